This is an optimization exercise on Yosys and OpenROAD, whose aim is small area, a short achievable clock period and few clock cycles, not a production implementation. Where RTL was checked, it was by simulation tests only, not by an equivalence proof against the original. The runs stand in the order in which they began. Some may have run side by side, so a run need not build on the results above it, and the first need not be the original design. Not every run is shown, and edits may drop behaviour that the tests do not exercise. Function not checked in runs 2 and 3: the RTL went through the layout flow alone. Power is estimated from default activity; no workload was simulated.

==> flow/design.v <==
module alu (
    input [31:0] a,
    input [31:0] b,
    input [3:0] op,
    output [31:0] out
);
    reg [31:0] c;
    always @(*) 
    begin
        case(op)
            4'b0000 : c <= a + b; 
            4'b1000 : c <= a - b;
            4'b0001 : c <= a << b[4:0];
            4'b0010 : c <= $signed(a) < $signed(b) ? 1 : 0;
            4'b0011 : c <= a < b ? 1 : 0;
            4'b0100 : c <= a ^ b;
            4'b0101 : c <= a >> b[4:0];
            4'b1101 : c <= $signed(a) >>> b[4:0];
            4'b0110 : c <= a | b;
            4'b0111 : c <= a & b;
            default : c <= 0;
        endcase
    end
    assign out = c;
endmodule
module regfile(
    input RegWrite,
    input clk,
    input reset,
    input [4:0] rs1,
    input [4:0] rs2,
    input [4:0] rd,
    input [31:0] rwdata,
    output [31:0] rv1,
    output [31:0] rv2
);
    reg [31:0] bank [0:31];  
    integer i;
    always @(posedge clk)
    begin
        if (reset == 1)
        begin
            for (i=0 ; i<32 ; i=i+1)
                bank[i] <= 0;
        end
        else
        begin
            if (RegWrite && rd != 5'b0)     
                bank[rd] <= rwdata;
            else
                bank[0] <= 0;
        end   
    end
    assign rv1 = bank[rs1];
    assign rv2 = bank[rs2];
endmodule
module immgen(
    input [31:0] instr,
    output [31:0] imm
);
    reg [31:0] c;
    always @(*)
    begin
        case(instr[6:0])
            7'b0110111,      
            7'b0010111:      
                c           <= {instr[31:12], 12'b0};  
            7'b1101111:      
                c           <= $signed({instr[31], instr[19:12], instr[20], instr[30:21], 1'b0});
            7'b1100111,      
            7'b0010011,      
            7'b0000011:      
                c           <= $signed(instr[31:20]);
            7'b0100011:      
                c           <= $signed({instr[31:25], instr[11:7]});
            7'b1100011:      
                c           <= $signed({instr[31], instr[7], instr[30:25], instr[11:8], 1'b0});
            default:
                c           <= 0;
        endcase
    end
    assign imm = c;
endmodule
module mask_n_shift(
    input [1:0] twolsb,
    input [2:0] funct3,
    input [31:0] drdata,
    output reg [31:0] sliced_drdata
);
    always @(*)
    begin
        case(funct3)
            3'b000:  
            begin
                case(twolsb)
                    2'b00: sliced_drdata <= $signed({drdata[7:0]});
                    2'b01: sliced_drdata <= $signed({drdata[15:8]});
                    2'b10: sliced_drdata <= $signed({drdata[23:16]});
                    2'b11: sliced_drdata <= $signed({drdata[31:24]});
                    default: sliced_drdata <= 32'b0;    
                endcase
            end
            3'b001:  
            begin
                case(twolsb)
                    2'b00: sliced_drdata <= $signed({drdata[15:0]});
                    2'b10: sliced_drdata <= $signed({drdata[31:16]});
                    default: sliced_drdata <= 32'b0;
                endcase    
            end
            3'b010:  
            begin
                case(twolsb)
                    2'b00: sliced_drdata <= drdata;
                    default: sliced_drdata <= 32'b0;
                endcase
            end
            3'b100:  
            begin
                case(twolsb)
                    2'b00: sliced_drdata <= {24'b0, drdata[7:0]};
                    2'b01: sliced_drdata <= {24'b0, drdata[15:8]};
                    2'b10: sliced_drdata <= {24'b0, drdata[23:16]};
                    2'b11: sliced_drdata <= {24'b0, drdata[31:24]};
                    default: sliced_drdata <= 32'b0;    
                endcase
            end
            3'b101:  
            begin
                case(twolsb)
                    2'b00: sliced_drdata <= {16'b0, drdata[15:0]};
                    2'b10: sliced_drdata <= {16'b0, drdata[31:16]};
                    default: sliced_drdata <= 32'b0;
                endcase    
            end
            default:  
                sliced_drdata <= 32'b0;
        endcase
    end
endmodule
module control (
    input [31:0] instr,
    input [31:0] ALU_out,      
    input reset,                 
    output [2:0] B_Target,         
    output MemToReg,         
    output [3:0] ALUOp,      
    output [3:0] dwe,        
    output RegWrite,         
    output [2:0] ALU_rv1,          
    output [2:0] ALU_rv2          
);
    reg [2:0] B_Target_r, ALU_rv1_r, ALU_rv2_r;
    reg [3:0] ALUOp_r, dwe_r;
    reg RegWrite_r, MemToReg_r;
    assign B_Target     = B_Target_r;
    assign ALU_rv1      = ALU_rv1_r;
    assign ALU_rv2      = ALU_rv2_r;
    assign ALUOp        = ALUOp_r;
    assign dwe          = dwe_r;
    assign RegWrite     = RegWrite_r;
    assign MemToReg     = MemToReg_r;
    always @(*)
    begin
        case(instr[6:2])  
            5'b01101:        
            begin
                B_Target_r      <= 3'b100;                       
                MemToReg_r      <= 0;
                ALUOp_r         <= 4'b0000;                      
                dwe_r           <= 4'b0000;
                ALU_rv1_r       <= 3'b010;                       
                ALU_rv2_r       <= 3'b010;                       
                RegWrite_r      <= reset == 1 ? 0 : (instr[11:7] != 5'b0 ? 1 : 0);  
            end   
            5'b00101:        
            begin
                B_Target_r      <= 3'b100;                       
                MemToReg_r      <= 0;
                ALUOp_r         <= 4'b0000;                      
                dwe_r           <= 4'b0000;
                ALU_rv1_r       <= 3'b001;                       
                ALU_rv2_r       <= 3'b010;                       
                RegWrite_r      <= reset == 1 ? 0 : (instr[11:7] != 5'b0 ? 1 : 0);
            end
            5'b11011:        
            begin
                B_Target_r      <= 3'b010;                       
                MemToReg_r      <= 0;
                ALUOp_r         <= 4'b0000;                      
                dwe_r           <= 4'b0000;
                ALU_rv1_r       <= 3'b001;                       
                ALU_rv2_r       <= 3'b001;                       
                RegWrite_r      <= reset == 1 ? 0 : (instr[11:7] != 5'b0 ? 1 : 0);
            end
            5'b11001:        
            begin
                B_Target_r      <= 3'b001;                       
                MemToReg_r      <= 0;
                ALUOp_r         <= 4'b0000;                      
                dwe_r           <= 4'b0000;
                ALU_rv1_r       <= 3'b001;                       
                ALU_rv2_r       <= 3'b001;                       
                RegWrite_r      <= reset == 1 ? 0 : (instr[11:7] != 5'b0 ? 1 : 0);
            end
            5'b11000:        
            begin
                MemToReg_r      <= 0;
                dwe_r           <= 4'b0000;
                ALU_rv1_r       <= 3'b100;                       
                ALU_rv2_r       <= 3'b100;                       
                RegWrite_r      <= 0;
                case(instr[14:12])                           
                    3'b000 :
                    begin 
                        ALUOp_r     = 4'b1000;                     
                        B_Target_r  = ALU_out == 32'b0 ? 3'b010 : 3'b100;
                    end
                    3'b001 :
                    begin 
                        ALUOp_r     = 4'b1000;                     
                        B_Target_r  = ALU_out != 32'b0 ? 3'b010 : 3'b100;
                    end
                    3'b100 : 
                    begin
                        ALUOp_r     = 4'b0010;                     
                        B_Target_r  = ALU_out[0] == 1 ? 3'b010 : 3'b100;
                    end
                    3'b101 : 
                    begin
                        ALUOp_r     = 4'b0010;                     
                        B_Target_r  = ALU_out[0] == 0 ? 3'b010 : 3'b100;
                    end
                    3'b110 : 
                    begin
                        ALUOp_r     = 4'b0011;                     
                        B_Target_r  = ALU_out[0] == 1 ? 3'b010 : 3'b100;
                    end
                    3'b111 : 
                    begin
                        ALUOp_r     = 4'b0011;                     
                        B_Target_r  = ALU_out[0] == 0 ? 3'b010 : 3'b100;
                    end
                    default :                                      
                    begin
                        ALUOp_r     = 4'b0000;                     
                        B_Target_r  = 3'b100;                      
                    end
                endcase
            end
            5'b00000:        
            begin
                B_Target_r      <= 3'b100;                       
                MemToReg_r      <= 1;                            
                ALUOp_r         <= 4'b0000;                      
                ALU_rv1_r       <= 3'b100;                       
                ALU_rv2_r       <= 3'b010;                       
                RegWrite_r      <= reset == 1 ? 0 : (instr[11:7] != 5'b0 ? 1 : 0);
                dwe_r           <= 4'b0000;
            end
            5'b01000:        
            begin
                B_Target_r      <= 3'b100;                       
                MemToReg_r      <= 0;
                ALU_rv1_r       <= 3'b100;                       
                ALU_rv2_r       <= 3'b010;                       
                ALUOp_r         <= 4'b0000;                      
                RegWrite_r      <= 0;                            
                case(reset)
                    1: dwe_r <= 4'b0000;
                    0:  
                    begin
                    case(instr[14:12])
                        3'b000:  
                        begin
                            case(ALU_out[1:0])
                                2'b00:  dwe_r <= 4'b0001;
                                2'b01:  dwe_r <= 4'b0010;
                                2'b10:  dwe_r <= 4'b0100;
                                2'b11:  dwe_r <= 4'b1000;
                                default: dwe_r <= 4'b0000;  
                            endcase
                        end
                        3'b001:  
                        begin
                            case(ALU_out[1:0])
                                2'b00: dwe_r <= 4'b0011;
                                2'b10: dwe_r <= 4'b1100;
                                default:  
                                        dwe_r <= 4'b0000;
                            endcase
                        end
                        3'b010:  
                        begin
                            dwe_r <= ALU_out[1:0] == 2'b00 ? 4'b1111 : 4'b0000;
                        end
                        default: dwe_r <= 4'b0000;  
                    endcase
                    end
                endcase
            end
            5'b00100:        
            begin
                B_Target_r      <= 3'b100;                       
                MemToReg_r      <= 0;
                ALUOp_r         <= {instr[30], instr[14:12]} == 4'b1101 ? {instr[30], instr[14:12]} : {1'b0, instr[14:12]};    
                dwe_r           <= 4'b0000;
                ALU_rv1_r       <= 3'b100;                       
                ALU_rv2_r       <= 3'b010;                       
                RegWrite_r      <= reset == 1 ? 0 : (instr[11:7] != 5'b0 ? 1 : 0);
            end
            5'b01100:        
            begin
                B_Target_r      <= 3'b100;                       
                MemToReg_r      <= 0;
                ALUOp_r         <= {instr[30], instr[14:12]};    
                dwe_r           <= 4'b0000;
                ALU_rv1_r       <= 3'b100;                       
                ALU_rv2_r       <= 3'b100;                       
                RegWrite_r      <= reset == 1 ? 0 : (instr[11:7] != 5'b0 ? 1 : 0);
            end  
            default:         
            begin
                B_Target_r      <= 3'b100;                       
                MemToReg_r      <= 0;
                ALUOp_r         <= 4'b0000;                      
                dwe_r           <= 4'b0000;
                ALU_rv1_r       <= 3'b100;                       
                ALU_rv2_r       <= 3'b100;                       
                RegWrite_r      <= 0;
            end     
        endcase
    end
endmodule
module cpu (
    input clk, 
    input reset,
    output reg [31:0] iaddr,
    input [31:0] idata,
    output reg [31:0] daddr,
    input [31:0] drdata,
    output reg [31:0] dwdata,
    output reg [3:0] dwe
);
    reg [31:0] iaddr_r;
    wire [3:0] dwe_w;
    wire [31:0] daddr_w;
    wire [31:0] dwdata_w;
    wire [31:0] PC_new;
    wire [31:0] ALU_a, ALU_b, ALU_out;
    wire [4:0] rs1, rs2, rd;
    wire [31:0] rwdata;
    wire [31:0] rv1, rv2;
    wire [31:0] imm;
    wire [2:0] B_Target, ALU_rv1, ALU_rv2;
    wire MemToReg, RegWrite;
    wire [3:0] ALUOp;
    wire [31:0] twocopy, fourcopy;
    wire [31:0] sliced_drdata;
    wire [31:0] rv1_plus_imm_full;
    wire [31:0] rv1_plus_imm_except_last;
    assign rs1 = idata[19:15];
    assign rs2 = idata[24:20];
    assign rd  = idata[11:7];
    assign daddr_w = {ALU_out[31:2], 2'b00};       
    assign rwdata = MemToReg == 1 ? sliced_drdata : ALU_out;
    assign ALU_a = ALU_rv1 == 3'b100 ? rv1 : (ALU_rv1 == 3'b010 ? 32'b0 : (ALU_rv1 == 3'b001 ? iaddr : 32'b0));
    assign ALU_b = ALU_rv2 == 3'b100 ? rv2 : (ALU_rv2 == 3'b010 ? imm : (ALU_rv2 == 3'b001 ? {29'b0, 3'b100} : 32'b0));
    assign rv1_plus_imm_full = rv1 + imm;
    assign rv1_plus_imm_except_last = rv1_plus_imm_full[31:1];
    assign PC_new = B_Target == 3'b100 ? iaddr_r+4 : (B_Target == 3'b010 ? iaddr_r+imm : (B_Target == 3'b001 ? {rv1_plus_imm_except_last, 1'b0} : iaddr_r+4));
    assign twocopy = {rv2[15:0], rv2[15:0]};         
    assign fourcopy = {rv2[7:0], rv2[7:0], rv2[7:0], rv2[7:0]};  
    assign dwdata_w = idata[14:12] == 3'b000 ? fourcopy : (idata[14:12] == 3'b001 ? twocopy : (idata[14:12] == 3'b010 ? rv2 : 32'b0));
    always @(*)
    begin
        case(reset)
            0:
            begin
                daddr   <= daddr_w;
                dwe     <= dwe_w;
                dwdata  <= dwdata_w;
            end
            1:
            begin
                daddr   <= 0;
                dwe     <= 0;
                dwdata  <= 0;
            end
        endcase
    end
    always @(posedge clk) begin
        if (reset) begin
            iaddr <= 0;
            iaddr_r <= 0;
        end else begin 
            iaddr <= PC_new;
            iaddr_r <= PC_new;
        end
    end
    alu _alu(
        .a(ALU_a),
        .b(ALU_b),
        .op(ALUOp),
        .out(ALU_out)
    );
    regfile _regfile(
        .clk(clk),
        .RegWrite(RegWrite),
        .rs1(rs1),
        .rs2(rs2),
        .rd(rd),
        .rwdata(rwdata),
        .reset(reset),
        .rv1(rv1),
        .rv2(rv2)
    );
    immgen _immgen(
        .instr(idata),
        .imm(imm)
    );
    control _control(
        .instr(idata),
        .ALU_out(ALU_out),
        .reset(reset),
        .B_Target(B_Target),
        .MemToReg(MemToReg),
        .ALUOp(ALUOp),
        .dwe(dwe_w),
        .ALU_rv1(ALU_rv1),
        .ALU_rv2(ALU_rv2),
        .RegWrite(RegWrite)
    );
    mask_n_shift _mask_n_shift(
        .twolsb(ALU_out[1:0]),
        .funct3(idata[14:12]),
        .drdata(drdata),
        .sliced_drdata(sliced_drdata)
    );
endmodule
==> flow/run.sh <==
#!/bin/bash
# synth_recipe.tcl (not shown) runs the flow's synth.tcl, then flattens the netlist and writes it again
# the make line also repeats each setting of config.mk as NAME=value (left out here)
make -C /OpenROAD-flow-scripts/flow DESIGN_CONFIG=/design/flow/config.mk WORK_HOME=/design/flow/orfs CLKGATE_MAP_FILE= SYNTH_SCRIPT=/design/flow/synth_recipe.tcl finish
==> flow/config.mk <==
export PLATFORM = sky130hd
export DESIGN_NAME = cpu
export DESIGN_NICKNAME = cpu
export VERILOG_FILES = /design/flow/design.v
export SDC_FILE = /design/flow/constraint.sdc
export NUM_CORES = 4
export LEC_CHECK = 0
export CAP_MARGIN = 20
export CORE_MARGIN = 2
export CORE_UTILIZATION = 45
export PLACE_DENSITY = 0.6
export SETUP_SLACK_MARGIN = 5
export SLEW_MARGIN = 20
export TNS_END_PERCENT = 5
==> flow/constraint.sdc <==
create_clock -name core_clock -period 10.5 [get_ports {clk}]
set_input_delay 2.1000 -clock core_clock [delete_from_list [all_inputs] [get_ports {clk}]]
set_output_delay 2.1000 -clock core_clock [all_outputs]
set_load 0.01 [all_outputs]
==> results.txt, run 1 <==
- Switch share: 36.6%
- Finished Core Util: 57.5%
- Cts bufs inserted: 112
- Drt first-iter violations: 8814
- Clock skew: 70.8 ps
- Number of flops mapped to enable cells by yosys: 1024
- Warning count from the yosys run: 6
- Core ar.: 0.152 sq mm
- Height of the die: 395 microns
- DR WL/cell: 36.2 microns
- Die Width: 395 microns
- Critical path arrival: 7490 ps
- Critical-path cell with the highest stage delay: sky130_fd_sc_hd__nor4_4
- Longest Clk Path Bufs: 3
- Initial antenna violation count: 10
- Maximum capacitance violations: 0
- Areal power density over the cells: 171 mW/mm^2
- Hold violation total from the final report: 0
- GPL Wtd Cong: 1.12
- Post-synthesis sequential area ratio: 45.6%
- Most common cell on crit path: sky130_fd_sc_hd__buf_6
- P_sw: 5.46 mW
- Type of the setup path with the least slack: in2out
- Site row count: 143
- Unrepaired setup endpoints after global routing: yes
- Internal power summed over all cells: 9.48 mW
- Combined area of the multi-input logic cells: 0.0374 sq mm
- Sequential cell area: 0.0314 sq mm
- Critical path endpoint category: output port
- Minimum period implied by the final worst setup slack: 9590 ps
- # DRC: 0
- TritonCTS clock tree: built
- Highest clock rate: 104 MHz
- Pins over their slew limit: 0
- Biggest fanout along the worst timing path: 6
- Leak Pwr: 34.3 nW
- Post-route setup TNS: 0 ps
- Post-Syn Area: 0.0688 sq mm
- Peak supply drop: 0.157 mV
- Most frequently used flop master after synthesis: sky130_fd_sc_hd__edfxtp_1
- Overflow left after global routing: 0
- Post-synthesis cell count: 6327
- Top Ports: 166
- Number of global-route vias before repair: 60300
- Synthesized area per cell: 10.9 sq um
- Master cell of the clock root buffer: sky130_fd_sc_hd__clkbuf_16
- Wire length of the first global-routing pass: 459 mm
- ANT nets after route: 0
- Final Cycle Share: 91.4%
- Starting density of the core: 45.3%
- Delay of the slowest cell on the worst path: 600 ps
- Worst hold slack after final layout: 575 ps
- Part of the power in combinational logic: 39.8%
- Clock H-tree levels: 3
- Worst setup slack after layout: 907 ps
- Slew at the pin closest to its max-slew limit: 1030 ps
- Clk pwr share: 27.6%
- Number of endpoints failing setup at the final stage: 0
- Number of clock sinks seen by CTS: 1056
- Status: timing/DRC/antenna clean
- HPWL after detailed placement: 219 mm
- Port Buf Inserts: 163
- Largest net degree at the start of global routing: 67
- Fraction of layout instances using a drive strength above 1: 28.6%
- Global-route usage over all layers: 41.5%
- Req. time, crit path: 8400 ps
- Worst-path clk slew: 80 ps
- Synth async-reset ratio: 0%
- Minimum setup slack after placement: -473 ps
- Element type at the critical path start: input port
- Final std cells w/o fill: 9198
- Post-Place Cells: 8774
- Clock latency at the later pin of the worst-skew pair: 780 ps
- Worst Hold Class: reg2reg
- Flop pwr share: 32.6%
- Number of nets in the finished design: 7302
- Die outline area: 0.156 sq mm
- Detailed Routing Iterations Pass 1: 8
- Filler cell count: 12800
- Area Overhead vs Synth: 26.9%
- Count of distinct cell types in the synthesized netlist: 100
- Total number of vias: 62000
- FF+latch count, synth: 1056
- Remaining max-slew budget at the tightest pin: 31.0%
- Via/cell ratio: 6.74
- Total length of routed wires: 333 mm
worst max-delay path: cells and delay by family:
kind	cells	cell delay [ps]
compound gates	11	2090
simple gates	9	1730
buf+inv	8	950
fa+ha+maj	2	580
per-layer routing:
metal  GRT usage [%]  routed length [microns]  vias to the layer above
li1                -                        -                    25400
met3            10.5                    39200                     1188
met4            28.5                    28300                        4
met5               0                       33                        -
met2            64.7                   149000                     4730
met1            50.7                   117000                    30700
synth_stat cells (48+ instances only):
master | n | area [sq um]
sky130_fd_sc_hd__a21oi_1 | 375 | 1880
sky130_fd_sc_hd__a22oi_1 | 299 | 2240
sky130_fd_sc_hd__buf_2 | 96 | 480
sky130_fd_sc_hd__clkbuf_1 | 373 | 1400
sky130_fd_sc_hd__edfxtp_1 | 1024 | 30700
sky130_fd_sc_hd__ha_1 | 162 | 2030
sky130_fd_sc_hd__inv_1 | 124 | 465
sky130_fd_sc_hd__mux2i_1 | 728 | 7290
sky130_fd_sc_hd__mux4_2 | 294 | 6620
sky130_fd_sc_hd__nand2_1 | 247 | 927
sky130_fd_sc_hd__nand3_1 | 48 | 240
sky130_fd_sc_hd__nor2_1 | 1289 | 4840
sky130_fd_sc_hd__nor3_1 | 83 | 415
sky130_fd_sc_hd__o21ai_0 | 117 | 586
sky130_fd_sc_hd__o22ai_1 | 59 | 369
sky130_fd_sc_hd__xnor2_1 | 62 | 543
cells in the final DEF, fill, tap and decap left out, types with 25 or more instances in the layout:
cell type	instances
sky130_fd_sc_hd__nand2_1	175
sky130_fd_sc_hd__nor3_1	74
sky130_fd_sc_hd__clkbuf_16	117
sky130_fd_sc_hd__a22oi_2	33
sky130_fd_sc_hd__xor2_1	41
sky130_fd_sc_hd__and2_1	34
sky130_fd_sc_hd__mux2i_2	39
sky130_fd_sc_hd__nand3_1	48
sky130_fd_sc_hd__a21o_1	29
sky130_fd_sc_hd__mux2i_1	678
sky130_fd_sc_hd__conb_1	34
sky130_fd_sc_hd__a21oi_1	301
sky130_fd_sc_hd__and3_1	25
sky130_fd_sc_hd__inv_1	121
sky130_fd_sc_hd__clkinv_1	27
sky130_fd_sc_hd__ha_1	145
sky130_fd_sc_hd__xnor2_1	60
sky130_fd_sc_hd__buf_16	48
sky130_fd_sc_hd__clkdlybuf4s50_1	112
sky130_fd_sc_hd__dfxtp_1	32
sky130_fd_sc_hd__buf_6	90
sky130_fd_sc_hd__o22ai_1	46
sky130_fd_sc_hd__buf_12	82
sky130_fd_sc_hd__a31oi_1	40
sky130_fd_sc_hd__clkinv_2	27
sky130_fd_sc_hd__o211ai_1	25
sky130_fd_sc_hd__a211oi_1	33
sky130_fd_sc_hd__nor2_1	1254
sky130_fd_sc_hd__a22oi_1	267
sky130_fd_sc_hd__o21ai_1	27
sky130_fd_sc_hd__o221ai_1	34
sky130_fd_sc_hd__nand2_2	52
sky130_fd_sc_hd__o21a_1	30
sky130_fd_sc_hd__buf_4	769
sky130_fd_sc_hd__o21ai_0	86
sky130_fd_sc_hd__a22o_1	27
sky130_fd_sc_hd__mux4_2	294
sky130_fd_sc_hd__a21oi_2	64
sky130_fd_sc_hd__edfxtp_1	1024
logic make-up (layout without fill, tap and decap cells):
logic type / after synthesis / after routing / share of synthesized area (%)
DFF: 1056 / 1056 / 45.6
adders and majority gates: 166 / 166 / 3.06
AOI/OAI and AO/OA: 1313 / 1313 / 12.9
muxes: 1053 / 1053 / 20.7
and+or+nand+nor: 1929 / 1929 / 11.9
other: 1 / 39 / 0.00545
xor gates and xnor gates: 103 / 103 / 1.31
buffers and inverters: 706 / 1509 / 4.46
state kept, by name, summed over array words and instances, names as in the netlist:
signal,flops
_regfile.bank,1024
iaddr,32
power groups by stage:
stage / clock network, mW / logic (mW) / registers [mW]
after floorplan: 0 / 2.61 / 4.93
after global placement: 0 / 5.10 / 4.95
after detailed placement: 0 / 5.09 / 4.96
after CTS: 4.12 / 5.49 / 4.88
after global routing: 4.28 / 6.10 / 4.90
final: 4.13 / 5.94 / 4.88
path summary, 6_finish.rpt:
kind                                           start        end  slack [ps]  cells past startpoint
worst min register to register              iaddr[0]   iaddr[0]         580                      2
worst min-delay path                        iaddr[0]   iaddr[0]         580                      2
worst max-delay path                       idata[17]     dwe[3]         910                     30
worst max register to register  _regfile.bank[31][8]  iaddr[20]        3080                     33
stage by stage:
stage | total power, mW | cell area, sq um
finish | 14.9 | 87300
global route | 15.3 | 87300
CTS | 14.5 | 85600
detailed placement | 10.0 | 78100
global placement | 10.1 | 78100
floorplan | 7.54 | 69600
repair_timing:
action	4_1_cts	5_1_grt
endpoints found under the setup margin	1740	1681
setup buffers	125	57
cloned	25	4
pin swaps	122	143
resized for setup	482	311
hold buffers	0	0
final cells by class:
type	count	share of cell area, %
clock buffers	126	3.30
clock inverters	81	0.980
well taps	2030	2.91
repair buffers	1167	13.4
flip-flops and latches	1056	36.0
multi-input cells	4598	42.8
diodes	5	0.0143
inverters	135	0.589
Testbench counts, summed over its fixed seeds: cycles 115,203.
==> inputs of run 2 (changes only) <==
==> flow/design.v (replaced) <==
module alu (
    input  [31:0] a,
    input  [31:0] b,
    input  [2:0]  f3,
    input         sub,     
    input         sra,     
    output reg [31:0] out,
    output [31:0] sum,     
    output        eq,
    output        lt,
    output        ltu
);
    wire [32:0] s33 = {1'b0, a} + {1'b0, b ^ {32{sub}}} + {32'd0, sub};
    assign sum = s33[31:0];
    wire [31:0] x = a ^ b;
    assign eq  = (x == 32'd0);
    assign ltu = ~s33[32];
    assign lt  = (a[31] ^ b[31]) ? a[31] : s33[31];
    wire        left = (f3 == 3'b001);
    reg  [31:0] ra, rr;
    integer k;
    always @(*) for (k = 0; k < 32; k = k + 1) ra[k] = a[31 - k];
    wire [31:0] sin = left ? ra : a;
    wire [31:0] sr  = $signed({sra & ~left & a[31], sin}) >>> b[4:0];
    always @(*) for (k = 0; k < 32; k = k + 1) rr[k] = sr[31 - k];
    always @(*) begin
        case (f3)
            3'b000: out = sum;
            3'b001: out = rr;
            3'b010: out = {31'd0, lt};
            3'b011: out = {31'd0, ltu};
            3'b100: out = x;
            3'b101: out = sr;
            3'b110: out = a | b;
            default: out = a & b;
        endcase
    end
endmodule
module regfile (
    input clk,
    input reset,
    input we,
    input [4:0] rd,
    input [31:0] wdata,
    input [4:0] rs1,
    input [4:0] rs2,
    output reg [31:0] rv1,
    output reg [31:0] rv2
);
    reg [31:0] bank [1:31];
    wire [31:0] wd = reset ? 32'd0 : wdata;
    integer i;
    always @(posedge clk)
        for (i = 1; i < 32; i = i + 1)
            if (reset | (we & (rd == i)))
                bank[i] <= wd;
    always @(*) begin
        rv1 = 32'd0;
        rv2 = 32'd0;
        for (i = 1; i < 32; i = i + 1) begin
            rv1 = rv1 | (bank[i] & {32{rs1 == i}});
            rv2 = rv2 | (bank[i] & {32{rs2 == i}});
        end
    end
endmodule
module immgen (
    input  [31:0] instr,
    output [31:0] imm_i,
    output [31:0] imm_s,
    output [31:0] imm_u,
    output [31:0] imm_f     
);
    wire [4:0] opc = instr[6:2];
    wire [31:0] imm_j = {{12{instr[31]}}, instr[19:12], instr[20], instr[30:21], 1'b0};
    wire [31:0] imm_b = {{20{instr[31]}}, instr[7], instr[30:25], instr[11:8], 1'b0};
    assign imm_i = {{20{instr[31]}}, instr[31:20]};
    assign imm_s = {{20{instr[31]}}, instr[31:25], instr[11:7]};
    assign imm_u = {instr[31:12], 12'b0};
    assign imm_f = ~opc[4] ? imm_u : (opc[1] ? imm_j : imm_b);
endmodule
module mask_n_shift (
    input  [1:0]  twolsb,
    input  [2:0]  funct3,
    input  [31:0] drdata,
    output [31:0] sliced_drdata
);
    wire [7:0]  byte_v = twolsb[1] ? (twolsb[0] ? drdata[31:24] : drdata[23:16])
                                   : (twolsb[0] ? drdata[15:8]  : drdata[7:0]);
    wire [15:0] half_v = twolsb[1] ? drdata[31:16] : drdata[15:0];
    reg  [31:0] r;
    always @(*) begin
        case (funct3)
            3'b000:  r = {{24{byte_v[7]}}, byte_v};
            3'b001:  r = twolsb[0] ? 32'd0 : {{16{half_v[15]}}, half_v};
            3'b010:  r = (twolsb == 2'b00) ? drdata : 32'd0;
            3'b100:  r = {24'd0, byte_v};
            3'b101:  r = twolsb[0] ? 32'd0 : {16'd0, half_v};
            default: r = 32'd0;
        endcase
    end
    assign sliced_drdata = r;
endmodule
module control (
    input  [31:0] instr,
    output lui, auipc, jal, jalr, br, load, store, opimm, op,
    output wen,        
    output use_imm,    
    output pass_b,     
    output sub,        
    output sra         
);
    wire [4:0] opc = instr[6:2];
    assign lui   = opc == 5'b01101;
    assign auipc = opc == 5'b00101;
    assign jal   = opc == 5'b11011;
    assign jalr  = opc == 5'b11001;
    assign br    = opc == 5'b11000;
    assign load  = opc == 5'b00000;
    assign store = opc == 5'b01000;
    assign opimm = opc == 5'b00100;
    assign op    = opc == 5'b01100;
    assign wen     = (lui | auipc | jal | jalr | load | opimm | op) & (instr[11:7] != 5'd0);
    assign use_imm = load | store | opimm | jalr;
    assign pass_b  = lui | auipc | jal | jalr;
    assign sub     = (op & instr[30]) | ((op | opimm) & (instr[14:13] == 2'b01)) | br;
    assign sra     = instr[30];
endmodule
module cpu (
    input clk,
    input reset,
    output [31:0] iaddr,
    input [31:0] idata,
    output [31:0] daddr,
    input [31:0] drdata,
    output [31:0] dwdata,
    output [3:0] dwe
);
    reg  [31:0] pc_f;                           
    wire        redirect;                       
    wire [31:0] target;
    wire [31:0] pc = redirect ? target : pc_f;  
    assign iaddr = pc;
    wire [4:0] rs1 = idata[19:15];
    wire [4:0] rs2 = idata[24:20];
    wire [4:0] rd  = idata[11:7];
    wire d_lui, d_auipc, d_jal, d_jalr, d_br, d_load, d_store, d_opimm, d_op;
    wire d_wen, d_use_imm, d_pass_b, d_sub, d_sra;
    control _control (
        .instr(idata),
        .lui(d_lui), .auipc(d_auipc), .jal(d_jal), .jalr(d_jalr), .br(d_br),
        .load(d_load), .store(d_store), .opimm(d_opimm), .op(d_op),
        .wen(d_wen), .use_imm(d_use_imm), .pass_b(d_pass_b), .sub(d_sub), .sra(d_sra)
    );
    wire [31:0] imm_i, imm_s, imm_u, imm_f;
    immgen _immgen (.instr(idata), .imm_i(imm_i), .imm_s(imm_s), .imm_u(imm_u), .imm_f(imm_f));
    wire [31:0] pc4   = pc + 32'd4;
    wire [31:0] fsum  = pc + imm_f;             
    reg  [31:0] a_e, b_e, i_e;
    reg  [4:0]  rd_e;
    reg  [2:0]  f3_e;
    reg         v_e, wen_e, load_e, store_e, br_e, jalr_e, pass_e, useimm_e, sub_e, sra_e;
    wire [31:0] res_e;
    wire        we_e = v_e & wen_e;
    wire [31:0] rv1, rv2;
    regfile _regfile (
        .clk(clk), .reset(reset),
        .we(we_e), .rd(rd_e), .wdata(res_e),
        .rs1(rs1), .rs2(rs2), .rv1(rv1), .rv2(rv2)
    );
    wire fwd1 = we_e & (rd_e == rs1);
    wire fwd2 = we_e & (rd_e == rs2);
    wire [31:0] opa = fwd1 ? res_e : rv1;
    wire [31:0] opb = fwd2 ? res_e : rv2;
    always @(posedge clk) begin
        if (reset)
            pc_f <= 32'd0;
        else if (d_jal)
            pc_f <= fsum;
        else
            pc_f <= pc4;
        v_e      <= ~reset;
        a_e      <= opa;
        b_e      <= (d_jal | d_jalr) ? pc4 : d_lui ? imm_u : d_auipc ? fsum : opb;
        i_e      <= d_br ? fsum : d_store ? imm_s : imm_i;
        rd_e     <= rd;
        f3_e     <= idata[14:12];
        wen_e    <= d_wen;
        load_e   <= d_load;
        store_e  <= d_store;
        br_e     <= d_br;
        jalr_e   <= d_jalr;
        pass_e   <= d_pass_b;
        useimm_e <= d_use_imm;
        sub_e    <= d_sub;
        sra_e    <= d_sra;
    end
    wire [31:0] alu_out, sum;
    wire        eq, lt, ltu;
    alu _alu (
        .a(a_e), .b(useimm_e ? i_e : b_e), .f3(f3_e), .sub(sub_e), .sra(sra_e),
        .out(alu_out), .sum(sum), .eq(eq), .lt(lt), .ltu(ltu)
    );
    wire [31:0] ldata;
    mask_n_shift _mask_n_shift (.twolsb(sum[1:0]), .funct3(f3_e), .drdata(drdata), .sliced_drdata(ldata));
    assign res_e = load_e ? ldata : pass_e ? b_e : alu_out;
    reg taken;
    always @(*) begin
        case (f3_e)
            3'b000:  taken = eq;
            3'b001:  taken = ~eq;
            3'b100:  taken = lt;
            3'b101:  taken = ~lt;
            3'b110:  taken = ltu;
            3'b111:  taken = ~ltu;
            default: taken = 1'b0;
        endcase
    end
    assign redirect = v_e & ((br_e & taken) | jalr_e);
    assign target   = jalr_e ? {sum[31:1], 1'b0} : i_e;
    reg [3:0] be;
    always @(*) begin
        case (f3_e[1:0])
            2'b00:   be = 4'b0001 << sum[1:0];
            2'b01:   be = sum[0] ? 4'b0000 : (sum[1] ? 4'b1100 : 4'b0011);
            2'b10:   be = (sum[1:0] == 2'b00) ? 4'b1111 : 4'b0000;
            default: be = 4'b0000;
        endcase
    end
    assign dwe    = (v_e & store_e & ~f3_e[2] & ~reset) ? be : 4'b0000;
    assign daddr  = {sum[31:2], 2'b00};
    assign dwdata = {f3_e[1] ? b_e[31:24] : f3_e[0] ? b_e[15:8] : b_e[7:0],
                     f3_e[1] ? b_e[23:16] : b_e[7:0],
                     (f3_e[1] | f3_e[0]) ? b_e[15:8] : b_e[7:0],
                     b_e[7:0]};
endmodule
==> results.txt, run 2 <==
- Status: timing/DRC/antenna clean
- Finished Core Util: 54.9% (-2.5 points)
- Critical path endpoint category: output port
- Beginning of the worst register-to-register path: useimm_e
- Cells on worst reg2reg path: 33 (unchanged)
- Site row count: 133 (-7.0%)
- Slew at the pin closest to its max-slew limit: 1430 ps (+395 ps)
- Synthesized area per cell: 11.8 sq um (+8.2%)
- P_sw: 5.21 mW (-4.7%)
- End point of the worst hold path: a_e[8]
- Most common cell in the synthesized netlist: sky130_fd_sc_hd__edfxtp_1
- Worst Hold Class: reg2reg
- Most frequent cells after synthesis: sky130_fd_sc_hd__edfxtp_1 (992), sky130_fd_sc_hd__a22oi_1 (377), sky130_fd_sc_hd__clkbuf_1 (307), sky130_fd_sc_hd__a221oi_1 (298), sky130_fd_sc_hd__nand2_1 (281)
- Element type at the critical path start: flip-flop
- Remaining max-slew budget at the tightest pin: 4.00% (-27 points)
- HPWL after detailed placement: 194 mm (-11%)
- Hold violation total from the final report: 0 (unchanged)
- Leak Pwr: 25.9 nW (-24%)
- Hold Path Depth: 4 (+2)
- Most common cell after layout, fill and taps aside: sky130_fd_sc_hd__edfxtp_1
- Post-route setup TNS: 0 ps (unchanged)
- Worst setup slack after layout: 3340 ps (+2440 ps)
- Clk pwr share: 29.5% (+1.9 points)
- Flop pwr share: 42.1% (+9.5 points)
- Master cell of the clock root buffer: sky130_fd_sc_hd__clkbuf_16
- Via/cell ratio: 7.78 (+15%)
- Warning count from the yosys run: 5 (-1)
- Number of endpoints failing setup at the final stage: 0 (unchanged)
- Longest Clk Path Bufs: 3 (unchanged)
- Cts bufs inserted: 116 (+3.6%)
- Height of the die: 367 microns (-7.2%)
- Initial antenna violation count: 21 (+11)
- ANT nets after route: 0 (unchanged)
- Largest net degree at the start of global routing: 55 (-18%)
- Highest clock rate: 140 MHz (+34%)
- Post-Place Cell Area: 0.0641 sq mm (-18%)
- Post-CTS Hold Fix Bufs: 0 (unchanged)
- Die Width: 367 microns (-7.2%)
- Starting density of the core: 45.2% (-0.076 points)
- Critical path arrival: 5060 ps (-2430 ps)
- TritonCTS clock tree: built
- Biggest fanout along the worst timing path: 6 (unchanged)
- Post-synthesis cell count: 5034 (-20%)
- Wire length of the first global-routing pass: 431 mm (-6.1%)
- Number of flops mapped to enable cells by yosys: 992 (-3.1%)
- Reg2Reg Capture Point: b_e[31]
- Total length of routed wires: 323 mm (-3.0%)
- Part of the power in combinational logic: 28.5% (-11 points)
- Top post-synthesis cells by area: sky130_fd_sc_hd__edfxtp_1 (50%), sky130_fd_sc_hd__dfxtp_1 (4.9%), sky130_fd_sc_hd__a22oi_1 (4.8%)
- DR WL/cell: 44.6 microns (+23%)
- Filler cell count: 11100 (-13%)
- Core ar.: 0.131 sq mm (-14%)
- Clock skew: 59.6 ps (-11.1 ps)
- Final instance area: 0.0719 sq mm (-18%)
- Synth async-reset ratio: 0% (unchanged)
- Largest Register: _regfile.bank
- Commonest non-fill, non-tap cells in the layout: sky130_fd_sc_hd__edfxtp_1 (992), sky130_fd_sc_hd__buf_4 (382), sky130_fd_sc_hd__a22oi_1 (377), sky130_fd_sc_hd__a221oi_1 (296), sky130_fd_sc_hd__a22o_1 (277)
- Req. time, crit path: 8400 ps (about the same)
- FF+latch count, synth: 1138 (+7.8%)
- Unrepaired setup endpoints after global routing: yes
- Global-route usage over all layers: 46.4% (+4.9 points)
- Switch share: 35.4% (-1.1 points)
- Sequential cell area: 0.0327 sq mm (+4.3%)
- Peak supply drop: 0.150 mV (-4.8%)
- Minimum setup slack after placement: 1760 ps (+2240 ps)
- Overflow left after global routing: 0 (unchanged)
- Final Cycle Share: 68.1% (-23 points)
- Total number of vias: 56400 (-9.0%)
- Cell accounting for the most synthesized area: sky130_fd_sc_hd__edfxtp_1
- Type of the setup path with the least slack: reg2out
- Internal power summed over all cells: 9.50 mW (+0.11%)
- Source of the worst hold timing path: _regfile.bank[18][8]
- Fraction of layout instances using a drive strength above 1: 20.2% (-8.4 points)
- Number of global-route vias before repair: 52200 (-13%)
- # DRC: 0 (unchanged)
- Clock H-tree levels: 3 (unchanged)
- Minimum period implied by the final worst setup slack: 7160 ps (-2440 ps)
- Post-Syn Area: 0.0592 sq mm (-14%)
- Top cell type's share of synthesized area: 50.3% (+5.6 points)
- Die outline area: 0.134 sq mm (-14%)
- Maximum capacitance violations: 0 (unchanged)
- Drt first-iter violations: 12100 (+37%)
- Number of nets in the finished design: 5569 (-24%)
- Pins over their slew limit: 0 (unchanged)
- Most frequently used flop master after synthesis: sky130_fd_sc_hd__edfxtp_1
- Combined area of the multi-input logic cells: 0.0272 sq mm (-27%)
- Clock latency at the later pin of the worst-skew pair: 790 ps (about the same)
- Areal power density over the cells: 204 mW/mm^2 (+19%)
- Area Overhead vs Synth: 21.5%
- Detailed Routing Iterations Pass 1: 10 (+2)
- Register-to-register path setup slack: 3570 ps (+490 ps)
- Number of clock sinks seen by CTS: 1138 (+7.8%)
- Flip-flop count of the largest register after layout: 992 (-3.1%)
- Post-synthesis sequential area ratio: 55.3% (+9.6 points)
- GPL Wtd Cong: 1.03 (-7.6%)
- Port Buf Inserts: 161 (-1.2%)
- Worst-path clk slew: 60 ps (-20 ps)
- Count of distinct cell types in the synthesized netlist: 97 (-3.0%)
- Top Ports: 166 (unchanged)
[run 2: cells by family after synthesis]
family	after synthesis	share of synthesized area, %
buf+inv	509	3.44
flops	1138	55.3
mux	259	5.25
fa+ha+maj	128	2.73
simple gates	1118	9.21
other cells	1	0.00633
compound gates	1757	22.3
xor+xnor	124	1.83
[run 2: stage by stage]
stage | power [mW] | hold WS (ps) | std cells
finish | 14.7 | 685 | 7254
global route | 14.9 | 735 | 7232
CTS | 14.3 | 702 | 7183
floorplan | 7.84 | 492 | 5035
global placement | 9.78 | 622 | 6794
detailed placement | 9.79 | 626 | 6796
[run 2: layout make-up]
cell class	count	share of cell area, %
well taps	1755	3.05
inverters	120	0.635
repair buffers	603	7.49
clock inverters	83	1.22
multi-input cells	3396	37.8
diodes	24	0.0835
clock buffers	135	4.25
flip-flops and latches	1138	45.5
[run 2: worst max path at each step]
| stage | start | endpoint | depth (start not counted) |
|---|---|---|---|
| 2_1_floorplan | useimm_e | pc_f[29] | 32 |
| 5_1_grt | useimm_e | iaddr[23] | 20 |
| 4_1_cts | useimm_e | iaddr[31] | 19 |
| 3_3_place_gp | useimm_e | iaddr[29] | 17 |
| 6_report | useimm_e | iaddr[23] | 18 |
| 3_5_place_dp | useimm_e | pc_f[29] | 26 |
[run 2: layer usage]
metal	part of all wire, %	up-vias	routed length (microns)	global-route usage, %
li1	-	21200	-	-
met1	32	27000	105000	55.1
met2	40	6247	129000	65.6
met3	17	1964	54300	20.5
met4	11	13	34200	35.7
met5	0.13	-	427	1.07
[run 2: what timing repair did]
action,4_1_cts,5_1_grt
pin swaps,87,38
buffers inserted,158,45
resized for setup,501,61
gates cloned,11,1
setup endpoints to repair,1047,744
[run 2: critical path, stage by stage, from the launching register on]
cell and delay, ps:
sky130_fd_sc_hd__dfxtp_4 430, sky130_fd_sc_hd__buf_4 180, sky130_fd_sc_hd__buf_12 160, sky130_fd_sc_hd__mux2i_4 360
sky130_fd_sc_hd__ha_1 450, sky130_fd_sc_hd__nor4_1 440, sky130_fd_sc_hd__nand4_1 230, sky130_fd_sc_hd__o31ai_2 340
sky130_fd_sc_hd__o311a_1 280, sky130_fd_sc_hd__o41ai_4 90, sky130_fd_sc_hd__buf_4 190, sky130_fd_sc_hd__o21ai_4 150
sky130_fd_sc_hd__buf_6 150, sky130_fd_sc_hd__nand2_8 80, sky130_fd_sc_hd__buf_12 160, sky130_fd_sc_hd__buf_4 150
sky130_fd_sc_hd__mux2i_4 190, sky130_fd_sc_hd__inv_2 130, sky130_fd_sc_hd__buf_6 120
[run 2: power by group through the flow]
stage | combinational [mW] | clock [mW] | sequential [mW]
after global placement | 3.56 | 0 | 6.22
after detailed placement | 3.57 | 0 | 6.22
after CTS | 3.89 | 4.30 | 6.15
after global routing | 4.24 | 4.47 | 6.20
final | 4.19 | 4.33 | 6.18
after floorplan | 1.87 | 0 | 5.96
==> inputs of run 3 (changes only) <==
==> flow/design.v (replaced) <==
module alu (
    input  [31:0] a,
    input  [31:0] b,
    input  [2:0]  f3,
    input         sub,     
    input         sra,     
    output reg [31:0] out
);
    wire [32:0] s33 = {1'b0, a} + {1'b0, b ^ {32{sub}}} + {32'd0, sub};
    wire        ltu = ~s33[32];
    wire        lt  = (a[31] ^ b[31]) ? a[31] : s33[31];
    wire        left = (f3 == 3'b001);
    reg  [31:0] ra, rr;
    integer k;
    always @(*) for (k = 0; k < 32; k = k + 1) ra[k] = a[31 - k];
    wire [31:0] sin = left ? ra : a;
    wire [31:0] sr  = $signed({sra & ~left & a[31], sin}) >>> b[4:0];
    always @(*) for (k = 0; k < 32; k = k + 1) rr[k] = sr[31 - k];
    always @(*) begin
        case (f3)
            3'b000: out = s33[31:0];
            3'b001: out = rr;
            3'b010: out = {31'd0, lt};
            3'b011: out = {31'd0, ltu};
            3'b100: out = a ^ b;
            3'b101: out = sr;
            3'b110: out = a | b;
            default: out = a & b;
        endcase
    end
endmodule
module regfile (
    input clk,
    input reset,
    input we,
    input [4:0] rd,
    input [31:0] wdata,
    input [4:0] rs1,
    input [4:0] rs2,
    output reg [31:0] rv1,
    output reg [31:0] rv2
);
    reg [31:0] bank [1:31];
    wire [31:0] wd = reset ? 32'd0 : wdata;
    integer i;
    always @(posedge clk)
        for (i = 1; i < 32; i = i + 1)
            if (reset | (we & (rd == i)))
                bank[i] <= wd;
    always @(*) begin
        rv1 = 32'd0;
        rv2 = 32'd0;
        for (i = 1; i < 32; i = i + 1) begin
            rv1 = rv1 | (bank[i] & {32{rs1 == i}});
            rv2 = rv2 | (bank[i] & {32{rs2 == i}});
        end
    end
endmodule
module immgen (
    input  [31:0] instr,
    output [31:0] imm_i,
    output [31:0] imm_s,
    output [31:0] imm_u,
    output [31:0] imm_f     
);
    wire [4:0] opc = instr[6:2];
    wire [31:0] imm_j = {{12{instr[31]}}, instr[19:12], instr[20], instr[30:21], 1'b0};
    wire [31:0] imm_b = {{20{instr[31]}}, instr[7], instr[30:25], instr[11:8], 1'b0};
    assign imm_i = {{20{instr[31]}}, instr[31:20]};
    assign imm_s = {{20{instr[31]}}, instr[31:25], instr[11:7]};
    assign imm_u = {instr[31:12], 12'b0};
    assign imm_f = ~opc[4] ? imm_u : (opc[1] ? imm_j : imm_b);
endmodule
module mask_n_shift (
    input  [1:0]  twolsb,
    input  [2:0]  funct3,
    input  [31:0] drdata,
    output [31:0] sliced_drdata
);
    wire [7:0]  byte_v = twolsb[1] ? (twolsb[0] ? drdata[31:24] : drdata[23:16])
                                   : (twolsb[0] ? drdata[15:8]  : drdata[7:0]);
    wire [15:0] half_v = twolsb[1] ? drdata[31:16] : drdata[15:0];
    reg  [31:0] r;
    always @(*) begin
        case (funct3)
            3'b000:  r = {{24{byte_v[7]}}, byte_v};
            3'b001:  r = twolsb[0] ? 32'd0 : {{16{half_v[15]}}, half_v};
            3'b010:  r = (twolsb == 2'b00) ? drdata : 32'd0;
            3'b100:  r = {24'd0, byte_v};
            3'b101:  r = twolsb[0] ? 32'd0 : {16'd0, half_v};
            default: r = 32'd0;
        endcase
    end
    assign sliced_drdata = r;
endmodule
module control (
    input  [31:0] instr,
    output lui, auipc, jal, jalr, br, load, store, op,
    output wen,        
    output pass_b,     
    output sub,        
    output sra         
);
    wire [4:0] opc = instr[6:2];
    wire opimm;
    assign lui   = opc == 5'b01101;
    assign auipc = opc == 5'b00101;
    assign jal   = opc == 5'b11011;
    assign jalr  = opc == 5'b11001;
    assign br    = opc == 5'b11000;
    assign load  = opc == 5'b00000;
    assign store = opc == 5'b01000;
    assign opimm = opc == 5'b00100;
    assign op    = opc == 5'b01100;
    assign wen    = (lui | auipc | jal | jalr | load | opimm | op) & (instr[11:7] != 5'd0);
    assign pass_b = lui | auipc | jal | jalr;
    assign sub    = (op & instr[30]) | (instr[14:13] == 2'b01);
    assign sra    = instr[30];
endmodule
module cpu (
    input clk,
    input reset,
    output [31:0] iaddr,
    input [31:0] idata,
    output [31:0] daddr,
    input [31:0] drdata,
    output [31:0] dwdata,
    output [3:0] dwe
);
    reg  [31:0] pc_f;                  
    reg  [31:0] a_e, b_e, x_e;         
    reg  [4:0]  rd_e;
    reg  [2:0]  f3_e;
    reg  [3:0]  be_e;
    reg         v_e, redir_e, wen_e, load_e, pass_e, sub_e, sra_e;
    wire [31:0] pc = (v_e & redir_e) ? x_e : pc_f;    
    assign iaddr = pc;
    wire [4:0] rs1 = idata[19:15];
    wire [4:0] rs2 = idata[24:20];
    wire [2:0] f3  = idata[14:12];
    wire d_lui, d_auipc, d_jal, d_jalr, d_br, d_load, d_store, d_op;
    wire d_wen, d_pass, d_sub, d_sra;
    control _control (
        .instr(idata),
        .lui(d_lui), .auipc(d_auipc), .jal(d_jal), .jalr(d_jalr), .br(d_br),
        .load(d_load), .store(d_store), .op(d_op),
        .wen(d_wen), .pass_b(d_pass), .sub(d_sub), .sra(d_sra)
    );
    wire [31:0] imm_i, imm_s, imm_u, imm_f;
    immgen _immgen (.instr(idata), .imm_i(imm_i), .imm_s(imm_s), .imm_u(imm_u), .imm_f(imm_f));
    wire [31:0] res_e;
    wire        we_e = v_e & wen_e;
    wire [31:0] rv1, rv2;
    regfile _regfile (
        .clk(clk), .reset(reset),
        .we(we_e), .rd(rd_e), .wdata(res_e),
        .rs1(rs1), .rs2(rs2), .rv1(rv1), .rv2(rv2)
    );
    wire [31:0] opa = (we_e & (rd_e == rs1)) ? res_e : rv1;
    wire [31:0] opb = (we_e & (rd_e == rs2)) ? res_e : rv2;
    wire [31:0] pc4  = pc + 32'd4;
    wire [31:0] fsum = pc + imm_f;                           
    wire [31:0] asum = opa + (d_store ? imm_s : imm_i);      
    wire eq  = (opa == opb);
    wire ltu = (opa < opb);
    wire lt  = (opa[31] ^ opb[31]) ? opa[31] : ltu;
    reg  cond;
    always @(*) begin
        case (f3)
            3'b000:  cond = eq;
            3'b001:  cond = ~eq;
            3'b100:  cond = lt;
            3'b101:  cond = ~lt;
            3'b110:  cond = ltu;
            3'b111:  cond = ~ltu;
            default: cond = 1'b0;
        endcase
    end
    reg [3:0] be;
    always @(*) begin
        case (f3)
            3'b000:  be = 4'b0001 << asum[1:0];
            3'b001:  be = asum[0] ? 4'b0000 : (asum[1] ? 4'b1100 : 4'b0011);
            3'b010:  be = (asum[1:0] == 2'b00) ? 4'b1111 : 4'b0000;
            default: be = 4'b0000;
        endcase
    end
    wire [31:0] sdata = {f3[1] ? opb[31:24] : f3[0] ? opb[15:8] : opb[7:0],
                         f3[1] ? opb[23:16] : opb[7:0],
                         (f3[1] | f3[0]) ? opb[15:8] : opb[7:0],
                         opb[7:0]};
    always @(posedge clk) begin
        if (reset)
            pc_f <= 32'd0;
        else if (d_jal)
            pc_f <= fsum;
        else
            pc_f <= pc4;
        v_e     <= ~reset;
        redir_e <= d_jalr | (d_br & cond);
        x_e     <= d_br ? fsum : {asum[31:1], asum[0] & ~d_jalr};
        be_e    <= d_store ? be : 4'b0000;
        a_e     <= opa;
        b_e     <= d_store ? sdata :
                   d_op    ? opb :
                   (d_jal | d_jalr) ? pc4 :
                   d_lui   ? imm_u :
                   d_auipc ? fsum : imm_i;
        rd_e    <= idata[11:7];
        f3_e    <= f3;
        wen_e   <= d_wen;
        load_e  <= d_load;
        pass_e  <= d_pass;
        sub_e   <= d_sub;
        sra_e   <= d_sra;
    end
    wire [31:0] alu_out;
    alu _alu (.a(a_e), .b(b_e), .f3(f3_e), .sub(sub_e), .sra(sra_e), .out(alu_out));
    wire [31:0] ldata;
    mask_n_shift _mask_n_shift (.twolsb(x_e[1:0]), .funct3(f3_e), .drdata(drdata), .sliced_drdata(ldata));
    assign res_e  = load_e ? ldata : pass_e ? b_e : alu_out;
    assign daddr  = {x_e[31:2], 2'b00};
    assign dwe    = be_e & {4{v_e & ~reset}};
    assign dwdata = b_e;
endmodule
==> results.txt, run 3 <==
- Starting density of the core: 45.2% (about the same)
- Element type at the critical path start: input port
- # DRC: 0 (unchanged)
- Critical path endpoint category: flip-flop
- Type of the setup path with the least slack: in2reg
- Clk pwr share: 30.7% (+1.2 points)
- Slew at the pin closest to its max-slew limit: 1220 ps (-207 ps)
- Clock skew: 101 ps (+41.3 ps)
- Drt first-iter violations: 12600 (+4.3%)
- Filler cell count: 11600 (+4.5%)
- Mux share of post-synthesis cell area: 3.63% (-1.6 points)
- Clock H-tree levels: 3 (unchanged)
- Top post-synthesis cells by area: sky130_fd_sc_hd__edfxtp_1 (48%), sky130_fd_sc_hd__a22oi_1 (6.5%), sky130_fd_sc_hd__dfxtp_1 (4.7%)
- Combined area of the multi-input logic cells: 0.0299 sq mm (+9.9%)
- Register-to-register path setup slack: 4350 ps (+780 ps)
- Most frequent cells after synthesis: sky130_fd_sc_hd__edfxtp_1 (992), sky130_fd_sc_hd__a22oi_1 (539), sky130_fd_sc_hd__nand2_1 (444), sky130_fd_sc_hd__nor2_1 (334), sky130_fd_sc_hd__clkbuf_1 (323)
- Initial antenna violation count: 19 (-9.5%)
- Finished Core Util: 55.7% (+0.77 points)
- Core ar.: 0.137 sq mm (+4.7%)
- Crit path capture: redir_e
- Port Buf Inserts: 161 (unchanged)
- Post-synthesis adder-cell area fraction: 3.91% (+1.2 points)
- Flop pwr share: 42.8% (+0.7 points)
- Die Width: 375 microns (+2.3%)
- Top Ports: 166 (unchanged)
- DR WL/cell: 43.1 microns (-3.4%)
- Largest net degree at the start of global routing: 65 (+18%)
- Synthesized-area fraction occupied by xor and xnor cells: 1.94% (+0.10 points)
- Post-route setup TNS: 0 ps (unchanged)
- Largest Register: _regfile.bank
- Leak Pwr: 28.3 nW (+9.1%)
- P_sw: 4.85 mW (-6.9%)
- Overflow left after global routing: 0 (unchanged)
- Post-Place Cells: 7372 (+8.5%)
- Warning count from the yosys run: 5 (unchanged)
- Worst-path clk slew: 70 ps (about the same)
- Via/cell ratio: 7.73 (-0.58%)
- Remaining max-slew budget at the tightest pin: 18.6% (+15 points)
- Biggest fanout along the worst timing path: 9 (+3)
- Combinational family with the most area after synthesis: compound AO/OA/AOI/OAI gates
- Number of nets in the finished design: 6254 (+12%)
- Longest Clk Path Bufs: 3 (unchanged)
- Reg2Reg Capture Point: x_e[24]
- Global-route usage over all layers: 46.9% (+0.49 points)
- Post-Syn Area: 0.0620 sq mm (+4.7%)
- Cell accounting for the most synthesized area: sky130_fd_sc_hd__edfxtp_1
- Site row count: 136 (+2.3%)
- ANT nets after route: 0 (unchanged)
- FF+latch count, synth: 1139 (+0.088%)
- Minimum period implied by the final worst setup slack: 6200 ps (-950 ps)
- Height of the die: 375 microns (+2.3%)
- Switch share: 34.2% (-1.3 points)
- Post-synthesis compound-gate area fraction: 23.0% (+0.69 points)
- Highest clock rate: 161 MHz (+15%)
- Detailed Routing Iterations Pass 1: 13 (+3)
- Cts bufs inserted: 117 (+0.86%)
- Post-synthesis cell count: 5558 (+10%)
- Fraction of layout instances using a drive strength above 1: 20.6% (+0.37 points)
- Status: timing/DRC/antenna clean
- GPL Wtd Cong: 1.05 (+1.7%)
- Worst Hold Class: reg2reg
- Unrepaired setup endpoints after global routing: yes
- HPWL after detailed placement: 204 mm (+5.2%)
- Minimum setup slack after placement: 1600 ps (-163 ps)
- Post-CTS Hold Fix Bufs: 0 (unchanged)
- Flip-flop count of the largest register after layout: 992 (unchanged)
- Commonest non-fill, non-tap cells in the layout: sky130_fd_sc_hd__edfxtp_1 (992), sky130_fd_sc_hd__a22oi_1 (533), sky130_fd_sc_hd__buf_4 (443), sky130_fd_sc_hd__nand2_1 (417), sky130_fd_sc_hd__nor2_1 (259)
- TritonCTS clock tree: built
- Number of flops mapped to enable cells by yosys: 992 (unchanged)
- Req. time, crit path: 11160 ps (+2760 ps)
- Wire length of the first global-routing pass: 461 mm (+6.8%)
- Final std cells w/o fill: 7903 (+8.9%)
- Synth async-reset ratio: 0% (unchanged)
- Total length of routed wires: 340 mm (+5.2%)
- Cells on worst reg2reg path: 24 (-27%)
- Maximum capacitance violations: 0 (unchanged)
- Count of distinct cell types in the synthesized netlist: 103 (+6.2%)
- Sequential cell area: 0.0328 sq mm (about the same)
- Pins over their slew limit: 0 (unchanged)
- Die outline area: 0.141 sq mm (+4.6%)
- Worst hold slack after final layout: 603 ps (-82.6 ps)
- Final Cycle Share: 59.1% (-9.1 points)
- Critical path arrival: 6860 ps (+1800 ps)
- Most frequently used flop master after synthesis: sky130_fd_sc_hd__edfxtp_1
- Area share of and/or/nand/nor cells after synthesis: 11.2% (+2.0 points)
- Most common cell after layout, fill and taps aside: sky130_fd_sc_hd__edfxtp_1
- Hold violation total from the final report: 0 (unchanged)
- Part of the power in combinational logic: 26.5% (-2.0 points)
- Critical path launch point: idata[16]
- Beginning of the worst register-to-register path: b_e[2]
- Worst setup slack after layout: 4300 ps (+950 ps)
- Master cell of the clock root buffer: sky130_fd_sc_hd__clkbuf_16
- Number of global-route vias before repair: 57100 (+9.3%)
- Most common cell in the synthesized netlist: sky130_fd_sc_hd__edfxtp_1
- Areal power density over the cells: 186 mW/mm^2 (-9.1%)
- Clock latency at the later pin of the worst-skew pair: 810 ps (+20 ps)
- Internal power summed over all cells: 9.34 mW (-1.6%)
- Area Overhead vs Synth: 23.3%
- Synthesized area per cell: 11.1 sq um (-5.2%)
- Number of endpoints failing setup at the final stage: 0 (unchanged)
- Peak supply drop: 0.159 mV (+5.9%)
- Total number of vias: 61100 (+8.3%)
- Post-synthesis sequential area ratio: 52.8% (-2.4 points)
- Top cell type's share of synthesized area: 48.1% (-2.2 points)
- Number of clock sinks seen by CTS: 1139 (+0.088%)
run 3: changes by cell type in the layout (fill, tap and decap cells not counted), moves of 36 or more:
cell	change
sky130_fd_sc_hd__a221oi_1	-117
sky130_fd_sc_hd__inv_1	+37
sky130_fd_sc_hd__ha_1	+68
sky130_fd_sc_hd__buf_4	+61
sky130_fd_sc_hd__nand2_1	+158
sky130_fd_sc_hd__buf_12	+44
sky130_fd_sc_hd__nor2_1	+76
sky130_fd_sc_hd__mux2i_1	-50
sky130_fd_sc_hd__xor2_1	+36
sky130_fd_sc_hd__a22oi_1	+156
sky130_fd_sc_hd__a22o_1	-83
run 3: through the flow:
stage	area (sq um)	total power [mW]
floorplan	62600	7.69
global placement	67200	9.23
detailed placement	67200	9.23
CTS	76300	13.9
global route	76400	14.5
finish	76400	14.2
run 3: critical path: stages:
cell                       delay [ps]
sky130_fd_sc_hd__buf_12           150
sky130_fd_sc_hd__or2_4            190
sky130_fd_sc_hd__buf_4            140
sky130_fd_sc_hd__nor2_4            50
sky130_fd_sc_hd__buf_4            220
sky130_fd_sc_hd__buf_4            190
sky130_fd_sc_hd__buf_4            180
sky130_fd_sc_hd__a221oi_1         430
sky130_fd_sc_hd__nand3_1          140
sky130_fd_sc_hd__nor3_1           900
sky130_fd_sc_hd__a21oi_4          260
sky130_fd_sc_hd__ha_1             350
sky130_fd_sc_hd__nand4_1          100
sky130_fd_sc_hd__nor2_1           140
sky130_fd_sc_hd__nand2_1           90
sky130_fd_sc_hd__or3_4            440
sky130_fd_sc_hd__nor3b_4          230
sky130_fd_sc_hd__nor3_2            90
sky130_fd_sc_hd__xor2_1           150
sky130_fd_sc_hd__o211ai_1         100
sky130_fd_sc_hd__a31oi_1          190
run 3: power by group through the flow:
stage / combinational, mW / sequential [mW] / clock (mW)
after floorplan: 1.73 / 5.97 / 0
after global placement: 3.10 / 6.12 / 0
after detailed placement: 3.11 / 6.12 / 0
after CTS: 3.53 / 6.04 / 4.33
after global routing: 3.86 / 6.10 / 4.50
final: 3.76 / 6.07 / 4.36
run 3: kinds of logic (layout without fill, tap and decap cells):
group,count (synthesis),in the layout
buffers and inverters,549,1088
xor gates and xnor gates,137,137
adders and majority gates,192,192
other,1,11
muxes,168,168
AOI/OAI and AO/OA,1925,1925
and+or+nand+nor,1447,1449
DFF,1139,1139
run 3: cell type report:
cell class              count  area share [%]
repair buffers            717            9.14
clock buffers             129            3.90
diodes                      9          0.0295
multi-input cells        3873            39.1
well taps                1794            2.94
clock inverters            94            1.28
repair inverters            1         0.00655
flip-flops and latches   1139            42.9
inverters                 147           0.744
run 3: worst min path at each step:
stage	start	endpoint	slack (ps)	cells after the start
6_report	pc_f[0]	pc_f[0]	600	2
5_1_grt	pc_f[0]	pc_f[0]	690	2
4_1_cts	pc_f[0]	pc_f[0]	610	2
3_5_place_dp	pc_f[0]	pc_f[0]	600	2
3_3_place_gp	pc_f[0]	pc_f[0]	600	2
2_1_floorplan	pc_f[0]	pc_f[0]	520	2
run 3: layer usage:
metal	global-route usage [%]	vias to the layer above	share of wire [%]
met5	0	-	0.068
met4	36.7	24	11
met3	21.2	2216	17
met2	66.6	6654	40
met1	54.9	29000	32
li1	-	23200	-
run 3: repair_timing:
item	in CTS	in global routing
buffers inserted	280	5
resized for setup	555	12
setup endpoints to repair	283	49
cloned	13	0
pin swaps	135	19
==> inputs of run 4 (changes only) <==
==> flow/design.v (replaced) <==
module regfile (
    input clk,
    input reset,
    input we,
    input [4:0] rd,
    input [31:0] wdata,
    input [4:0] rs1,
    input [4:0] rs2,
    output [31:0] rv1,
    output [31:0] rv2
);
    reg [31:0] bank [1:31];
    wire [31:0] wd = reset ? 32'd0 : wdata;
    wire [31:1] wr;                    
    wire [31:0] sel1, sel2;            
    integer i;
    always @(posedge clk)
        for (i = 1; i < 32; i = i + 1)
            if (reset | wr[i])
                bank[i] <= wd;
    assign sel1[0] = we & (rd == rs1) & (rd != 5'd0);
    assign sel2[0] = we & (rd == rs2) & (rd != 5'd0);
    genvar g, b;
    generate
        for (g = 1; g < 32; g = g + 1) begin : dec
            assign wr[g]   = we & (rd == g);
            assign sel1[g] = (rs1 == g) & ~wr[g];
            assign sel2[g] = (rs2 == g) & ~wr[g];
        end
        for (b = 0; b < 32; b = b + 1) begin : bits
            wire [31:0] col;
            assign col[0] = wdata[b];
            for (g = 1; g < 32; g = g + 1) begin : c
                assign col[g] = bank[g][b];
            end
            rdmux _m1 (.d(col), .s(sel1), .y(rv1[b]));
            rdmux _m2 (.d(col), .s(sel2), .y(rv2[b]));
        end
    endgenerate
endmodule
module rdmux (
    input  [31:0] d,
    input  [31:0] s,
    output y
);
    assign y = |(d & s);
endmodule
module cpu (
    input clk,
    input reset,
    output [31:0] iaddr,
    input [31:0] idata,
    output [31:0] daddr,
    input [31:0] drdata,
    output [31:0] dwdata,
    output [3:0] dwe
);
    reg  [31:0] pc_f;                  
    reg  [31:0] a_e, b_e;              
    reg  [11:0] x_e;                   
    reg         inc_e, dec_e;          
    reg  [4:0]  rd_e;
    reg  [2:0]  f3_e;
    reg  [3:0]  be_e;
    reg         redir_e, wen_e, load_e, pass_e, sub_e, sra_e;    
    wire [19:0] a_inc = a_e[31:12] + 20'd1;
    wire [19:0] a_dec = a_e[31:12] - 20'd1;
    wire [19:0] hi = inc_e ? a_inc : dec_e ? a_dec : a_e[31:12];
    wire [31:0] tgt = {hi, x_e};                         
    wire [31:0] pc = {redir_e ? (inc_e ? a_inc : dec_e ? a_dec : a_e[31:12]) : pc_f[31:12],
                      redir_e ? x_e : pc_f[11:0]};
    assign iaddr = pc;
    wire [4:0] rs1 = idata[19:15];
    wire [4:0] rs2 = idata[24:20];
    wire [2:0] f3  = idata[14:12];
    wire [4:0] opc   = idata[6:2];
    wire d_lui   = opc == 5'b01101;
    wire d_auipc = opc == 5'b00101;
    wire d_jal   = opc == 5'b11011;
    wire d_jalr  = opc == 5'b11001;
    wire d_br    = opc == 5'b11000;
    wire d_load  = opc == 5'b00000;
    wire d_store = opc == 5'b01000;
    wire d_opimm = opc == 5'b00100;
    wire d_op    = opc == 5'b01100;
    wire d_wen   = (d_lui | d_auipc | d_jal | d_jalr | d_load | d_opimm | d_op) & (idata[11:7] != 5'd0);
    wire d_pass  = d_lui | d_auipc | d_jal | d_jalr;
    wire d_sub   = (d_op & idata[30]) | (idata[14:13] == 2'b01);    
    wire d_sra   = idata[30];
    wire [31:0] imm_i = {{20{idata[31]}}, idata[31:20]};
    wire [31:0] imm_s = {{20{idata[31]}}, idata[31:25], idata[11:7]};
    wire [31:0] imm_u = {idata[31:12], 12'b0};
    wire [31:0] imm_j = {{12{idata[31]}}, idata[19:12], idata[20], idata[30:21], 1'b0};
    wire [31:0] imm_b = {{20{idata[31]}}, idata[7], idata[30:25], idata[11:8], 1'b0};
    wire [31:0] imm_f = ~opc[4] ? imm_u : (opc[1] ? imm_j : imm_b);    
    wire [31:0] res_e;
    wire [31:0] opa, opb;
    regfile _regfile (
        .clk(clk), .reset(reset),
        .we(wen_e), .rd(rd_e), .wdata(res_e),
        .rs1(rs1), .rs2(rs2), .rv1(opa), .rv2(opb)
    );
    wire [31:0] pc4  = pc + 32'd4;
    wire [31:0] fsum = pc + imm_f;                           
    wire [11:0] imm12 = d_store ? imm_s[11:0] : imm_i[11:0];
    wire [12:0] lsum = {1'b0, opa[11:0]} + {1'b0, imm12};   
    wire [11:0] asum = lsum[11:0];
    wire eq  = (opa == opb);
    wire ltu = (opa < opb);
    wire lt  = (opa[31] ^ opb[31]) ? opa[31] : ltu;
    reg  cond;
    always @(*) begin
        case (f3)
            3'b000:  cond = eq;
            3'b001:  cond = ~eq;
            3'b100:  cond = lt;
            3'b101:  cond = ~lt;
            3'b110:  cond = ltu;
            3'b111:  cond = ~ltu;
            default: cond = 1'b0;
        endcase
    end
    reg [3:0] be;
    always @(*) begin
        case (f3)
            3'b000:  be = 4'b0001 << asum[1:0];
            3'b001:  be = asum[0] ? 4'b0000 : (asum[1] ? 4'b1100 : 4'b0011);
            3'b010:  be = (asum[1:0] == 2'b00) ? 4'b1111 : 4'b0000;
            default: be = 4'b0000;
        endcase
    end
    wire [31:0] sdata = {f3[1] ? opb[31:24] : f3[0] ? opb[15:8] : opb[7:0],
                         f3[1] ? opb[23:16] : opb[7:0],
                         (f3[1] | f3[0]) ? opb[15:8] : opb[7:0],
                         opb[7:0]};
    always @(posedge clk) begin
        if (reset)
            pc_f <= 32'd0;
        else if (d_jal)
            pc_f <= fsum;
        else
            pc_f <= pc4;
        redir_e <= ~reset & (d_jalr | (d_br & cond));
        x_e     <= d_br ? fsum[11:0] : {asum[11:1], asum[0] & ~d_jalr};
        inc_e   <= ~d_br & lsum[12] & ~imm12[11];
        dec_e   <= ~d_br & ~lsum[12] & imm12[11];
        be_e    <= (d_store & ~reset) ? be : 4'b0000;
        a_e     <= d_br ? fsum : opa;
        b_e     <= d_store ? sdata :
                   d_op    ? opb :
                   (d_jal | d_jalr) ? pc4 :
                   d_lui   ? imm_u :
                   d_auipc ? fsum : imm_i;
        rd_e    <= idata[11:7];
        f3_e    <= f3;
        wen_e   <= d_wen & ~reset;
        load_e  <= d_load;
        pass_e  <= d_pass;
        sub_e   <= d_sub;
        sra_e   <= d_sra;
    end
    wire [32:0] s33 = {1'b0, a_e} + {1'b0, b_e ^ {32{sub_e}}} + {32'd0, sub_e};
    wire        altu = ~s33[32];
    wire        alt  = (a_e[31] ^ b_e[31]) ? a_e[31] : s33[31];
    wire        left = (f3_e == 3'b001);
    reg  [31:0] ra, rr;
    integer k;
    always @(*) for (k = 0; k < 32; k = k + 1) ra[k] = a_e[31 - k];
    wire [31:0] sin = left ? ra : a_e;
    wire [31:0] sr  = $signed({sra_e & ~left & a_e[31], sin}) >>> b_e[4:0];
    always @(*) for (k = 0; k < 32; k = k + 1) rr[k] = sr[31 - k];
    reg  [31:0] alu_out;
    always @(*) begin
        case (f3_e)
            3'b000: alu_out = s33[31:0];
            3'b001: alu_out = rr;
            3'b010: alu_out = {31'd0, alt};
            3'b011: alu_out = {31'd0, altu};
            3'b100: alu_out = a_e ^ b_e;
            3'b101: alu_out = sr;
            3'b110: alu_out = a_e | b_e;
            default: alu_out = a_e & b_e;
        endcase
    end
    wire [7:0]  lbyte = x_e[1] ? (x_e[0] ? drdata[31:24] : drdata[23:16])
                               : (x_e[0] ? drdata[15:8]  : drdata[7:0]);
    wire [15:0] lhalf = x_e[1] ? drdata[31:16] : drdata[15:0];
    reg  [31:0] ldata;
    always @(*) begin
        case (f3_e)
            3'b000:  ldata = {{24{lbyte[7]}}, lbyte};
            3'b001:  ldata = x_e[0] ? 32'd0 : {{16{lhalf[15]}}, lhalf};
            3'b010:  ldata = (x_e[1:0] == 2'b00) ? drdata : 32'd0;
            3'b100:  ldata = {24'd0, lbyte};
            3'b101:  ldata = x_e[0] ? 32'd0 : {16'd0, lhalf};
            default: ldata = 32'd0;
        endcase
    end
    assign res_e  = load_e ? ldata : pass_e ? b_e : alu_out;
    assign daddr  = {tgt[31:2], 2'b00};
    assign dwe    = be_e & {4{~reset}};
    assign dwdata = b_e;
endmodule
--- a/flow/config.mk
+++ b/flow/config.mk
@@ -12,3 +12,5 @@
 export SETUP_SLACK_MARGIN = 5
 export SLEW_MARGIN = 20
+export SYNTH_HIERARCHICAL = 1
+export SYNTH_MINIMUM_KEEP_SIZE = 0
 export TNS_END_PERCENT = 5
==> results.txt, run 4 <==
- Status: timing/DRC/antenna clean
- Synthesized-area fraction occupied by xor and xnor cells: 2.11% (+0.18 points)
- Remaining max-slew budget at the tightest pin: 19.7% (+1.1 points)
- Worst setup slack after layout: 3890 ps (-407 ps)
- Area share of and/or/nand/nor cells after synthesis: 11.5% (+0.29 points)
- Minimum setup slack after placement: 2430 ps (+828 ps)
- Clock skew: 86.2 ps (-14.8 ps)
- Clock latency at the later pin of the worst-skew pair: 800 ps (about the same)
- Number of global-route vias before repair: 48100 (-16%)
- Overflow left after global routing: 0 (unchanged)
- Pins over their slew limit: 0 (unchanged)
- Highest clock rate: 151 MHz (-6.2%)
- ANT nets after route: 0 (unchanged)
- Worst-path clk slew: 60 ps (about the same)
- Post-synthesis compound-gate area fraction: 22.1% (-0.82 points)
- Flip-flop count of the largest register after layout: 992 (unchanged)
- Initial antenna violation count: 12 (-7)
- Post-CTS Hold Fix Bufs: 0 (unchanged)
- Largest Register: _regfile.bank
- Most common cell in the synthesized netlist: sky130_fd_sc_hd__edfxtp_1
- GPL Wtd Cong: 1.04 (-1.4%)
- Number of clock sinks seen by CTS: 1120 (-1.7%)
- Post-synthesis cell count: 5075 (-8.7%)
- Post-synthesis adder-cell area fraction: 3.73% (-0.18 points)
- # DRC: 0 (unchanged)
- Combinational family with the most area after synthesis: compound AO/OA/AOI/OAI gates
- Post-synthesis sequential area ratio: 54.6% (+1.8 points)
- Post-Place Cell Area: 0.0646 sq mm (-3.9%)
- Most frequently used flop master after synthesis: sky130_fd_sc_hd__edfxtp_1
- Worst Hold Class: reg2reg
- Drt first-iter violations: 7912 (-37%)
- Number of flops mapped to enable cells by yosys: 992 (unchanged)
- Number of endpoints failing setup at the final stage: 0 (unchanged)
- Post-route setup TNS: 0 ps (unchanged)
- Synth async-reset ratio: 0% (unchanged)
- Core ar.: 0.131 sq mm (-4.4%)
- Wire length of the first global-routing pass: 372 mm (-19%)
- Most frequent cells after synthesis: sky130_fd_sc_hd__edfxtp_1 (992), sky130_fd_sc_hd__a22oi_1 (973), sky130_fd_sc_hd__nand2_1 (348), sky130_fd_sc_hd__nand4_1 (289), sky130_fd_sc_hd__a21oi_1 (236)
- Power after layout: 13.1 mW (-7.5%)
- Commonest non-fill, non-tap cells in the layout: sky130_fd_sc_hd__edfxtp_1 (992), sky130_fd_sc_hd__a22oi_1 (967), sky130_fd_sc_hd__nand2_1 (343), sky130_fd_sc_hd__buf_4 (304), sky130_fd_sc_hd__nand4_1 (289)
- Critical path endpoint category: flip-flop
- Req. time, crit path: 11150 ps (about the same)
- DR WL/cell: 37.0 microns (-14%)
- Slew at the pin closest to its max-slew limit: 1200 ps (-17.0 ps)
- Mux share of post-synthesis cell area: 3.26% (-0.37 points)
- Maximum capacitance violations: 0 (unchanged)
- Warning count from the yosys run: 9 (+4)
- Area Overhead vs Synth: 19.4%
- Most common cell after layout, fill and taps aside: sky130_fd_sc_hd__edfxtp_1
- Hold violation total from the final report: 0 (unchanged)
- Post-Syn Area: 0.0593 sq mm (-4.4%)
- Areal power density over the cells: 186 mW/mm^2 (about the same)
- Final instance area: 0.0707 sq mm (-7.4%)
- Detailed Routing Iterations Pass 1: 7 (-6)
- Total length of routed wires: 271 mm (-20%)
- Peak supply drop: 0.203 mV (+28%)
- Largest net degree at the start of global routing: 54 (-17%)
- Biggest fanout along the worst timing path: 32 (+23)
- HPWL after detailed placement: 182 mm (-11%)
- Starting density of the core: 45.2% (about the same)
- Leak Pwr: 25.1 nW (-11%)
- Critical path arrival: 7260 ps (+400 ps)
- Number of nets in the finished design: 5717 (-8.6%)
- Global-route usage over all layers: 38.8% (-8.1 points)
- Site row count: 133 (-2.2%)
- Top cell type's share of synthesized area: 50.3% (+2.2 points)
- Height of the die: 367 microns (-2.2%)
- Port Buf Inserts: 161 (unchanged)
- Final Cycle Share: 63.0% (+3.9 points)
- Type of the setup path with the least slack: in2reg
- FF+latch count, synth: 1120 (-1.7%)
- Worst hold slack after final layout: 605 ps (+2.66 ps)
- Unrepaired setup endpoints after global routing: yes
- Top post-synthesis cells by area: sky130_fd_sc_hd__edfxtp_1 (50%), sky130_fd_sc_hd__a22oi_1 (12%), sky130_fd_sc_hd__dfxtp_1 (4.3%)
- Die Width: 367 microns (-2.2%)
- Synthesized area per cell: 11.7 sq um (+4.7%)
- Minimum period implied by the final worst setup slack: 6610 ps (+407 ps)
- Total number of vias: 52100 (-15%)
- Fraction of layout instances using a drive strength above 1: 17.6% (-3.0 points)
- Via/cell ratio: 7.10 (-8.2%)
- Longest Clk Path Bufs: 3 (unchanged)
- Cts bufs inserted: 118 (+0.85%)
- Element type at the critical path start: input port
- Count of distinct cell types in the synthesized netlist: 96 (-6.8%)
- Top Ports: 166 (unchanged)
- Die outline area: 0.135 sq mm (-4.3%)
- Master cell of the clock root buffer: sky130_fd_sc_hd__clkbuf_16
- TritonCTS clock tree: built
- Clock H-tree levels: 3 (unchanged)
- Cell accounting for the most synthesized area: sky130_fd_sc_hd__edfxtp_1
[run 4: cell types whose count changed in the layout (fill, tap and decap cells not counted), moves of 64 or more]
cell,change
sky130_fd_sc_hd__nand3_1,-70
sky130_fd_sc_hd__a22oi_1,+434
sky130_fd_sc_hd__nor2_1,-78
sky130_fd_sc_hd__nand4_1,+150
sky130_fd_sc_hd__a221oi_1,-157
sky130_fd_sc_hd__buf_4,-139
sky130_fd_sc_hd__nand2_1,-74
sky130_fd_sc_hd__a22oi_2,+64
sky130_fd_sc_hd__a22o_1,-189
[run 4: path summary, 6_finish.rpt]
check	start	to	slack (ps)	depth (start not counted)
min	pc_f[0]	pc_f[0]	610	2
max	idata[18]	redir_e	3890	19
min reg2reg	pc_f[0]	pc_f[0]	610	2
max reg2reg	f3_e[1]	redir_e	3980	27
[run 4: modules after synthesis, one instance, submodules excluded]
module	cells	flip-flops and latches
cpu	2503	128
regfile	1228	992
rdmux	21	0
[run 4: cell families after synthesis]
family	after synthesis
AND/OR/NAND/NOR	1294
other	1
multiplexers	146
XOR/XNOR	143
buffers and inverters	374
AO/OA/AOI/OAI	1822
adder cells (fa/ha/maj)	175
flip-flops	1120
[run 4: where the power goes]
| part | total (mW) | internal [mW] | switching [mW] |
|---|---|---|---|
| Combinational | 3.13 | 1.07 | 2.06 |
| Sequential | 5.85 | 5.47 | 0.374 |
| Clock | 4.16 | 2.35 | 1.81 |
| Total | 13.1 | 8.89 | 4.24 |
[run 4: metal layers]
metal	share of wire, %	routed length, microns	GRT usage [%]	up-vias
met5	0.070	190	0.855	-
met4	9.4	25600	29.3	10
met3	12	31600	9.47	891
met2	44	118000	58.6	3893
met1	35	95500	48.2	25700
li1	-	-	-	21500
[run 4: area by class of cell]
cell class	count	area (sq um)
clock buffer	150	3130
fill	11300	60400
multi-input combinational	3583	27200
inverter	158	601
antenna	7	17.5
clock inverter	61	667
sequential	1120	32400
tap	1755	2200
timing repair buffer	495	4570
[run 4: critical path: stages]
cell                            delay (ps)
sky130_fd_sc_hd__dlygate4sd2_1         670
sky130_fd_sc_hd__buf_4                 330
sky130_fd_sc_hd__nand2b_2              340
sky130_fd_sc_hd__nor3_4                 70
sky130_fd_sc_hd__buf_4                 350
sky130_fd_sc_hd__a22oi_2               240
sky130_fd_sc_hd__nand4_1               520
sky130_fd_sc_hd__or4_4                 790
sky130_fd_sc_hd__buf_4                 170
sky130_fd_sc_hd__ha_1                  310
sky130_fd_sc_hd__o21ai_0                90
sky130_fd_sc_hd__nand2b_1              120
sky130_fd_sc_hd__a21oi_2               190
sky130_fd_sc_hd__nor2b_1                70
sky130_fd_sc_hd__o21ai_1               110
sky130_fd_sc_hd__a21oi_1               100
sky130_fd_sc_hd__o31ai_2               350
sky130_fd_sc_hd__nor2b_1               180
sky130_fd_sc_hd__o211ai_1              100
[run 4: timing repair]
| item | in CTS | in global routing |
|---|---|---|
| gates cloned | 7 | 4 |
| buffers inserted | 75 | 36 |
| setup endpoints to repair | 296 | 85 |
| pin swaps | 76 | 80 |
| gates resized for setup | 164 | 112 |
[run 4: through the flow]
stage,std cells,utilization [%]
after floorplan,5076,-
after global placement,6983,49.2
after detailed placement,6985,49.3
after CTS,7278,53.2
after global routing,7328,53.9
final,7329,53.9
Testbench counts for the RTL of run 4, summed over its fixed seeds: cycles 115,251.
==> inputs of run 5 (changes only) <==
==> flow/design.v (replaced) <==
module regfile (
    input clk,
    input clr,
    input we,
    input [4:0] rd,
    input [31:0] wdata,
    input [4:0] rs1,
    input [4:0] rs2,
    output [31:0] rv1,
    output [31:0] rv2
);
    reg [31:0] bank [1:31];
    wire [31:0] wd = clr ? 32'd0 : wdata;
    integer i;
    always @(posedge clk)
        for (i = 1; i < 32; i = i + 1)
            if (clr | (we & (rd == i)))
                bank[i] <= wd;
    wire       f1 = we & (rd == rs1) & (rd != 5'd0);
    wire       f2 = we & (rd == rs2) & (rd != 5'd0);
    wire [7:0] lo1, lo2;
    wire [4:0] hi1, hi2;               
    genvar g, b;
    generate
        for (g = 0; g < 8; g = g + 1) begin : dlo
            assign lo1[g] = (rs1[2:0] == g);
            assign lo2[g] = (rs2[2:0] == g);
        end
        for (g = 0; g < 4; g = g + 1) begin : dhi
            assign hi1[g] = (rs1[4:3] == g) & ~f1;
            assign hi2[g] = (rs2[4:3] == g) & ~f2;
        end
    endgenerate
    assign hi1[4] = f1;
    assign hi2[4] = f2;
    generate
        for (b = 0; b < 32; b = b + 1) begin : bits
            wire [3:0] g1, g2;
            rgrp7 _a1 (.d({bank[7][b], bank[6][b], bank[5][b], bank[4][b], bank[3][b], bank[2][b], bank[1][b]}),
                       .s(lo1[7:1]), .y(g1[0]));
            rgrp7 _a2 (.d({bank[7][b], bank[6][b], bank[5][b], bank[4][b], bank[3][b], bank[2][b], bank[1][b]}),
                       .s(lo2[7:1]), .y(g2[0]));
            for (g = 1; g < 4; g = g + 1) begin : grp
                wire [7:0] d = {bank[8*g+7][b], bank[8*g+6][b], bank[8*g+5][b], bank[8*g+4][b],
                                bank[8*g+3][b], bank[8*g+2][b], bank[8*g+1][b], bank[8*g][b]};
                rgrp8 _b1 (.d(d), .s(lo1), .y(g1[g]));
                rgrp8 _b2 (.d(d), .s(lo2), .y(g2[g]));
            end
            rfin _f1 (.d({wdata[b], g1}), .s(hi1), .y(rv1[b]));
            rfin _f2 (.d({wdata[b], g2}), .s(hi2), .y(rv2[b]));
        end
    endgenerate
endmodule
module rgrp8 (input [7:0] d, input [7:0] s, output y);
    assign y = |(d & s);
endmodule
module rgrp7 (input [6:0] d, input [6:0] s, output y);
    assign y = |(d & s);
endmodule
module rfin (input [4:0] d, input [4:0] s, output y);
    assign y = |(d & s);
endmodule
module cpu (
    input clk,
    input reset,
    output [31:0] iaddr,
    input [31:0] idata,
    output [31:0] daddr,
    input [31:0] drdata,
    output [31:0] dwdata,
    output [3:0] dwe
);
    reg  [31:0] pc_f;                  
    reg  [31:0] a_e, b_e;              
    reg  [11:0] x_e;                   
    reg  [4:0]  rd_e;
    reg  [2:0]  f3_e;
    reg  [3:0]  be_e;                  
    reg         wen_e;                 
    reg         cin_e, sra_e;        
    reg         clr;                 
    reg         go_e;                
    reg         jalr_e, br_e;
    reg         c12_e, s12_e;        
    reg         eq_e, lt_e, ltu_e;   
    reg         o_add, o_sll, o_slt, o_sltu, o_xor, o_sr, o_or, o_and;    
    reg         r_b;                                     
    reg  [3:0]  r_l;                                     
    reg         r_m0, r_m1;                              
    reg         r_w;                                     
    reg  [3:0]  r_sb;                                    
    reg  [3:0]  r_sh;                                    
    wire [19:0] a_inc, a_dec;
    incdec20 _incdec (.a(a_e[31:12]), .inc(a_inc), .dec(a_dec));
    wire        d_inc = c12_e & ~s12_e;
    wire        d_dec = ~c12_e & s12_e;
    reg         cond;
    always @(*) begin
        case (f3_e)
            3'b000:  cond = eq_e;
            3'b001:  cond = ~eq_e;
            3'b100:  cond = lt_e;
            3'b101:  cond = ~lt_e;
            3'b110:  cond = ltu_e;
            3'b111:  cond = ~ltu_e;
            default: cond = 1'b0;
        endcase
    end
    wire        ia_x    = jalr_e | (br_e & cond);           
    wire        ia_pc   = go_e & ~ia_x;
    wire        ia_inc  = jalr_e & d_inc;
    wire        ia_dec  = jalr_e & d_dec;
    wire        ia_keep = (br_e & cond) | (jalr_e & ~d_inc & ~d_dec);
    wire [31:0] pc;                    
    assign pc[31:12] = ({20{ia_inc}} & a_inc) | ({20{ia_dec}} & a_dec) |
                       ({20{ia_keep}} & a_e[31:12]) | ({20{ia_pc}} & pc_f[31:12]);
    assign pc[11:0]  = ({12{ia_x}} & x_e) | ({12{ia_pc}} & pc_f[11:0]);
    assign iaddr = pc;
    wire [4:0] rs1 = idata[19:15];
    wire [4:0] rs2 = idata[24:20];
    wire [2:0] f3  = idata[14:12];
    wire [4:0] opc   = idata[6:2];
    wire d_lui   = opc == 5'b01101;
    wire d_auipc = opc == 5'b00101;
    wire d_jal   = opc == 5'b11011;
    wire d_jalr  = opc == 5'b11001;
    wire d_br    = opc == 5'b11000;
    wire d_load  = opc == 5'b00000;
    wire d_store = opc == 5'b01000;
    wire d_opimm = opc == 5'b00100;
    wire d_op    = opc == 5'b01100;
    wire d_wen   = (d_lui | d_auipc | d_jal | d_jalr | d_load | d_opimm | d_op) & (idata[11:7] != 5'd0);
    wire d_pass  = d_lui | d_auipc | d_jal | d_jalr;
    wire [31:0] imm_i = {{20{idata[31]}}, idata[31:20]};
    wire [31:0] imm_s = {{20{idata[31]}}, idata[31:25], idata[11:7]};
    wire [31:0] imm_u = {idata[31:12], 12'b0};
    wire [31:0] imm_j = {{12{idata[31]}}, idata[19:12], idata[20], idata[30:21], 1'b0};
    wire [31:0] imm_b = {{20{idata[31]}}, idata[7], idata[30:25], idata[11:8], 1'b0};
    wire [31:0] imm_f = ~opc[4] ? imm_u : (opc[1] ? imm_j : imm_b);    
    wire [31:0] res_e;
    wire [31:0] opa, opb;
    regfile _regfile (
        .clk(clk), .clr(clr),
        .we(wen_e), .rd(rd_e), .wdata(res_e),
        .rs1(rs1), .rs2(rs2), .rv1(opa), .rv2(opb)
    );
    wire [31:0] pc4, fsum;
    inc30 _pc4 (.a(pc[31:2]), .y(pc4[31:2]));
    assign pc4[1:0] = pc[1:0];
    add32 _fsum (.a(pc), .b(imm_f), .y(fsum));                
    wire [11:0] imm12 = d_store ? imm_s[11:0] : imm_i[11:0];
    wire [12:0] lsum;                                         
    add12 _lsum (.a(opa[11:0]), .b(imm12), .y(lsum));
    wire [1:0]  lo2 = lsum[1:0];
    wire eq, lt, ltu;
    cmp32 _cmp (.a(opa), .b(opb), .eq(eq), .lt(lt), .ltu(ltu));
    wire d_sub = (d_op & idata[30] & (f3 == 3'b000)) | ((d_op | d_opimm) & (f3[2:1] == 2'b01));   
    wire d_alu = d_op | d_opimm;
    reg [3:0] be;
    always @(*) begin
        case (f3)
            3'b000:  be = 4'b0001 << lo2;
            3'b001:  be = lo2[0] ? 4'b0000 : (lo2[1] ? 4'b1100 : 4'b0011);
            3'b010:  be = (lo2 == 2'b00) ? 4'b1111 : 4'b0000;
            default: be = 4'b0000;
        endcase
    end
    wire [31:0] sdata = {f3[1] ? opb[31:24] : f3[0] ? opb[15:8] : opb[7:0],
                         f3[1] ? opb[23:16] : opb[7:0],
                         (f3[1] | f3[0]) ? opb[15:8] : opb[7:0],
                         opb[7:0]};
    wire ld_b  = d_load & (f3[1:0] == 2'b00);                  
    wire ld_h  = d_load & (f3[1:0] == 2'b01) & ~lo2[0];        
    wire ld_w  = d_load & (f3 == 3'b010) & (lo2 == 2'b00);     
    wire ld_s  = ~f3[2];                                       
    wire [3:0] lane = 4'b0001 << lo2;
    always @(posedge clk) begin
        clr     <= reset;
        pc_f    <= d_jal ? fsum : pc4;
        x_e     <= d_br ? fsum[11:0] : {lsum[11:1], lsum[0] & ~d_jalr};
        a_e     <= d_br ? fsum : opa;
        b_e     <= d_store ? sdata :
                   d_op    ? (opb ^ {32{d_sub}}) :
                   (d_jal | d_jalr) ? pc4 :
                   d_lui   ? imm_u :
                   d_auipc ? fsum : (imm_i ^ {32{d_sub}});
        be_e    <= (d_store & ~reset) ? be : 4'b0000;
        rd_e    <= idata[11:7];
        f3_e    <= f3;
        wen_e   <= d_wen & ~reset;
        cin_e   <= d_sub;
        sra_e   <= idata[30];
        o_add   <= d_alu & (f3 == 3'b000);
        o_sll   <= d_alu & (f3 == 3'b001);
        o_slt   <= d_alu & (f3 == 3'b010);
        o_sltu  <= d_alu & (f3 == 3'b011);
        o_xor   <= d_alu & (f3 == 3'b100);
        o_sr    <= d_alu & (f3 == 3'b101);
        o_or    <= d_alu & (f3 == 3'b110);
        o_and   <= d_alu & (f3 == 3'b111);
        go_e    <= ~reset;             
        jalr_e  <= d_jalr & ~reset;
        br_e    <= d_br & ~reset;
        c12_e   <= lsum[12];
        s12_e   <= imm12[11] & ~d_br;
        eq_e    <= eq;
        lt_e    <= lt;
        ltu_e   <= ltu;
        r_b     <= d_pass;
        r_l     <= {4{ld_b}} & lane | {3'b000, ld_h & ~lo2[1] | ld_w} | {1'b0, ld_h & lo2[1], 2'b00};
        r_m0    <= (ld_h & ~lo2[1]) | ld_w;
        r_m1    <= ld_h & lo2[1];
        r_w     <= ld_w;
        r_sb    <= {4{ld_b & ld_s}} & lane;
        r_sh    <= ({4{ld_b & ld_s}} & lane) | {ld_h & ld_s & lo2[1], 1'b0, ld_h & ld_s & ~lo2[1], 1'b0};
    end
    wire [32:0] s33;
    add33 _add (.a(a_e), .b(b_e), .cin(cin_e), .y(s33));
    wire        altu = ~s33[32];
    wire        alt  = (a_e[31] == b_e[31]) ? a_e[31] : s33[31];
    wire [31:0] sr;
    shr32 _shr (.a(a_e), .left(o_sll), .fill(sra_e & ~o_sll & a_e[31]), .sh(b_e[4:0]), .y(sr));
    reg  [31:0] rr;
    integer k;
    always @(*) for (k = 0; k < 32; k = k + 1) rr[k] = sr[31 - k];
    wire [31:0] alu_out = ({32{o_add}} & s33[31:0]) | ({32{o_sll}} & rr) | ({32{o_sr}} & sr) |
                          {31'd0, (o_slt & alt) | (o_sltu & altu)} |
                          ({32{o_xor}} & (a_e ^ b_e)) | ({32{o_or}} & (a_e | b_e)) |
                          ({32{o_and}} & (a_e & b_e));
    wire [7:0] lbyte = ({8{r_l[0]}} & drdata[7:0])   | ({8{r_l[1]}} & drdata[15:8]) |
                       ({8{r_l[2]}} & drdata[23:16]) | ({8{r_l[3]}} & drdata[31:24]);
    wire       sgnb  = (r_sb[0] & drdata[7]) | (r_sb[1] & drdata[15]) |
                       (r_sb[2] & drdata[23]) | (r_sb[3] & drdata[31]);
    wire       sgnh  = (r_sh[0] & drdata[7]) | (r_sh[1] & drdata[15]) |
                       (r_sh[2] & drdata[23]) | (r_sh[3] & drdata[31]);
    wire [31:0] ldata = {({16{r_w}} & drdata[31:16]) | {16{sgnh}},
                         ({8{r_m0}} & drdata[15:8]) | ({8{r_m1}} & drdata[31:24]) | {8{sgnb}},
                         lbyte};
    assign res_e  = ldata | ({32{r_b}} & b_e) | alu_out;
    assign daddr  = {({20{d_inc}} & a_inc) | ({20{d_dec}} & a_dec) | ({20{~d_inc & ~d_dec}} & a_e[31:12]),
                     x_e[11:2], 2'b00};
    assign dwe    = be_e & {4{~reset}};
    assign dwdata = b_e;
endmodule
module add12 (input [11:0] a, input [11:0] b, output [12:0] y);
    assign y = {1'b0, a} + {1'b0, b};
endmodule
module add32 (input [31:0] a, input [31:0] b, output [31:0] y);
    assign y = a + b;
endmodule
module inc30 (input [29:0] a, output [29:0] y);
    assign y = a + 30'd1;
endmodule
module incdec20 (input [19:0] a, output [19:0] inc, output [19:0] dec);
    assign inc = a + 20'd1;
    assign dec = a - 20'd1;
endmodule
module add33 (input [31:0] a, input [31:0] b, input cin, output [32:0] y);
    assign y = {1'b0, a} + {1'b0, b} + {32'd0, cin};
endmodule
module shr32 (input [31:0] a, input left, input fill, input [4:0] sh, output [31:0] y);
    reg  [31:0] ra;
    integer k;
    always @(*) for (k = 0; k < 32; k = k + 1) ra[k] = a[31 - k];
    wire [31:0] sin = left ? ra : a;
    assign y = $signed({fill, sin}) >>> sh;
endmodule
module cmp32 (input [31:0] a, input [31:0] b, output eq, output lt, output ltu);
    assign eq  = (a == b);
    assign ltu = (a < b);
    assign lt  = (a[31] ^ b[31]) ? a[31] : ltu;
endmodule
==> flow/flow/run.sh (new file) <==
#!/bin/bash
# The standard layout (standard.sh: standard synthesis, floorplan,
# placement, CTS, routing), with two changes to how it is made:
#  - the port buffers are buf_4 cells instead of the default delay-cell
#    buffers, which the timing repair cannot resize;
#  - the timing repair aims for a setup margin of 5.8 ns.
# The clock, the constraints and the synthesis are the standard flow's own.
set -euo pipefail
bash standard.sh SETUP_SLACK_MARGIN=5.8 "BUFFER_PORTS_ARGS=-buffer_cell sky130_fd_sc_hd__buf_4" finish > standard_flow.log 2>&1
==> flow/standard.sh (new file) <==
#!/bin/bash
# synth_recipe.tcl (not shown) runs the flow's synth.tcl, then flattens the netlist and writes it again
# the make line also repeats each setting of config.mk as NAME=value (left out here)
make -C /OpenROAD-flow-scripts/flow DESIGN_CONFIG=/design/flow/config.mk WORK_HOME=/design/flow/orfs CLKGATE_MAP_FILE= SYNTH_SCRIPT=/design/flow/synth_recipe.tcl "${@:-finish}"
removed: flow/run.sh
==> results.txt, run 5 <==
- Largest Register: _regfile.bank
- Source of the worst hold timing path: x_e[0]
- Beginning of the worst register-to-register path: f3_e[2]
- Warning count from the yosys run: 10 (+1)
- Number of endpoints failing setup at the final stage: 0 (unchanged)
- Post-CTS Hold Fix Bufs: 0 (unchanged)
- Top cell type's share of synthesized area: 48.4% (-1.8 points)
- Sequence of cells on the critical path: buf_16 -> clkinvlp_4 -> buf_6 -> nor2_2 -> fa_1 -> a21o_1 -> a311o_1 -> nand4_1 -> a211oi_1 -> nor2_1 -> xnor2_1 -> mux2_2 -> a21oi_1 -> o22ai_1 -> a21o_1
- Post-synthesis sequential area ratio: 53.5% (-1.1 points)
- Peak supply drop: 0.151 mV (-26%)
- Post-route setup TNS: 0 ps (unchanged)
- Detailed Routing Iterations Pass 1: 9 (+2)
- # DRC: 0 (unchanged)
- Initial antenna violation count: 8 (-4)
- Synthesized area per cell: 11.9 sq um (+1.5%)
- Slew at the pin closest to its max-slew limit: 1180 ps (-21.3 ps)
- FF+latch count, synth: 1146 (+2.3%)
- Final Cycle Share: 49.6% (-13 points)
- Worst setup slack after layout: 5290 ps (+1400 ps)
- Fraction of layout instances using a drive strength above 1: 21.2% (+3.7 points)
- Areal power density over the cells: 169 mW/mm^2 (-8.7%)
- Flop pwr share: 43.8% (-0.7 points)
- Die outline area: 0.140 sq mm (+3.7%)
- DR WL/cell: 36.0 microns (-2.7%)
- TritonCTS clock tree: built
- Die Width: 374 microns (+1.8%)
- Longest Clk Path Bufs: 3 (unchanged)
- Clock H-tree levels: 3 (unchanged)
- Type of the setup path with the least slack: in2reg
- Global-route usage over all layers: 37.3% (-1.5 points)
- Commonest non-fill, non-tap cells in the layout: sky130_fd_sc_hd__a22oi_1 (1008), sky130_fd_sc_hd__edfxtp_1 (992), sky130_fd_sc_hd__nand2_1 (376), sky130_fd_sc_hd__buf_4 (366), sky130_fd_sc_hd__nand4_1 (252)
- Master cell of the clock root buffer: sky130_fd_sc_hd__clkbuf_16
- Post-Place Cells: 7063 (+1.1%)
- Biggest fanout along the worst timing path: 28 (-13%)
- Final std cells w/o fill: 7476 (+2.0%)
- Largest net degree at the start of global routing: 97 (+80%)
- Cells on worst reg2reg path: 16 (-41%)
- Element type at the critical path start: input port
- Highest clock rate: 192 MHz (+27%)
- Overflow left after global routing: 0 (unchanged)
- Final instance area: 0.0738 sq mm (+4.4%)
- Switch share: 31.1% (-1.2 points)
- ANT nets after route: 0 (unchanged)
- Clock skew: 53.8 ps (-32.4 ps)
- Height of the die: 374 microns (+1.8%)
- Buffers and inverters on the worst path: 3 (-1)
- Worst Hold Class: reg2reg
- Worst-path clk slew: 60 ps (about the same)
- Synth async-reset ratio: 0% (unchanged)
- Number of global-route vias before repair: 51900 (+8.0%)
- Maximum capacitance violations: 0 (unchanged)
- Hold violation total from the final report: 0 (unchanged)
- Clock latency at the later pin of the worst-skew pair: 760 ps (-40 ps)
- Req. time, crit path: 11100 ps (-50 ps)
- End point of the worst hold path: pc_f[0]
- Part of the power in combinational logic: 23.0% (-0.8 points)
- Total length of routed wires: 269 mm (-0.71%)
- Critical path endpoint category: flip-flop
- Status: timing/DRC/antenna clean
- Total number of vias: 54400 (+4.6%)
- Core ar.: 0.135 sq mm (+3.3%)
- Critical path arrival: 5810 ps (-1450 ps)
- Area Overhead vs Synth: 20.1%
- Most common cell after layout, fill and taps aside: sky130_fd_sc_hd__a22oi_1
- Count of distinct cell types in the synthesized netlist: 128 (+33%)
- Port Buf Inserts: 161 (unchanged)
- P_sw: 3.89 mW (-8.4%)
- Unrepaired setup endpoints after global routing: yes
- Minimum setup slack after placement: 3950 ps (+1520 ps)
- Post-synthesis cell count: 5188 (+2.2%)
- GPL Wtd Cong: 1.04 (+0.59%)
- Clk pwr share: 33.2% (+1.5 points)
- Delay of the slowest cell on the worst path: 500 ps (-290 ps)
- Starting density of the core: 45.4% (+0.20 points)
- Hold Path Depth: 3 (+1)
- Reg2Reg Capture Point: b_e[16]
- Drt first-iter violations: 9144 (+16%)
- Register-to-register path setup slack: 5370 ps (+1390 ps)
- HPWL after detailed placement: 157 mm (-13%)
- Minimum period implied by the final worst setup slack: 5210 ps (-1400 ps)
- Cts bufs inserted: 117 (-0.85%)
- Post-Place Cell Area: 0.0656 sq mm (+1.5%)
- Critical-path cell with the highest stage delay: sky130_fd_sc_hd__a211oi_1
- Number of flops mapped to enable cells by yosys: 992 (unchanged)
- Via/cell ratio: 7.28 (+2.5%)
- Remaining max-slew budget at the tightest pin: 21.1% (+1.4 points)
- Most common cell in the synthesized netlist: sky130_fd_sc_hd__a22oi_1
- Internal power summed over all cells: 8.62 mW (-3.0%)
- Most common cell on crit path: sky130_fd_sc_hd__a21o_1
- Top Ports: 166 (unchanged)
- Pins over their slew limit: 0 (unchanged)
- Most frequently used flop master after synthesis: sky130_fd_sc_hd__edfxtp_1
- Post-Syn Area: 0.0615 sq mm (+3.8%)
- Site row count: 135 (+1.5%)
- Cell accounting for the most synthesized area: sky130_fd_sc_hd__edfxtp_1
- Gate family responsible for the most delay along the worst path: compound AO/OA/AOI/OAI gates
- Most frequent cells after synthesis: sky130_fd_sc_hd__a22oi_1 (1039), sky130_fd_sc_hd__edfxtp_1 (992), sky130_fd_sc_hd__nand2_1 (424), sky130_fd_sc_hd__nand4_1 (252), sky130_fd_sc_hd__ha_1 (175)
- Number of nets in the finished design: 5832 (+2.0%)
- Leak Pwr: 26.9 nW (+7.2%)
- Flip-flop count of the largest register after layout: 992 (unchanged)
- Number of clock sinks seen by CTS: 1146 (+2.3%)
- Wire length of the first global-routing pass: 378 mm (+1.6%)
- Top post-synthesis cells by area: sky130_fd_sc_hd__edfxtp_1 (48%), sky130_fd_sc_hd__a22oi_1 (13%), sky130_fd_sc_hd__dfxtp_1 (5.0%)
[run 5: cell types whose count changed after synthesis, sizes merged, moves of 28 or more]
cell	delta
mux2	+51
nand4	-31
or2	-33
nor3	-59
o221ai	-28
nand3	+72
or4	-57
a222oi	+136
a21oi	-92
nand2	+78
[run 5: power groups by stage]
stage | Combinational, mW | Sequential (mW) | Clock (mW)
detailed placement | 2.33 | 5.56 | 0
CTS | 2.71 | 5.46 | 4.16
global route | 2.98 | 5.50 | 4.35
finish | 2.88 | 5.48 | 4.16
global placement | 2.31 | 5.55 | 0
floorplan | 1.41 | 5.50 | 0
[run 5: stage by stage]
step | power, mW | hold WS, ps | utilization (%)
finish | 12.5 | 824 | 54.5
CTS | 12.3 | 816 | 54.1
global placement | 7.86 | 901 | 48.4
floorplan | 6.91 | 703 | -
global route | 12.8 | 865 | 54.5
detailed placement | 7.89 | 893 | 48.4
[run 5: area by class of cell]
cell class / instances / area (sq um)
repair buffers: 479 / 4960
multi-input cells: 3676 / 29300
clock buffers: 137 / 3060
flip-flops and latches: 1146 / 32900
well taps: 1781 / 2230
inverters: 166 / 642
repair inverters: 1 / 7.51
fillers: 11500 / 61600
diodes: 8 / 20.0
clock inverters: 82 / 722
[run 5: what timing repair did]
action | in CTS | in global routing
pin swaps | 147 | 49
endpoints found under the setup margin | 809 | 111
cloned | 25 | 0
resized for setup | 491 | 37
buffers inserted | 143 | 17
[run 5: Yosys stat by module, one instance, submodules excluded]
module / cells inside / flip-flops and latches / times used
add12: 82 / 0 / 1
rgrp8: 5 / 0 / 192
add33: 259 / 0 / 1
regfile: 1140 / 992 / 1
rgrp7: 4 / 0 / 64
inc30: 81 / 0 / 1
cmp32: 120 / 0 / 1
cpu: 1387 / 154 / 1
shr32: 320 / 0 / 1
incdec20: 116 / 0 / 1
add32: 275 / 0 / 1
rfin: 3 / 0 / 64
[run 5: how the worst max path moves through the flow]
stage / slack (ps) / endpoint / from / cells past startpoint
floorplan: 3600 / lt_e / idata[22] / 12
global placement: 3830 / lt_e / idata[21] / 14
detailed placement: 3950 / lt_e / idata[22] / 15
CTS: 5400 / iaddr[31] / a_e[26] / 9
global route: 5210 / x_e[10] / a_e[0] / 24
finish: 5290 / b_e[16] / idata[6] / 15
[run 5: logic make-up (layout without fill, tap and decap cells)]
group	Yosys count	count (layout)	synth area share (%)
multiplexers	194	194	4.29
AND/OR/NAND/NOR	1242	1247	10.5
XOR/XNOR	167	167	2.42
AO/OA/AOI/OAI	1886	1886	22.9
buffers and inverters	373	865	2.76
flip-flops	1146	1146	53.5
other	1	11	0.00610
adder cells (fa/ha/maj)	179	179	3.69
[run 5: tightest hold or removal path: cells and delay by family (launching register included)]
family,cells,cell delay (ps)
muxes,2,420
DFF,1,290
buffers and inverters,1,60
[run 5: routing by layer]
metal	share of wire, %	vias up	GRT usage, %
li1	-	22300	-
met1	36	26700	46.3
met2	44	4303	57.7
met3	12	1117	8.29
met4	8.2	6	26.6
met5	0.015	-	0
Testbench counts for the RTL of run 5, summed over its fixed seeds: cycles 115,251.
==> inputs of run 6 (changes only) <==
--- a/flow/design.v
+++ b/flow/design.v
@@ -157,4 +157,8 @@
     wire d_sub = (d_op & idata[30] & (f3 == 3'b000)) | ((d_op | d_opimm) & (f3[2:1] == 2'b01));   
     wire d_alu = d_op | d_opimm;
+    wire d_sll = d_alu & (f3 == 3'b001);
+    reg  [31:0] opa_rev;
+    integer m;
+    always @(*) for (m = 0; m < 32; m = m + 1) opa_rev[m] = opa[31 - m];
     reg [3:0] be;
     always @(*) begin
@@ -179,5 +183,5 @@
         pc_f    <= d_jal ? fsum : pc4;
         x_e     <= d_br ? fsum[11:0] : {lsum[11:1], lsum[0] & ~d_jalr};
-        a_e     <= d_br ? fsum : opa;
+        a_e     <= d_br ? fsum : d_sll ? opa_rev : opa;    
         b_e     <= d_store ? sdata :
                    d_op    ? (opb ^ {32{d_sub}}) :
@@ -220,5 +224,5 @@
     wire        alt  = (a_e[31] == b_e[31]) ? a_e[31] : s33[31];
     wire [31:0] sr;
-    shr32 _shr (.a(a_e), .left(o_sll), .fill(sra_e & ~o_sll & a_e[31]), .sh(b_e[4:0]), .y(sr));
+    shr32 _shr (.a(a_e), .fill(sra_e & ~o_sll & a_e[31]), .sh(b_e[4:0]), .y(sr));
     reg  [31:0] rr;
     integer k;
@@ -259,10 +263,30 @@
     assign y = {1'b0, a} + {1'b0, b} + {32'd0, cin};
 endmodule
-module shr32 (input [31:0] a, input left, input fill, input [4:0] sh, output [31:0] y);
-    reg  [31:0] ra;
+module shr32 (input [31:0] a, input fill, input [4:0] sh, output [31:0] y);
     integer k;
-    always @(*) for (k = 0; k < 32; k = k + 1) ra[k] = a[31 - k];
-    wire [31:0] sin = left ? ra : a;
-    assign y = $signed({fill, sin}) >>> sh;
+    wire [63:0] x0 = {{32{fill}}, a};
+    reg  [34:0] x1;
+    reg  [31:0] x2;
+    always @(*) begin
+        for (k = 0; k < 35; k = k + 1)
+            case (sh[1:0])
+                2'd0: x1[k] = x0[k];
+                2'd1: x1[k] = x0[k + 1];
+                2'd2: x1[k] = x0[k + 2];
+                default: x1[k] = x0[k + 3];
+            endcase
+    end
+    wire [63:0] x1e = {{29{fill}}, x1};
+    always @(*) begin
+        for (k = 0; k < 32; k = k + 1)
+            case (sh[3:2])
+                2'd0: x2[k] = x1e[k];
+                2'd1: x2[k] = x1e[k + 4];
+                2'd2: x2[k] = x1e[k + 8];
+                default: x2[k] = x1e[k + 12];
+            endcase
+    end
+    wire [47:0] x2e = {{16{fill}}, x2};
+    assign y = sh[4] ? x2e[47:16] : x2;
 endmodule
 module cmp32 (input [31:0] a, input [31:0] b, output eq, output lt, output ltu);
--- a/flow/config.mk
+++ b/flow/config.mk
@@ -8,6 +8,6 @@
 export CAP_MARGIN = 20
 export CORE_MARGIN = 2
-export CORE_UTILIZATION = 45
-export PLACE_DENSITY = 0.6
+export CORE_UTILIZATION = 62
+export PLACE_DENSITY = 0.8
 export SETUP_SLACK_MARGIN = 5
 export SLEW_MARGIN = 20
==> results.txt, run 6 <==
- Post-route setup TNS: 0 ps (unchanged)
- Critical-path cell with the highest stage delay: sky130_fd_sc_hd__nand2_1
- Clock skew: 39.6 ps (-14.2 ps)
- Post-CTS Hold Fix Bufs: 0 (unchanged)
- Post-synthesis sequential area ratio: 54.2% (+0.70 points)
- Most frequent cells after synthesis: sky130_fd_sc_hd__a22oi_1 (1044), sky130_fd_sc_hd__edfxtp_1 (992), sky130_fd_sc_hd__nand2_1 (347), sky130_fd_sc_hd__nand4_1 (258), sky130_fd_sc_hd__ha_1 (175)
- Overflow left after global routing: 0 (unchanged)
- Status: timing/DRC/antenna clean
- Most common cell after layout, fill and taps aside: sky130_fd_sc_hd__a22oi_1
- Top post-synthesis cells by area: sky130_fd_sc_hd__edfxtp_1 (49%), sky130_fd_sc_hd__a22oi_1 (13%), sky130_fd_sc_hd__dfxtp_1 (5.1%)
- Number of flops mapped to enable cells by yosys: 992 (unchanged)
- Biggest fanout along the worst timing path: 64 (+130%)
- Type of the setup path with the least slack: in2reg
- Final Cycle Share: 52.1% (+2.5 points)
- Die Width: 317 microns (-15%)
- Areal power density over the cells: 178 mW/mm^2 (+5.1%)
- Number of clock sinks seen by CTS: 1146 (unchanged)
- Synthesized area per cell: 12.0 sq um (+0.88%)
- Remaining max-slew budget at the tightest pin: 16.8% (-4.4 points)
- HPWL after detailed placement: 141 mm (-10%)
- Flip-flop count of the largest register after layout: 992 (unchanged)
- # DRC: 0 (unchanged)
- ANT nets after route: 0 (unchanged)
- Internal power summed over all cells: 8.73 mW (+1.3%)
- P_sw: 3.89 mW (+0.17%)
- Finished Core Util: 73.2% (+19 points)
- Most common cell on crit path: sky130_fd_sc_hd__a22oi_1
- Top cell type's share of synthesized area: 49.1% (+0.64 points)
- Worst-path clk slew: 70 ps (about the same)
- Largest Register: _regfile.bank
- Leak Pwr: 25.9 nW (-3.6%)
- Starting density of the core: 62.7% (+17 points)
- Post-synthesis cell count: 5076 (-2.2%)
- Global-route usage over all layers: 48.2% (+11 points)
- Clock H-tree levels: 3 (unchanged)
- Longest Clk Path Bufs: 3 (unchanged)
- Number of global-route vias before repair: 52100 (+0.37%)
- Top Ports: 166 (unchanged)
- Cell accounting for the most synthesized area: sky130_fd_sc_hd__edfxtp_1
- Total length of routed wires: 247 mm (-8.1%)
- Number of endpoints failing setup at the final stage: 0 (unchanged)
- Master cell of the clock root buffer: sky130_fd_sc_hd__clkbuf_16
- GPL Wtd Cong: 1.07 (+2.2%)
- Peak supply drop: 0.169 mV (+12%)
- Clock latency at the later pin of the worst-skew pair: 760 ps (about the same)
- Port Buf Inserts: 161 (unchanged)
- Critical path endpoint category: flip-flop
- Wire length of the first global-routing pass: 350 mm (-7.4%)
- Count of distinct cell types in the synthesized netlist: 121 (-5.5%)
- Highest clock rate: 183 MHz (-4.8%)
- Drt first-iter violations: 11500 (+25%)
- Site row count: 114 (-16%)
- Height of the die: 317 microns (-15%)
- Initial antenna violation count: 14 (+6)
- Largest net degree at the start of global routing: 129 (+33%)
- Minimum period implied by the final worst setup slack: 5470 ps (+262 ps)
- Maximum capacitance violations: 0 (unchanged)
- Post-Syn Area: 0.0607 sq mm (-1.3%)
- Clk pwr share: 34.3% (+1.1 points)
- TritonCTS clock tree: built
- Via/cell ratio: 8.05 (+11%)
- Power after layout: 12.6 mW (+0.92%)
- FF+latch count, synth: 1146 (unchanged)
- DR WL/cell: 36.4 microns (+1.1%)
- Synth async-reset ratio: 0% (unchanged)
- Unrepaired setup endpoints after global routing: yes
- Element type at the critical path start: input port
- Most frequently used flop master after synthesis: sky130_fd_sc_hd__edfxtp_1
- Flop pwr share: 43.5% (-0.3 points)
- Core ar.: 0.0969 sq mm (-29%)
- Warning count from the yosys run: 10 (unchanged)
- Delay of the slowest cell on the worst path: 580 ps (+80 ps)
- Slew at the pin closest to its max-slew limit: 1250 ps (+65.4 ps)
- Area Overhead vs Synth: 16.8%
- Die outline area: 0.100 sq mm (-28%)
- Switch share: 30.8% (-0.23 points)
- Sequence of cells on the critical path: buf_4 -> nor3b_4 -> buf_4 -> bufbuf_16 -> a22oi_1 -> nand4_1 -> a22oi_1 -> nand2_1 -> mux2i_1 -> o21ai_0 -> a22oi_1 -> nand3_1
- Detailed Routing Iterations Pass 1: 13 (+4)
- Hold violation total from the final report: 0 (unchanged)
- Pins over their slew limit: 0 (unchanged)
- Fraction of layout instances using a drive strength above 1: 19.0% (-2.3 points)
- Number of nets in the finished design: 5658 (-3.0%)
- Worst Hold Class: reg2reg
- Req. time, crit path: 10950 ps (-150 ps)
- Critical path arrival: 5920 ps (+110 ps)
- Most common cell in the synthesized netlist: sky130_fd_sc_hd__a22oi_1
- Commonest non-fill, non-tap cells in the layout: sky130_fd_sc_hd__a22oi_1 (1029), sky130_fd_sc_hd__edfxtp_1 (992), sky130_fd_sc_hd__buf_4 (330), sky130_fd_sc_hd__nand2_1 (311), sky130_fd_sc_hd__nand4_1 (258)
- Cts bufs inserted: 111 (-5.1%)
- Part of the power in combinational logic: 22.3% (-0.7 points)
- Total number of vias: 54700 (+0.50%)
[run 6: cell type report]
cell class	instances	area (sq um)
diodes	6	15.0
clock buffers	136	3030
clock inverters	76	910
fillers	6337	26000
inverters	158	603
multi-input cells	3585	27900
flip-flops and latches	1146	32900
well taps	1276	1600
repair buffers	410	3890
repair inverters	1	7.51
[run 6: through the flow]
stage | hold slack [ps] | cells | worst slack [ps] | instance area (sq um)
finish | 634 | 6794 | 5030 | 70900
global route | 655 | 6788 | 5060 | 70900
CTS | 625 | 6766 | 5390 | 70100
detailed placement | 613 | 6456 | 3630 | 64200
global placement | 592 | 6456 | 3740 | 64200
floorplan | 517 | 5078 | 3600 | 60900
[run 6: power by group through the flow]
stage / combinational, mW / clock, mW / sequential (mW)
floorplan: 1.44 / 0 / 5.51
global placement: 2.30 / 0 / 5.53
detailed placement: 2.34 / 0 / 5.56
CTS: 2.57 / 4.28 / 5.47
global route: 2.89 / 4.47 / 5.51
finish: 2.81 / 4.33 / 5.49
[run 6: path summary, 6_finish.rpt]
kind | start | end | slack (ps) | cells past startpoint
max | idata[20] | b_e[25] | 5030 | 12
min reg2reg | x_e[1] | pc_f[1] | 630 | 2
max reg2reg | b_e[0] | lt_e | 5170 | 21
min | x_e[1] | pc_f[1] | 630 | 2
[run 6: per-module statistics from Yosys (local to each module, per instance), excerpt]
module    cell area, sq um  cells inside  flops+latches  times used
rgrp7                 30.0             4              0          64
rfin                  21.3             3              0          64
add32                 1730           235              0           1
shr32                 2060           230              0           1
cmp32                  843           120              0           1
inc30                  566            81              0           1
rgrp8                 36.3             5              0         192
incdec20               833           116              0           1
regfile              30800          1140            992           1
[run 6: metal layers]
layer  share of wire (%)  up-vias  track usage, %
met5               0.067        -           0.379
met1                  31    25600            56.8
met4                  10       20            38.5
met2                  42     5649            70.7
li1                    -    21800               -
met3                  17     1618            18.5
[run 6: logic make-up (layout without fill, tap and decap cells)]
logic type / after synthesis / in the layout / share of synthesized area [%]
AO/OA/AOI/OAI: 1873 / 1873 / 23.0
XOR/XNOR: 162 / 162 / 2.35
adder cells (fa/ha/maj): 179 / 179 / 3.74
buffers and inverters: 352 / 781 / 2.53
flip-flops: 1146 / 1146 / 54.2
multiplexers: 196 / 196 / 3.96
other: 1 / 9 / 0.00618
AND/OR/NAND/NOR: 1167 / 1172 / 10.3
[run 6: critical path, delay by kind of cell]
kind,cells,cell delay [ps]
AOI/OAI and AO/OA,4,1230
muxes,1,270
and+or+nand+nor,4,1290
buffers and inverters,3,960
[run 6: what timing repair did]
| action | 4_1_cts | 5_1_grt |
|---|---|---|
| endpoints found under the setup margin | 434 | 128 |
| buffers inserted | 85 | 18 |
| cloned | 13 | 1 |
| gates resized for setup | 243 | 107 |
| pin swaps | 94 | 36 |
Testbench counts for the RTL of run 6, summed over its fixed seeds: cycles 115,251.
==> inputs of run 7 (changes only) <==
--- a/flow/config.mk
+++ b/flow/config.mk
@@ -9,4 +9,6 @@
 export CORE_MARGIN = 2
 export CORE_UTILIZATION = 62
+export CTS_CLUSTER_DIAMETER = 100
+export CTS_CLUSTER_SIZE = 30
 export PLACE_DENSITY = 0.8
 export SETUP_SLACK_MARGIN = 5
==> results.txt, run 7 <==
- # DRC: 0 (unchanged)
- GPL Wtd Cong: 1.07 (unchanged)
- Delay of the slowest cell on the worst path: 440 ps (-140 ps)
- Drt first-iter violations: 10900 (-5.0%)
- Total length of routed wires: 244 mm (-1.4%)
- Type of the setup path with the least slack: in2reg
- Final Cycle Share: 51.1% (-0.96 points)
- Minimum setup slack after placement: 3630 ps (unchanged)
- Slew at the pin closest to its max-slew limit: 1240 ps (-10.8 ps)
- Number of clock sinks seen by CTS: 1146 (unchanged)
- Critical-path cell with the highest stage delay: sky130_fd_sc_hd__a22oi_1
- Core ar.: 0.0969 sq mm (unchanged)
- Number of flops mapped to enable cells by yosys: 992 (unchanged)
- Highest clock rate: 186 MHz (+1.9%)
- Synth async-reset ratio: 0% (unchanged)
- Height of the die: 317 microns (unchanged)
- Longest Clk Path Bufs: 3 (unchanged)
- Number of global-route vias before repair: 50700 (-2.6%)
- Pins over their slew limit: 0 (unchanged)
- Largest Register: _regfile.bank
- Buffers and inverters on the worst path: 2 (-1)
- Post-synthesis sequential area ratio: 54.2% (unchanged)
- HPWL after detailed placement: 141 mm (unchanged)
- Maximum capacitance violations: 0 (unchanged)
- Port Buf Inserts: 161 (unchanged)
- Global-route usage over all layers: 47.3% (-0.93 points)
- Reg2Reg Capture Point: lt_e
- Commonest non-fill, non-tap cells in the layout: sky130_fd_sc_hd__a22oi_1 (1027), sky130_fd_sc_hd__edfxtp_1 (992), sky130_fd_sc_hd__buf_4 (341), sky130_fd_sc_hd__nand2_1 (305), sky130_fd_sc_hd__nand4_1 (258)
- Post-CTS Hold Fix Bufs: 0 (unchanged)
- Overflow left after global routing: 0 (unchanged)
- Post-route setup TNS: 0 ps (unchanged)
- Total number of vias: 54200 (-0.84%)
- Post-synthesis cell count: 5076 (unchanged)
- Largest net degree at the start of global routing: 129 (unchanged)
- Worst Hold Class: reg2reg
- Finished Core Util: 70.6% (-2.6 points)
- Area Overhead vs Synth: 12.6%
- Worst setup slack after layout: 5130 ps (+101 ps)
- Critical path arrival: 5950 ps (+30 ps)
- Remaining max-slew budget at the tightest pin: 17.5% (+0.72 points)
- Warning count from the yosys run: 10 (unchanged)
- Minimum period implied by the final worst setup slack: 5370 ps (-101 ps)
- Starting density of the core: 62.7% (unchanged)
- Flip-flop count of the largest register after layout: 992 (unchanged)
- Leak Pwr: 24.7 nW (-4.6%)
- Beginning of the worst register-to-register path: a_e[31]
- Element type at the critical path start: input port
- ANT nets after route: 0 (unchanged)
- Areal power density over the cells: 155 mW/mm^2 (-13%)
- Most frequently used flop master after synthesis: sky130_fd_sc_hd__edfxtp_1
- Critical path launch point: idata[15]
- Worst-path clk slew: 100 ps (+30 ps)
- Biggest fanout along the worst timing path: 127 (+98%)
- Req. time, crit path: 11080 ps (+130 ps)
- Filler cell count: 6698 (+5.7%)
- Top Ports: 166 (unchanged)
- Initial antenna violation count: 9 (-5)
- Peak supply drop: 0.194 mV (+15%)
- Top post-synthesis cells by area: sky130_fd_sc_hd__edfxtp_1 (49%), sky130_fd_sc_hd__a22oi_1 (13%), sky130_fd_sc_hd__dfxtp_1 (5.1%)
- Wire length of the first global-routing pass: 344 mm (-1.6%)
- Die Width: 317 microns (unchanged)
- Sequence of cells on the critical path: buf_6 -> nand2_1 -> nor2_4 -> buf_12 -> a22oi_1 -> nand4_1 -> a22oi_1 -> nand2_1 -> ha_1 -> nand4_1 -> nor4b_2 -> o21ai_0 -> a21oi_2 -> o32ai_1
- Synthesized area per cell: 12.0 sq um (unchanged)
- Number of endpoints failing setup at the final stage: 0 (unchanged)
- Via/cell ratio: 8.15 (+1.2%)
- Clock H-tree levels: 2 (-1)
- Register-to-register path setup slack: 5140 ps (-30 ps)
- Most frequent cells after synthesis: sky130_fd_sc_hd__a22oi_1 (1044), sky130_fd_sc_hd__edfxtp_1 (992), sky130_fd_sc_hd__nand2_1 (347), sky130_fd_sc_hd__nand4_1 (258), sky130_fd_sc_hd__ha_1 (175)
- Master cell of the clock root buffer: sky130_fd_sc_hd__clkbuf_16
- Source of the worst hold timing path: x_e[1]
- DR WL/cell: 36.6 microns (+0.63%)
- Detailed Routing Iterations Pass 1: 14 (+1)
- Critical path endpoint category: flip-flop
- Gate family responsible for the most delay along the worst path: compound AO/OA/AOI/OAI gates
- Hold violation total from the final report: 0 (unchanged)
- Site row count: 114 (unchanged)
- FF+latch count, synth: 1146 (unchanged)
- End point of the worst hold path: pc_f[1]
- Cts bufs inserted: 47 (-58%)
- Hold Path Depth: 2 (unchanged)
- Post-Syn Area: 0.0607 sq mm (unchanged)
- Cell accounting for the most synthesized area: sky130_fd_sc_hd__edfxtp_1
- Count of distinct cell types in the synthesized netlist: 121 (unchanged)
- Number of nets in the finished design: 5605 (-0.94%)
- Top cell type's share of synthesized area: 49.1% (unchanged)
- Most common cell after layout, fill and taps aside: sky130_fd_sc_hd__a22oi_1
- TritonCTS clock tree: built
- Status: timing/DRC/antenna clean
- Fraction of layout instances using a drive strength above 1: 17.5% (-1.4 points)
- Clock latency at the later pin of the worst-skew pair: 700 ps (-60 ps)
- Clock skew: 33.1 ps (-6.48 ps)
- Most common cell in the synthesized netlist: sky130_fd_sc_hd__a22oi_1
- Cells on worst reg2reg path: 20 (-4.8%)
- Die outline area: 0.100 sq mm (unchanged)
- Unrepaired setup endpoints after global routing: yes
==> run 7: changes by cell type in the layout (fill, tap and decap cells not counted), sizes merged <==
| cell | delta |
|---|---|
| buf | +13 |
| bufbuf | -2 |
| bufinv | -17 |
| clkbuf | -80 |
| clkinv | -37 |
| clkinvlp | -8 |
| diode | -3 |
| inv | -2 |
==> run 7: worst min-delay path, stage by stage (launching register included) <==
cell and delay (ps):
sky130_fd_sc_hd__dfxtp_1 330, sky130_fd_sc_hd__mux2i_1 140, sky130_fd_sc_hd__a21oi_1 150
==> run 7: Yosys stat by module, one instance, submodules excluded <==
module	area, sq um	flops+latches	cells inside
add12	628	0	82
add32	1730	0	235
add33	1830	0	258
cmp32	843	0	120
cpu	11200	154	1406
inc30	566	0	81
incdec20	833	0	116
regfile	30800	992	1140
rfin	21.3	0	3
rgrp7	30.0	0	4
rgrp8	36.3	0	5
shr32	2060	0	230
==> run 7: area by class of cell <==
type	instances	area (sq um)	share of cell area [%]
flip-flops and latches	1146	32900	48.1
multi-input cells	3585	27900	40.9
repair buffers	421	3910	5.73
well taps	1276	1600	2.34
clock buffers	56	1230	1.80
inverters	158	608	0.890
clock inverters	12	153	0.223
repair inverters	1	7.51	0.0110
diodes	3	7.51	0.0110
==> run 7: metrics by stage <==
step	hold WS [ps]	cell area, sq um	total power, mW	std cells
after global routing	665	68300	10.8	6657
after detailed placement	613	64200	7.89	6456
final	650	68300	10.6	6658
after CTS	633	67600	10.3	6623
after global placement	592	64200	7.84	6456
after floorplan	517	60900	6.95	5078
==> run 7: cell families after synthesis <==
family / Yosys count / synth area share [%]
buffers and inverters: 352 / 2.53
xor gates and xnor gates: 162 / 2.35
AOI/OAI and AO/OA: 1873 / 23.0
and+or+nand+nor: 1167 / 10.3
other: 1 / 0.00618
adders and majority gates: 179 / 3.74
DFF: 1146 / 54.2
muxes: 196 / 3.96
==> run 7: power by group <==
group	switching (mW)	internal, mW
Clock	1.43	0.871
Combinational	1.83	0.976
Sequential	0.218	5.26
Total	3.48	7.10
==> run 7: what timing repair did <==
| item | CTS | global route |
|---|---|---|
| cloned | 13 | 3 |
| endpoints found under the setup margin | 435 | 120 |
| endpoints found under the hold margin | 0 | 0 |
| pin swaps | 75 | 45 |
| resized for setup | 258 | 100 |
| buffers inserted | 86 | 29 |
==> run 7: layer usage <==
metal / vias up / GRT usage [%] / part of all wire, %
met5: - / 0.189 / 0.037
met2: 5580 / 69.9 / 42
met3: 1603 / 17.0 / 17
met4: 10 / 36.0 / 10
li1: 21600 / - / -
met1: 25500 / 56.8 / 31
==> run 7: worst max-delay path by stage <==
stage               endpoint  cells past startpoint
floorplan            x_e[11]                     13
global placement       c12_e                     21
detailed placement   x_e[10]                     23
CTS                  x_e[10]                     24
global route            lt_e                     20
finish                  lt_e                     14
==> inputs of run 8 (changes only) <==
--- a/flow/config.mk
+++ b/flow/config.mk
@@ -8,8 +8,8 @@
 export CAP_MARGIN = 20
 export CORE_MARGIN = 2
-export CORE_UTILIZATION = 62
+export CORE_UTILIZATION = 45
 export CTS_CLUSTER_DIAMETER = 100
 export CTS_CLUSTER_SIZE = 30
-export PLACE_DENSITY = 0.8
+export PLACE_DENSITY = 0.6
 export SETUP_SLACK_MARGIN = 5
 export SLEW_MARGIN = 20
==> results.txt, run 8 <==
- Via/cell ratio: 7.31 (-10%)
- Pins over their slew limit: 0 (unchanged)
- Synthesized area per cell: 12.0 sq um (unchanged)
- Post-synthesis sequential area ratio: 54.2% (unchanged)
- Longest Clk Path Bufs: 3 (unchanged)
- Number of nets in the finished design: 5571 (-0.61%)
- Flip-flop count of the largest register after layout: 992 (unchanged)
- ANT nets after route: 0 (unchanged)
- Total number of vias: 52000 (-4.1%)
- Unrepaired setup endpoints after global routing: yes
- Final Cycle Share: 50.9% (-0.28 points)
- Cts bufs inserted: 47 (unchanged)
- TritonCTS clock tree: built
- Worst hold slack after final layout: 659 ps (+9.08 ps)
- Maximum capacitance violations: 0 (unchanged)
- Commonest non-fill, non-tap cells in the layout: sky130_fd_sc_hd__a22oi_1 (1027), sky130_fd_sc_hd__edfxtp_1 (992), sky130_fd_sc_hd__buf_4 (306), sky130_fd_sc_hd__nand2_1 (305), sky130_fd_sc_hd__nand4_1 (258)
- Most common cell on crit path: sky130_fd_sc_hd__nand2_1
- Drt first-iter violations: 8465 (-22%)
- Top post-synthesis cells by area: sky130_fd_sc_hd__edfxtp_1 (49%), sky130_fd_sc_hd__a22oi_1 (13%), sky130_fd_sc_hd__dfxtp_1 (5.1%)
- Sequence of cells on the critical path: buf_4 -> buf_12 -> mux4_2 -> mux2_2 -> o211ai_1 -> nand3_1 -> a221oi_1 -> and3_1 -> nand2_1 -> a222oi_1 -> nand2_2 -> ha_2 -> and4_2 -> a2111oi_0 -> a2111oi_1 -> o211ai_1 -> nand2_1 -> nand2_1
- Site row count: 134 (+18%)
- Biggest fanout along the worst timing path: 43 (-66%)
- Detailed Routing Iterations Pass 1: 10 (-4)
- Peak supply drop: 0.116 mV (-40%)
- Register-to-register path setup slack: 5160 ps (+20 ps)
- Hold violation total from the final report: 0 (unchanged)
- Minimum period implied by the final worst setup slack: 5340 ps (-29.5 ps)
- Critical path arrival: 5940 ps (about the same)
- Number of endpoints failing setup at the final stage: 0 (unchanged)
- Starting density of the core: 45.4% (-17 points)
- FF+latch count, synth: 1146 (unchanged)
- Leak Pwr: 24.5 nW (-0.64%)
- # DRC: 0 (unchanged)
- Post-Syn Area: 0.0607 sq mm (unchanged)
- Initial antenna violation count: 10 (+1)
- Clock latency at the later pin of the worst-skew pair: 720 ps (+20 ps)
- Global-route usage over all layers: 36.3% (-11 points)
- Critical path endpoint category: flip-flop
- Top cell type's share of synthesized area: 49.1% (unchanged)
- Wire length of the first global-routing pass: 359 mm (+4.3%)
- Port Buf Inserts: 161 (unchanged)
- Areal power density over the cells: 154 mW/mm^2 (-0.68%)
- Remaining max-slew budget at the tightest pin: 24.3% (+6.8 points)
- Number of global-route vias before repair: 48700 (-3.9%)
- Type of the setup path with the least slack: reg2reg
- Core ar.: 0.134 sq mm (+38%)
- Master cell of the clock root buffer: sky130_fd_sc_hd__clkbuf_16
- Clock skew: 41.5 ps (+8.44 ps)
- Warning count from the yosys run: 10 (unchanged)
- Highest clock rate: 187 MHz (+0.55%)
- Delay of the slowest cell on the worst path: 560 ps (+120 ps)
- Fraction of layout instances using a drive strength above 1: 16.6% (-0.94 points)
- Die outline area: 0.138 sq mm (+37%)
- Most frequent cells after synthesis: sky130_fd_sc_hd__a22oi_1 (1044), sky130_fd_sc_hd__edfxtp_1 (992), sky130_fd_sc_hd__nand2_1 (347), sky130_fd_sc_hd__nand4_1 (258), sky130_fd_sc_hd__ha_1 (175)
- Cell accounting for the most synthesized area: sky130_fd_sc_hd__edfxtp_1
- Met2 Wirelength: 115 mm (+12%)
- Total length of routed wires: 258 mm (+5.7%)
- Post-CTS Hold Fix Bufs: 0 (unchanged)
- Most common cell after layout, fill and taps aside: sky130_fd_sc_hd__a22oi_1
- Most frequently used flop master after synthesis: sky130_fd_sc_hd__edfxtp_1
- Slew at the pin closest to its max-slew limit: 1140 ps (-102 ps)
- Critical-path cell with the highest stage delay: sky130_fd_sc_hd__mux4_2
- Uppermost metal layer occupied by signal nets: met5
- Count of distinct cell types in the synthesized netlist: 121 (unchanged)
- Worst-path clk slew: 120 ps (+20 ps)
- Clock H-tree levels: 2 (unchanged)
- GPL Wtd Cong: 1.01 (-4.8%)
- Height of the die: 371 microns (+17%)
- Area Overhead vs Synth: 13.2%
- Wire length on met3: 30.1 mm (-26%)
- Finished Core Util: 51.4% (-19 points)
- Largest Register: _regfile.bank
- Status: timing/DRC/antenna clean
- Power after layout: 10.6 mW (-0.17%)
- Top Ports: 166 (unchanged)
- Routed metal-1 wire length: 93.0 mm (+23%)
- DR WL/cell: 36.2 microns (-1.1%)
- Overflow left after global routing: 0 (unchanged)
- Element type at the critical path start: flip-flop
- Post-route setup TNS: 0 ps (unchanged)
- Synth async-reset ratio: 0% (unchanged)
- HPWL after detailed placement: 154 mm (+9.1%)
- Die Width: 371 microns (+17%)
- Number of flops mapped to enable cells by yosys: 992 (unchanged)
- Worst Hold Class: reg2reg
- Number of clock sinks seen by CTS: 1146 (unchanged)
- Largest net degree at the start of global routing: 97 (-25%)
- Req. time, crit path: 11100 ps (+20 ps)
- Most common cell in the synthesized netlist: sky130_fd_sc_hd__a22oi_1
- Post-synthesis cell count: 5076 (unchanged)
==> run 8: cell types whose count changed in the layout (fill, tap and decap cells not counted), sizes merged <==
| cell | before | now |
|---|---|---|
| buf | 415 | 383 |
| clkinv | 4 | 10 |
| inv | 163 | 159 |
| clkinvlp | 4 | 2 |
| and3 | 32 | 31 |
| and3b | 6 | 7 |
| diode | 3 | 2 |
| nor2 | 146 | 145 |
==> run 8: layer usage <==
| metal | GRT usage [%] | up-vias |
|---|---|---|
| li1 | - | 21500 |
| met2 | 56.4 | 3780 |
| met5 | 0 | - |
| met4 | 22.9 | 8 |
| met3 | 7.84 | 930 |
| met1 | 46.1 | 25800 |
==> run 8: where the power goes <==
part / internal [mW] / total (mW) / switching [mW]
clock: 0.874 / 2.35 / 1.47
combinational: 0.943 / 2.76 / 1.81
sequential: 5.26 / 5.46 / 0.205
total: 7.07 / 10.6 / 3.49
==> run 8: repair_timing <==
item,in CTS,in global routing
setup endpoints to repair,500,119
gates cloned,10,0
pin swaps,58,16
resized for setup,272,24
setup buffers,84,6
==> run 8: kinds of logic (layout without fill, tap and decap cells) <==
| kind of cell | count (synthesis) | in the layout | share of synthesized area (%) |
|---|---|---|---|
| and+or+nand+nor | 1167 | 1171 | 10.3 |
| buffers and inverters | 352 | 616 | 2.53 |
| muxes | 196 | 196 | 3.96 |
| DFF | 1146 | 1146 | 54.2 |
| xor gates and xnor gates | 162 | 162 | 2.35 |
| AOI/OAI and AO/OA | 1873 | 1873 | 23.0 |
| other | 1 | 5 | 0.00618 |
| adders and majority gates | 179 | 179 | 3.74 |
==> run 8: worst paths after layout <==
check,cells after the start,startpoint,endpoint
setup / recovery,18,b_e[0],x_e[11]
hold / removal,2,x_e[0],pc_f[0]
setup reg to reg,18,b_e[0],x_e[11]
hold reg to reg,2,x_e[0],pc_f[0]
==> run 8: area by class of cell <==
| class | instances | area (sq um) |
|---|---|---|
| diodes | 2 | 5.00 |
| clock buffers | 57 | 1230 |
| clock inverters | 12 | 174 |
| fillers | 11600 | 64900 |
| inverters | 158 | 604 |
| multi-input cells | 3584 | 27900 |
| flip-flops and latches | 1146 | 32900 |
| well taps | 1768 | 2210 |
| repair buffers | 388 | 3690 |
| repair inverters | 1 | 7.51 |
==> run 8: per-stage QoR <==
step | instance area [sq um] | cells | worst slack [ps]
floorplan | 60900 | 5078 | 3600
global placement | 64900 | 6943 | 3840
detailed placement | 64900 | 6943 | 3830
CTS | 68400 | 7106 | 5370
global route | 68700 | 7115 | 5020
finish | 68700 | 7116 | 5160
==> run 8: Yosys stat by module, one instance, submodules excluded <==
| module | copies in the design | flip-flops and latches | area, sq um | cells |
|---|---|---|---|---|
| cmp32 | 1 | 0 | 843 | 120 |
| add12 | 1 | 0 | 628 | 82 |
| inc30 | 1 | 0 | 566 | 81 |
| rfin | 64 | 0 | 21.3 | 3 |
| shr32 | 1 | 0 | 2060 | 230 |
| add33 | 1 | 0 | 1830 | 258 |
| rgrp7 | 64 | 0 | 30.0 | 4 |
| incdec20 | 1 | 0 | 833 | 116 |
| add32 | 1 | 0 | 1730 | 235 |
| rgrp8 | 192 | 0 | 36.3 | 5 |
| cpu | 1 | 154 | 11200 | 1406 |
| regfile | 1 | 992 | 30800 | 1140 |
==> run 8: critical path: cells and delay by family, from the launching register on <==
family | cells | cell delay (ps)
adders and majority gates | 1 | 510
AOI/OAI and AO/OA | 6 | 1580
buffers and inverters | 2 | 390
DFF | 1 | 390
muxes | 2 | 860
and+or+nand+nor | 7 | 1450
==> inputs of run 9 (changes only) <==
--- a/flow/design.v
+++ b/flow/design.v
@@ -109,7 +109,7 @@
     wire        ia_x    = jalr_e | (br_e & cond);           
     wire        ia_pc   = go_e & ~ia_x;
-    wire        ia_inc  = jalr_e & d_inc;
-    wire        ia_dec  = jalr_e & d_dec;
-    wire        ia_keep = (br_e & cond) | (jalr_e & ~d_inc & ~d_dec);
+    wire        ia_inc  = ia_x & d_inc;
+    wire        ia_dec  = ia_x & d_dec;
+    wire        ia_keep = ia_x & ~d_inc & ~d_dec;
     wire [31:0] pc;                    
     assign pc[31:12] = ({20{ia_inc}} & a_inc) | ({20{ia_dec}} & a_dec) |
@@ -137,5 +137,4 @@
     wire [31:0] imm_j = {{12{idata[31]}}, idata[19:12], idata[20], idata[30:21], 1'b0};
     wire [31:0] imm_b = {{20{idata[31]}}, idata[7], idata[30:25], idata[11:8], 1'b0};
-    wire [31:0] imm_f = ~opc[4] ? imm_u : (opc[1] ? imm_j : imm_b);    
     wire [31:0] res_e;
     wire [31:0] opa, opb;
@@ -148,6 +147,8 @@
     inc30 _pc4 (.a(pc[31:2]), .y(pc4[31:2]));
     assign pc4[1:0] = pc[1:0];
-    add32 _fsum (.a(pc), .b(imm_f), .y(fsum));                
-    wire [11:0] imm12 = d_store ? imm_s[11:0] : imm_i[11:0];
+    add32 _fsum (.a(pc), .b(imm_j), .y(fsum));                
+    wire [12:0] bsum;                                         
+    add12 _bsum (.a(pc[11:0]), .b(imm_b[11:0]), .y(bsum));
+    wire [11:0] imm12 = d_store ? imm_s[11:0] : imm_i[11:0];    
     wire [12:0] lsum;                                         
     add12 _lsum (.a(opa[11:0]), .b(imm12), .y(lsum));
@@ -170,8 +171,4 @@
         endcase
     end
-    wire [31:0] sdata = {f3[1] ? opb[31:24] : f3[0] ? opb[15:8] : opb[7:0],
-                         f3[1] ? opb[23:16] : opb[7:0],
-                         (f3[1] | f3[0]) ? opb[15:8] : opb[7:0],
-                         opb[7:0]};
     wire ld_b  = d_load & (f3[1:0] == 2'b00);                  
     wire ld_h  = d_load & (f3[1:0] == 2'b01) & ~lo2[0];        
@@ -182,11 +179,9 @@
         clr     <= reset;
         pc_f    <= d_jal ? fsum : pc4;
-        x_e     <= d_br ? fsum[11:0] : {lsum[11:1], lsum[0] & ~d_jalr};
-        a_e     <= d_br ? fsum : d_sll ? opa_rev : opa;    
-        b_e     <= d_store ? sdata :
-                   d_op    ? (opb ^ {32{d_sub}}) :
+        x_e     <= d_br ? bsum[11:0] : {lsum[11:1], lsum[0] & ~d_jalr};
+        a_e     <= (d_br | d_auipc) ? pc : d_sll ? opa_rev : opa;    
+        b_e     <= (d_store | d_op) ? (opb ^ {32{d_sub}}) :
                    (d_jal | d_jalr) ? pc4 :
-                   d_lui   ? imm_u :
-                   d_auipc ? fsum : (imm_i ^ {32{d_sub}});
+                   (d_lui | d_auipc) ? imm_u : (imm_i ^ {32{d_sub}});
         be_e    <= (d_store & ~reset) ? be : 4'b0000;
         rd_e    <= idata[11:7];
@@ -195,5 +190,5 @@
         cin_e   <= d_sub;
         sra_e   <= idata[30];
-        o_add   <= d_alu & (f3 == 3'b000);
+        o_add   <= (d_alu & (f3 == 3'b000)) | d_auipc;
         o_sll   <= d_alu & (f3 == 3'b001);
         o_slt   <= d_alu & (f3 == 3'b010);
@@ -206,10 +201,10 @@
         jalr_e  <= d_jalr & ~reset;
         br_e    <= d_br & ~reset;
-        c12_e   <= lsum[12];
-        s12_e   <= imm12[11] & ~d_br;
+        c12_e   <= d_br ? bsum[12] : lsum[12];
+        s12_e   <= d_br ? imm_b[12] : imm12[11];
         eq_e    <= eq;
         lt_e    <= lt;
         ltu_e   <= ltu;
-        r_b     <= d_pass;
+        r_b     <= d_pass & ~d_auipc;
         r_l     <= {4{ld_b}} & lane | {3'b000, ld_h & ~lo2[1] | ld_w} | {1'b0, ld_h & lo2[1], 2'b00};
         r_m0    <= (ld_h & ~lo2[1]) | ld_w;
@@ -245,5 +240,8 @@
                      x_e[11:2], 2'b00};
     assign dwe    = be_e & {4{~reset}};
-    assign dwdata = b_e;
+    assign dwdata = {f3_e[1] ? b_e[31:24] : f3_e[0] ? b_e[15:8] : b_e[7:0],
+                     f3_e[1] ? b_e[23:16] : b_e[7:0],
+                     (f3_e[1] | f3_e[0]) ? b_e[15:8] : b_e[7:0],
+                     b_e[7:0]};
 endmodule
 module add12 (input [11:0] a, input [11:0] b, output [12:0] y);
==> results.txt, run 9 <==
- Core ar.: 0.134 sq mm (unchanged)
- Most common cell in the synthesized netlist: sky130_fd_sc_hd__a22oi_1
- Post-CTS Hold Fix Bufs: 0 (unchanged)
- # DRC: 0 (unchanged)
- Beginning of the worst register-to-register path: a_e[31]
- Most frequently used flop master after synthesis: sky130_fd_sc_hd__edfxtp_1
- Biggest fanout along the worst timing path: 86 (+100%)
- Top Ports: 166 (unchanged)
- Post-synthesis cell count: 5047 (-0.57%)
- Via/cell ratio: 7.36 (+0.62%)
- Commonest non-fill, non-tap cells in the layout: sky130_fd_sc_hd__a22oi_1 (1023), sky130_fd_sc_hd__edfxtp_1 (992), sky130_fd_sc_hd__buf_4 (336), sky130_fd_sc_hd__nand4_1 (288), sky130_fd_sc_hd__nand2_1 (224)
- Final std cells w/o fill: 7129 (+0.18%)
- Clock H-tree levels: 2 (unchanged)
- Peak supply drop: 0.123 mV (+6.1%)
- Largest Register: _regfile.bank
- Height of the die: 371 microns (about the same)
- Fraction of layout instances using a drive strength above 1: 17.3% (+0.73 points)
- Post-route setup TNS: 0 ps (unchanged)
- Cell accounting for the most synthesized area: sky130_fd_sc_hd__edfxtp_1
- Minimum period implied by the final worst setup slack: 5250 ps (-87.7 ps)
- Req. time, crit path: 11120 ps (+20 ps)
- Post-Syn Area: 0.0607 sq mm (about the same)
- Final instance area: 0.0695 sq mm (+1.2%)
- Worst-path clk slew: 120 ps (about the same)
- Total number of vias: 52500 (+0.80%)
- Site row count: 134 (unchanged)
- Areal power density over the cells: 153 mW/mm^2 (-0.32%)
- Number of clock sinks seen by CTS: 1146 (unchanged)
- Number of global-route vias before repair: 49000 (+0.52%)
- Unrepaired setup endpoints after global routing: yes
- Highest clock rate: 190 MHz (+1.7%)
- Top post-synthesis cells by area: sky130_fd_sc_hd__edfxtp_1 (49%), sky130_fd_sc_hd__a22oi_1 (13%), sky130_fd_sc_hd__dfxtp_1 (5.1%)
- Slew at the pin closest to its max-slew limit: 1100 ps (-35.4 ps)
- Drt first-iter violations: 8555 (+1.1%)
- Total length of routed wires: 261 mm (+1.4%)
- Top cell type's share of synthesized area: 49.1% (about the same)
- Post-Place Cells: 6909 (-0.49%)
- Critical path arrival: 5880 ps (-60 ps)
- Post-synthesis sequential area ratio: 54.2% (about the same)
- Most frequent cells after synthesis: sky130_fd_sc_hd__a22oi_1 (1037), sky130_fd_sc_hd__edfxtp_1 (992), sky130_fd_sc_hd__nand4_1 (288), sky130_fd_sc_hd__nand2_1 (265), sky130_fd_sc_hd__a21oi_1 (188)
- Initial antenna violation count: 7 (-3)
- Status: timing/DRC/antenna clean
- Most common cell after layout, fill and taps aside: sky130_fd_sc_hd__a22oi_1
- Leak Pwr: 25.0 nW (+2.0%)
- Longest Clk Path Bufs: 3 (unchanged)
- Number of nets in the finished design: 5594 (+0.41%)
- HPWL after detailed placement: 151 mm (-1.8%)
- Pins over their slew limit: 0 (unchanged)
- Master cell of the clock root buffer: sky130_fd_sc_hd__clkbuf_16
- Hold Path Depth: 2 (unchanged)
- Detailed Routing Iterations Pass 1: 11 (+1)
- Area Overhead vs Synth: 14.6%
- Count of distinct cell types in the synthesized netlist: 114 (-5.8%)
- Reg2Reg Capture Point: x_e[9]
- Die outline area: 0.138 sq mm (about the same)
- Die Width: 371 microns (about the same)
- Register-to-register path setup slack: 5270 ps (+110 ps)
- End point of the worst hold path: a_e[27]
- Maximum capacitance violations: 0 (unchanged)
- Global-route usage over all layers: 36.8% (+0.53 points)
- Synthesized area per cell: 12.0 sq um (+0.51%)
- Post-Place Cell Area: 0.0648 sq mm (about the same)
- Hold violation total from the final report: 0 (unchanged)
- Minimum setup slack after placement: 3570 ps (-259 ps)
- Final Cycle Share: 50.0% (-0.83 points)
- Source of the worst hold timing path: pc_f[27]
- Remaining max-slew budget at the tightest pin: 25.9% (+1.6 points)
- Warning count from the yosys run: 10 (unchanged)
- Clock skew: 49.2 ps (+7.64 ps)
- Worst hold slack after final layout: 528 ps (-131 ps)
- Element type at the critical path start: input port
- TritonCTS clock tree: built
- Critical path endpoint category: flip-flop
- Wire length of the first global-routing pass: 364 mm (+1.3%)
- Number of flops mapped to enable cells by yosys: 992 (unchanged)
- Power after layout: 10.7 mW (+0.84%)
- GPL Wtd Cong: 1.01 (-0.49%)
- Worst setup slack after layout: 5250 ps (+87.7 ps)
- ANT nets after route: 0 (unchanged)
- Number of endpoints failing setup at the final stage: 0 (unchanged)
- Finished Core Util: 52.0% (+0.60 points)
- Type of the setup path with the least slack: in2reg
- FF+latch count, synth: 1146 (unchanged)
- Starting density of the core: 45.4% (about the same)
- Port Buf Inserts: 161 (unchanged)
- Largest net degree at the start of global routing: 129 (+33%)
- Cts bufs inserted: 48 (+2.1%)
- Overflow left after global routing: 0 (unchanged)
- Clock latency at the later pin of the worst-skew pair: 740 ps (+20 ps)
- Cells on worst reg2reg path: 19 (+1)
- DR WL/cell: 36.6 microns (+1.2%)
- Flip-flop count of the largest register after layout: 992 (unchanged)
- Synth async-reset ratio: 0% (unchanged)
- Filler cell count: 11500 (-1.1%)
- Worst Hold Class: reg2reg
-- run 9: how the worst max path moves through the flow --
stage | startpoint | to | slack (ps) | cells after the start
after floorplan | idata[17] | c12_e | 3390 | 12
after global placement | b_e[0] | c12_e | 3560 | 21
after detailed placement | b_e[0] | c12_e | 3570 | 21
after CTS | a_e[15] | iaddr[25] | 5390 | 9
after global routing | a_e[13] | c12_e | 5190 | 23
final | idata[17] | lt_e | 5250 | 13
-- run 9: repair_timing --
action | 4_1_cts | 5_1_grt
setup buffers | 105 | 16
setup endpoints to repair | 544 | 87
resized for setup | 303 | 48
pin swaps | 82 | 22
gates cloned | 24 | 0
-- run 9: area by class of cell --
type                            count  area [sq um]  area share (%)
Sequential cell                  1146         32900            47.4
Clock buffer                       55          1230            1.77
Multi-Input combinational cell   3545         27900            40.1
Clock inverter                     16           223           0.320
Timing Repair Buffer              428          4390            6.32
Tap cell                         1768          2210            3.18
Inverter                          167           634           0.913
Antenna cell                        4          10.0          0.0144
-- run 9: cell families (layout without fill, tap and decap cells) --
| kind of cell | after synthesis | after routing | share of synthesized area, % |
|---|---|---|---|
| fa+ha+maj | 192 | 192 | 4.02 |
| mux | 175 | 175 | 3.63 |
| simple gates | 1107 | 1116 | 10.0 |
| compound gates | 1878 | 1880 | 22.8 |
| buf+inv | 370 | 666 | 2.71 |
| xor+xnor | 178 | 178 | 2.58 |
| flops | 1146 | 1146 | 54.2 |
| other cells | 1 | 8 | 0.00618 |
-- run 9: per-module statistics from Yosys, one instance, submodules excluded, excerpt --
module / cells inside / flops+latches / times used
add32: 235 / 0 / 1
add33: 258 / 0 / 1
rfin: 3 / 0 / 64
rgrp8: 5 / 0 / 192
add12: 82 / 0 / 2
cpu: 1295 / 154 / 1
cmp32: 120 / 0 / 1
incdec20: 116 / 0 / 1
inc30: 81 / 0 / 1
shr32: 230 / 0 / 1
rgrp7: 4 / 0 / 64
-- run 9: worst max-delay path: stages --
cell,delay [ps]
sky130_fd_sc_hd__buf_8,160
sky130_fd_sc_hd__and3_4,310
sky130_fd_sc_hd__buf_16,250
sky130_fd_sc_hd__a22oi_1,320
sky130_fd_sc_hd__nand4_1,130
sky130_fd_sc_hd__a22oi_1,640
sky130_fd_sc_hd__nand2_2,330
sky130_fd_sc_hd__ha_1,390
sky130_fd_sc_hd__a21oi_1,140
sky130_fd_sc_hd__o21ai_1,90
sky130_fd_sc_hd__a211oi_2,250
sky130_fd_sc_hd__o2111ai_1,160
sky130_fd_sc_hd__o32ai_1,310
-- run 9: report_power, final --
part	switching, mW	total, mW	internal [mW]
registers	0.247	5.53	5.28
clock network	1.52	2.40	0.888
logic	1.76	2.72	0.963
total	3.52	10.7	7.13
-- run 9: routing by layer --
layer / up-vias / global-route usage, % / part of all wire (%)
met5: - / 0 / 0.026
met4: 10 / 22.3 / 7.1
met3: 886 / 9.12 / 12
met1: 26000 / 47.4 / 36
li1: 21600 / - / -
met2: 3998 / 56.1 / 44
Testbench counts for the RTL of run 9, summed over its fixed seeds: cycles 115,251.
==> inputs of run 10 (changes only) <==
--- a/flow/design.v
+++ b/flow/design.v
@@ -5,4 +5,7 @@
     input [4:0] rd,
     input [31:0] wdata,
+    input [31:0] fslow,                
+    input [31:0] ffast,
+    input fast,
     input [4:0] rs1,
     input [4:0] rs2,
@@ -19,34 +22,34 @@
     wire       f1 = we & (rd == rs1) & (rd != 5'd0);
     wire       f2 = we & (rd == rs2) & (rd != 5'd0);
-    wire [7:0] lo1, lo2;
-    wire [4:0] hi1, hi2;               
+    wire [7:0] lo1 [0:3];
+    wire [7:0] lo2 [0:3];
+    wire [5:0] hi1 [0:3];              
+    wire [5:0] hi2 [0:3];
     genvar g, b;
     generate
-        for (g = 0; g < 8; g = g + 1) begin : dlo
-            assign lo1[g] = (rs1[2:0] == g);
-            assign lo2[g] = (rs2[2:0] == g);
-        end
-        for (g = 0; g < 4; g = g + 1) begin : dhi
-            assign hi1[g] = (rs1[4:3] == g) & ~f1;
-            assign hi2[g] = (rs2[4:3] == g) & ~f2;
+        for (g = 0; g < 4; g = g + 1) begin : dec
+            rdec3 _l1 (.a(rs1[2:0]), .y(lo1[g]));
+            rdec3 _l2 (.a(rs2[2:0]), .y(lo2[g]));
+            rdec2 _h1 (.a(rs1[4:3]), .f(f1), .fast(fast), .y(hi1[g]));
+            rdec2 _h2 (.a(rs2[4:3]), .f(f2), .fast(fast), .y(hi2[g]));
         end
     endgenerate
-    assign hi1[4] = f1;
-    assign hi2[4] = f2;
     generate
         for (b = 0; b < 32; b = b + 1) begin : bits
             wire [3:0] g1, g2;
+            wire [7:0] s1 = lo1[b / 8];
+            wire [7:0] s2 = lo2[b / 8];
             rgrp7 _a1 (.d({bank[7][b], bank[6][b], bank[5][b], bank[4][b], bank[3][b], bank[2][b], bank[1][b]}),
-                       .s(lo1[7:1]), .y(g1[0]));
+                       .s(s1[7:1]), .y(g1[0]));
             rgrp7 _a2 (.d({bank[7][b], bank[6][b], bank[5][b], bank[4][b], bank[3][b], bank[2][b], bank[1][b]}),
-                       .s(lo2[7:1]), .y(g2[0]));
+                       .s(s2[7:1]), .y(g2[0]));
             for (g = 1; g < 4; g = g + 1) begin : grp
                 wire [7:0] d = {bank[8*g+7][b], bank[8*g+6][b], bank[8*g+5][b], bank[8*g+4][b],
                                 bank[8*g+3][b], bank[8*g+2][b], bank[8*g+1][b], bank[8*g][b]};
-                rgrp8 _b1 (.d(d), .s(lo1), .y(g1[g]));
-                rgrp8 _b2 (.d(d), .s(lo2), .y(g2[g]));
+                rgrp8 _b1 (.d(d), .s(s1), .y(g1[g]));
+                rgrp8 _b2 (.d(d), .s(s2), .y(g2[g]));
             end
-            rfin _f1 (.d({wdata[b], g1}), .s(hi1), .y(rv1[b]));
-            rfin _f2 (.d({wdata[b], g2}), .s(hi2), .y(rv2[b]));
+            rfin _f1 (.d({ffast[b], fslow[b], g1}), .s(hi1[b / 8]), .y(rv1[b]));
+            rfin _f2 (.d({ffast[b], fslow[b], g2}), .s(hi2[b / 8]), .y(rv2[b]));
         end
     endgenerate
@@ -58,7 +61,13 @@
     assign y = |(d & s);
 endmodule
-module rfin (input [4:0] d, input [4:0] s, output y);
+module rfin (input [5:0] d, input [5:0] s, output y);
     assign y = |(d & s);
 endmodule
+module rdec3 (input [2:0] a, output [7:0] y);
+    assign y = 8'b1 << a;
+endmodule
+module rdec2 (input [1:0] a, input f, input fast, output [5:0] y);
+    assign y = {f & fast, f, (4'b1 << a) & {4{~f}}};
+endmodule
 module cpu (
     input clk,
@@ -137,9 +146,11 @@
     wire [31:0] imm_j = {{12{idata[31]}}, idata[19:12], idata[20], idata[30:21], 1'b0};
     wire [31:0] imm_b = {{20{idata[31]}}, idata[7], idata[30:25], idata[11:8], 1'b0};
-    wire [31:0] res_e;
+    wire [31:0] res_e, res_slow;
+    wire [32:0] s33;
     wire [31:0] opa, opb;
     regfile _regfile (
         .clk(clk), .clr(clr),
         .we(wen_e), .rd(rd_e), .wdata(res_e),
+        .fslow(res_slow), .ffast(s33[31:0]), .fast(o_add),
         .rs1(rs1), .rs2(rs2), .rv1(opa), .rv2(opb)
     );
@@ -214,5 +225,4 @@
         r_sh    <= ({4{ld_b & ld_s}} & lane) | {ld_h & ld_s & lo2[1], 1'b0, ld_h & ld_s & ~lo2[1], 1'b0};
     end
-    wire [32:0] s33;
     add33 _add (.a(a_e), .b(b_e), .cin(cin_e), .y(s33));
     wire        altu = ~s33[32];
@@ -223,5 +233,6 @@
     integer k;
     always @(*) for (k = 0; k < 32; k = k + 1) rr[k] = sr[31 - k];
-    wire [31:0] alu_out = ({32{o_add}} & s33[31:0]) | ({32{o_sll}} & rr) | ({32{o_sr}} & sr) |
+    wire [31:0] alu_out;    
+    assign alu_out = ({32{o_sll}} & rr) | ({32{o_sr}} & sr) |
                           {31'd0, (o_slt & alt) | (o_sltu & altu)} |
                           ({32{o_xor}} & (a_e ^ b_e)) | ({32{o_or}} & (a_e | b_e)) |
@@ -236,5 +247,6 @@
                          ({8{r_m0}} & drdata[15:8]) | ({8{r_m1}} & drdata[31:24]) | {8{sgnb}},
                          lbyte};
-    assign res_e  = ldata | ({32{r_b}} & b_e) | alu_out;
+    assign res_slow = ldata | ({32{r_b}} & b_e) | alu_out;
+    assign res_e    = res_slow | ({32{o_add}} & s33[31:0]);
     assign daddr  = {({20{d_inc}} & a_inc) | ({20{d_dec}} & a_dec) | ({20{~d_inc & ~d_dec}} & a_e[31:12]),
                      x_e[11:2], 2'b00};
--- a/flow/config.mk
+++ b/flow/config.mk
@@ -9,5 +9,5 @@
 export CORE_MARGIN = 2
 export CORE_UTILIZATION = 45
-export CTS_CLUSTER_DIAMETER = 100
+export CTS_CLUSTER_DIAMETER = 80
 export CTS_CLUSTER_SIZE = 30
 export PLACE_DENSITY = 0.6
==> results.txt, run 10 <==
- Beginning of the worst register-to-register path: b_e[0]
- Worst-path clk slew: 110 ps (about the same)
- Drt first-iter violations: 8782 (+2.7%)
- Die Width: 375 microns (+0.95%)
- Switch share: 33.9% (+0.87 points)
- Commonest non-fill, non-tap cells in the layout: sky130_fd_sc_hd__a22oi_1 (1105), sky130_fd_sc_hd__edfxtp_1 (992), sky130_fd_sc_hd__buf_4 (422), sky130_fd_sc_hd__nand4_1 (292), sky130_fd_sc_hd__nand3_1 (181)
- Initial antenna violation count: 7 (unchanged)
- Port Buf Inserts: 161 (unchanged)
- Clock H-tree levels: 2 (unchanged)
- Area Overhead vs Synth: 17.2%
- Finished Core Util: 53.3% (+1.3 points)
- Biggest fanout along the worst timing path: 8 (-91%)
- Longest Clk Path Bufs: 3 (unchanged)
- Highest clock rate: 197 MHz (+3.4%)
- Master cell of the clock root buffer: sky130_fd_sc_hd__clkbuf_16
- Critical path endpoint category: flip-flop
- Req. time, crit path: 11110 ps (about the same)
- Global-route met1 utilization: 50.1% (+2.8 points)
- ANT nets after route: 0 (unchanged)
- Met3 capacity usage during global routing: 9.96% (+0.84 points)
- Top post-synthesis cells by area: sky130_fd_sc_hd__edfxtp_1 (48%), sky130_fd_sc_hd__a22oi_1 (14%), sky130_fd_sc_hd__dfxtp_1 (5.0%)
- Internal power summed over all cells: 7.46 mW (+4.6%)
- Number of flops mapped to enable cells by yosys: 992 (unchanged)
- Crit path capture: c12_e
- Slew at the pin closest to its max-slew limit: 1120 ps (+20.1 ps)
- Clk pwr share: 25.1% (+2.5 points)
- Unrepaired setup endpoints after global routing: yes
- Total length of routed wires: 273 mm (+4.3%)
- Starting density of the core: 45.5% (+0.073 points)
- Core ar.: 0.136 sq mm (+1.8%)
- Remaining max-slew budget at the tightest pin: 25.0% (-0.83 points)
- Post-route setup TNS: 0 ps (unchanged)
- Largest net degree at the start of global routing: 71 (-45%)
- Reg2Reg Capture Point: c12_e
- Wire length of the first global-routing pass: 381 mm (+4.7%)
- Total number of vias: 54600 (+4.1%)
- Global-route usage over all layers: 37.5% (+0.65 points)
- Post-Syn Area: 0.0618 sq mm (+1.9%)
- Flip-flop count of the largest register after layout: 992 (unchanged)
- Peak supply drop: 0.153 mV (+24%)
- Die outline area: 0.140 sq mm (+1.9%)
- Detailed Routing Iterations Pass 1: 10 (-1)
- Met2 layer usage reported by global route: 55.4% (-0.65 points)
- Flop pwr share: 48.9% (-3.0 points)
- Minimum setup slack after placement: 3570 ps (+0.540 ps)
- Fraction of layout instances using a drive strength above 1: 20.8% (+3.5 points)
- Maximum capacitance violations: 0 (unchanged)
- Type of the setup path with the least slack: reg2reg
- Mux share of post-synthesis cell area: 3.56% (-0.068 points)
- Register-to-register path setup slack: 5420 ps (+150 ps)
- Synthesized area per cell: 11.9 sq um (-0.89%)
- Power after layout: 11.3 mW (+6.0%)
- Clock skew: 92.0 ps (+42.8 ps)
- Post-synthesis sequential area ratio: 53.2% (-1.0 points)
- Areal power density over the cells: 156 mW/mm^2 (+1.6%)
- Top cell type's share of synthesized area: 48.2% (-0.93 points)
- Via/cell ratio: 7.40 (+0.60%)
- Warning count from the yosys run: 11 (+1)
- Cell accounting for the most synthesized area: sky130_fd_sc_hd__edfxtp_1
- Worst setup slack after layout: 5420 ps (+171 ps)
- Worst Hold Class: reg2reg
- Cells on worst reg2reg path: 18 (-1)
- Height of the die: 375 microns (+0.95%)
- Post-synthesis compound-gate area fraction: 23.2% (+0.34 points)
- Clock latency at the later pin of the worst-skew pair: 770 ps (+30 ps)
- Hold violation total from the final report: 0 (unchanged)
- GPL Wtd Cong: 1.06 (+4.5%)
- Filler cell count: 11600 (+1.4%)
- Most frequent cells after synthesis: sky130_fd_sc_hd__a22oi_1 (1165), sky130_fd_sc_hd__edfxtp_1 (992), sky130_fd_sc_hd__nand4_1 (292), sky130_fd_sc_hd__nand3_1 (229), sky130_fd_sc_hd__a21oi_1 (191)
- GR peak layer: met2
- Post-synthesis adder-cell area fraction: 3.95% (-0.076 points)
- Pins over their slew limit: 0 (unchanged)
- TritonCTS clock tree: built
- FF+latch count, synth: 1146 (unchanged)
- Number of clock sinks seen by CTS: 1146 (unchanged)
- Cts bufs inserted: 56 (+17%)
- Most common cell after layout, fill and taps aside: sky130_fd_sc_hd__a22oi_1
- Top Ports: 166 (unchanged)
- Sequential cell area: 0.0329 sq mm (about the same)
- # DRC: 0 (unchanged)
- Most common cell in the synthesized netlist: sky130_fd_sc_hd__a22oi_1
- Site row count: 135 (+0.75%)
- Post-synthesis cell count: 5190 (+2.8%)
- Combinational family with the most area after synthesis: compound AO/OA/AOI/OAI gates
- Minimum period implied by the final worst setup slack: 5080 ps (-171 ps)
- Number of nets in the finished design: 5812 (+3.9%)
- Critical path arrival: 5690 ps (-190 ps)
- Element type at the critical path start: flip-flop
- Worst hold slack after final layout: 516 ps (-11.7 ps)
- Part of the power in combinational logic: 26.0% (+0.5 points)
- Largest Register: _regfile.bank
- Overflow left after global routing: 0 (unchanged)
- Synthesized-area fraction occupied by xor and xnor cells: 2.52% (-0.061 points)
- Status: timing/DRC/antenna clean
- Final Cycle Share: 48.4% (-1.6 points)
- DR WL/cell: 36.9 microns (+0.83%)
- Count of distinct cell types in the synthesized netlist: 117 (+2.6%)
- P_sw: 3.83 mW (+8.7%)
- Leak Pwr: 26.6 nW (+6.4%)
- Number of endpoints failing setup at the final stage: 0 (unchanged)
- Critical path launch point: b_e[0]
- HPWL after detailed placement: 165 mm (+8.8%)
- Synth async-reset ratio: 0% (unchanged)
- Number of global-route vias before repair: 50800 (+3.7%)
- Area share of and/or/nand/nor cells after synthesis: 10.9% (+0.89 points)
- Most frequently used flop master after synthesis: sky130_fd_sc_hd__edfxtp_1
- Combined area of the multi-input logic cells: 0.0299 sq mm (+7.4%)
## run 10: cell types whose count changed in the layout (fill, tap and decap cells not counted), sizes merged, moves of 14 or more
cell and change:
a21o +34, a221oi -14, a222oi -60, a22oi +127, a2bb2oi +15, and3b +30
buf +74, clkinv +15, nand2 -93, nand3 +65, nor3 +14, nor3b +33
## run 10: layout make-up
cell class / instances / share of cell area (%)
flip-flops and latches: 1146 / 45.4
inverters: 163 / 0.860
clock buffers: 57 / 1.94
clock inverters: 40 / 0.853
repair buffers: 504 / 6.56
diodes: 2 / 0.00691
multi-input cells: 3683 / 41.3
well taps: 1781 / 3.08
## run 10: worst min-delay path by stage
stage / endpoint / slack (ps) / cells past startpoint / startpoint
after floorplan: a_e[10] / 490 / 2 / x_e[10]
after global placement: a_e[29] / 510 / 2 / pc_f[29]
after detailed placement: a_e[24] / 510 / 2 / pc_f[24]
after CTS: a_e[28] / 520 / 2 / pc_f[28]
after global routing: a_e[28] / 530 / 2 / pc_f[28]
final: a_e[28] / 520 / 2 / pc_f[28]
## run 10: worst max-delay path: stages (launching register included)
cell and delay [ps]:
sky130_fd_sc_hd__dfxtp_4 400, sky130_fd_sc_hd__buf_12 140, sky130_fd_sc_hd__buf_16 130, sky130_fd_sc_hd__mux4_2 510, sky130_fd_sc_hd__mux2_4 300, sky130_fd_sc_hd__buf_4 140, sky130_fd_sc_hd__buf_4 130, sky130_fd_sc_hd__a22oi_1 320
sky130_fd_sc_hd__nand3_1 230, sky130_fd_sc_hd__a22oi_1 220, sky130_fd_sc_hd__nand4_1 260, sky130_fd_sc_hd__a22oi_1 380, sky130_fd_sc_hd__nand3_4 250, sky130_fd_sc_hd__ha_4 250, sky130_fd_sc_hd__a21o_1 210, sky130_fd_sc_hd__a2111o_1 410
sky130_fd_sc_hd__a31o_1 190, sky130_fd_sc_hd__a31o_1 230, sky130_fd_sc_hd__mux2_4 260
## run 10: cell families after synthesis
group / Yosys count
xor+xnor: 178
simple gates: 1165
compound gates: 1961
mux: 175
fa+ha+maj: 192
flops: 1146
other cells: 1
buf+inv: 372
## run 10: power groups by stage
stage | Sequential (mW) | Clock [mW] | Combinational (mW)
finish | 5.52 | 2.83 | 2.94
global route | 5.55 | 2.99 | 3.02
CTS | 5.51 | 2.83 | 2.78
detailed placement | 5.61 | 0 | 2.44
global placement | 5.60 | 0 | 2.42
floorplan | 5.53 | 0 | 1.42
## run 10: metal layers
layer  wire [microns]  vias up
met4            17700        4
li1                 -    22300
met1           101000    27400
met5               21        -
met3            37000      777
met2           117000     4154
## run 10: per-stage QoR
step | instances | instance area [sq um]
final | 7376 | 72500
after global routing | 7374 | 72500
after CTS | 7359 | 72100
after detailed placement | 7081 | 66100
after global placement | 7081 | 66100
after floorplan | 5193 | 62100
## run 10: per-module statistics from Yosys (local to each module, per instance), a selection
module   area [sq um]  copies in the design  flops+latches  cells
add12             628                     2              0     82
add33            1830                     1              0    258
regfile         30600                     1            992   1100
cpu             10500                     1            154   1287
rgrp8            36.3                   192              0      5
rdec3            65.1                     8              0      8
cmp32             843                     1              0    120
shr32            2060                     1              0    230
inc30             566                     1              0     81
rfin             27.5                    64              0      4
## run 10: what timing repair did
| item | CTS | global route |
|---|---|---|
| buffers inserted | 156 | 15 |
| gates resized for setup | 467 | 32 |
| setup endpoints to repair | 308 | 85 |
| cloned | 25 | 0 |
| hold buffers | 0 | 0 |
| pin swaps | 125 | 27 |
Testbench counts for the RTL of run 10, summed over its fixed seeds: cycles 115,251.
==> inputs of run 11 (changes only) <==
--- a/flow/design.v
+++ b/flow/design.v
@@ -5,7 +5,4 @@
     input [4:0] rd,
     input [31:0] wdata,
-    input [31:0] fslow,                
-    input [31:0] ffast,
-    input fast,
     input [4:0] rs1,
     input [4:0] rs2,
@@ -22,34 +19,34 @@
     wire       f1 = we & (rd == rs1) & (rd != 5'd0);
     wire       f2 = we & (rd == rs2) & (rd != 5'd0);
-    wire [7:0] lo1 [0:3];
-    wire [7:0] lo2 [0:3];
-    wire [5:0] hi1 [0:3];              
-    wire [5:0] hi2 [0:3];
+    wire [7:0] lo1, lo2;
+    wire [4:0] hi1, hi2;               
     genvar g, b;
     generate
-        for (g = 0; g < 4; g = g + 1) begin : dec
-            rdec3 _l1 (.a(rs1[2:0]), .y(lo1[g]));
-            rdec3 _l2 (.a(rs2[2:0]), .y(lo2[g]));
-            rdec2 _h1 (.a(rs1[4:3]), .f(f1), .fast(fast), .y(hi1[g]));
-            rdec2 _h2 (.a(rs2[4:3]), .f(f2), .fast(fast), .y(hi2[g]));
+        for (g = 0; g < 8; g = g + 1) begin : dlo
+            assign lo1[g] = (rs1[2:0] == g);
+            assign lo2[g] = (rs2[2:0] == g);
+        end
+        for (g = 0; g < 4; g = g + 1) begin : dhi
+            assign hi1[g] = (rs1[4:3] == g) & ~f1;
+            assign hi2[g] = (rs2[4:3] == g) & ~f2;
         end
     endgenerate
+    assign hi1[4] = f1;
+    assign hi2[4] = f2;
     generate
         for (b = 0; b < 32; b = b + 1) begin : bits
             wire [3:0] g1, g2;
-            wire [7:0] s1 = lo1[b / 8];
-            wire [7:0] s2 = lo2[b / 8];
             rgrp7 _a1 (.d({bank[7][b], bank[6][b], bank[5][b], bank[4][b], bank[3][b], bank[2][b], bank[1][b]}),
-                       .s(s1[7:1]), .y(g1[0]));
+                       .s(lo1[7:1]), .y(g1[0]));
             rgrp7 _a2 (.d({bank[7][b], bank[6][b], bank[5][b], bank[4][b], bank[3][b], bank[2][b], bank[1][b]}),
-                       .s(s2[7:1]), .y(g2[0]));
+                       .s(lo2[7:1]), .y(g2[0]));
             for (g = 1; g < 4; g = g + 1) begin : grp
                 wire [7:0] d = {bank[8*g+7][b], bank[8*g+6][b], bank[8*g+5][b], bank[8*g+4][b],
                                 bank[8*g+3][b], bank[8*g+2][b], bank[8*g+1][b], bank[8*g][b]};
-                rgrp8 _b1 (.d(d), .s(s1), .y(g1[g]));
-                rgrp8 _b2 (.d(d), .s(s2), .y(g2[g]));
+                rgrp8 _b1 (.d(d), .s(lo1), .y(g1[g]));
+                rgrp8 _b2 (.d(d), .s(lo2), .y(g2[g]));
             end
-            rfin _f1 (.d({ffast[b], fslow[b], g1}), .s(hi1[b / 8]), .y(rv1[b]));
-            rfin _f2 (.d({ffast[b], fslow[b], g2}), .s(hi2[b / 8]), .y(rv2[b]));
+            rfin _f1 (.d({wdata[b], g1}), .s(hi1), .y(rv1[b]));
+            rfin _f2 (.d({wdata[b], g2}), .s(hi2), .y(rv2[b]));
         end
     endgenerate
@@ -61,12 +58,6 @@
     assign y = |(d & s);
 endmodule
-module rfin (input [5:0] d, input [5:0] s, output y);
+module rfin (input [4:0] d, input [4:0] s, output y);
     assign y = |(d & s);
-endmodule
-module rdec3 (input [2:0] a, output [7:0] y);
-    assign y = 8'b1 << a;
-endmodule
-module rdec2 (input [1:0] a, input f, input fast, output [5:0] y);
-    assign y = {f & fast, f, (4'b1 << a) & {4{~f}}};
 endmodule
 module cpu (
@@ -146,17 +137,13 @@
     wire [31:0] imm_j = {{12{idata[31]}}, idata[19:12], idata[20], idata[30:21], 1'b0};
     wire [31:0] imm_b = {{20{idata[31]}}, idata[7], idata[30:25], idata[11:8], 1'b0};
-    wire [31:0] res_e, res_slow;
-    wire [32:0] s33;
+    wire [31:0] res_e;
     wire [31:0] opa, opb;
     regfile _regfile (
         .clk(clk), .clr(clr),
         .we(wen_e), .rd(rd_e), .wdata(res_e),
-        .fslow(res_slow), .ffast(s33[31:0]), .fast(o_add),
         .rs1(rs1), .rs2(rs2), .rv1(opa), .rv2(opb)
     );
-    wire [31:0] pc4, fsum;
-    inc30 _pc4 (.a(pc[31:2]), .y(pc4[31:2]));
-    assign pc4[1:0] = pc[1:0];
-    add32 _fsum (.a(pc), .b(imm_j), .y(fsum));                
+    wire [31:0] fsum;                                         
+    add32 _fsum (.a(pc), .b(d_jal ? imm_j : 32'd4), .y(fsum));
     wire [12:0] bsum;                                         
     add12 _bsum (.a(pc[11:0]), .b(imm_b[11:0]), .y(bsum));
@@ -189,9 +176,10 @@
     always @(posedge clk) begin
         clr     <= reset;
-        pc_f    <= d_jal ? fsum : pc4;
+        pc_f    <= fsum;
         x_e     <= d_br ? bsum[11:0] : {lsum[11:1], lsum[0] & ~d_jalr};
-        a_e     <= (d_br | d_auipc) ? pc : d_sll ? opa_rev : opa;    
+        a_e     <= (d_br | d_auipc | d_jal) ? pc : d_sll ? opa_rev : opa;    
         b_e     <= (d_store | d_op) ? (opb ^ {32{d_sub}}) :
-                   (d_jal | d_jalr) ? pc4 :
+                   d_jal   ? 32'd4 :                  
+                   d_jalr  ? fsum :                   
                    (d_lui | d_auipc) ? imm_u : (imm_i ^ {32{d_sub}});
         be_e    <= (d_store & ~reset) ? be : 4'b0000;
@@ -201,5 +189,5 @@
         cin_e   <= d_sub;
         sra_e   <= idata[30];
-        o_add   <= (d_alu & (f3 == 3'b000)) | d_auipc;
+        o_add   <= (d_alu & (f3 == 3'b000)) | d_auipc | d_jal;
         o_sll   <= d_alu & (f3 == 3'b001);
         o_slt   <= d_alu & (f3 == 3'b010);
@@ -217,5 +205,5 @@
         lt_e    <= lt;
         ltu_e   <= ltu;
-        r_b     <= d_pass & ~d_auipc;
+        r_b     <= d_pass & ~d_auipc & ~d_jal;
         r_l     <= {4{ld_b}} & lane | {3'b000, ld_h & ~lo2[1] | ld_w} | {1'b0, ld_h & lo2[1], 2'b00};
         r_m0    <= (ld_h & ~lo2[1]) | ld_w;
@@ -225,4 +213,5 @@
         r_sh    <= ({4{ld_b & ld_s}} & lane) | {ld_h & ld_s & lo2[1], 1'b0, ld_h & ld_s & ~lo2[1], 1'b0};
     end
+    wire [32:0] s33;
     add33 _add (.a(a_e), .b(b_e), .cin(cin_e), .y(s33));
     wire        altu = ~s33[32];
@@ -233,6 +222,5 @@
     integer k;
     always @(*) for (k = 0; k < 32; k = k + 1) rr[k] = sr[31 - k];
-    wire [31:0] alu_out;    
-    assign alu_out = ({32{o_sll}} & rr) | ({32{o_sr}} & sr) |
+    wire [31:0] alu_out = ({32{o_add}} & s33[31:0]) | ({32{o_sll}} & rr) | ({32{o_sr}} & sr) |
                           {31'd0, (o_slt & alt) | (o_sltu & altu)} |
                           ({32{o_xor}} & (a_e ^ b_e)) | ({32{o_or}} & (a_e | b_e)) |
@@ -247,6 +235,5 @@
                          ({8{r_m0}} & drdata[15:8]) | ({8{r_m1}} & drdata[31:24]) | {8{sgnb}},
                          lbyte};
-    assign res_slow = ldata | ({32{r_b}} & b_e) | alu_out;
-    assign res_e    = res_slow | ({32{o_add}} & s33[31:0]);
+    assign res_e  = ldata | ({32{r_b}} & b_e) | alu_out;
     assign daddr  = {({20{d_inc}} & a_inc) | ({20{d_dec}} & a_dec) | ({20{~d_inc & ~d_dec}} & a_e[31:12]),
                      x_e[11:2], 2'b00};
@@ -263,7 +250,4 @@
     assign y = a + b;
 endmodule
-module inc30 (input [29:0] a, output [29:0] y);
-    assign y = a + 30'd1;
-endmodule
 module incdec20 (input [19:0] a, output [19:0] inc, output [19:0] dec);
     assign inc = a + 20'd1;
--- a/flow/config.mk
+++ b/flow/config.mk
@@ -9,5 +9,5 @@
 export CORE_MARGIN = 2
 export CORE_UTILIZATION = 45
-export CTS_CLUSTER_DIAMETER = 80
+export CTS_CLUSTER_DIAMETER = 100
 export CTS_CLUSTER_SIZE = 30
 export PLACE_DENSITY = 0.6
==> results.txt, run 11 <==
- Status: timing/DRC/antenna clean
- Delay of the slowest cell on the worst path: 560 ps (+50 ps)
- Top Ports: 166 (unchanged)
- Areal power density over the cells: 154 mW/mm^2 (-1.2%)
- Critical-path cell with the highest stage delay: sky130_fd_sc_hd__a22oi_1
- TritonCTS clock tree: built
- Critical path arrival: 5870 ps (+180 ps)
- Cts bufs inserted: 47 (-16%)
- Unrepaired setup endpoints after global routing: yes
- Largest net degree at the start of global routing: 97 (+37%)
- Overflow left after global routing: 0 (unchanged)
- Flop pwr share: 51.9% (+3.0 points)
- GPL Wtd Cong: 0.999 (-5.4%)
- Number of endpoints failing setup at the final stage: 0 (unchanged)
- Master cell of the clock root buffer: sky130_fd_sc_hd__clkbuf_16
- Fraction of layout instances using a drive strength above 1: 18.7% (-2.2 points)
- # DRC: 0 (unchanged)
- Final std cells w/o fill: 7073 (-4.1%)
- Number of nets in the finished design: 5536 (-4.7%)
- Cell accounting for the most synthesized area: sky130_fd_sc_hd__edfxtp_1
- Worst setup slack after layout: 5270 ps (-150 ps)
- Met2 layer usage reported by global route: 56.7% (+1.3 points)
- FF+latch count, synth: 1146 (unchanged)
- Post-Place Cells: 6841 (-3.4%)
- Clock skew: 81.3 ps (-10.7 ps)
- Number of clock sinks seen by CTS: 1146 (unchanged)
- Port Buf Inserts: 161 (unchanged)
- Element type at the critical path start: input port
- Die Width: 370 microns (-1.3%)
- Warning count from the yosys run: 10 (-1)
- Minimum period implied by the final worst setup slack: 5230 ps (+150 ps)
- Most common cell after layout, fill and taps aside: sky130_fd_sc_hd__a22oi_1
- Post-synthesis cell count: 4958 (-4.5%)
- DR WL/cell: 36.8 microns (-0.42%)
- Via/cell ratio: 7.31 (-1.2%)
- Slew at the pin closest to its max-slew limit: 1120 ps (-1.32 ps)
- GR peak layer: met2
- Global-route usage over all layers: 36.8% (-0.68 points)
- Req. time, crit path: 11140 ps (+30 ps)
- HPWL after detailed placement: 151 mm (-8.2%)
- Finished Core Util: 51.9% (-1.4 points)
- Type of the setup path with the least slack: in2reg
- Most common cell in the synthesized netlist: sky130_fd_sc_hd__a22oi_1
- Synth async-reset ratio: 0% (unchanged)
- Met3 capacity usage during global routing: 9.53% (-0.43 points)
- Detailed Routing Iterations Pass 1: 10 (unchanged)
- Core ar.: 0.133 sq mm (-2.1%)
- Longest Clk Path Bufs: 3 (unchanged)
- ANT nets after route: 0 (unchanged)
- Post-Syn Area: 0.0601 sq mm (-2.7%)
- Die outline area: 0.137 sq mm (-2.7%)
- Commonest non-fill, non-tap cells in the layout: sky130_fd_sc_hd__a22oi_1 (1027), sky130_fd_sc_hd__edfxtp_1 (992), sky130_fd_sc_hd__buf_4 (355), sky130_fd_sc_hd__nand2_1 (293), sky130_fd_sc_hd__nand4_1 (247)
- Drt first-iter violations: 8056 (-8.3%)
- P_sw: 3.47 mW (-9.3%)
- Area Overhead vs Synth: 14.8%
- Worst Hold Class: reg2reg
- Most frequently used flop master after synthesis: sky130_fd_sc_hd__edfxtp_1
- Pins over their slew limit: 0 (unchanged)
- Final Cycle Share: 49.8% (+1.4 points)
- Initial antenna violation count: 10 (+3)
- Wire length of the first global-routing pass: 360 mm (-5.4%)
- Number of global-route vias before repair: 48400 (-4.8%)
- Peak supply drop: 0.134 mV (-12%)
- Starting density of the core: 45.2% (-0.28 points)
- Height of the die: 370 microns (-1.3%)
- Biggest fanout along the worst timing path: 39 (+31)
- Post-route setup TNS: 0 ps (unchanged)
- Sequence of cells on the critical path: buf_4 -> and3b_4 -> buf_6 -> a22oi_1 -> nand4_1 -> a22oi_1 -> nand2_2 -> inv_1 -> ha_1 -> a21oi_1 -> nand2_1 -> a221oi_1 -> nor3_4 -> o32ai_1
- Worst-path clk slew: 120 ps (about the same)
- Switch share: 32.7% (-1.2 points)
- Top cell type's share of synthesized area: 49.5% (+1.3 points)
- Site row count: 134 (-0.74%)
- Highest clock rate: 191 MHz (-2.9%)
- Minimum setup slack after placement: 3710 ps (+138 ps)
- Part of the power in combinational logic: 25.8% (-0.2 points)
- Most frequent cells after synthesis: sky130_fd_sc_hd__a22oi_1 (1048), sky130_fd_sc_hd__edfxtp_1 (992), sky130_fd_sc_hd__nand2_1 (341), sky130_fd_sc_hd__nand4_1 (247), sky130_fd_sc_hd__ha_1 (186)
- Synthesized area per cell: 12.1 sq um (+1.8%)
- Maximum capacitance violations: 0 (unchanged)
- Internal power summed over all cells: 7.15 mW (-4.1%)
- Post-Place Cell Area: 0.0643 sq mm (-2.7%)
- Clock H-tree levels: 2 (unchanged)
- Clk pwr share: 22.4% (-2.7 points)
- Power after layout: 10.6 mW (-5.8%)
- Clock latency at the later pin of the worst-skew pair: 730 ps (-40 ps)
- Worst hold slack after final layout: 733 ps (+216 ps)
- Total length of routed wires: 260 mm (-4.5%)
- Most common cell on crit path: sky130_fd_sc_hd__a22oi_1
- Number of flops mapped to enable cells by yosys: 992 (unchanged)
- Largest Register: _regfile.bank
- Leak Pwr: 25.0 nW (-6.1%)
- Critical path endpoint category: flip-flop
- Final instance area: 0.0691 sq mm (-4.7%)
- Post-synthesis sequential area ratio: 54.7% (+1.5 points)
- Top post-synthesis cells by area: sky130_fd_sc_hd__edfxtp_1 (50%), sky130_fd_sc_hd__a22oi_1 (13%), sky130_fd_sc_hd__dfxtp_1 (5.1%)
- Total number of vias: 51700 (-5.3%)
- Hold violation total from the final report: 0 (unchanged)
- Flip-flop count of the largest register after layout: 992 (unchanged)
- Global-route met1 utilization: 46.4% (-3.7 points)
- Filler cell count: 11400 (-1.7%)
- Remaining max-slew budget at the tightest pin: 25.4% (+0.35 points)
- Count of distinct cell types in the synthesized netlist: 128 (+9.4%)
==> run 11: cell types whose count changed after synthesis, moves of 45 or more <==
cell                       delta
sky130_fd_sc_hd__nand2_1    +169
sky130_fd_sc_hd__a22oi_1    -117
sky130_fd_sc_hd__nand3_1     -94
sky130_fd_sc_hd__a21oi_1     -78
sky130_fd_sc_hd__a222oi_1    +58
sky130_fd_sc_hd__xnor2_1     -49
sky130_fd_sc_hd__nand4_1     -45
==> run 11: timing repair <==
action,in CTS,in global routing
buffers inserted,112,22
setup endpoints to repair,453,113
gates resized for setup,310,68
gates cloned,21,2
pin swaps,90,50
hold buffers,0,0
==> run 11: modules after synthesis, one instance, submodules excluded <==
module	cells inside	area, sq um
add33	259	1850
shr32	230	2060
add12	82	628
cpu	1246	10200
cmp32	120	843
rgrp7	4	30.0
add32	275	2050
incdec20	116	833
regfile	1140	30800
rgrp8	5	36.3
rfin	3	21.3
==> run 11: cell families (layout without fill, tap and decap cells) <==
logic type / after synthesis / count (layout) / share of synthesized area [%]
XOR/XNOR: 122 / 122 / 1.79
buffers and inverters: 367 / 695 / 2.78
AO/OA/AOI/OAI: 1806 / 1806 / 22.7
multiplexers: 198 / 198 / 4.06
AND/OR/NAND/NOR: 1127 / 1135 / 10.0
flip-flops: 1146 / 1146 / 54.7
other: 1 / 12 / 0.00624
adder cells (fa/ha/maj): 191 / 191 / 4.04
==> run 11: final cells by class <==
type | instances | area [sq um] | share of cell area, %
antenna | 8 | 20.0 | 0.0290
tap | 1768 | 2210 | 3.20
timing repair buffer | 446 | 4380 | 6.34
sequential | 1146 | 32900 | 47.7
clock inverter | 14 | 218 | 0.315
multi-input combinational | 3456 | 27400 | 39.7
inverter | 182 | 697 | 1.01
clock buffer | 53 | 1220 | 1.77
==> run 11: path summary, 6_finish.rpt <==
check | startpoint | endpoint | slack [ps] | cells past startpoint
max | idata[21] | lt_e | 5270 | 14
min | pc_f[5] | a_e[5] | 730 | 3
max reg2reg | b_e[0] | lt_e | 5330 | 19
min reg2reg | pc_f[5] | a_e[5] | 730 | 3
==> run 11: critical path: cells and delay by family <==
| kind | cells | cell delay, ps |
|---|---|---|
| adder cells (fa/ha/maj) | 1 | 250 |
| AND/OR/NAND/NOR | 5 | 920 |
| AO/OA/AOI/OAI | 5 | 1800 |
| buffers and inverters | 3 | 690 |
==> run 11: routing by layer <==
metal  vias to the layer above  part of all wire, %
met5                         -                0.016
met4                         6                  7.2
met3                       878                   12
met2                      3871                   44
met1                     25700                   36
li1                      21200                    -
==> run 11: power groups by stage <==
stage               sequential [mW]  combinational [mW]  clock, mW
floorplan                      5.54                1.38          0
global placement               5.59                2.30          0
detailed placement             5.60                2.31          0
CTS                            5.50                2.58       2.38
global route                   5.54                2.85       2.54
finish                         5.51                2.74       2.38
Testbench counts for the RTL of run 11, summed over its fixed seeds: cycles 115,251.
==> inputs of run 12 (changes only) <==
--- a/flow/config.mk
+++ b/flow/config.mk
@@ -9,6 +9,6 @@
 export CORE_MARGIN = 2
 export CORE_UTILIZATION = 45
-export CTS_CLUSTER_DIAMETER = 100
-export CTS_CLUSTER_SIZE = 30
+export CTS_CLUSTER_DIAMETER = 70
+export CTS_CLUSTER_SIZE = 25
 export PLACE_DENSITY = 0.6
 export SETUP_SLACK_MARGIN = 5
==> results.txt, run 12 <==
- Status: timing/DRC/antenna clean
- Wire length of the first global-routing pass: 356 mm (-1.2%)
- Sequential cell area: 0.0329 sq mm (about the same)
- FF+latch count, synth: 1146 (unchanged)
- Master cell of the clock root buffer: sky130_fd_sc_hd__clkbuf_16
- Minimum setup slack after placement: 3710 ps (unchanged)
- Areal power density over the cells: 165 mW/mm^2 (+7.0%)
- Largest Register: _regfile.bank
- Cts bufs inserted: 76 (+62%)
- Height of the die: 370 microns (unchanged)
- Detailed Routing Iterations Pass 1: 16 (+6)
- Type of the setup path with the least slack: in2reg
- Cell accounting for the most synthesized area: sky130_fd_sc_hd__edfxtp_1
- HPWL after detailed placement: 151 mm (unchanged)
- Combined area of the multi-input logic cells: 0.0272 sq mm (-0.68%)
- Port Buf Inserts: 161 (unchanged)
- Synthesized area per cell: 12.1 sq um (unchanged)
- Number of endpoints failing setup at the final stage: 0 (unchanged)
- Filler cell count: 11400 (-0.36%)
- Maximum capacitance violations: 0 (unchanged)
- Via/cell ratio: 7.27 (-0.57%)
- Worst Hold Class: reg2reg
- Flip-flop count of the largest register after layout: 992 (unchanged)
- Delay of the slowest cell on the worst path: 470 ps (-90 ps)
- GPL Wtd Cong: 0.999 (unchanged)
- Number of global-route vias before repair: 48300 (-0.13%)
- Leak Pwr: 25.3 nW (+1.2%)
- Critical-path cell with the highest stage delay: sky130_fd_sc_hd__nand2_1
- Biggest fanout along the worst timing path: 32 (-18%)
- Minimum period implied by the final worst setup slack: 5380 ps (+154 ps)
- Remaining max-slew budget at the tightest pin: 25.7% (+0.27 points)
- Die Width: 370 microns (unchanged)
- Synth async-reset ratio: 0% (unchanged)
- Peak supply drop: 0.110 mV (-18%)
- Worst setup slack after layout: 5120 ps (-154 ps)
- Overflow left after global routing: 0 (unchanged)
- Count of distinct cell types in the synthesized netlist: 128 (unchanged)
- Element type at the critical path start: input port
- Post-Syn Area: 0.0601 sq mm (unchanged)
- Req. time, crit path: 11080 ps (-60 ps)
- Fraction of layout instances using a drive strength above 1: 18.6% (-0.084 points)
- Top cell type's share of synthesized area: 49.5% (unchanged)
- Die outline area: 0.137 sq mm (unchanged)
- Slew at the pin closest to its max-slew limit: 1120 ps (-4.02 ps)
- Worst-path clk slew: 80 ps (-40 ps)
- Drt first-iter violations: 8605 (+6.8%)
- Site row count: 134 (unchanged)
- Sequence of cells on the critical path: buf_4 -> xnor2_1 -> and4_4 -> a311oi_4 -> buf_6 -> a22oi_1 -> nand2_1 -> inv_1 -> ha_1 -> and4_1 -> nor4b_2 -> o21ai_0 -> a21oi_2 -> o32ai_1
- Total number of vias: 51700 (-0.068%)
- Most frequently used flop master after synthesis: sky130_fd_sc_hd__edfxtp_1
- Finished Core Util: 52.2% (+0.35 points)
- ANT nets after route: 0 (unchanged)
- Hold violation total from the final report: 0 (unchanged)
- Post-route setup TNS: 0 ps (unchanged)
- Clock skew: 48.7 ps (-32.7 ps)
- Buffers and inverters on the worst path: 3 (unchanged)
- Most common cell in the synthesized netlist: sky130_fd_sc_hd__a22oi_1
- Total length of routed wires: 256 mm (-1.6%)
- Clock H-tree levels: 3 (+1)
- Gate family responsible for the most delay along the worst path: simple AND/OR/NAND/NOR gates
- # DRC: 0 (unchanged)
- Clock latency at the later pin of the worst-skew pair: 730 ps (about the same)
- Final instance area: 0.0695 sq mm (+0.67%)
- Post-Place Cell Area: 0.0643 sq mm (unchanged)
- Warning count from the yosys run: 10 (unchanged)
- Number of clock sinks seen by CTS: 1146 (unchanged)
- Highest clock rate: 186 MHz (-2.9%)
- Final Cycle Share: 51.3% (+1.5 points)
- Pins over their slew limit: 0 (unchanged)
- Number of nets in the finished design: 5540 (+0.072%)
- Top post-synthesis cells by area: sky130_fd_sc_hd__edfxtp_1 (50%), sky130_fd_sc_hd__a22oi_1 (13%), sky130_fd_sc_hd__dfxtp_1 (5.1%)
- Critical path arrival: 5960 ps (+90 ps)
- Critical path endpoint category: flip-flop
- Most frequent cells after synthesis: sky130_fd_sc_hd__a22oi_1 (1048), sky130_fd_sc_hd__edfxtp_1 (992), sky130_fd_sc_hd__nand2_1 (341), sky130_fd_sc_hd__nand4_1 (247), sky130_fd_sc_hd__ha_1 (186)
- Post-CTS Hold Fix Bufs: 0 (unchanged)
- Post-synthesis sequential area ratio: 54.7% (unchanged)
- Unrepaired setup endpoints after global routing: yes
- Largest net degree at the start of global routing: 97 (unchanged)
- Number of flops mapped to enable cells by yosys: 992 (unchanged)
- Post-synthesis cell count: 4958 (unchanged)
- Global-route usage over all layers: 36.3% (-0.46 points)
- Power after layout: 11.5 mW (+7.8%)
- Area Overhead vs Synth: 15.6%
- TritonCTS clock tree: built
- Most common cell after layout, fill and taps aside: sky130_fd_sc_hd__a22oi_1
- Core ar.: 0.133 sq mm (unchanged)
- Initial antenna violation count: 8 (-2)
- Top Ports: 166 (unchanged)
- Starting density of the core: 45.2% (unchanged)
- DR WL/cell: 36.0 microns (-2.1%)
- Commonest non-fill, non-tap cells in the layout: sky130_fd_sc_hd__a22oi_1 (1032), sky130_fd_sc_hd__edfxtp_1 (992), sky130_fd_sc_hd__buf_4 (351), sky130_fd_sc_hd__nand2_1 (295), sky130_fd_sc_hd__nand4_1 (247)
- Longest Clk Path Bufs: 3 (unchanged)
run 12: cell types whose count changed in the layout (fill, tap and decap cells not counted), sizes merged, moves of 5 or more:
cell	delta
clkbuf	+28
clkinvlp	+5
buf	-17
clkinv	+8
bufbuf	-5
inv	+21
run 12: where the power goes:
| part | switching, mW | leakage (nW) | internal, mW |
|---|---|---|---|
| combinational | 1.74 | 12.6 | 0.928 |
| clock | 1.76 | 1.25 | 1.51 |
| sequential | 0.226 | 11.5 | 5.29 |
run 12: tightest hold or removal path: cells and delay by family, from the launching register on:
kind | cells | cell delay [ps]
simple gates | 1 | 50
mux | 2 | 320
flops | 1 | 300
run 12: modules after synthesis, one instance, submodules excluded:
module / cells inside / copies in the design / flip-flops and latches
rgrp8: 5 / 192 / 0
rgrp7: 4 / 64 / 0
add12: 82 / 2 / 0
cpu: 1246 / 1 / 154
shr32: 230 / 1 / 0
add33: 259 / 1 / 0
regfile: 1140 / 1 / 992
cmp32: 120 / 1 / 0
add32: 275 / 1 / 0
incdec20: 116 / 1 / 0
rfin: 3 / 64 / 0
run 12: kinds of logic (layout without fill, tap and decap cells):
kind of cell | count (synthesis) | after routing | synth area share [%]
compound gates | 1806 | 1806 | 22.7
flops | 1146 | 1146 | 54.7
simple gates | 1127 | 1135 | 10.0
buf+inv | 367 | 735 | 2.78
mux | 198 | 198 | 4.06
fa+ha+maj | 191 | 191 | 4.04
xor+xnor | 122 | 122 | 1.79
other cells | 1 | 8 | 0.00624
run 12: repair_timing:
item | CTS | global route
pin swaps | 41 | 69
setup endpoints to repair | 438 | 111
endpoints found under the hold margin | 0 | 0
setup buffers | 80 | 37
resized for setup | 193 | 97
gates cloned | 15 | 0
run 12: path summary, 6_finish.rpt:
kind	endpoint	cells past startpoint	start	slack, ps
setup / recovery	lt_e	14	idata[20]	5120
hold / removal	a_e[11]	3	pc_f[11]	690
setup reg to reg	lt_e	17	b_e[0]	5190
hold reg to reg	a_e[11]	3	pc_f[11]	690
run 12: area by class of cell:
| type | instances | area share, % |
|---|---|---|
| Tap cell | 1768 | 3.18 |
| Clock inverter | 48 | 0.851 |
| Multi-Input combinational cell | 3456 | 39.1 |
| Inverter | 182 | 0.990 |
| Timing Repair Buffer | 421 | 5.58 |
| Sequential cell | 1146 | 47.3 |
| Antenna cell | 4 | 0.0144 |
| Clock buffer | 84 | 2.90 |
run 12: per-layer routing:
layer	vias up	part of all wire, %	track usage [%]
met5	-	0.011	0
met4	4	7.1	21.8
met3	870	12	8.85
met2	3946	44	55.9
met1	25600	36	46.4
li1	21300	-	-
run 12: metrics by stage:
step / hold WS (ps) / std cells
3_5_place_dp: 732 / 6841
6_report: 695 / 7109
5_1_grt: 725 / 7105
4_1_cts: 727 / 7068
3_3_place_gp: 719 / 6841
2_1_floorplan: 554 / 4961
==> inputs of run 13 (changes only) <==
--- a/flow/config.mk
+++ b/flow/config.mk
@@ -9,6 +9,6 @@
 export CORE_MARGIN = 2
 export CORE_UTILIZATION = 45
-export CTS_CLUSTER_DIAMETER = 70
-export CTS_CLUSTER_SIZE = 25
+export CTS_CLUSTER_DIAMETER = 80
+export CTS_CLUSTER_SIZE = 30
 export PLACE_DENSITY = 0.6
 export SETUP_SLACK_MARGIN = 5
==> results.txt, run 13 <==
- Critical path endpoint category: flip-flop
- Switch share: 32.9% (+0.35 points)
- Pins over their slew limit: 0 (unchanged)
- DR WL/cell: 36.5 microns (+1.4%)
- Cts bufs inserted: 53 (-30%)
- Type of the setup path with the least slack: in2reg
- # DRC: 0 (unchanged)
- Worst-path clk slew: 120 ps (+40 ps)
- TritonCTS clock tree: built
- Leak Pwr: 25.1 nW (-0.84%)
- Status: timing/DRC/antenna clean
- Starting density of the core: 45.2% (unchanged)
- Drt first-iter violations: 8227 (-4.4%)
- Port Buf Inserts: 161 (unchanged)
- Minimum period implied by the final worst setup slack: 5280 ps (-107 ps)
- Site row count: 134 (unchanged)
- Clock latency at the later pin of the worst-skew pair: 740 ps (about the same)
- Flop pwr share: 50.8% (+2.6 points)
- GPL Wtd Cong: 0.999 (unchanged)
- Final Cycle Share: 50.3% (-1.0 points)
- Delay of the slowest cell on the worst path: 590 ps (+120 ps)
- FF+latch count, synth: 1146 (unchanged)
- Internal power summed over all cells: 7.28 mW (-5.7%)
- Final std cells w/o fill: 7077 (-0.45%)
- Critical-path cell with the highest stage delay: sky130_fd_sc_hd__or4_4
- Total length of routed wires: 258 mm (+0.90%)
- HPWL after detailed placement: 151 mm (unchanged)
- Areal power density over the cells: 157 mW/mm^2 (-4.7%)
- Buffers and inverters on the worst path: 3 (unchanged)
- Element type at the critical path start: input port
- Number of nets in the finished design: 5533 (-0.13%)
- Die Width: 370 microns (unchanged)
- Detailed Routing Iterations Pass 1: 10 (-6)
- Unrepaired setup endpoints after global routing: yes
- P_sw: 3.57 mW (-4.2%)
- Sequence of cells on the critical path: buf_6 -> nand2_2 -> nor2_4 -> buf_6 -> buf_6 -> a22oi_1 -> nand4_1 -> a22oi_1 -> nand2_2 -> ha_1 -> nand4_1 -> or4_4 -> nor3_4 -> o32ai_1
- Number of endpoints failing setup at the final stage: 0 (unchanged)
- Master cell of the clock root buffer: sky130_fd_sc_hd__clkbuf_16
- Core ar.: 0.133 sq mm (unchanged)
- Top Ports: 166 (unchanged)
- Post-CTS Hold Fix Bufs: 0 (unchanged)
- Clk pwr share: 24.1% (-4.5 points)
- Critical path arrival: 5880 ps (-80 ps)
- Flip-flop count of the largest register after layout: 992 (unchanged)
- Most frequent cells after synthesis: sky130_fd_sc_hd__a22oi_1 (1048), sky130_fd_sc_hd__edfxtp_1 (992), sky130_fd_sc_hd__nand2_1 (341), sky130_fd_sc_hd__nand4_1 (247), sky130_fd_sc_hd__ha_1 (186)
- Most frequently used flop master after synthesis: sky130_fd_sc_hd__edfxtp_1
- Most common cell on crit path: sky130_fd_sc_hd__buf_6
- Number of clock sinks seen by CTS: 1146 (unchanged)
- Most common cell after layout, fill and taps aside: sky130_fd_sc_hd__a22oi_1
- Number of flops mapped to enable cells by yosys: 992 (unchanged)
- Synthesized area per cell: 12.1 sq um (unchanged)
- Via/cell ratio: 7.29 (+0.20%)
- Top post-synthesis cells by area: sky130_fd_sc_hd__edfxtp_1 (50%), sky130_fd_sc_hd__a22oi_1 (13%), sky130_fd_sc_hd__dfxtp_1 (5.1%)
- Longest Clk Path Bufs: 3 (unchanged)
- Largest net degree at the start of global routing: 97 (unchanged)
- Die outline area: 0.137 sq mm (unchanged)
- Global-route usage over all layers: 36.5% (+0.17 points)
- Height of the die: 370 microns (unchanged)
- Largest Register: _regfile.bank
- Commonest non-fill, non-tap cells in the layout: sky130_fd_sc_hd__a22oi_1 (1026), sky130_fd_sc_hd__edfxtp_1 (992), sky130_fd_sc_hd__buf_4 (344), sky130_fd_sc_hd__nand2_1 (296), sky130_fd_sc_hd__nand4_1 (247)
- Initial antenna violation count: 5 (-3)
- Finished Core Util: 52.0% (-0.26 points)
- Most common cell in the synthesized netlist: sky130_fd_sc_hd__a22oi_1
- Worst Hold Class: reg2reg
- Total number of vias: 51600 (-0.26%)
- Area Overhead vs Synth: 15.0%
- Wire length of the first global-routing pass: 358 mm (+0.46%)
- Hold violation total from the final report: 0 (unchanged)
- Post-Syn Area: 0.0601 sq mm (unchanged)
- Count of distinct cell types in the synthesized netlist: 128 (unchanged)
- Post-Place Cells: 6841 (unchanged)
- Gate family responsible for the most delay along the worst path: simple AND/OR/NAND/NOR gates
- Biggest fanout along the worst timing path: 32 (unchanged)
- Clock skew: 56.5 ps (+7.85 ps)
- Highest clock rate: 189 MHz (+2.0%)
- Fraction of layout instances using a drive strength above 1: 18.5% (-0.076 points)
- Clock H-tree levels: 2 (-1)
- Part of the power in combinational logic: 25.1% (+1.8 points)
- Top cell type's share of synthesized area: 49.5% (unchanged)
- Remaining max-slew budget at the tightest pin: 24.2% (-1.4 points)
- Synth async-reset ratio: 0% (unchanged)
- Req. time, crit path: 11110 ps (+30 ps)
- Number of global-route vias before repair: 48300 (-0.12%)
- ANT nets after route: 0 (unchanged)
- Overflow left after global routing: 0 (unchanged)
- Maximum capacitance violations: 0 (unchanged)
- Slew at the pin closest to its max-slew limit: 1140 ps (+21.5 ps)
- Filler cell count: 11400 (+0.0088%)
- Cell accounting for the most synthesized area: sky130_fd_sc_hd__edfxtp_1
- Post-route setup TNS: 0 ps (unchanged)
- Post-synthesis sequential area ratio: 54.7% (unchanged)
- Warning count from the yosys run: 10 (unchanged)
- Peak supply drop: 0.145 mV (+33%)
- Post-synthesis cell count: 4958 (unchanged)
-- run 13: per-module statistics from Yosys (local to each module, per instance), excerpt --
module / cells / times used / flops+latches
add12: 82 / 2 / 0
incdec20: 116 / 1 / 0
rgrp7: 4 / 64 / 0
rfin: 3 / 64 / 0
add33: 259 / 1 / 0
cmp32: 120 / 1 / 0
shr32: 230 / 1 / 0
rgrp8: 5 / 192 / 0
cpu: 1246 / 1 / 154
add32: 275 / 1 / 0
-- run 13: layout make-up --
cell class,count,area [sq um],area share [%]
Clock inverter,23,409,0.591
Clock buffer,61,1370,1.97
Multi-Input combinational cell,3456,27300,39.5
Antenna cell,4,10.0,0.0145
Inverter,182,697,1.01
Timing Repair Buffer,437,4270,6.17
Sequential cell,1146,32900,47.6
Tap cell,1768,2210,3.20
-- run 13: worst paths after layout --
check | from | end | slack, ps | cells after the start
setup / recovery | idata[15] | lt_e | 5220 | 14
hold / removal | pc_f[5] | a_e[5] | 720 | 3
setup reg to reg | b_e[0] | lt_e | 5250 | 17
hold reg to reg | pc_f[5] | a_e[5] | 720 | 3
-- run 13: stage by stage --
step	hold slack, ps	power [mW]	instance area [sq um]	setup WS (ps)
global placement	719	7.88	64300	3790
finish	720	10.9	69200	5220
CTS	725	10.7	68500	5390
floorplan	554	6.92	60400	3550
global route	724	11.2	69200	5170
detailed placement	732	7.91	64300	3710
-- run 13: what timing repair did --
item                       CTS  global route
setup endpoints to repair  437           112
setup buffers              105            22
cloned                      19             2
pin swaps                   89            36
resized for setup          289            59
-- run 13: per-layer routing --
layer | routed length [microns] | up-vias | track usage [%]
li1 | - | 21200 | -
met1 | 93700 | 25600 | 46.6
met2 | 114000 | 3897 | 55.9
met3 | 32000 | 857 | 8.81
met4 | 18300 | 8 | 22.9
met5 | 45 | - | 0
-- run 13: worst reg2reg max path: stages (launching register included) --
cell and delay [ps]:
sky130_fd_sc_hd__dfxtp_4 480, sky130_fd_sc_hd__buf_12 150, sky130_fd_sc_hd__buf_16 110, sky130_fd_sc_hd__buf_6 100, sky130_fd_sc_hd__mux4_2 490, sky130_fd_sc_hd__mux2_4 300, sky130_fd_sc_hd__buf_4 150, sky130_fd_sc_hd__a22oi_1 190
sky130_fd_sc_hd__nand3_1 270, sky130_fd_sc_hd__a22oi_1 390, sky130_fd_sc_hd__nand4_1 490, sky130_fd_sc_hd__a222oi_1 400, sky130_fd_sc_hd__nand2_1 300, sky130_fd_sc_hd__ha_1 420, sky130_fd_sc_hd__nand4_1 130, sky130_fd_sc_hd__or4_4 470
sky130_fd_sc_hd__nor3_4 190, sky130_fd_sc_hd__o32ai_1 110
-- run 13: power groups by stage --
stage          Combinational (mW)  Clock [mW]  Sequential (mW)
2_1_floorplan                1.38           0             5.54
3_3_place_gp                 2.30           0             5.59
3_5_place_dp                 2.31           0             5.60
4_1_cts                      2.56        2.62             5.50
5_1_grt                      2.83        2.78             5.54
6_report                     2.72        2.62             5.51
-- run 13: logic make-up (layout without fill, tap and decap cells) --
family          Yosys count  count (layout)  share of synthesized area [%]
compound gates         1806            1806                           22.7
flops                  1146            1146                           54.7
simple gates           1127            1135                           10.0
buf+inv                 367             703                           2.78
mux                     198             198                           4.06
fa+ha+maj               191             191                           4.04
xor+xnor                122             122                           1.79
other cells               1               8                        0.00624
==> inputs of run 14 (changes only) <==
--- a/flow/design.v
+++ b/flow/design.v
@@ -5,4 +5,7 @@
     input [4:0] rd,
     input [31:0] wdata,
+    input [31:0] fslow,                
+    input [31:0] ffast,
+    input fast,
     input [4:0] rs1,
     input [4:0] rs2,
@@ -19,34 +22,34 @@
     wire       f1 = we & (rd == rs1) & (rd != 5'd0);
     wire       f2 = we & (rd == rs2) & (rd != 5'd0);
-    wire [7:0] lo1, lo2;
-    wire [4:0] hi1, hi2;               
+    wire [7:0] lo1 [0:3];
+    wire [7:0] lo2 [0:3];
+    wire [5:0] hi1 [0:3];              
+    wire [5:0] hi2 [0:3];
     genvar g, b;
     generate
-        for (g = 0; g < 8; g = g + 1) begin : dlo
-            assign lo1[g] = (rs1[2:0] == g);
-            assign lo2[g] = (rs2[2:0] == g);
-        end
-        for (g = 0; g < 4; g = g + 1) begin : dhi
-            assign hi1[g] = (rs1[4:3] == g) & ~f1;
-            assign hi2[g] = (rs2[4:3] == g) & ~f2;
+        for (g = 0; g < 4; g = g + 1) begin : dec
+            rdec3 _l1 (.a(rs1[2:0]), .y(lo1[g]));
+            rdec3 _l2 (.a(rs2[2:0]), .y(lo2[g]));
+            rdec2 _h1 (.a(rs1[4:3]), .f(f1), .fast(fast), .y(hi1[g]));
+            rdec2 _h2 (.a(rs2[4:3]), .f(f2), .fast(fast), .y(hi2[g]));
         end
     endgenerate
-    assign hi1[4] = f1;
-    assign hi2[4] = f2;
     generate
         for (b = 0; b < 32; b = b + 1) begin : bits
             wire [3:0] g1, g2;
+            wire [7:0] s1 = lo1[b / 8];
+            wire [7:0] s2 = lo2[b / 8];
             rgrp7 _a1 (.d({bank[7][b], bank[6][b], bank[5][b], bank[4][b], bank[3][b], bank[2][b], bank[1][b]}),
-                       .s(lo1[7:1]), .y(g1[0]));
+                       .s(s1[7:1]), .y(g1[0]));
             rgrp7 _a2 (.d({bank[7][b], bank[6][b], bank[5][b], bank[4][b], bank[3][b], bank[2][b], bank[1][b]}),
-                       .s(lo2[7:1]), .y(g2[0]));
+                       .s(s2[7:1]), .y(g2[0]));
             for (g = 1; g < 4; g = g + 1) begin : grp
                 wire [7:0] d = {bank[8*g+7][b], bank[8*g+6][b], bank[8*g+5][b], bank[8*g+4][b],
                                 bank[8*g+3][b], bank[8*g+2][b], bank[8*g+1][b], bank[8*g][b]};
-                rgrp8 _b1 (.d(d), .s(lo1), .y(g1[g]));
-                rgrp8 _b2 (.d(d), .s(lo2), .y(g2[g]));
+                rgrp8 _b1 (.d(d), .s(s1), .y(g1[g]));
+                rgrp8 _b2 (.d(d), .s(s2), .y(g2[g]));
             end
-            rfin _f1 (.d({wdata[b], g1}), .s(hi1), .y(rv1[b]));
-            rfin _f2 (.d({wdata[b], g2}), .s(hi2), .y(rv2[b]));
+            rfin _f1 (.d({ffast[b], fslow[b], g1}), .s(hi1[b / 8]), .y(rv1[b]));
+            rfin _f2 (.d({ffast[b], fslow[b], g2}), .s(hi2[b / 8]), .y(rv2[b]));
         end
     endgenerate
@@ -58,6 +61,12 @@
     assign y = |(d & s);
 endmodule
-module rfin (input [4:0] d, input [4:0] s, output y);
+module rfin (input [5:0] d, input [5:0] s, output y);
     assign y = |(d & s);
+endmodule
+module rdec3 (input [2:0] a, output [7:0] y);
+    assign y = 8'b1 << a;
+endmodule
+module rdec2 (input [1:0] a, input f, input fast, output [5:0] y);
+    assign y = {f & fast, f, (4'b1 << a) & {4{~f}}};
 endmodule
 module cpu (
@@ -137,9 +146,11 @@
     wire [31:0] imm_j = {{12{idata[31]}}, idata[19:12], idata[20], idata[30:21], 1'b0};
     wire [31:0] imm_b = {{20{idata[31]}}, idata[7], idata[30:25], idata[11:8], 1'b0};
-    wire [31:0] res_e;
+    wire [31:0] res_e, res_slow;
+    wire [32:0] s33;
     wire [31:0] opa, opb;
     regfile _regfile (
         .clk(clk), .clr(clr),
         .we(wen_e), .rd(rd_e), .wdata(res_e),
+        .fslow(res_slow), .ffast(s33[31:0]), .fast(o_add),
         .rs1(rs1), .rs2(rs2), .rv1(opa), .rv2(opb)
     );
@@ -213,5 +224,4 @@
         r_sh    <= ({4{ld_b & ld_s}} & lane) | {ld_h & ld_s & lo2[1], 1'b0, ld_h & ld_s & ~lo2[1], 1'b0};
     end
-    wire [32:0] s33;
     add33 _add (.a(a_e), .b(b_e), .cin(cin_e), .y(s33));
     wire        altu = ~s33[32];
@@ -222,5 +232,6 @@
     integer k;
     always @(*) for (k = 0; k < 32; k = k + 1) rr[k] = sr[31 - k];
-    wire [31:0] alu_out = ({32{o_add}} & s33[31:0]) | ({32{o_sll}} & rr) | ({32{o_sr}} & sr) |
+    wire [31:0] alu_out;    
+    assign alu_out = ({32{o_sll}} & rr) | ({32{o_sr}} & sr) |
                           {31'd0, (o_slt & alt) | (o_sltu & altu)} |
                           ({32{o_xor}} & (a_e ^ b_e)) | ({32{o_or}} & (a_e | b_e)) |
@@ -235,5 +246,6 @@
                          ({8{r_m0}} & drdata[15:8]) | ({8{r_m1}} & drdata[31:24]) | {8{sgnb}},
                          lbyte};
-    assign res_e  = ldata | ({32{r_b}} & b_e) | alu_out;
+    assign res_slow = ldata | ({32{r_b}} & b_e) | alu_out;
+    assign res_e    = res_slow | ({32{o_add}} & s33[31:0]);
     assign daddr  = {({20{d_inc}} & a_inc) | ({20{d_dec}} & a_dec) | ({20{~d_inc & ~d_dec}} & a_e[31:12]),
                      x_e[11:2], 2'b00};
==> results.txt, run 14 <==
- Die outline area: 0.139 sq mm (+1.7%)
- Post-route setup TNS: 0 ps (unchanged)
- Hold Path Depth: 3 (unchanged)
- Areal power density over the cells: 158 mW/mm^2 (+0.61%)
- Final Cycle Share: 50.2% (about the same)
- Reg2Reg Capture Point: lt_e
- Detailed Routing Iterations Pass 1: 7 (-3)
- Buffers and inverters on the worst path: 2 (-1)
- Longest Clk Path Bufs: 3 (unchanged)
- Crit path capture: lt_e
- Critical path arrival: 5950 ps (+70 ps)
- Remaining max-slew budget at the tightest pin: 25.4% (+1.2 points)
- Port Buf Inserts: 161 (unchanged)
- Cell accounting for the most synthesized area: sky130_fd_sc_hd__edfxtp_1
- Area Overhead vs Synth: 17.1%
- TritonCTS clock tree: built
- Die Width: 373 microns (+0.85%)
- Core ar.: 0.135 sq mm (+1.5%)
- Register-to-register path setup slack: 5320 ps (+70 ps)
- Fraction of layout instances using a drive strength above 1: 21.0% (+2.5 points)
- Largest Register: _regfile.bank
- Number of clock sinks seen by CTS: 1146 (unchanged)
- Most frequent cells after synthesis: sky130_fd_sc_hd__a22oi_1 (1176), sky130_fd_sc_hd__edfxtp_1 (992), sky130_fd_sc_hd__nand4_1 (254), sky130_fd_sc_hd__nand2_1 (251), sky130_fd_sc_hd__nand3_1 (198)
- Crit. path cell count: 13 (-1)
- Cts bufs inserted: 59 (+11%)
- Biggest fanout along the worst timing path: 8 (-75%)
- Post-Syn Area: 0.0612 sq mm (+1.7%)
- Top Ports: 166 (unchanged)
- Worst setup slack after layout: 5230 ps (+4.32 ps)
- Drt first-iter violations: 8962 (+8.9%)
- Slew at the pin closest to its max-slew limit: 1110 ps (-29.7 ps)
- Starting density of the core: 45.3% (+0.098 points)
- Most frequently used flop master after synthesis: sky130_fd_sc_hd__edfxtp_1
- Warning count from the yosys run: 11 (+1)
- Critical-path cell with the highest stage delay: sky130_fd_sc_hd__a221oi_4
- Via/cell ratio: 7.32 (+0.48%)
- Master cell of the clock root buffer: sky130_fd_sc_hd__clkbuf_16
- ANT nets after route: 0 (unchanged)
- Peak supply drop: 0.146 mV (+0.75%)
- Pins over their slew limit: 0 (unchanged)
- DR WL/cell: 37.4 microns (+2.5%)
- Top post-synthesis cells by area: sky130_fd_sc_hd__edfxtp_1 (49%), sky130_fd_sc_hd__a22oi_1 (14%), sky130_fd_sc_hd__dfxtp_1 (5.0%)
- Total number of vias: 53100 (+3.1%)
- Critical path launch point: drdata[7]
- Gate family responsible for the most delay along the worst path: compound AO/OA/AOI/OAI gates
- Element type at the critical path start: input port
- Delay of the slowest cell on the worst path: 590 ps (about the same)
- Minimum setup slack after placement: 3450 ps (-265 ps)
- # DRC: 0 (unchanged)
- Total length of routed wires: 272 mm (+5.2%)
- Maximum capacitance violations: 0 (unchanged)
- Worst-path clk slew: 120 ps (about the same)
- Initial antenna violation count: 14 (+9)
- Commonest non-fill, non-tap cells in the layout: sky130_fd_sc_hd__a22oi_1 (1112), sky130_fd_sc_hd__edfxtp_1 (992), sky130_fd_sc_hd__buf_4 (385), sky130_fd_sc_hd__nand4_1 (254), sky130_fd_sc_hd__nand2_1 (248)
- Synth async-reset ratio: 0% (unchanged)
- Largest net degree at the start of global routing: 64 (-34%)
- Top cell type's share of synthesized area: 48.7% (-0.84 points)
- Most common cell in the synthesized netlist: sky130_fd_sc_hd__a22oi_1
- Flip-flop count of the largest register after layout: 992 (unchanged)
- Overflow left after global routing: 0 (unchanged)
- Count of distinct cell types in the synthesized netlist: 130 (+1.6%)
- Finished Core Util: 53.0% (+1.0 points)
- Req. time, crit path: 11180 ps (+70 ps)
- Post-CTS Hold Fix Bufs: 0 (unchanged)
- Unrepaired setup endpoints after global routing: yes
- Minimum period implied by the final worst setup slack: 5270 ps (-4.32 ps)
- Post-synthesis cell count: 5082 (+2.5%)
- Clock latency at the later pin of the worst-skew pair: 780 ps (+40 ps)
- Number of nets in the finished design: 5686 (+2.8%)
- Number of global-route vias before repair: 49300 (+2.1%)
- Wire length of the first global-routing pass: 376 mm (+5.1%)
- Hold violation total from the final report: 0 (unchanged)
- Site row count: 135 (+0.75%)
- Clock H-tree levels: 2 (unchanged)
- Critical path endpoint category: flip-flop
- Post-synthesis sequential area ratio: 53.7% (-0.93 points)
- Cells on worst reg2reg path: 15 (-2)
- Type of the setup path with the least slack: in2reg
- Clock skew: 76.1 ps (+19.6 ps)
- Worst hold slack after final layout: 642 ps (-78.0 ps)
- HPWL after detailed placement: 169 mm (+12%)
- Global-route usage over all layers: 37.6% (+1.1 points)
- GPL Wtd Cong: 1.08 (+8.5%)
- Worst Hold Class: reg2reg
- Beginning of the worst register-to-register path: b_e[0]
- Leak Pwr: 26.3 nW (+4.8%)
- Height of the die: 373 microns (+0.85%)
- FF+latch count, synth: 1146 (unchanged)
- Status: timing/DRC/antenna clean
- Most common cell after layout, fill and taps aside: sky130_fd_sc_hd__a22oi_1
- Number of endpoints failing setup at the final stage: 0 (unchanged)
- Sequence of cells on the critical path: buf_4 -> a22o_1 -> a221oi_4 -> nand4_1 -> a22oi_1 -> nand3_2 -> ha_1 -> nand4_1 -> buf_4 -> nor4b_2 -> o21ai_0 -> a21oi_2 -> o32ai_2
- Number of flops mapped to enable cells by yosys: 992 (unchanged)
- Highest clock rate: 190 MHz (about the same)
- Synthesized area per cell: 12.0 sq um (-0.76%)
-- run 14: changes by cell type in the layout (fill, tap and decap cells not counted), sizes merged, moves of 32 or more --
cell,previous run,this run
a21o,54,86
a22oi,1048,1176
nand3,136,201
nor3b,14,48
buf,424,460
nand2,343,253
a222oi,139,81
-- run 14: how the worst min path moves through the flow --
| stage | from | slack, ps | end |
|---|---|---|---|
| after global placement | pc_f[3] | 630 | a_e[3] |
| after global routing | x_e[1] | 680 | a_e[1] |
| after detailed placement | x_e[0] | 620 | a_e[0] |
| after floorplan | x_e[0] | 550 | a_e[0] |
| final | pc_f[4] | 640 | a_e[4] |
| after CTS | pc_f[4] | 620 | a_e[4] |
-- run 14: timing repair --
action | in CTS | in global routing
endpoints found under the setup margin | 285 | 118
pin swaps | 110 | 31
setup buffers | 134 | 20
gates cloned | 11 | 2
gates resized for setup | 398 | 97
-- run 14: cell type report --
| cell class | count | area, sq um |
|---|---|---|
| inverters | 176 | 671 |
| well taps | 1781 | 2230 |
| diodes | 9 | 22.5 |
| clock buffers | 63 | 1490 |
| clock inverters | 39 | 657 |
| multi-input cells | 3579 | 29200 |
| fillers | 11600 | 63500 |
| repair buffers | 467 | 4420 |
| flip-flops and latches | 1146 | 32900 |
-- run 14: power breakdown --
group | internal (mW) | leakage [nW] | switching, mW | total (mW)
clock network | 1.17 | 1.02 | 1.74 | 2.91
logic | 0.985 | 13.8 | 1.88 | 2.86
registers | 5.29 | 11.5 | 0.244 | 5.53
total | 7.45 | 26.3 | 3.86 | 11.3
-- run 14: stage by stage --
step | total power, mW | instances | cell area [sq um]
3_5_place_dp | 8.02 | 6982 | 65500
5_1_grt | 11.6 | 7255 | 71600
4_1_cts | 11.1 | 7229 | 71000
2_1_floorplan | 6.95 | 5085 | 61600
6_report | 11.3 | 7260 | 71600
3_3_place_gp | 7.99 | 6982 | 65500
-- run 14: per-module statistics from Yosys (local to each module, per instance), excerpt --
module / cells / area (sq um)
regfile: 1100 / 30600
cpu: 1234 / 10200
shr32: 230 / 2060
add33: 259 / 1850
cmp32: 120 / 843
incdec20: 116 / 833
add12: 82 / 628
rdec3: 8 / 65.1
rgrp8: 5 / 36.3
rfin: 4 / 27.5
-- run 14: logic make-up (layout without fill, tap and decap cells) --
kind of cell / Yosys count / after routing / share of synthesized area (%)
AO/OA/AOI/OAI: 1874 / 1874 / 22.8
multiplexers: 198 / 198 / 3.99
flip-flops: 1146 / 1146 / 53.7
XOR/XNOR: 122 / 122 / 1.75
buffers and inverters: 363 / 745 / 2.75
adder cells (fa/ha/maj): 191 / 191 / 3.97
AND/OR/NAND/NOR: 1187 / 1190 / 11.0
other: 1 / 13 / 0.00613
-- run 14: worst reg2reg max path, cell delays in order (launching register included) --
cell	delay, ps
sky130_fd_sc_hd__dfxtp_4	430
sky130_fd_sc_hd__buf_6	210
sky130_fd_sc_hd__mux4_1	620
sky130_fd_sc_hd__mux2_2	310
sky130_fd_sc_hd__mux2_4	310
sky130_fd_sc_hd__o21ba_2	230
sky130_fd_sc_hd__a222oi_1	560
sky130_fd_sc_hd__nand4_1	180
sky130_fd_sc_hd__buf_4	200
sky130_fd_sc_hd__a22oi_1	180
sky130_fd_sc_hd__nand3_1	130
sky130_fd_sc_hd__ha_1	310
sky130_fd_sc_hd__nand4_1	460
sky130_fd_sc_hd__or4_4	650
sky130_fd_sc_hd__nor3_4	220
sky130_fd_sc_hd__o32ai_2	110
-- run 14: routing by layer --
layer / vias to the layer above / wire (microns) / track usage (%)
met3: 674 / 40900 / 13.5
met2: 4103 / 111000 / 52.7
met1: 26600 / 103000 / 51.0
met4: 14 / 16800 / 19.4
met5: - / 92 / 0
li1: 21800 / - / -
Testbench counts for the RTL of run 14, summed over its fixed seeds: cycles 115,251.
==> inputs of run 15 (changes only) <==
--- a/flow/config.mk
+++ b/flow/config.mk
@@ -9,5 +9,5 @@
 export CORE_MARGIN = 2
 export CORE_UTILIZATION = 45
-export CTS_CLUSTER_DIAMETER = 80
+export CTS_CLUSTER_DIAMETER = 100
 export CTS_CLUSTER_SIZE = 30
 export PLACE_DENSITY = 0.6
==> results.txt, run 15 <==
- Cells on worst reg2reg path: 17 (+2)
- Commonest non-fill, non-tap cells in the layout: sky130_fd_sc_hd__a22oi_1 (1116), sky130_fd_sc_hd__edfxtp_1 (992), sky130_fd_sc_hd__buf_4 (426), sky130_fd_sc_hd__nand4_1 (254), sky130_fd_sc_hd__nand2_1 (248)
- Status: timing/DRC/antenna clean
- Largest net degree at the start of global routing: 64 (unchanged)
- Post-synthesis sequential area ratio: 53.7% (unchanged)
- Number of global-route vias before repair: 49400 (+0.24%)
- Most common cell after layout, fill and taps aside: sky130_fd_sc_hd__a22oi_1
- Core ar.: 0.135 sq mm (unchanged)
- Clock latency at the later pin of the worst-skew pair: 740 ps (-40 ps)
- Delay of the slowest cell on the worst path: 620 ps (+30 ps)
- Post-synthesis cell count: 5082 (unchanged)
- Gate family responsible for the most delay along the worst path: buffers and inverters
- Peak supply drop: 0.133 mV (-9.4%)
- Via/cell ratio: 7.33 (+0.13%)
- Synth async-reset ratio: 0% (unchanged)
- DR WL/cell: 37.8 microns (+0.95%)
- Drt first-iter violations: 8723 (-2.7%)
- Clock H-tree levels: 2 (unchanged)
- Reg2Reg Capture Point: lt_e
- Warning count from the yosys run: 11 (unchanged)
- Cts bufs inserted: 48 (-19%)
- Sequence of cells on the critical path: buf_4 -> nor2_1 -> a31oi_1 -> o21ai_4 -> buf_8 -> mux2i_1 -> buf_4
- Final Cycle Share: 49.2% (-1.0 points)
- Minimum period implied by the final worst setup slack: 5160 ps (-109 ps)
- Total number of vias: 53400 (+0.40%)
- Die outline area: 0.139 sq mm (unchanged)
- Crit. path cell count: 7 (-6)
- Number of nets in the finished design: 5722 (+0.63%)
- Source of the worst hold timing path: pc_f[4]
- Initial antenna violation count: 16 (+2)
- Post-Syn Area: 0.0612 sq mm (unchanged)
- Top Ports: 166 (unchanged)
- Top cell type's share of synthesized area: 48.7% (unchanged)
- Critical-path cell with the highest stage delay: sky130_fd_sc_hd__mux2i_1
- Site row count: 135 (unchanged)
- Detailed Routing Iterations Pass 1: 9 (+2)
- Largest Register: _regfile.bank
- Element type at the critical path start: flip-flop
- Cell accounting for the most synthesized area: sky130_fd_sc_hd__edfxtp_1
- End point of the worst hold path: a_e[4]
- Buffers and inverters on the worst path: 3 (+1)
- Register-to-register path setup slack: 5370 ps (+50 ps)
- Remaining max-slew budget at the tightest pin: 15.1% (-10 points)
- Post-Place Cells: 6982 (unchanged)
- Count of distinct cell types in the synthesized netlist: 130 (unchanged)
- Area Overhead vs Synth: 17.4%
- Pins over their slew limit: 0 (unchanged)
- ANT nets after route: 0 (unchanged)
- Fraction of layout instances using a drive strength above 1: 21.8% (+0.85 points)
- Beginning of the worst register-to-register path: a_e[31]
- Req. time, crit path: 8400 ps (-2780 ps)
- Highest clock rate: 194 MHz (+2.1%)
- Critical path arrival: 3060 ps (-2890 ps)
- Number of endpoints failing setup at the final stage: 0 (unchanged)
- Number of flops mapped to enable cells by yosys: 992 (unchanged)
- Global-route usage over all layers: 38.0% (+0.37 points)
- Worst-path clk slew: 120 ps (about the same)
- Most frequent cells after synthesis: sky130_fd_sc_hd__a22oi_1 (1176), sky130_fd_sc_hd__edfxtp_1 (992), sky130_fd_sc_hd__nand4_1 (254), sky130_fd_sc_hd__nand2_1 (251), sky130_fd_sc_hd__nand3_1 (198)
- Maximum capacitance violations: 0 (unchanged)
- FF+latch count, synth: 1146 (unchanged)
- Master cell of the clock root buffer: sky130_fd_sc_hd__clkbuf_16
- Leak Pwr: 26.4 nW (+0.27%)
- Critical path endpoint category: output port
- HPWL after detailed placement: 169 mm (unchanged)
- Height of the die: 373 microns (unchanged)
- Clock skew: 60.6 ps (-15.6 ps)
- TritonCTS clock tree: built
- Port Buf Inserts: 161 (unchanged)
- Biggest fanout along the worst timing path: 34 (+26)
- Most common cell on crit path: sky130_fd_sc_hd__buf_4
- Die Width: 373 microns (unchanged)
- Most common cell in the synthesized netlist: sky130_fd_sc_hd__a22oi_1
- Number of clock sinks seen by CTS: 1146 (unchanged)
- Areal power density over the cells: 152 mW/mm^2 (-3.8%)
- Total length of routed wires: 275 mm (+1.2%)
- Overflow left after global routing: 0 (unchanged)
- Top post-synthesis cells by area: sky130_fd_sc_hd__edfxtp_1 (49%), sky130_fd_sc_hd__a22oi_1 (14%), sky130_fd_sc_hd__dfxtp_1 (5.0%)
- Hold Path Depth: 3 (unchanged)
- Wire length of the first global-routing pass: 379 mm (+0.76%)
- Worst Hold Class: reg2reg
- Flip-flop count of the largest register after layout: 992 (unchanged)
- Unrepaired setup endpoints after global routing: yes
- Post-route setup TNS: 0 ps (unchanged)
- Most frequently used flop master after synthesis: sky130_fd_sc_hd__edfxtp_1
- Slew at the pin closest to its max-slew limit: 1260 ps (+154 ps)
- Longest Clk Path Bufs: 3 (unchanged)
- Synthesized area per cell: 12.0 sq um (unchanged)
- Type of the setup path with the least slack: reg2out
- GPL Wtd Cong: 1.08 (unchanged)
- Power after layout: 10.9 mW (-3.6%)
- # DRC: 0 (unchanged)
- Hold violation total from the final report: 0 (unchanged)
- Final std cells w/o fill: 7279 (+0.26%)
- Starting density of the core: 45.3% (unchanged)
[run 15: cell counts after synthesis]
Identical to the previous run, type by type.
[run 15: tightest hold or removal path, stage by stage, from the launching register on]
cell	delay, ps
sky130_fd_sc_hd__dfxtp_1	310
sky130_fd_sc_hd__nand2_1	50
sky130_fd_sc_hd__mux2_2	180
sky130_fd_sc_hd__mux2i_1	80
[run 15: layout make-up]
cell class	instances	area, sq um
Antenna cell	8	20.0
Clock buffer	58	1260
Clock inverter	17	205
Fill cell	11600	63300
Inverter	176	669
Multi-Input combinational cell	3578	29500
Sequential cell	1146	32900
Tap cell	1781	2230
Timing Repair Buffer	515	4990
[run 15: worst max-delay path by stage]
stage | startpoint | end
after floorplan | idata[17] | c12_e
after global placement | idata[15] | lt_e
after detailed placement | idata[15] | lt_e
after CTS | a_e[27] | iaddr[31]
after global routing | a_e[18] | iaddr[29]
final | f3_e[1] | iaddr[13]
[run 15: metal layers]
layer | track usage (%) | vias to the layer above | routed length [microns] | part of all wire (%)
met2 | 53.5 | 4213 | 112000 | 41
met1 | 51.4 | 26600 | 103000 | 37
met3 | 13.7 | 675 | 42300 | 15
met5 | 0 | - | 140 | 0.051
li1 | - | 21900 | - | -
met4 | 19.3 | 10 | 17500 | 6.4
[run 15: kinds of logic after synthesis]
family / Yosys count / share of synthesized area (%)
compound gates: 1874 / 22.8
simple gates: 1187 / 11.0
flops: 1146 / 53.7
buf+inv: 363 / 2.75
mux: 198 / 3.99
fa+ha+maj: 191 / 3.97
xor+xnor: 122 / 1.75
other cells: 1 / 0.00613
[run 15: repair_timing]
action | in CTS | in global routing
endpoints found under the setup margin | 291 | 150
buffers inserted | 147 | 49
endpoints found under the hold margin | 0 | 0
gates resized for setup | 431 | 131
hold buffers | 0 | 0
pin swaps | 113 | 80
cloned | 15 | 3
[run 15: per-module statistics from Yosys (local to each module, per instance), a selection]
| module | flops+latches | copies in the design | area, sq um |
|---|---|---|---|
| add12 | 0 | 2 | 628 |
| add32 | 0 | 1 | 2050 |
| cmp32 | 0 | 1 | 843 |
| cpu | 154 | 1 | 10200 |
| rdec3 | 0 | 8 | 65.1 |
| regfile | 992 | 1 | 30600 |
| rfin | 0 | 64 | 27.5 |
| rgrp7 | 0 | 64 | 30.0 |
| rgrp8 | 0 | 192 | 36.3 |
| shr32 | 0 | 1 | 2060 |
[run 15: per-stage QoR]
step | setup slack, ps | util (%) | hold WS [ps] | instance area, sq um
after floorplan | 5300 | - | 554 | 61600
after CTS | 5390 | 52.3 | 637 | 70700
final | 5340 | 53.1 | 662 | 71800
after global placement | 3480 | 48.5 | 630 | 65500
after global routing | 5300 | 53.1 | 669 | 71800
after detailed placement | 3450 | 48.5 | 625 | 65500
[run 15: power by group]
part	internal, mW	leakage [nW]	switching, mW	total (mW)
Sequential	5.29	11.5	0.244	5.53
Clock	0.896	0.700	1.52	2.41
Combinational	1.04	14.2	1.91	2.95

## port drivers added, routing unchanged
The results above use ideal ports. As a check the final layouts listed here were re-extracted and re-timed, cells and wires unchanged.
Step 1 assumes that a clkbuf_16 drives the clock port and a buf_2 every other input.
Step 2 moves the port delays by t, midway between the first and last clock arrival at a register: inputs arrive t later, outputs are due t later. That takes back most of the time a late clock gives input paths.
Three values: ideal ports, drivers, drivers and shift; two values: the first two.
run	t (ns)	setup slack, ns	worst setup path at the end	worst register clock-pin slew, ns	pins driven straight from the clock port
run 1	0.822	0.907 / 0.608 / 0.608	input to output	0.08 / 0.08	1
run 2	0.843	3.345 / 3.266 / 2.879	input to register	0.07 / 0.07	1
run 3	0.840	4.295 / 4.296 / 3.457	input to register	0.07 / 0.07	1
run 4	0.837	3.889 / 3.952 / 3.115	input to register	0.07 / 0.07	1
run 5	0.815	5.292 / 5.245 / 4.430	input to register	0.07 / 0.07	1
run 6	0.805	5.030 / 5.065 / 4.260	input to register	0.08 / 0.08	1
run 7	0.758	5.131 / 5.141 / 4.413	input to register	0.12 / 0.12	1
run 8	0.784	5.160 / 5.160 / 4.441	input to register	0.12 / 0.12	1
run 9	0.815	5.248 / 5.259 / 4.476	input to register	0.12 / 0.12	1
run 10	0.815	5.419 / 5.258 / 4.443	input to register	0.12 / 0.12	1
run 11	0.777	5.269 / 5.264 / 4.534	input to register	0.12 / 0.12	1
run 12	0.795	5.115 / 5.177 / 4.383	input to register	0.10 / 0.10	1
run 13	0.795	5.222 / 5.250 / 4.484	input to register	0.12 / 0.12	1
run 14	0.812	5.227 / 5.153 / 4.341	input to register	0.12 / 0.12	1
run 15	0.788	5.336 / 5.143 / 4.354	input to register	0.12 / 0.12	1
After both steps setup and hold are still met in every run listed. The setup slack of run 15, which loses most, moves by -0.193 ns with the drivers and by -0.982 ns with both steps.
